Source: an optimization exercise on an open RTL-to-GDS flow (aim: small area). Production flows keep margins and buffers that such runs may drop. The RTL was checked by simulation tests, not by an equivalence proof against the original design. Order is by start time. A run may have started before the one above it ended, and the first run may already hold edits. The series may have gaps, and a smaller design here may also do less where the tests do not look. Power and IR drop assume default switching activity.

File: flow/run.sh
#!/bin/bash
# synth_recipe.tcl (not shown) runs the flow's synth.tcl, then flattens the netlist and writes it again
# the make line also repeats each setting of config.mk as NAME=value (left out here)
make -C /OpenROAD-flow-scripts/flow DESIGN_CONFIG=/design/flow/config.mk WORK_HOME=/design/flow/orfs CLKGATE_MAP_FILE= SYNTH_SCRIPT=/design/flow/synth_recipe.tcl finish
File: flow/config.mk
export PLATFORM = sky130hd
export DESIGN_NAME = main
export DESIGN_NICKNAME = main
export VERILOG_FILES = /design/flow/design.v
export SDC_FILE = /design/flow/constraint.sdc
export NUM_CORES = 4
export LEC_CHECK = 0
export CAP_MARGIN = 20
export CORE_MARGIN = 2
export CORE_UTILIZATION = 40
export SLEW_MARGIN = 20
File: flow/constraint.sdc
create_clock -name core_clock -period 20.0 [get_ports {clk}]
set_input_delay 4.0000 -clock core_clock [delete_from_list [all_inputs] [get_ports {clk}]]
set_output_delay 4.0000 -clock core_clock [all_outputs]
set_load 0.01 [all_outputs]
File: flow/design.v
module i2c_controller(
		input reset,					 
		input clk,						 
		input i2c_sda,
		output i2c_sda_out,
		output i2c_scl_out,
		input [6:0] addr_in,
		input R_Wbar,
		input send_start,
		input [7:0] data_in,
		input write_enable,
		output reg [7:0] data_out,
		input read_enable,
		input send_ack,
		input send_nack,
		input send_stop,
		output reg slave_ack_received,
		output reg slave_nack_received,
		output reg communication_ongoing,
		output controller_idle
    );
	reg [6:0] slave_addr;
	reg slave_R_Wbar;
	reg [7:0] data_tx_buff;
	reg [7:0] data_rx_buff;
	reg [2:0] bit_addr;
	reg sda_en;
	reg scl_en;
	assign i2c_sda_out = sda_en;
	assign i2c_scl_out = scl_en;
	parameter sys_clk = 50000000;
	parameter i2c_frequency = 400 * 1000;
	parameter i2c_clock_divider_clocks = (sys_clk / i2c_frequency);
	parameter i2c_high_time = (i2c_clock_divider_clocks * 9) / 25;
	parameter i2c_half_high_time = i2c_high_time / 2;
	parameter i2c_low_time = (i2c_clock_divider_clocks - i2c_high_time);
	parameter i2c_half_low_time = i2c_low_time/2;
	parameter i2c_half_high_time_count = i2c_half_high_time - 1;
	parameter i2c_high_time_count = i2c_high_time - 1;
	parameter i2c_high_and_half_low_time_count =  i2c_high_time + i2c_half_low_time - 1;
	parameter i2c_low_time_count = i2c_low_time - 1;
	parameter i2c_half_low_time_count = i2c_half_low_time - 1;
	parameter i2c_half_low_and_half_high_time_count =  i2c_half_low_time + i2c_half_high_time - 1;
	parameter i2c_half_low_and_high_time_count =  i2c_half_low_time + i2c_high_time - 1;
	parameter i2c_half_low_and_high_and_half_low_time_count = i2c_low_time + i2c_high_time - 1;
	reg [2:0] i2c_state;
	localparam IDLE					= 3'b000;
	localparam START					= 3'b001;
	localparam SEND_BYTE				= 3'b010;
	localparam RECEIVE_BYTE			= 3'b011;
	localparam SEND_ACK				= 3'b100;
	localparam SEND_NACK				= 3'b101;
	localparam RECEIVE_ACK_NACK	= 3'b110;
	localparam SEND_STOP				= 3'b111;
	assign controller_idle = ((reset == 0) && (i2c_state == IDLE)) ? 1'b1 : 1'b0;
	integer i2c_clock_counter;
	always@(posedge clk) begin
		if(reset) begin
			i2c_state <= IDLE;
			sda_en <= 1;
			scl_en <= 1;
			i2c_clock_counter <= 0;
			communication_ongoing <= 0;
			slave_ack_received <= 0;
			slave_nack_received <= 0;
		end
		else begin
			case(i2c_state)
				IDLE : 
					begin
						if(send_start) begin
							sda_en <= 1;
							scl_en <= 1;
							slave_ack_received <= 0;
							slave_nack_received <= 0;
							i2c_clock_counter <= 0;
							i2c_state <= START;
							communication_ongoing <= 1;
							slave_addr <= addr_in;
							slave_R_Wbar <= R_Wbar;
						end
						else if(communication_ongoing) begin
							if(send_stop && !send_ack && !send_nack) begin
								i2c_clock_counter <= 0;
								i2c_state <= SEND_STOP;
								sda_en <= 0;
								scl_en <= 0;
							end
							else if(!send_stop && send_ack && !send_nack && slave_R_Wbar) begin
								i2c_clock_counter <= 0;
								i2c_state <= SEND_ACK;
								sda_en <= 0;
							end
							else if(!send_stop && !send_ack && send_nack && slave_R_Wbar) begin
								i2c_clock_counter <= 0;
								i2c_state <= SEND_NACK;
								sda_en <= 1;
							end
							else if(write_enable && !slave_R_Wbar) begin
								i2c_clock_counter <= 0;
								data_tx_buff <= data_in;
								i2c_state <= SEND_BYTE;
								bit_addr <= 7;
								sda_en <= data_in[7];
								scl_en <= 0;
							end
							else if(read_enable && slave_R_Wbar) begin
								i2c_clock_counter <= 0;
								slave_ack_received <= 0;
								slave_nack_received <= 0;
							end
						end
					end
				START	:
					begin
						if(i2c_clock_counter == i2c_half_high_time_count) begin
							sda_en <= 0;
							i2c_clock_counter <= i2c_clock_counter + 1;
						end
						else if(i2c_clock_counter == i2c_high_time_count) begin
							scl_en <= 0;
							i2c_clock_counter <= i2c_clock_counter + 1;
						end
						else if(i2c_clock_counter == i2c_high_and_half_low_time_count) begin
							i2c_clock_counter <= 0;
							data_tx_buff <= {slave_addr, slave_R_Wbar};
							bit_addr <= 7;
							sda_en <= slave_addr[6];
							i2c_state <= SEND_BYTE;
						end
						else begin
							i2c_clock_counter <= i2c_clock_counter + 1;
						end
					end
				SEND_BYTE :
					begin
						if(i2c_clock_counter == i2c_half_low_time_count) begin
							scl_en <= 1;
							i2c_clock_counter <= i2c_clock_counter + 1;
						end
						else if(i2c_clock_counter == i2c_half_low_and_high_time_count) begin
							scl_en <= 0;
							i2c_clock_counter <= i2c_clock_counter + 1;
						end
						else if(i2c_clock_counter == i2c_half_low_and_high_and_half_low_time_count) begin
							i2c_clock_counter <= 0;
							if(bit_addr == 0) begin
								i2c_state <= RECEIVE_ACK_NACK;
								sda_en <= 1;
							end
							else begin
								bit_addr <= bit_addr - 1;
								sda_en <= data_tx_buff[bit_addr - 1];
							end
						end
						else
							i2c_clock_counter <= i2c_clock_counter + 1;
					end
				RECEIVE_BYTE :
					begin
						if(i2c_clock_counter == i2c_half_low_time_count) begin
							scl_en <= 1;
							i2c_clock_counter <= i2c_clock_counter + 1;
						end
						else if(i2c_clock_counter == i2c_half_low_and_half_high_time_count) begin
							data_rx_buff[bit_addr] <= i2c_sda;
							bit_addr <= bit_addr - 1;
							i2c_clock_counter <= i2c_clock_counter + 1;
						end
						else if(i2c_clock_counter == i2c_half_low_and_high_time_count) begin
							scl_en <= 0;
							i2c_clock_counter <= i2c_clock_counter + 1;
						end
						else if(i2c_clock_counter == i2c_half_low_and_high_and_half_low_time_count) begin
							i2c_clock_counter <= 0;
							if(bit_addr == 7) begin
								data_out <= data_rx_buff;
								i2c_state <= IDLE;
							end
						end
						else
							i2c_clock_counter <= i2c_clock_counter + 1;
					end
				SEND_ACK :
					begin
						if(i2c_clock_counter == i2c_half_low_time_count) begin
							scl_en <= 1;
							i2c_clock_counter <= i2c_clock_counter + 1;
						end
						else if(i2c_clock_counter == i2c_half_low_and_high_time_count) begin
							scl_en <= 0;
							i2c_clock_counter <= i2c_clock_counter + 1;
						end
						else if(i2c_clock_counter == i2c_half_low_and_high_and_half_low_time_count) begin
							i2c_clock_counter <= 0;
							if(i2c_state == SEND_ACK) begin
								bit_addr <= 7;
								i2c_state <= RECEIVE_BYTE;
								sda_en <= 1;
							end
							else begin
								i2c_state <= SEND_STOP;
								sda_en <= 0;
								scl_en <= 0;
							end
						end
						else begin
							i2c_clock_counter <= i2c_clock_counter + 1;
						end
					end
				SEND_NACK :
					begin
						if(i2c_clock_counter == i2c_half_low_time_count) begin
							scl_en <= 1;
							i2c_clock_counter <= i2c_clock_counter + 1;
						end
						else if(i2c_clock_counter == i2c_half_low_and_high_time_count) begin
							scl_en <= 0;
							i2c_clock_counter <= i2c_clock_counter + 1;
						end
						else if(i2c_clock_counter == i2c_half_low_and_high_and_half_low_time_count) begin
							i2c_clock_counter <= 0;
							if(i2c_state == SEND_ACK) begin
								bit_addr <= 7;
								i2c_state <= RECEIVE_BYTE;
								sda_en <= 1;
							end
							else begin
								i2c_state <= SEND_STOP;
								sda_en <= 0;
								scl_en <= 0;
							end
						end
						else begin
							i2c_clock_counter <= i2c_clock_counter + 1;
						end
					end
				RECEIVE_ACK_NACK :
					begin
						if(i2c_clock_counter == i2c_half_low_time_count) begin
							scl_en <= 1;
							i2c_clock_counter <= i2c_clock_counter + 1;
						end
						else if(i2c_clock_counter == i2c_half_low_and_half_high_time_count) begin
							if(i2c_sda) begin
								slave_nack_received <= 1;
								slave_ack_received <= 0;
							end
							else begin
								slave_nack_received <= 0;
								slave_ack_received <= 1;
							end
							i2c_clock_counter <= i2c_clock_counter + 1;
						end
						else if(i2c_clock_counter == i2c_half_low_and_high_time_count) begin
							scl_en <= 0;
							i2c_clock_counter <= i2c_clock_counter + 1;
						end
						else if(i2c_clock_counter == i2c_half_low_and_high_and_half_low_time_count) begin
							i2c_clock_counter <= 0;
							if(slave_R_Wbar && slave_ack_received) begin
								bit_addr <= 7;
								i2c_state <= RECEIVE_BYTE;
							end
							else begin
								i2c_state <= IDLE;
							end
						end
						else
							i2c_clock_counter <= i2c_clock_counter + 1;
					end
				SEND_STOP :
					begin
						if(i2c_clock_counter == i2c_half_low_time_count) begin
							scl_en <= 1;
							i2c_clock_counter <= i2c_clock_counter + 1;
						end
						else if(i2c_clock_counter == i2c_half_low_and_half_high_time_count) begin
							sda_en <= 1;
							i2c_clock_counter <= i2c_clock_counter + 1;
						end
						else if(i2c_clock_counter == i2c_half_low_and_high_time_count) begin
							communication_ongoing <= 0;
							i2c_clock_counter <= 0;
							i2c_state <= IDLE;
						end
						else
							i2c_clock_counter <= i2c_clock_counter + 1;
					end
			endcase
		end
	end
endmodule
module main(
	input reset_bar,
	input clk,
	input start_bar,
	input i2c_sda_in,
	output i2c_sda_out,
	output i2c_scl_out,
	output indicate_ack_received_bar,
	output indicate_nack_received_bar,
	output reg [7:0] display
    );
	 wire reset;
	 assign reset = ~reset_bar;
	 wire start;
	 assign start = ~start_bar;
	 reg indicate_ack_received;
	 assign indicate_ack_received_bar = ~indicate_ack_received;
	 reg indicate_nack_received;
	 assign indicate_nack_received_bar = ~indicate_nack_received;
	 reg [3:0]dev_state;
	 reg [6:0]device_addr;
	 reg R_Wbar;
	 reg send_start;
	 reg send_ack;
	 reg send_nack;
	 reg send_stop;
	 wire ack_received;
	 wire nack_received;
	 wire communication_ongoing;
	 wire controller_idle;
	 reg [7:0] data_in;
	 reg write_enable;
	 wire [7:0] data_out;
	 reg read_enable;
	 localparam I2C_CONT_RESET 		= 0;
	 localparam DETECT_DEVICE 			= 1;
	 localparam SETUP_DEVICE			= 2;
	 localparam READ_SENSOR_DATA 		= 3;
	 localparam WAIT_1_SEC 				= 4;
	 localparam HALT						= 5;
	 reg [7:0] SETUP_ADDR;
	 reg [7:0] mpu_data_addr;
	 reg [7:0] mpu_data [0:13];
	 reg [7:0] bytes_read;
	integer step_counter;
	reg signalled;
	integer i;
	always@(posedge clk) begin
		if(reset) begin
			dev_state <= I2C_CONT_RESET;
			for(i = 0; i < 14; i = i + 1)
				mpu_data[i] <= 8'h00;
			device_addr <= 8'h00;
			R_Wbar <= 0;
			send_start <= 0;
			send_ack <= 0;
			send_nack <= 0;
			send_stop <= 0;
			data_in <= 0;
			write_enable <= 0;
			read_enable <= 0;
			step_counter <= 0;
			indicate_ack_received <= 0;
			indicate_nack_received <= 0;
			signalled <= 0;
		end
		else begin
			case (dev_state)
				I2C_CONT_RESET : begin
					if(start) begin
						step_counter <= 0;
						dev_state <= DETECT_DEVICE;
						signalled <= 0;
					end
				end
				DETECT_DEVICE : begin
					if(controller_idle && !signalled) begin
						if(step_counter == 0) begin
							R_Wbar <= 0;
							send_start <= 1;
							signalled <= 1;
							step_counter <= step_counter + 1;
						end
						else if(step_counter == 1) begin
							if(ack_received) begin
								indicate_ack_received <= 1;
								indicate_nack_received <= 0;
							end
							else if(nack_received) begin
								indicate_ack_received <= 0;
								indicate_nack_received <= 1;
							end
							send_stop <= 1;
							signalled <= 1;
							step_counter <= step_counter + 1;
						end
						else if(step_counter == 2) begin
							if(ack_received) begin
								dev_state <= SETUP_DEVICE;
							end
							else if(device_addr == 7'h7f) begin
								dev_state <= HALT;
							end
							else begin
								device_addr <= device_addr + 1;
							end
							step_counter <= 0;
						end
					end
					else begin
						send_start <= 0;
						send_stop <= 0;
						signalled <= 0;
					end
				end
				SETUP_DEVICE : begin
					if(controller_idle && !signalled) begin
						if(step_counter == 0) begin
							R_Wbar <= 0;
							send_start <= 1;
							signalled <= 1;
							step_counter <= step_counter + 1;
						end
						else if(step_counter == 1) begin
							if(ack_received) begin
								indicate_ack_received <= 1;
								data_in <= 8'h6b;
								write_enable <= 1;
								signalled <= 1;
								step_counter <= step_counter + 1;
							end
							else if(nack_received) begin
								dev_state <= HALT;
								indicate_nack_received <= 1;
							end
						end
						else if(step_counter == 2) begin
							if(ack_received) begin
								indicate_ack_received <= 1;
								data_in <= 8'h00;
								write_enable <= 1;
								signalled <= 1;
								step_counter <= step_counter + 1;
							end
							else if(nack_received) begin
								dev_state <= HALT;
								indicate_nack_received <= 1;
							end
						end
						else if(step_counter == 3) begin
							if(ack_received) begin
								indicate_ack_received <= 1;
								send_stop <= 1;
								signalled <= 1;
								step_counter <= step_counter + 1;
							end
							else if(nack_received) begin
								dev_state <= HALT;
								indicate_nack_received <= 1;
							end
						end
						else if(step_counter == 4) begin
							step_counter <= 0;
							dev_state <= READ_SENSOR_DATA;
						end
						else begin
							step_counter <= 0;
						end
					end
					else begin
						send_start <= 0;
						write_enable <= 0;
						send_stop <= 0;
						signalled <= 0;
					end
				end
				READ_SENSOR_DATA : begin
					if(controller_idle && !signalled) begin
						if(step_counter == 0) begin
							R_Wbar <= 0;
							send_start <= 1;
							signalled <= 1;
							step_counter <= step_counter + 1;
						end
						else if(step_counter == 1) begin
							if(ack_received) begin
								indicate_ack_received <= 1;
								data_in <= 8'h3b;
								write_enable <= 1;
								signalled <= 1;
								step_counter <= step_counter + 1;
							end
							else if(nack_received) begin
								dev_state <= HALT;
								indicate_nack_received <= 1;
							end
						end
						else if(step_counter == 2) begin
							if(ack_received) begin
								indicate_ack_received <= 1;
								R_Wbar <= 1;
								send_start <= 1;
								bytes_read <= 0;
								signalled <= 1;
								step_counter <= step_counter + 1;
							end
							else if(nack_received) begin
								dev_state <= HALT;
								indicate_nack_received <= 1;
							end
						end
						else if(step_counter == 3) begin
							if(bytes_read == 0 && nack_received) begin
								dev_state <= HALT;
								indicate_nack_received <= 1;
							end
							else begin
								if(bytes_read == 0) begin
									indicate_ack_received <= 1;
								end
								read_enable <= 1;
								step_counter <= step_counter + 1;
							end
						end
						else if(step_counter == 4) begin
							mpu_data[bytes_read] <= data_out;
							bytes_read <= bytes_read + 1;
							read_enable <= 0;
							if(bytes_read == 13) begin
								send_nack <= 1;
								step_counter <= step_counter + 1;
							end
							else begin
								send_ack <= 1;
								step_counter <= 3;		
							end
							signalled <= 1;
						end
						else if(step_counter == 5) begin
							send_stop <= 1;
							signalled <= 1;
							step_counter <= step_counter + 1;
						end
						else if(step_counter == 6) begin
							step_counter <= 0;
							dev_state <= WAIT_1_SEC;
						end
						else begin
							step_counter <= 0;
						end
					end
					else begin
						send_start <= 0;
						write_enable <= 0;
						read_enable <= 0;
						send_ack <= 0;
						send_nack <= 0;
						send_stop <= 0;
						signalled <= 0;
					end
				end
				WAIT_1_SEC : begin
					if(step_counter == 5000000) begin
						dev_state <= READ_SENSOR_DATA;
						step_counter <= 0;
					end
					else begin
						step_counter <= step_counter + 1;
					end
				end
				HALT : begin
				end
			endcase
		end
	end
	wire[15:0] acclz;
	assign acclz = {mpu_data[4],mpu_data[5]};
	wire[15:0] pos_acclz;
	assign pos_acclz = (acclz[15]) ? ((~acclz) + 1) : acclz;
	wire[2:0] pos_acclz_3;
	assign pos_acclz_3 = pos_acclz[14:12];
	always@(posedge clk) begin
		if(reset) begin
			display <= 0;
		end
		else if(send_stop) begin
			case(pos_acclz_3)
				3'b000 : display <= 8'b00000001;
				3'b001 : display <= 8'b00000011;
				3'b010 : display <= 8'b00000111;
				3'b011 : display <= 8'b00001111;
				3'b100 : display <= 8'b00011111;
				3'b101 : display <= 8'b00111111;
				3'b110 : display <= 8'b01111111;
				3'b111 : display <= 8'b11111111;
			endcase
		end
	end
	i2c_controller i2c_controller (
						reset, clk, 
						i2c_sda_in, i2c_sda_out, i2c_scl_out, 
						device_addr, R_Wbar, send_start,
						data_in, write_enable,
						data_out, read_enable,
						send_ack, send_nack, send_stop,
						ack_received, nack_received,
						communication_ongoing, controller_idle);
endmodule
==> run summary, run 1 <==
----------------------------------------------------
[Routing]
  Avg WL per Cell ... 17.08 um
  Via/cell ratio ... 5.850
  Post-detailed-route DRC marker count ... 0
  Vias ... 8225
  Number of antenna-violating nets in the routed design ... 0
  Routed Wire Length ... 24010 um
  Total iterations of the first detailed-routing run ... 5
  Number of violations reported at the end of detailed-routing iteration 0 ... 826

[Floorplanning]
  Starting density of the core ... 0.4063
  Overall die height ... 158.4 um
  Standard-cell row count ... 56
  Placeable core area ... 23470 um2
  Horizontal extent of the die ... 158.4 um
  Count of boundary I/O pins ... 16
  Area of the die ... 25090 um2

[Logic synthesis]
  Post-synthesis sequential area ratio ... 0.4041
  Yosys top cell by area ... sky130_fd_sc_hd__dfxtp_1
  Synthesized flop and latch total ... 163
  Most used DFF post-synth ... sky130_fd_sc_hd__dfxtp_1
  Post-synthesis cell type count ... 96
  Most frequent cell after synthesis ... sky130_fd_sc_hd__nand2_1
  Synthesis Warnings ... 2
  Number of instances in the synthesized netlist ... 1098
  Mean instance size in the synthesized netlist ... 8.685 um2
  Proportion of netlist area held by the largest area contributor ... 0.2183
  Net count after synthesis ... 1118
  FFs w/ async S/R, synth ... 0
  Synth top cells by count ... sky130_fd_sc_hd__nand2_1, sky130_fd_sc_hd__nor2_1, sky130_fd_sc_hd__dfxtp_1
  Netlist Area Pre-Place ... 9537 um2
  Number of enable flip-flop cells after synthesis ... 59
  Area contributors post-synth ... sky130_fd_sc_hd__dfxtp_1, sky130_fd_sc_hd__edfxtp_1, sky130_fd_sc_hd__nand2_1

[Hold path]
  Startpoint of the lowest-slack hold path ... i2c_controller.data_rx_buff[4]
  Hold Crit Class ... flop to flop

[Timing]
  Part of the cycle the worst path needs ... 0.3280
  Highest clock frequency the design can meet ... 0.1525 GHz
  RSZ-0062 raised after global routing ... no
  Setup-violating endpoint count in the final report ... 0
  Worst Clk Skew ... 22.93 ps
  Worst max-slew margin expressed relative to the limit ... 0.2743
  Final critical delay including setup and external delays ... 6559 ps
  Worst Setup Slack, final ... 13440 ps
  Sum Neg Setup Slack ... 0 ps
  Final Max Tran Viols ... 0
  Transition at the pin with the smallest max-transition slack ... 1079 ps
  Endpoints failing hold ... 0

[Clocking]
  Clock-pin slew on the worst setup and hold paths ... 70 ps
  Deepest clock path buffer count ... 2
  CTS-repair resized insts ... 0
  CTS sink count ... 163
  Post-CTS Setup Inserts ... 0
  Cell chosen for the clock root ... sky130_fd_sc_hd__clkbuf_16
  Insertion delay of the later-clocked pin in the worst-skew pair ... 440 ps
  Clock tree from TritonCTS ... yes
  H-tree Lvls ... 4
  Cts-stage hold buffer count ... 0
  CTS Buf Count ... 17

[Layout]
  Final cell count without fillers ... 1406
  Final design utilization ... 0.4432
  Fraction of final layout cells with drive strength greater than 1 ... 0.08280
  Inserted Diodes ... 0
  Total Nets Final ... 1094
  P&R area growth vs syn ... 9.092%

[Global route]
  Pin count of the biggest net entering global routing ... 44
  Vias in the first global route ... 7544
  GRT Overall Usage ... 0.1956
  Number of antenna violations at the first check in global routing ... 0
  Wire length of the first global-routing pass ... 39110 um
  Congestion Overflow GR ... 0

[Job]
  Number of max-cap violations ... 0

[Power]
  Lkg Pwr ... 3.544 nW
  Total power after layout ... 966.8 uW
  Power density of the placed cells ... 92.93 nW/um2
  Worst IR Drop VDD ... 0.00005959 V

[Placed design]
  Post-Place Setup Slack ... 13010 ps
  Placer congestion estimate ... 0.9520
  Number of input and output port buffers inserted ... 15
  Sum of net half-perimeters after detailed placement ... 17000 um
  Number of placed cells counting well taps ... 1374

[Setup path]
  Kind of start point of the critical path ... input pin
  Req. time, crit path ... 20110 ps
  Worst setup path startpoint ... reset_bar
  Critical path fanouts, max ... 35
  Critical Setup Path Class ... input pin to flop
  Launching point of the worst reg2reg path ... step_counter[16]
  CP endpoint kind ... flop
  Arrival time at the worst endpoint ... 6670 ps

[Status]
  Result of the run ... no timing/DRC/antenna violations

----------------------------------------------------
==> layout by cell type (no fill, tap or decap), types with 15 or more instances in the layout <==
cell type and count:
sky130_fd_sc_hd__nand2_1 108, sky130_fd_sc_hd__clkbuf_16 17, sky130_fd_sc_hd__nand4_1 36, sky130_fd_sc_hd__clkdlybuf4s50_1 15, sky130_fd_sc_hd__xnor2_1 17, sky130_fd_sc_hd__inv_1 30
sky130_fd_sc_hd__o21ai_0 56, sky130_fd_sc_hd__edfxtp_1 59, sky130_fd_sc_hd__nor3_1 30, sky130_fd_sc_hd__a21oi_1 59, sky130_fd_sc_hd__and3_1 29, sky130_fd_sc_hd__dfxtp_1 104
sky130_fd_sc_hd__xor2_1 24, sky130_fd_sc_hd__nor4_1 35, sky130_fd_sc_hd__ha_1 16, sky130_fd_sc_hd__nand3_1 53, sky130_fd_sc_hd__or3_1 17, sky130_fd_sc_hd__nor2_1 106
==> per-layer routing <==
| layer | wire length, um | vias up | track usage |
|---|---|---|---|
| met5 | 0 | - | 0 |
| met1 | 11300 | 3850 | 0.2733 |
| met4 | 575 | 0 | 0.07722 |
| met3 | 1463 | 43 | 0.03865 |
| li1 | - | 4073 | - |
| met2 | 10680 | 259 | 0.2973 |
==> path summary, 6_finish.rpt <==
path                                 to  slack (ps)  cells past startpoint
max reg2reg              mpu_data[5][4]       15930                      7
max                      mpu_data[5][4]       13440                      7
min          i2c_controller.data_out[4]         450                      0
min reg2reg  i2c_controller.data_out[4]         450                      0
==> cell families (layout without fill, tap and decap cells) <==
group / after synthesis / in the layout / synth area share
AND/OR/NAND/NOR: 505 / 505 / 0.2816
AO/OA/AOI/OAI: 256 / 256 / 0.1871
flip-flops: 163 / 163 / 0.4041
buffers and inverters: 98 / 87 / 0.04658
XOR/XNOR: 41 / 41 / 0.03765
multiplexers: 18 / 18 / 0.02099
adder cells (fa/ha/maj): 17 / 17 / 0.02204
==> critical path, stage by stage <==
cell,delay (ps)
sky130_fd_sc_hd__clkdlybuf4s50_1,450
sky130_fd_sc_hd__buf_4,380
sky130_fd_sc_hd__and2_1,450
sky130_fd_sc_hd__nand2_1,160
sky130_fd_sc_hd__nor4_2,790
sky130_fd_sc_hd__nand2_1,120
sky130_fd_sc_hd__nand2_1,280
==> flip-flops by register name, indices dropped and copies added, names as in the netlist, 8 cells and up <==
name	flops
i2c_controller.i2c_clock_counter	32
step_counter	32
mpu_data	16
bytes_read	8
display	8
i2c_controller.data_out	8
i2c_controller.data_rx_buff	8
i2c_controller.data_tx_buff	8
==> area by class of cell <==
type / instances / area (um2)
tap: 319 / 399.1
inverter: 32 / 120.1
fill: 2268 / 13070
multi-input combinational: 837 / 5239
sequential: 163 / 3854
clock inverter: 15 / 156.4
clock buffer: 17 / 425.4
timing repair buffer: 23 / 210.2
==> where the power goes <==
part | switching (mW) | internal, mW
logic | 0.177 | 0.0891
clock network | 0.156 | 0.167
registers | 0.0215 | 0.357
==> per-stage QoR <==
step                hold slack (ps)  area (um2)
global route                  476.9       10400
detailed placement            439.5        9822
floorplan                     409.1        9537
global placement              431.2        9822
CTS                           455.8       10400
finish                        451.8       10400
==> run 2: changes to the inputs <==
==> flow/design.v (replaced) <==
module i2c_controller(
	input v,
	input [2:0] code,
	output [7:0] display
    );
	assign display[0] = v;
	assign display[1] = v & (code != 3'd0);
	assign display[2] = v & (code[2] | code[1]);
	assign display[3] = v & (code[2] | (code[1] & code[0]));
	assign display[4] = v & code[2];
	assign display[5] = v & code[2] & (code[1] | code[0]);
	assign display[6] = v & code[2] & code[1];
	assign display[7] = v & (code == 3'd7);
endmodule
module main(
	input reset_bar,
	input clk,
	input start_bar,
	input i2c_sda_in,
	output i2c_sda_out,
	output i2c_scl_out,
	output indicate_ack_received_bar,
	output indicate_nack_received_bar,
	output [7:0] display
    );
	localparam P_RST = 4'd0, P_START = 4'd1, P_TX = 4'd2, P_RXACK = 4'd3,
	           P_RX = 4'd4, P_TXACK = 4'd5, P_TXNACK = 4'd6, P_STOP = 4'd7,
	           P_WAIT = 4'd8, P_HALT = 4'd9;
	localparam D_DET = 2'd0, D_SET = 2'd1, D_RD = 2'd2;
	reg [3:0] ph;
	reg [6:0] cnt;
	reg [2:0] bitn;
	reg [3:0] k;
	reg [1:0] dev;
	reg [6:0] addr;
	reg ack;
	reg sda, scl;
	reg ind_ack, ind_nack;
	reg dv;
	reg [2:0] dcode;
	reg [2:0] c;
	reg p;
	reg [15:0] hi;
	assign i2c_sda_out = sda;
	assign i2c_scl_out = scl;
	assign indicate_ack_received_bar = ~ind_ack;
	assign indicate_nack_received_bar = ~ind_nack;
	i2c_controller disp_dec(.v(dv), .code(dcode), .display(display));
	reg [7:0] txbyte;
	always @(*) begin
		if (k == 4'd0) txbyte = {addr, 1'b0};
		else if (dev == D_SET) txbyte = (k == 4'd1) ? 8'h6b : 8'h00;
		else txbyte = (k == 4'd1) ? 8'h3b : {addr, 1'b1};
	end
	wire c39 = (cnt == 7'd39);
	wire c61 = (cnt == 7'd61);
	wire c84 = (cnt == 7'd84);
	wire c124 = (cnt == 7'd124);
	always @(posedge clk) begin
		if (!reset_bar) begin
			ph <= P_RST;
			cnt <= 7'd126;
			sda <= 1'b1;
			scl <= 1'b1;
			ind_ack <= 1'b0;
			ind_nack <= 1'b0;
			dv <= 1'b0;
			dcode <= 3'd0;
			c <= 3'd0;
			p <= 1'b0;
			addr <= 7'd0;
			dev <= D_DET;
			k <= 4'd0;
			hi <= 16'd0;
		end else begin
			case (ph)
			P_RST: begin
				if (!start_bar) ph <= P_START;
			end
			P_START: begin
				cnt <= cnt + 7'd1;
				if (cnt == 7'd21) sda <= 1'b0;
				if (cnt == 7'd44) scl <= 1'b0;
				if (c84) begin
					ph <= P_TX;
					cnt <= 7'd0;
					bitn <= 3'd7;
					sda <= txbyte[7];
				end
			end
			P_TX, P_TXACK, P_TXNACK, P_RXACK, P_RX: begin
				cnt <= cnt + 7'd1;
				if (c39) scl <= 1'b1;
				if (c84) scl <= 1'b0;
				if (c61 && ph == P_RXACK) ack <= ~i2c_sda_in;
				if (c61 && ph == P_RX) begin
					if (k == 4'd4) begin
						if (bitn == 3'd7) p <= i2c_sda_in;
						else if (bitn[2]) c[bitn[1:0]] <= i2c_sda_in ^ p;
						else p <= p & ~i2c_sda_in;
					end
					if (k == 4'd5) p <= p & ~i2c_sda_in;
				end
				case (ph)
				P_TX: if (c124) begin
					cnt <= 7'd0;
					bitn <= bitn - 3'd1;
					if (bitn == 3'd0) begin
						ph <= P_RXACK;
						sda <= 1'b1;
					end else
						sda <= txbyte[bitn - 3'd1];
				end
				P_TXACK: if (c124) begin
					cnt <= 7'd0;
					ph <= P_RX;
					bitn <= 3'd7;
					sda <= 1'b1;
				end
				P_TXNACK: if (c124) begin
					cnt <= 7'd0;
					ph <= P_STOP;
					sda <= 1'b0;
					scl <= 1'b0;
				end
				P_RX: begin
					if (c124 && bitn != 3'd0) begin
						cnt <= 7'd0;
						bitn <= bitn - 3'd1;
					end
					if (cnt == 7'd127) begin
						k <= k + 4'd1;
						bitn <= 3'd7;
						if (k == 4'd13) begin
							ph <= P_TXNACK;
							sda <= 1'b1;
						end else begin
							ph <= P_TXACK;
							sda <= 1'b0;
						end
					end
				end
				default: begin  
					if (c124 && dev == D_RD && k == 4'd2 && ack) begin
						cnt <= 7'd0;
						ph <= P_RX;
						bitn <= 3'd7;
						k <= 4'd0;
					end
					if (cnt == 7'd125) begin
						ind_nack <= ~ack;
						if (ack) ind_ack <= 1'b1;
						if (!ack && dev != D_DET) ph <= P_HALT;
					end
					if (cnt == 7'd126) begin
						cnt <= 7'd0;
						if (dev == D_DET || (dev == D_SET && k == 4'd2)) begin
							ph <= P_STOP;
							sda <= 1'b0;
							scl <= 1'b0;
							dv <= 1'b1;
							dcode <= c + {2'b00, p};
						end else if (dev == D_RD && k == 4'd1) begin
							ph <= P_START;
							k <= 4'd2;
							sda <= 1'b1;
							scl <= 1'b1;
						end else begin
							ph <= P_TX;
							k <= k + 4'd1;
							bitn <= 3'd7;
							sda <= 1'b0;
						end
					end
				end
				endcase
			end
			P_STOP: begin
				cnt <= cnt + 7'd1;
				if (c39) scl <= 1'b1;
				if (c61) sda <= 1'b1;
				if (cnt == 7'd85 && dev == D_DET && !ack && addr == 7'h7f) ph <= P_HALT;
				if (cnt == 7'd86 && dev == D_RD) begin
					dv <= 1'b1;
					dcode <= c + {2'b00, p};
				end
				if (cnt == 7'd87) begin
					cnt <= 7'd0;
					k <= 4'd0;
					if (dev == D_RD) ph <= P_WAIT;
					else begin
						ph <= P_START;
						scl <= 1'b1;
						if (dev == D_SET) dev <= D_RD;
						else if (ack) dev <= D_SET;
						else addr <= addr + 7'd1;
					end
				end
			end
			P_WAIT: begin
				cnt <= cnt + 7'd1;
				if (cnt == 7'd127) hi <= hi + 16'd1;
				if (hi == 16'd39062 && cnt == 7'd66) begin
					hi <= 16'd0;
					cnt <= 7'd0;
					ph <= P_START;
				end
			end
			default: ;
			endcase
		end
	end
endmodule
==> run summary, run 2 <==
----------------------------------------------------
[Status]
  Result of the run ... no timing/DRC/antenna violations

[Logic synthesis]
  Post-synthesis sequential area ratio ... 0.2787 (-0.1254)
  Number of instances in the synthesized netlist ... 518 (-53%)
  Net count after synthesis ... 544 (-51%)
  Number of enable flip-flop cells after synthesis ... 4 (-93%)
  Post-synthesis cell type count ... 81 (-16%)
  Yosys top cell by area ... sky130_fd_sc_hd__dfxtp_1
  FFs w/ async S/R, synth ... 0 (unchanged)
  Most frequent cell after synthesis ... sky130_fd_sc_hd__nor2_1
  Synth top cells by count ... sky130_fd_sc_hd__nor2_1, sky130_fd_sc_hd__dfxtp_1, sky130_fd_sc_hd__nand2_1
  Synthesized flop and latch total ... 56 (-66%)
  Most used DFF post-synth ... sky130_fd_sc_hd__dfxtp_1
  Proportion of netlist area held by the largest area contributor ... 0.2498 (+0.03153)
  Area contributors post-synth ... sky130_fd_sc_hd__dfxtp_1, sky130_fd_sc_hd__ha_1, sky130_fd_sc_hd__nor2_1
  Synthesis Warnings ... 1 (-1)
  Mean instance size in the synthesized netlist ... 8.043 um2 (-7.4%)
  Netlist Area Pre-Place ... 4166 um2 (-56%)

[Power]
  Total power after layout ... 385.8 uW (-60%)
  Worst IR Drop VDD ... 0.00004010 V (-33%)
  Power density of the placed cells ... 88.55 nW/um2 (-4.7%)
  Lkg Pwr ... 1.610 nW (-55%)

[Global route]
  Congestion Overflow GR ... 0 (unchanged)
  Pin count of the biggest net entering global routing ... 31 (-30%)
  Number of antenna violations at the first check in global routing ... 0 (unchanged)
  Vias in the first global route ... 3616 (-52%)
  GRT Overall Usage ... 0.1988 (+0.003131)
  Wire length of the first global-routing pass ... 18110 um (-54%)

[Clocking]
  Cell chosen for the clock root ... sky130_fd_sc_hd__clkbuf_8
  Post-CTS Setup Inserts ... 0 (unchanged)
  Clock tree from TritonCTS ... yes
  H-tree Lvls ... 2 (-2)
  CTS sink count ... 56 (-66%)
  Clock-pin slew on the worst setup and hold paths ... 110 ps (+40 ps)
  Insertion delay of the later-clocked pin in the worst-skew pair ... 320 ps (-120 ps)
  CTS-repair resized insts ... 0 (unchanged)
  CTS Buf Count ... 5 (-12)
  Deepest clock path buffer count ... 2 (unchanged)
  Cts-stage hold buffer count ... 0 (unchanged)

[Placed design]
  Number of placed cells counting well taps ... 640 (-53%)
  Number of input and output port buffers inserted ... 15 (unchanged)
  Sum of net half-perimeters after detailed placement ... 7985 um (-53%)
  Placer congestion estimate ... 1.009 (+6.0%)

[Timing]
  Worst Clk Skew ... 5.228 ps (-17.70 ps)
  Sum Neg Setup Slack ... 0 ps (unchanged)
  Setup-violating endpoint count in the final report ... 0 (unchanged)
  Highest clock frequency the design can meet ... 0.1757 GHz (+15%)
  Endpoints failing hold ... 0 (unchanged)
  Worst max-slew margin expressed relative to the limit ... 0.3839 (+0.1095)
  RSZ-0062 raised after global routing ... no
  Final critical delay including setup and external delays ... 5693 ps (-866.4 ps)
  Part of the cycle the worst path needs ... 0.2846 (-0.04332)
  Transition at the pin with the smallest max-transition slack ... 911.3 ps (-167.2 ps)
  Final Max Tran Viols ... 0 (unchanged)

[Setup path]
  Critical Setup Path Class ... input pin to flop
  Launching point of the worst reg2reg path ... ph[3]
  Req. time, crit path ... 19970 ps (-140 ps)
  CP endpoint kind ... flop
  Worst setup path startpoint ... reset_bar
  Critical path fanouts, max ... 14 (-60%)
  End of the critical path ... bitn[0]
  Kind of start point of the critical path ... input pin
  Arrival time at the worst endpoint ... 5660 ps (-1010 ps)
  Count of cells along the worst register-to-register path ... 6 (-1)
  Capture point of the worst reg-to-reg path ... cnt[3]
  Reg2Reg Setup Slack ... 16830 ps (+900 ps)

[Floorplanning]
  Area of the die ... 11250 um2 (-55%)
  Count of boundary I/O pins ... 16 (unchanged)
  Standard-cell row count ... 37 (-34%)
  Starting density of the core ... 0.4072 (+0.0009499)
  Overall die height ... 106.1 um (-33%)
  Placeable core area ... 10230 um2 (-56%)
  Horizontal extent of the die ... 106.1 um (-33%)

[Layout]
  Largest Register ... hi
  Final cell count without fillers ... 648 (-54%)
  Most used cells in the layout excluding fill and tap cells ... sky130_fd_sc_hd__nor2_1, sky130_fd_sc_hd__dfxtp_1, sky130_fd_sc_hd__nand2_1
  P&R area growth vs syn ... 4.565%
  Total Nets Final ... 537 (-51%)
  Leading cell type in the layout, fill and taps excluded ... sky130_fd_sc_hd__nor2_1
  Fraction of final layout cells with drive strength greater than 1 ... 0.06055 (-0.02225)
  Top Registers ... hi: 16 flops, addr: 7 flops, cnt: 7 flops
  Final design utilization ... 0.4258 (-0.01740)
  Inserted Diodes ... 0 (unchanged)
  Largest register FFs ... 16

[Routing]
  Routed Wire Length ... 11090 um (-54%)
  Number of violations reported at the end of detailed-routing iteration 0 ... 318 (-62%)
  Via/cell ratio ... 5.980 (+2.2%)
  Post-detailed-route DRC marker count ... 0 (unchanged)
  Number of antenna-violating nets in the routed design ... 0 (unchanged)
  Vias ... 3875 (-53%)
  Avg WL per Cell ... 17.11 um (+0.17%)
  Total iterations of the first detailed-routing run ... 5 (unchanged)

[Hold path]
  Hold Crit Class ... flop to flop

[Job]
  Number of max-cap violations ... 0 (unchanged)

----------------------------------------------------
-- run 2: changes by cell type after synthesis, moves of 17 or more --
cell	before	now
sky130_fd_sc_hd__nand4_1	36	17
sky130_fd_sc_hd__a21oi_1	59	37
sky130_fd_sc_hd__clkbuf_1	39	10
sky130_fd_sc_hd__and3_1	29	12
sky130_fd_sc_hd__nand3_1	53	21
sky130_fd_sc_hd__nand2_1	108	39
sky130_fd_sc_hd__nor2_1	106	60
sky130_fd_sc_hd__edfxtp_1	59	4
sky130_fd_sc_hd__dfxtp_1	104	52
sky130_fd_sc_hd__o21ai_0	56	19
sky130_fd_sc_hd__nor4_1	35	5
sky130_fd_sc_hd__nor3_1	30	13
-- run 2: worst max-delay path, stage by stage --
cell,delay [ps]
sky130_fd_sc_hd__clkdlybuf4s50_1,890
sky130_fd_sc_hd__inv_1,130
sky130_fd_sc_hd__nor4b_1,640
-- run 2: worst min path at each step --
stage | startpoint | endpoint | slack (ps) | depth (start not counted)
finish | ind_ack | ind_ack | 470 | 2
global route | ind_ack | ind_ack | 500 | 2
CTS | ind_ack | ind_ack | 480 | 2
detailed placement | ind_ack | ind_ack | 460 | 2
global placement | ind_ack | ind_ack | 440 | 2
floorplan | c[2] | c[2] | 450 | 2
-- run 2: power by group --
group	internal (mW)	leakage [nW]	switching, mW	total (mW)
combinational	0.0607	1.12	0.103	0.163
clock	0.0258	0.0463	0.0419	0.0677
sequential	0.124	0.448	0.0311	0.155
total	0.210	1.61	0.176	0.386
-- run 2: metal layers --
| layer | share of wire | global-route usage |
|---|---|---|
| met1 | 0.46 | 0.2729 |
| met5 | 0 | 0 |
| met4 | 0.022 | 0.06391 |
| met3 | 0.059 | 0.03679 |
| met2 | 0.46 | 0.3157 |
-- run 2: logic make-up after synthesis --
family / synth area share
flip-flops: 0.2787
XOR/XNOR: 0.03994
multiplexers: 0.02222
adder cells (fa/ha/maj): 0.06607
AO/OA/AOI/OAI: 0.2108
buffers and inverters: 0.07958
AND/OR/NAND/NOR: 0.3027
-- run 2: through the flow --
step                      setup WS, ps  hold slack [ps]  instance area (um2)
final                            14310            470.9                 4357
after global routing             14220            499.5                 4357
after CTS                        14380            475.6                 4357
after detailed placement         14040            459.4                 4260
after global placement           14050            443.6                 4260
after floorplan                  14900            448.1                 4167
-- run 2: final cells by class --
class                   count  area [um2]
inverters                  24       90.09
well taps                 136       170.2
repair buffers             17       165.2
fillers                  1024        5874
clock inverters             3       27.53
clock buffers               5       68.82
multi-input cells         407        2674
flip-flops and latches     56        1161
==> run 3: changes to the inputs <==
==> flow/design.v (replaced) <==
module i2c_controller(
	input v,
	input [2:0] code,
	output [7:0] display
    );
	assign display[0] = v;
	assign display[1] = (code != 3'd0);
	assign display[2] = code[2] | code[1];
	assign display[3] = code[2] | (code[1] & code[0]);
	assign display[4] = code[2];
	assign display[5] = code[2] & (code[1] | code[0]);
	assign display[6] = code[2] & code[1];
	assign display[7] = (code == 3'd7);
endmodule
module main(
	input reset_bar,
	input clk,
	input start_bar,
	input i2c_sda_in,
	output i2c_sda_out,
	output i2c_scl_out,
	output indicate_ack_received_bar,
	output indicate_nack_received_bar,
	output [7:0] display
    );
	localparam P_TX = 3'd0, P_RX = 3'd1, P_TXA = 3'd2, P_RXACK = 3'd3,
	           P_START = 3'd4, P_WAIT = 3'd5, P_STOP = 3'd6;
	localparam D_DET = 2'd0, D_SET = 2'd1, D_RD = 2'd2;
	reg [2:0] ph;
	reg [6:0] cnt;
	reg [2:0] bitn;
	reg [3:0] k;
	reg [1:0] dev;
	reg [6:0] addr;
	reg p;           
	reg ind_ack, ind_nack;
	reg dv;
	reg [2:0] dcode;
	reg [2:0] c;
	reg [8:0] hi;
	wire st_start = (ph == P_START);
	wire st_tx = (ph == P_TX);
	wire st_rx = (ph == P_RX);
	wire st_txa = (ph == P_TXA);
	wire st_rxack = (ph == P_RXACK);
	wire st_stop = (ph == P_STOP);
	wire st_wait = (ph == P_WAIT);
	wire ge40 = cnt >= 7'd40;
	wire le84 = cnt <= 7'd84;
	wire ge62 = cnt >= 7'd62;
	wire c61 = (cnt == 7'd61);
	wire c124 = (cnt == 7'd124);
	wire c125 = (cnt == 7'd125);
	wire c126 = (cnt == 7'd126);
	wire c127 = (cnt == 7'd127);
	wire c86 = (cnt == 7'd86);
	wire c87 = (cnt == 7'd87);
	wire det = (dev == D_DET);
	wire set = (dev == D_SET);
	wire rd = (dev == D_RD);
	reg txbit;
	always @(*) begin
		if (k[1:0] == 2'd0 || (rd && k[1:0] == 2'd2))
			txbit = (bitn == 3'd0) ? (k[1:0] == 2'd2) : addr[bitn - 3'd1];
		else if (set) txbit = (k[1:0] == 2'd1) ? 8'h6b >> bitn : 1'b0;
		else txbit = 8'h3b >> bitn;
	end
	reg sda, scl;
	always @(*) begin
		sda = 1'b1;
		if (st_tx) sda = txbit;
		if (st_txa) sda = (k == 4'd0);
		if (st_start) sda = ~ge62;
		if (st_stop) sda = ge62;
		scl = ge40 & le84;
		if (st_start) scl = le84;
		if (st_stop) scl = ge40;
		if (st_wait) scl = 1'b1;
	end
	assign i2c_sda_out = sda;
	assign i2c_scl_out = scl;
	assign indicate_ack_received_bar = ~ind_ack;
	assign indicate_nack_received_bar = ~ind_nack;
	i2c_controller disp_dec(.v(dv), .code(dcode), .display(display));
	wire addr_max = (addr == 7'h7f);
	wire wait_end = st_wait && hi == 9'd312 && k == 4'd8 && bitn == 3'd7 && cnt == 7'd90;
	wire freeze = (st_start && cnt == 7'd37 && start_bar) ||
	              (st_rxack && c125 && !p && !det) ||
	              (st_stop && c87 && det && !p && addr_max);
	wire rx_to_data = st_rxack && c124 && rd && k[1:0] == 2'd2 && p;
	wire rxack_next = st_rxack && c126;
	wire stop_end = st_stop && c87;
	wire load40 = (rxack_next && rd && k[1:0] == 2'd1) || (stop_end && !rd) || wait_end;
	wire load0 = ((st_start || st_tx || st_txa || st_wait) && c124) ||
	             (st_rx && c124 && bitn != 3'd0) || rx_to_data || rxack_next;
	wire bit_step = (st_tx || st_rx || st_wait) && c124;
	wire samp = st_rx && c61;
	always @(posedge clk) begin
		if (!reset_bar) cnt <= 7'd37;
		else if (freeze) cnt <= cnt;
		else if (load40) cnt <= 7'd40;
		else if (load0) cnt <= 7'd0;
		else cnt <= cnt + 7'd1;
		if (!reset_bar) ph <= P_START;
		else if (!freeze) begin
			if (st_start && c124) ph <= P_TX;
			if (st_tx && c124 && bitn == 3'd0) ph <= P_RXACK;
			if (st_rx && c127) ph <= P_TXA;
			if (st_txa && c124) ph <= (k == 4'd0) ? P_STOP : P_RX;
			if (rx_to_data) ph <= P_RX;
			if (rxack_next) ph <= (det || (set && k[1:0] == 2'd2)) ? P_STOP :
			                      (rd && k[1:0] == 2'd1) ? P_START : P_TX;
			if (stop_end) ph <= rd ? P_WAIT : P_START;
			if (wait_end) ph <= P_START;
		end
		if (!reset_bar || wait_end) bitn <= 3'd7;
		else if (bit_step) bitn <= bitn - 3'd1;
		if (!reset_bar || wait_end || stop_end) k <= 4'd0;
		else if ((st_rx && c127) || rxack_next ||
		         (st_wait && c124 && bitn == 3'd0)) k <= k + 4'd1;
		if (!reset_bar || wait_end) hi <= 9'd0;
		else if (st_wait && c124 && bitn == 3'd0 && k == 4'd15) hi <= hi + 9'd1;
		if (!reset_bar) begin
			dev <= D_DET;
			addr <= 7'd0;
		end else if (stop_end && !freeze) begin
			if (set) dev <= D_RD;
			else if (det && p) dev <= D_SET;
			else if (det) addr <= addr + 7'd1;
		end
		if (st_rxack && c61) p <= ~i2c_sda_in;
		else if (samp && k == 4'd6 && bitn == 3'd7) p <= i2c_sda_in;
		else if (samp && ((k == 4'd6 && !bitn[2]) || k == 4'd7)) p <= p & ~i2c_sda_in;
		if (samp && k == 4'd6 && bitn[2]) c <= {c[1:0], i2c_sda_in ^ p};
		if (!reset_bar) begin
			ind_ack <= 1'b0;
			ind_nack <= 1'b0;
		end else if (st_rxack && c125) begin
			ind_nack <= ~p;
			if (p) ind_ack <= 1'b1;
		end
		if (!reset_bar) dv <= 1'b0;
		else if (rxack_next && det) dv <= 1'b1;
		if (!reset_bar) dcode <= 3'd0;
		else if (st_stop && c86 && rd) dcode <= c + {2'b00, p};
	end
endmodule
==> run summary, run 3 <==
----------------------------------------------------
[Logic synthesis]
  Most used DFF post-synth ... sky130_fd_sc_hd__dfxtp_1
  FFs w/ async S/R, synth ... 0 (unchanged)
  Net count after synthesis ... 382 (-30%)
  Number of instances in the synthesized netlist ... 360 (-31%)
  Synthesis Warnings ... 1 (unchanged)
  Area contributors post-synth ... sky130_fd_sc_hd__dfxtp_1, sky130_fd_sc_hd__ha_1, sky130_fd_sc_hd__nor2_1
  Post-synthesis sequential area ratio ... 0.3141 (+0.03544)
  Yosys top cell by area ... sky130_fd_sc_hd__dfxtp_1
  Post-synthesis cell type count ... 63 (-22%)
  Mean instance size in the synthesized netlist ... 8.320 um2 (+3.4%)
  Synthesized flop and latch total ... 45 (-20%)
  Netlist Area Pre-Place ... 2995 um2 (-28%)
  Proportion of netlist area held by the largest area contributor ... 0.2740 (+0.02417)
  Most frequent cell after synthesis ... sky130_fd_sc_hd__nor2_1
  Synth top cells by count ... sky130_fd_sc_hd__nor2_1, sky130_fd_sc_hd__dfxtp_1, sky130_fd_sc_hd__nand2_1
  Number of enable flip-flop cells after synthesis ... 4 (unchanged)

[Clocking]
  Cell chosen for the clock root ... sky130_fd_sc_hd__clkbuf_8
  Post-CTS Setup Inserts ... 0 (unchanged)
  H-tree Lvls ... 2 (unchanged)
  CTS-repair resized insts ... 0 (unchanged)
  Deepest clock path buffer count ... 2 (unchanged)
  CTS Buf Count ... 5 (unchanged)
  Clock-pin slew on the worst setup and hold paths ... 90 ps (-20 ps)
  Clock tree from TritonCTS ... yes
  Cts-stage hold buffer count ... 0 (unchanged)
  Insertion delay of the later-clocked pin in the worst-skew pair ... 300 ps (-20 ps)
  CTS sink count ... 45 (-20%)

[Layout]
  Seq. cell area ... 940.9 um2 (-19%)
  P&R area growth vs syn ... 10.74%
  Inserted Diodes ... 0 (unchanged)
  Top Registers ... hi: 9 flops, addr: 7 flops, cnt: 7 flops
  Fraction of final layout cells with drive strength greater than 1 ... 0.05234 (-0.008205)
  Largest Register ... hi
  Area of the multi-input gates ... 1886 um2 (-29%)
  Final cell count without fillers ... 462 (-29%)
  Total Nets Final ... 384 (-28%)
  Leading cell type in the layout, fill and taps excluded ... sky130_fd_sc_hd__nor2_1
  Most used cells in the layout excluding fill and tap cells ... sky130_fd_sc_hd__nor2_1, sky130_fd_sc_hd__dfxtp_1, sky130_fd_sc_hd__nand2_1
  FILL cells ... 741 (-28%)
  Largest register FFs ... 9 (-7)

[Setup path]
  End of the critical path ... i2c_sda_out
  Capture point of the worst reg-to-reg path ... cnt[6]
  Cell at the slowest stage of the critical path ... sky130_fd_sc_hd__clkdlybuf4s50_1
  Delay of the slowest cell on the worst path ... 500 ps (-390 ps)
  Dominant cell type by count on the critical path ... sky130_fd_sc_hd__a2111oi_0
  CP endpoint kind ... output pin
  Critical Setup Path Class ... flop to output pin
  Launching point of the worst reg2reg path ... cnt[0]
  Req. time, crit path ... 16000 ps (-3970 ps)
  Critical path fanouts, max ... 5 (-9)
  Count of cells along the worst register-to-register path ... 8 (+2)
  Kind of start point of the critical path ... flop
  Worst setup path startpoint ... bitn[0]
  Arrival time at the worst endpoint ... 3190 ps (-2470 ps)
  Reg2Reg Setup Slack ... 17340 ps (+510 ps)
  Crit-path cells ... inv_1, ha_1, mux4_2, nor2b_1, a2111oi_0, a211oi_1, a2111oi_0, o31ai_1, clkdlybuf4s50_1

[Global route]
  GRT Overall Usage ... 0.1782 (-0.02057)
  Number of antenna violations at the first check in global routing ... 0 (unchanged)
  Congestion Overflow GR ... 0 (unchanged)
  Global route hottest layer ... met2
  Met2 usage in global routing ... 0.2873 (-0.02835)
  Met3 Use GR ... 0.02838 (-0.008407)
  Met1 capacity usage during global routing ... 0.2438 (-0.02915)
  Vias in the first global route ... 2442 (-32%)
  Wire length of the first global-routing pass ... 12020 um (-34%)
  Pin count of the biggest net entering global routing ... 27 (-13%)

[Hold path]
  Startpoint of the lowest-slack hold path ... ind_nack
  Hold Crit Class ... flop to flop

[Floorplanning]
  Area of the die ... 8197 um2 (-27%)
  Count of boundary I/O pins ... 16 (unchanged)
  Standard-cell row count ... 31 (-16%)
  Overall die height ... 90.54 um (-15%)
  Horizontal extent of the die ... 90.54 um (-15%)
  Placeable core area ... 7253 um2 (-29%)
  Starting density of the core ... 0.4130 (+0.005732)

[Routing]
  Routed Wire Length ... 7231 um (-35%)
  Number of violations reported at the end of detailed-routing iteration 0 ... 267 (-16%)
  Post-detailed-route DRC marker count ... 0 (unchanged)
  Vias ... 2662 (-31%)
  Via/cell ratio ... 5.762 (-3.6%)
  Avg WL per Cell ... 15.65 um (-8.5%)
  Total iterations of the first detailed-routing run ... 7 (+2)
  Number of antenna-violating nets in the routed design ... 0 (unchanged)

[Timing]
  Endpoints failing hold ... 0 (unchanged)
  Final critical delay including setup and external delays ... 7191 ps (+1498 ps)
  Setup-violating endpoint count in the final report ... 0 (unchanged)
  Sum Neg Setup Slack ... 0 ps (unchanged)
  Transition at the pin with the smallest max-transition slack ... 879.0 ps (-32.36 ps)
  RSZ-0062 raised after global routing ... no
  Part of the cycle the worst path needs ... 0.3595 (+0.07489)
  Worst Clk Skew ... 5.780 ps (+0.5518 ps)
  Final Max Tran Viols ... 0 (unchanged)
  Highest clock frequency the design can meet ... 0.1391 GHz (-21%)
  Worst max-slew margin expressed relative to the limit ... 0.4086 (+0.02473)

[Placed design]
  Placer congestion estimate ... 0.8633 (-14%)
  Number of placed cells counting well taps ... 454 (-29%)
  Sum of net half-perimeters after detailed placement ... 5261 um (-34%)
  Number of input and output port buffers inserted ... 15 (unchanged)

[Power]
  Total power after layout ... 219.0 uW (-43%)
  Power density of the placed cells ... 66.03 nW/um2 (-25%)
  Lkg Pwr ... 1.225 nW (-24%)
  Worst IR Drop VDD ... 0.00002819 V (-30%)

[Status]
  Result of the run ... no timing/DRC/antenna violations

[Job]
  Number of max-cap violations ... 0 (unchanged)

----------------------------------------------------
[run 3: cell types whose count changed in the layout (fill, tap and decap cells not counted), moves of 5 or more]
cell,previous run,this run
sky130_fd_sc_hd__a21oi_1,37,9
sky130_fd_sc_hd__nor2_1,60,42
sky130_fd_sc_hd__nand2_1,39,25
sky130_fd_sc_hd__o21ai_0,19,7
sky130_fd_sc_hd__dfxtp_1,52,41
sky130_fd_sc_hd__nand3_1,21,13
sky130_fd_sc_hd__mux2i_1,7,13
sky130_fd_sc_hd__nand4_1,17,12
sky130_fd_sc_hd__nor3_1,13,8
[run 3: power breakdown]
part / internal (mW) / total (mW) / switching, mW / leakage, nW
combinational: 0.0146 / 0.0354 / 0.0207 / 0.789
sequential: 0.0940 / 0.101 / 0.00721 / 0.367
clock: 0.0497 / 0.0825 / 0.0328 / 0.0681
total: 0.158 / 0.219 / 0.0607 / 1.22
[run 3: worst min path at each step]
stage	to	slack, ps	cells after the start
4_1_cts	ind_nack	470	2
5_1_grt	c[1]	500	0
3_3_place_gp	c[2]	450	0
2_1_floorplan	c[1]	430	0
6_report	ind_nack	470	2
3_5_place_dp	ind_nack	460	2
[run 3: through the flow]
step | hold slack [ps] | setup slack (ps) | utilization | area, um2
after floorplan | 433.4 | 13840 | - | 2995
after global placement | 448.4 | 13290 | 0.4378 | 3176
after detailed placement | 457.1 | 13160 | 0.4388 | 3183
after CTS | 474.1 | 12810 | 0.4573 | 3317
after global routing | 497.0 | 12500 | 0.4573 | 3317
final | 467.4 | 12810 | 0.4573 | 3317
[run 3: cells by family after synthesis]
family,count (synthesis),synth area share
xor gates and xnor gates,20,0.05848
AOI/OAI and AO/OA,57,0.1370
buffers and inverters,41,0.05889
DFF,45,0.3141
and+or+nand+nor,165,0.3054
muxes,14,0.05096
adders and majority gates,18,0.07519
[run 3: routing by layer]
layer	wire, um	share of wire
met1	3364	0.47
met2	3309	0.46
met3	383	0.053
met4	174	0.024
met5	0	0
[run 3: critical path: cells and delay by family (launching register included)]
| kind | cells | cell delay [ps] |
|---|---|---|
| fa+ha+maj | 1 | 400 |
| buf+inv | 2 | 620 |
| flops | 1 | 440 |
| simple gates | 1 | 140 |
| mux | 1 | 340 |
| compound gates | 4 | 960 |
[run 3: area by class of cell]
| type | count | share of cell area |
|---|---|---|
| well taps | 99 | 0.03734 |
| multi-input cells | 274 | 0.5685 |
| flip-flops and latches | 45 | 0.2837 |
| clock inverters | 3 | 0.01962 |
| inverters | 20 | 0.02263 |
| repair buffers | 16 | 0.04753 |
| clock buffers | 5 | 0.02075 |
==> run 4: changes to the inputs <==
==> flow/flow/run.sh (new file) <==
#!/bin/bash
# Standard ORFS layout with buf_1 port buffers and a lean clock tree without dummy loads.
set -e
bash standard.sh BUFFER_PORTS_ARGS="-buffer_cell sky130_fd_sc_hd__buf_1" \
  CTS_ARGS="-sink_clustering_enable -repair_clock_nets -dont_use_dummy_load -buf_list sky130_fd_sc_hd__clkbuf_16 -sink_clustering_size 50 -sink_clustering_max_diameter 500" \
  finish > standard.log 2>&1
==> flow/standard.sh (new file) <==
#!/bin/bash
# synth_recipe.tcl (not shown) runs the flow's synth.tcl, then flattens the netlist and writes it again
# the make line also repeats each setting of config.mk as NAME=value (left out here)
make -C /OpenROAD-flow-scripts/flow DESIGN_CONFIG=/design/flow/config.mk WORK_HOME=/design/flow/orfs CLKGATE_MAP_FILE= SYNTH_SCRIPT=/design/flow/synth_recipe.tcl "${@:-finish}"
removed: flow/run.sh
==> run summary, run 4 <==
----------------------------------------------------
[Timing]
  Worst max-slew margin expressed relative to the limit ... 0.3449 (-0.06369)
  Highest clock frequency the design can meet ... 0.1480 GHz (+6.4%)
  Endpoints failing hold ... 0 (unchanged)
  Setup-violating endpoint count in the final report ... 0 (unchanged)
  Part of the cycle the worst path needs ... 0.3379 (-0.02167)
  Worst Clk Skew ... 13.38 ps (+7.601 ps)
  Worst Setup Slack, final ... 13240 ps (+433.4 ps)
  Transition at the pin with the smallest max-transition slack ... 973.6 ps (+94.66 ps)
  Final Max Tran Viols ... 0 (unchanged)
  Final critical delay including setup and external delays ... 6757 ps (-433.4 ps)
  RSZ-0062 raised after global routing ... no
  Sum Neg Setup Slack ... 0 ps (unchanged)

[Placed design]
  Sum of net half-perimeters after detailed placement ... 5298 um (+0.72%)
  Number of input and output port buffers inserted ... 15 (unchanged)
  Post-Place Setup Slack ... 13540 ps (+376.8 ps)
  Placer congestion estimate ... 0.8721 (+1.0%)

[Floorplanning]
  Overall die height ... 90.54 um (unchanged)
  Count of boundary I/O pins ... 16 (unchanged)
  Starting density of the core ... 0.4130 (unchanged)
  Standard-cell row count ... 31 (unchanged)
  Area of the die ... 8197 um2 (unchanged)
  Horizontal extent of the die ... 90.54 um (unchanged)
  Placeable core area ... 7253 um2 (unchanged)

[Logic synthesis]
  Number of enable flip-flop cells after synthesis ... 4 (unchanged)
  Proportion of netlist area held by the largest area contributor ... 0.2740 (unchanged)
  Area contributors post-synth ... sky130_fd_sc_hd__dfxtp_1, sky130_fd_sc_hd__ha_1, sky130_fd_sc_hd__nor2_1
  Mux cell area share after synthesis ... 0.05096 (unchanged)
  Net count after synthesis ... 382 (unchanged)
  Simple-gate area share of the yosys netlist ... 0.3053 (unchanged)
  Post-synthesis cell type count ... 63 (unchanged)
  Post-synthesis sequential area ratio ... 0.3141 (unchanged)
  Yosys top cell by area ... sky130_fd_sc_hd__dfxtp_1
  Netlist Area Pre-Place ... 2995 um2 (unchanged)
  Number of instances in the synthesized netlist ... 360 (unchanged)
  Main combinational cell family by area after synthesis ... simple AND/OR/NAND/NOR gates
  FFs w/ async S/R, synth ... 0 (unchanged)
  Most used DFF post-synth ... sky130_fd_sc_hd__dfxtp_1
  Synth top cells by count ... sky130_fd_sc_hd__nor2_1, sky130_fd_sc_hd__dfxtp_1, sky130_fd_sc_hd__nand2_1
  Share of the synthesized area in compound gates (AO/OA/AOI/OAI) ... 0.1370 (unchanged)
  Adder-cell share of the synthesized area ... 0.07519 (unchanged)
  Mean instance size in the synthesized netlist ... 8.320 um2 (unchanged)
  Most frequent cell after synthesis ... sky130_fd_sc_hd__nor2_1
  Fraction of synthesized cell area in xor and xnor cells ... 0.05848 (unchanged)
  Synthesis Warnings ... 1 (unchanged)
  Synthesized flop and latch total ... 45 (unchanged)

[Setup path]
  Arrival time at the worst endpoint ... 2760 ps (-430 ps)
  Critical path fanouts, max ... 5 (unchanged)
  CP endpoint kind ... output pin
  Critical Setup Path Class ... flop to output pin
  Reg2Reg Setup Slack ... 17400 ps (+60 ps)
  Kind of start point of the critical path ... flop
  Req. time, crit path ... 16000 ps (about the same)

[Layout]
  Area of the multi-input gates ... 1878 um2 (-0.40%)
  Seq. cell area ... 940.9 um2 (unchanged)
  P&R area growth vs syn ... 7.059%
  Leading cell type in the layout, fill and taps excluded ... sky130_fd_sc_hd__nor2_1
  Largest register FFs ... 9 (unchanged)
  Total Nets Final ... 384 (unchanged)
  Most used cells in the layout excluding fill and tap cells ... sky130_fd_sc_hd__nor2_1, sky130_fd_sc_hd__dfxtp_1, sky130_fd_sc_hd__nand2_1
  Largest Register ... hi
  Fraction of final layout cells with drive strength greater than 1 ... 0.04167 (-0.01067)
  FILL cells ... 746 (+0.67%)
  Inserted Diodes ... 0 (unchanged)
  Top Registers ... hi: 9 flops, addr: 7 flops, cnt: 7 flops

[Global route]
  Congestion Overflow GR ... 0 (unchanged)
  Number of antenna violations at the first check in global routing ... 0 (unchanged)
  Pin count of the biggest net entering global routing ... 27 (unchanged)
  Wire length of the first global-routing pass ... 12510 um (+4.1%)
  GRT Overall Usage ... 0.1862 (+0.007997)
  Vias in the first global route ... 2495 (+2.2%)

[Power]
  Lkg Pwr ... 1.178 nW (-3.8%)
  Worst IR Drop VDD ... 0.00003400 V (+21%)
  Power density of the placed cells ... 66.69 nW/um2 (+1.0%)

[Clocking]
  CTS Buf Count ... 5 (unchanged)
  CTS-repair resized insts ... 0 (unchanged)
  Clock tree from TritonCTS ... yes
  Deepest clock path buffer count ... 2 (unchanged)
  Clock-pin slew on the worst setup and hold paths ... 60 ps (-30 ps)
  Cts-stage hold buffer count ... 0 (unchanged)
  Post-CTS Setup Inserts ... 0 (unchanged)
  Insertion delay of the later-clocked pin in the worst-skew pair ... 290 ps (about the same)
  CTS sink count ... 45 (unchanged)
  Cell chosen for the clock root ... sky130_fd_sc_hd__clkbuf_16
  H-tree Lvls ... 2 (unchanged)

[Routing]
  Post-detailed-route DRC marker count ... 0 (unchanged)
  Routed Wire Length ... 7215 um (-0.22%)
  Vias ... 2588 (-2.8%)
  Number of violations reported at the end of detailed-routing iteration 0 ... 220 (-18%)
  Avg WL per Cell ... 15.72 um (+0.43%)
  Number of antenna-violating nets in the routed design ... 0 (unchanged)
  Total iterations of the first detailed-routing run ... 4 (-3)
  Via/cell ratio ... 5.638 (-2.1%)

[Job]
  Number of max-cap violations ... 0 (unchanged)

[Status]
  Result of the run ... no timing/DRC/antenna violations

[Hold path]
  Hold Crit Class ... flop to flop

----------------------------------------------------
-- run 4: cell count changes in the layout (fill, tap and decap cells not counted), sizes merged --
| cell | change |
|---|---|
| clkdlybuf4s50 | -15 |
| buf | +15 |
| clkinv | -1 |
| bufinv | -2 |
-- run 4: where the power goes --
part,switching [mW],internal [mW],leakage [nW]
Sequential,0.00715,0.0941,0.367
Combinational,0.0208,0.0149,0.749
Clock,0.0327,0.0442,0.0616
-- run 4: area by class of cell --
type,instances,area share
Clock buffer,5,0.03902
Tap cell,99,0.03863
Multi-Input combinational cell,274,0.5856
Sequential cell,45,0.2934
Timing Repair Buffer,16,0.01990
Inverter,20,0.02341
-- run 4: metal layers --
layer,GRT usage,wire length [um],vias to the layer above
li1,-,-,1285
met2,0.2979,3329,62
met1,0.2601,3436,1234
met4,0.05000,85,0
met3,0.03005,364,7
met5,0,0,-
-- run 4: final timing paths --
check                               from           to  depth (start not counted)
worst max-delay path             bitn[0]  i2c_sda_out                          9
worst min-delay path            ind_nack     ind_nack                          2
worst max register to register    cnt[0]       cnt[6]                          8
worst min register to register  ind_nack     ind_nack                          2
-- run 4: stage by stage --
step	hold WS, ps	power [mW]	instances	cell area, um2	utilization
finish	462.5	0.2139	459	3207	0.4421
global route	484.0	0.2242	459	3207	0.4421
CTS	468.2	0.2153	459	3207	0.4421
detailed placement	456.7	0.1382	454	3082	0.4249
global placement	448.2	0.1381	454	3082	0.4249
floorplan	433.4	0.1292	360	2995	-
-- run 4: cells by family after synthesis --
| family | after synthesis |
|---|---|
| buffers and inverters | 41 |
| and+or+nand+nor | 165 |
| AOI/OAI and AO/OA | 57 |
| DFF | 45 |
| xor gates and xnor gates | 20 |
| adders and majority gates | 18 |
| muxes | 14 |
-- run 4: worst max-delay path: stages (launching register included) --
cell and delay (ps):
sky130_fd_sc_hd__dfxtp_1 420, sky130_fd_sc_hd__inv_1 120, sky130_fd_sc_hd__ha_1 400, sky130_fd_sc_hd__mux4_2 340
sky130_fd_sc_hd__nor2b_1 150, sky130_fd_sc_hd__a2111oi_0 410, sky130_fd_sc_hd__a211oi_1 90, sky130_fd_sc_hd__a2111oi_0 310
sky130_fd_sc_hd__o31ai_1 120, sky130_fd_sc_hd__buf_1 140
==> run 5: changes to the inputs <==
==> flow/flow/run.sh (replaced) <==
#!/bin/bash
# Standard ORFS layout with buf_1 port buffers and a lean clock tree without dummy loads.
set -e
bash standard.sh BUFFER_PORTS_ARGS="-buffer_cell sky130_fd_sc_hd__buf_1" \
  CTS_ARGS="-sink_clustering_enable -repair_clock_nets -dont_use_dummy_load -buf_list sky130_fd_sc_hd__clkbuf_8 -sink_clustering_size 50 -sink_clustering_max_diameter 500" \
  finish > standard.log 2>&1
==> run summary, run 5 <==
----------------------------------------------------
[Power]
  Internal power of the cells ... 131.5 uW (-14%)
  Power density of the placed cells ... 59.66 nW/um2 (-11%)
  Lkg Pwr ... 1.152 nW (-2.2%)
  Combinational share of power ... 0.190 (+0.023)
  Power dissipated by switching net loads ... 56.51 uW (-6.9%)
  Worst IR Drop VDD ... 0.00002296 V (-32%)
  Part of the power in the clock network ... 0.272 (-0.088)
  Sequential cell fraction of total power ... 0.538 (+0.064)
  Switching share of power ... 0.3006 (+0.01688)

[Routing]
  Post-detailed-route DRC marker count ... 0 (unchanged)
  Number of antenna-violating nets in the routed design ... 0 (unchanged)
  Total iterations of the first detailed-routing run ... 5 (+1)
  Avg WL per Cell ... 15.71 um (about the same)
  Via/cell ratio ... 5.673 (+0.62%)
  Vias ... 2604 (+0.62%)
  Routed Wire Length ... 7210 um (about the same)
  Number of violations reported at the end of detailed-routing iteration 0 ... 225 (+2.3%)

[Timing]
  Worst Clk Skew ... 22.30 ps (+8.917 ps)
  Setup-violating endpoint count in the final report ... 0 (unchanged)
  Sum Neg Setup Slack ... 0 ps (unchanged)
  RSZ-0062 raised after global routing ... no
  Transition at the pin with the smallest max-transition slack ... 971.8 ps (-1.831 ps)
  Worst Setup Slack, final ... 13250 ps (+3.100 ps)
  Part of the cycle the worst path needs ... 0.3377 (about the same)
  Worst max-slew margin expressed relative to the limit ... 0.3461 (+0.001232)
  Highest clock frequency the design can meet ... 0.1481 GHz (about the same)
  Final Max Tran Viols ... 0 (unchanged)
  Endpoints failing hold ... 0 (unchanged)
  Final critical delay including setup and external delays ... 6754 ps (-3.100 ps)

[Logic synthesis]
  Post-synthesis cell type count ... 63 (unchanged)
  Number of instances in the synthesized netlist ... 360 (unchanged)
  Adder-cell share of the synthesized area ... 0.07519 (unchanged)
  Post-synthesis sequential area ratio ... 0.3141 (unchanged)
  Most frequent cell after synthesis ... sky130_fd_sc_hd__nor2_1
  FFs w/ async S/R, synth ... 0 (unchanged)
  Net count after synthesis ... 382 (unchanged)
  Proportion of netlist area held by the largest area contributor ... 0.2740 (unchanged)
  Number of enable flip-flop cells after synthesis ... 4 (unchanged)
  Main combinational cell family by area after synthesis ... simple AND/OR/NAND/NOR gates
  Share of the synthesized area in compound gates (AO/OA/AOI/OAI) ... 0.1370 (unchanged)
  Fraction of synthesized cell area in xor and xnor cells ... 0.05848 (unchanged)
  Simple-gate area share of the yosys netlist ... 0.3053 (unchanged)
  Mux cell area share after synthesis ... 0.05096 (unchanged)
  Area contributors post-synth ... sky130_fd_sc_hd__dfxtp_1, sky130_fd_sc_hd__ha_1, sky130_fd_sc_hd__nor2_1
  Netlist Area Pre-Place ... 2995 um2 (unchanged)
  Mean instance size in the synthesized netlist ... 8.320 um2 (unchanged)
  Synth top cells by count ... sky130_fd_sc_hd__nor2_1, sky130_fd_sc_hd__dfxtp_1, sky130_fd_sc_hd__nand2_1
  Most used DFF post-synth ... sky130_fd_sc_hd__dfxtp_1
  Synthesized flop and latch total ... 45 (unchanged)
  Yosys top cell by area ... sky130_fd_sc_hd__dfxtp_1
  Synthesis Warnings ... 1 (unchanged)

[Clocking]
  Cell chosen for the clock root ... sky130_fd_sc_hd__clkbuf_8
  Insertion delay of the later-clocked pin in the worst-skew pair ... 290 ps (about the same)
  Clock tree from TritonCTS ... yes
  H-tree Lvls ... 2 (unchanged)
  CTS Buf Count ... 5 (unchanged)
  Post-CTS Setup Inserts ... 0 (unchanged)
  Clock-pin slew on the worst setup and hold paths ... 80 ps (+20 ps)
  Deepest clock path buffer count ... 2 (unchanged)
  CTS sink count ... 45 (unchanged)
  CTS-repair resized insts ... 0 (unchanged)
  Cts-stage hold buffer count ... 0 (unchanged)

[Global route]
  Met2 usage in global routing ... 0.2973 (-0.0006219)
  Global route hottest layer ... met2
  GRT Overall Usage ... 0.1834 (-0.002821)
  Wire length of the first global-routing pass ... 12430 um (-0.61%)
  Met1 capacity usage during global routing ... 0.2575 (-0.002591)
  Vias in the first global route ... 2492 (-0.12%)
  Pin count of the biggest net entering global routing ... 27 (unchanged)
  Congestion Overflow GR ... 0 (unchanged)
  Met3 Use GR ... 0.02838 (-0.001669)
  Number of antenna violations at the first check in global routing ... 0 (unchanged)

[Floorplanning]
  Placeable core area ... 7253 um2 (unchanged)
  Overall die height ... 90.54 um (unchanged)
  Area of the die ... 8197 um2 (unchanged)
  Count of boundary I/O pins ... 16 (unchanged)
  Horizontal extent of the die ... 90.54 um (unchanged)
  Starting density of the core ... 0.4130 (unchanged)
  Standard-cell row count ... 31 (unchanged)

[Layout]
  Most used cells in the layout excluding fill and tap cells ... sky130_fd_sc_hd__nor2_1, sky130_fd_sc_hd__dfxtp_1, sky130_fd_sc_hd__nand2_1
  P&R area growth vs syn ... 5.180%
  Top Registers ... hi: 9 flops, addr: 7 flops, cnt: 7 flops
  Leading cell type in the layout, fill and taps excluded ... sky130_fd_sc_hd__nor2_1
  Fraction of final layout cells with drive strength greater than 1 ... 0.04167 (unchanged)
  Inserted Diodes ... 0 (unchanged)
  Largest Register ... hi
  Final design utilization ... 0.4344 (-0.007762)
  Largest register FFs ... 9 (unchanged)
  Total Nets Final ... 384 (unchanged)

[Hold path]
  Hold Crit Class ... flop to flop
  Startpoint of the lowest-slack hold path ... ind_nack

[Placed design]
  Placer congestion estimate ... 0.8721 (unchanged)
  Post-Place Setup Slack ... 13540 ps (unchanged)
  Number of input and output port buffers inserted ... 15 (unchanged)
  Sum of net half-perimeters after detailed placement ... 5298 um (unchanged)

[Setup path]
  Arrival time at the worst endpoint ... 2750 ps (about the same)
  Critical Setup Path Class ... flop to output pin
  Worst setup path startpoint ... bitn[0]
  Launching point of the worst reg2reg path ... cnt[0]
  CP endpoint kind ... output pin
  End of the critical path ... i2c_sda_out
  Capture point of the worst reg-to-reg path ... cnt[6]
  Req. time, crit path ... 16000 ps (about the same)
  Reg2Reg Setup Slack ... 17390 ps (about the same)
  Critical path fanouts, max ... 5 (unchanged)
  Count of cells along the worst register-to-register path ... 8 (unchanged)
  Kind of start point of the critical path ... flop

[Status]
  Result of the run ... no timing/DRC/antenna violations

[Job]
  Number of max-cap violations ... 0 (unchanged)

----------------------------------------------------
-- run 5: cell counts after synthesis --
Identical to the previous run, type by type.
-- run 5: kinds of logic after synthesis --
family          count (synthesis)
simple gates                  165
compound gates                 57
flops                          45
buf+inv                        41
xor+xnor                       20
fa+ha+maj                      18
mux                            14
-- run 5: how the worst min path moves through the flow --
stage / depth (start not counted) / to / slack, ps
after floorplan: 0 / c[1] / 430
after global placement: 0 / c[2] / 450
after detailed placement: 0 / c[2] / 460
after CTS: 2 / ind_nack / 470
after global routing: 2 / ind_nack / 490
final: 2 / ind_nack / 470
-- run 5: per-layer routing --
layer / wire length, um / vias up / part of all wire
met3: 312 / 8 / 0.043
li1: - / 1285 / -
met1: 3497 / 1234 / 0.49
met4: 72 / 0 / 0.010
met5: 0 / - / 0
met2: 3326 / 77 / 0.46
-- run 5: layout make-up --
class	count	area, um2
fillers	750	4103
multi-input cells	274	1878
flip-flops and latches	45	940.9
well taps	99	123.9
inverters	20	75.07
clock buffers	5	68.82
repair buffers	16	63.81
-- run 5: metrics by stage --
stage	cells	hold slack [ps]	instance area, um2	total power, mW
final	459	465.4	3151	0.1880
after global routing	459	487.2	3151	0.1986
after CTS	459	471.4	3151	0.1899
after detailed placement	454	456.7	3082	0.1382
after global placement	454	448.2	3082	0.1381
after floorplan	360	433.4	2995	0.1292
-- run 5: power groups by stage --
stage | clock, mW | sequential (mW) | combinational, mW
global route | 0.0568 | 0.102 | 0.0395
detailed placement | 0 | 0.103 | 0.0351
global placement | 0 | 0.103 | 0.0348
floorplan | 0 | 0.0985 | 0.0307
finish | 0.0511 | 0.101 | 0.0357
CTS | 0.0537 | 0.101 | 0.0353
-- run 5: critical path, cell delays in order (launching register included) --
cell	delay (ps)
sky130_fd_sc_hd__dfxtp_1	420
sky130_fd_sc_hd__inv_1	120
sky130_fd_sc_hd__ha_1	400
sky130_fd_sc_hd__mux4_2	340
sky130_fd_sc_hd__nor2b_1	150
sky130_fd_sc_hd__a2111oi_0	410
sky130_fd_sc_hd__a211oi_1	90
sky130_fd_sc_hd__a2111oi_0	310
sky130_fd_sc_hd__o31ai_1	110
sky130_fd_sc_hd__buf_1	140
==> run 6: changes to the inputs <==
==> flow/flow/run.sh (replaced) <==
#!/bin/bash
set -e
bash standard.sh BUFFER_PORTS_ARGS="-buffer_cell sky130_fd_sc_hd__buf_1" \
  CTS_ARGS="-repair_clock_nets -dont_use_dummy_load -buf_list sky130_fd_sc_hd__clkbuf_8 -root_buf sky130_fd_sc_hd__clkbuf_8" \
  finish > standard.log 2>&1
==> run summary, run 6 <==
----------------------------------------------------
[Status]
  Result of the run ... no timing/DRC/antenna violations

[Timing]
  Endpoints failing hold ... 0 (unchanged)
  Worst Clk Skew ... 22.30 ps (unchanged)
  Setup-violating endpoint count in the final report ... 0 (unchanged)
  Hold Worst Slack ... 465.4 ps (unchanged)
  Worst max-slew margin expressed relative to the limit ... 0.3461 (unchanged)
  Final Max Tran Viols ... 0 (unchanged)
  Worst Setup Slack, final ... 13250 ps (unchanged)
  RSZ-0062 raised after global routing ... no
  Sum Neg Setup Slack ... 0 ps (unchanged)
  Part of the cycle the worst path needs ... 0.3377 (unchanged)
  Transition at the pin with the smallest max-transition slack ... 971.8 ps (unchanged)
  Final critical delay including setup and external delays ... 6754 ps (unchanged)
  Highest clock frequency the design can meet ... 0.1481 GHz (unchanged)

[Clocking]
  CTS Buf Count ... 5 (unchanged)
  Insertion delay of the later-clocked pin in the worst-skew pair ... 290 ps (about the same)
  Cell chosen for the clock root ... sky130_fd_sc_hd__clkbuf_8
  CTS sink count ... 45 (unchanged)
  Clock-pin slew on the worst setup and hold paths ... 80 ps (about the same)
  CTS-repair resized insts ... 0 (unchanged)
  Deepest clock path buffer count ... 2 (unchanged)
  Clock tree from TritonCTS ... yes
  Cts-stage hold buffer count ... 0 (unchanged)
  H-tree Lvls ... 2 (unchanged)
  Post-CTS Setup Inserts ... 0 (unchanged)

[Floorplanning]
  Area of the die ... 8197 um2 (unchanged)
  Standard-cell row count ... 31 (unchanged)
  Count of boundary I/O pins ... 16 (unchanged)
  Placeable core area ... 7253 um2 (unchanged)
  Overall die height ... 90.54 um (unchanged)
  Horizontal extent of the die ... 90.54 um (unchanged)
  Starting density of the core ... 0.4130 (unchanged)

[Logic synthesis]
  Most frequent cell after synthesis ... sky130_fd_sc_hd__nor2_1
  Synth top cells by count ... sky130_fd_sc_hd__nor2_1, sky130_fd_sc_hd__dfxtp_1, sky130_fd_sc_hd__nand2_1
  Yosys top cell by area ... sky130_fd_sc_hd__dfxtp_1
  Number of instances in the synthesized netlist ... 360 (unchanged)
  Proportion of netlist area held by the largest area contributor ... 0.2740 (unchanged)
  Netlist Area Pre-Place ... 2995 um2 (unchanged)
  Net count after synthesis ... 382 (unchanged)
  Post-synthesis cell type count ... 63 (unchanged)
  Synthesis Warnings ... 1 (unchanged)
  Number of enable flip-flop cells after synthesis ... 4 (unchanged)
  Post-synthesis sequential area ratio ... 0.3141 (unchanged)
  FFs w/ async S/R, synth ... 0 (unchanged)
  Synthesized flop and latch total ... 45 (unchanged)
  Most used DFF post-synth ... sky130_fd_sc_hd__dfxtp_1
  Mean instance size in the synthesized netlist ... 8.320 um2 (unchanged)
  Area contributors post-synth ... sky130_fd_sc_hd__dfxtp_1, sky130_fd_sc_hd__ha_1, sky130_fd_sc_hd__nor2_1

[Setup path]
  Dominant cell type by count on the critical path ... sky130_fd_sc_hd__a2111oi_0
  Critical Setup Path Class ... flop to output pin
  Top Family by Delay on Critical Path ... compound AO/OA/AOI/OAI gates
  Crit path buf inv count ... 2 (unchanged)
  Kind of start point of the critical path ... flop
  CP endpoint kind ... output pin
  Critical path fanouts, max ... 5 (unchanged)
  Req. time, crit path ... 16000 ps (about the same)
  Cell at the slowest stage of the critical path ... sky130_fd_sc_hd__dfxtp_1
  Worst setup path startpoint ... bitn[0]
  Launching point of the worst reg2reg path ... cnt[0]
  Delay of the slowest cell on the worst path ... 420 ps (about the same)
  Reg2Reg Setup Slack ... 17390 ps (about the same)
  Crit-path cells ... inv_1, ha_1, mux4_2, nor2b_1, a2111oi_0, a211oi_1, a2111oi_0, o31ai_1, buf_1
  Arrival time at the worst endpoint ... 2750 ps (about the same)

[Layout]
  Fraction of final layout cells with drive strength greater than 1 ... 0.04167 (unchanged)
  FILL cells ... 750 (unchanged)
  Most used cells in the layout excluding fill and tap cells ... sky130_fd_sc_hd__nor2_1, sky130_fd_sc_hd__dfxtp_1, sky130_fd_sc_hd__nand2_1
  Inserted Diodes ... 0 (unchanged)
  Largest register FFs ... 9 (unchanged)
  Largest Register ... hi
  Total Nets Final ... 384 (unchanged)
  P&R area growth vs syn ... 5.180% (unchanged)
  Top Registers ... hi: 9 flops, addr: 7 flops, cnt: 7 flops
  Final cell count without fillers ... 459 (unchanged)
  Leading cell type in the layout, fill and taps excluded ... sky130_fd_sc_hd__nor2_1

[Placed design]
  Sum of net half-perimeters after detailed placement ... 5298 um (unchanged)
  Placer congestion estimate ... 0.8721 (unchanged)
  Number of input and output port buffers inserted ... 15 (unchanged)
  Post-Place Setup Slack ... 13540 ps (unchanged)
  Number of placed cells counting well taps ... 454 (unchanged)

[Routing]
  Number of violations reported at the end of detailed-routing iteration 0 ... 225 (unchanged)
  Number of antenna-violating nets in the routed design ... 0 (unchanged)
  Avg WL per Cell ... 15.71 um (unchanged)
  Routed Wire Length ... 7210 um (unchanged)
  Vias ... 2604 (unchanged)
  Total iterations of the first detailed-routing run ... 5 (unchanged)
  Via/cell ratio ... 5.673 (unchanged)
  Post-detailed-route DRC marker count ... 0 (unchanged)

[Global route]
  Vias in the first global route ... 2492 (unchanged)
  Wire length of the first global-routing pass ... 12430 um (unchanged)
  GRT Overall Usage ... 0.1834 (unchanged)
  Congestion Overflow GR ... 0 (unchanged)
  Number of antenna violations at the first check in global routing ... 0 (unchanged)
  Pin count of the biggest net entering global routing ... 27 (unchanged)

[Power]
  Worst IR Drop VDD ... 0.00002296 V (unchanged)
  Lkg Pwr ... 1.152 nW (unchanged)
  Power density of the placed cells ... 59.66 nW/um2 (unchanged)

[Job]
  Number of max-cap violations ... 0 (unchanged)

[Hold path]
  Hold Crit Class ... flop to flop
  Startpoint of the lowest-slack hold path ... ind_nack

----------------------------------------------------
[run 6: power by group]
part,switching [mW],total (mW),internal (mW)
clock,0.0285,0.0511,0.0226
combinational,0.0208,0.0357,0.0149
sequential,0.00719,0.101,0.0940
total,0.0565,0.188,0.131
[run 6: metrics by stage]
step	total power, mW	area, um2	util
finish	0.1880	3151	0.4344
global route	0.1986	3151	0.4344
CTS	0.1899	3151	0.4344
detailed placement	0.1382	3082	0.4249
global placement	0.1381	3082	0.4249
floorplan	0.1292	2995	-
[run 6: cells by family after synthesis]
logic type	synth area share
buf+inv	0.05889
compound gates	0.1370
mux	0.05096
xor+xnor	0.05848
fa+ha+maj	0.07519
flops	0.3141
simple gates	0.3054
[run 6: worst reg2reg max path, stage by stage, from the launching register on]
cell and delay, ps:
sky130_fd_sc_hd__dfxtp_1 370, sky130_fd_sc_hd__inv_1 120, sky130_fd_sc_hd__ha_1 390, sky130_fd_sc_hd__nand4_1 130, sky130_fd_sc_hd__or4_1 540, sky130_fd_sc_hd__o221ai_1 340
sky130_fd_sc_hd__nor3_1 190, sky130_fd_sc_hd__a21boi_0 160, sky130_fd_sc_hd__o221a_2 280
[run 6: cell type report]
cell class | count | area [um2] | area share
Clock buffer | 5 | 68.82 | 0.02184
Inverter | 20 | 75.07 | 0.02383
Multi-Input combinational cell | 274 | 1878 | 0.5961
Sequential cell | 45 | 940.9 | 0.2986
Tap cell | 99 | 123.9 | 0.03932
Timing Repair Buffer | 16 | 63.81 | 0.02025
[run 6: worst paths after layout]
| path | to | depth (start not counted) |
|---|---|---|
| max reg2reg | cnt[6] | 8 |
| max | i2c_sda_out | 9 |
| min | ind_nack | 2 |
| min reg2reg | ind_nack | 2 |
[run 6: routing by layer]
layer / vias to the layer above / part of all wire / global-route usage
li1: 1285 / - / -
met1: 1234 / 0.49 / 0.2575
met2: 77 / 0.46 / 0.2973
met3: 8 / 0.043 / 0.02838
met4: 0 / 0.010 / 0.03974
met5: - / 0 / 0
==> run 7: changes to the inputs <==
==> flow/flow/run.sh (replaced) <==
#!/bin/bash
set -e
bash standard.sh BUFFER_PORTS_ARGS="-buffer_cell sky130_fd_sc_hd__buf_1" \
  CTS_ARGS="-sink_clustering_enable -repair_clock_nets -dont_use_dummy_load -root_buf sky130_fd_sc_hd__clkbuf_8 -buf_list sky130_fd_sc_hd__clkbuf_4 -sink_clustering_size 12 -sink_clustering_max_diameter 100" \
  finish > standard.log 2>&1
--- a/flow/config.mk
+++ b/flow/config.mk
@@ -7,5 +7,5 @@
 export LEC_CHECK = 0
 export CAP_MARGIN = 20
 export CORE_MARGIN = 2
-export CORE_UTILIZATION = 40
+export CORE_UTILIZATION = 75
 export SLEW_MARGIN = 20
==> run summary, run 7 <==
----------------------------------------------------
[Status]
  Result of the run ... no timing/DRC/antenna violations

[Logic synthesis]
  Most used DFF post-synth ... sky130_fd_sc_hd__dfxtp_1
  Number of instances in the synthesized netlist ... 360 (unchanged)
  Mean instance size in the synthesized netlist ... 8.320 um2 (unchanged)
  Synth top cells by count ... sky130_fd_sc_hd__nor2_1, sky130_fd_sc_hd__dfxtp_1, sky130_fd_sc_hd__nand2_1
  Net count after synthesis ... 382 (unchanged)
  Synthesized flop and latch total ... 45 (unchanged)
  Area contributors post-synth ... sky130_fd_sc_hd__dfxtp_1, sky130_fd_sc_hd__ha_1, sky130_fd_sc_hd__nor2_1
  Most frequent cell after synthesis ... sky130_fd_sc_hd__nor2_1
  Proportion of netlist area held by the largest area contributor ... 0.2740 (unchanged)
  Post-synthesis sequential area ratio ... 0.3141 (unchanged)
  FFs w/ async S/R, synth ... 0 (unchanged)
  Netlist Area Pre-Place ... 2995 um2 (unchanged)
  Synthesis Warnings ... 1 (unchanged)
  Yosys top cell by area ... sky130_fd_sc_hd__dfxtp_1
  Post-synthesis cell type count ... 63 (unchanged)
  Number of enable flip-flop cells after synthesis ... 4 (unchanged)

[Clocking]
  Post-CTS Setup Inserts ... 0 (unchanged)
  CTS Buf Count ... 5 (unchanged)
  CTS-repair resized insts ... 0 (unchanged)
  Clock tree from TritonCTS ... yes
  Cell chosen for the clock root ... sky130_fd_sc_hd__clkbuf_8
  Clock-pin slew on the worst setup and hold paths ... 80 ps (about the same)
  Cts-stage hold buffer count ... 0 (unchanged)
  Deepest clock path buffer count ... 2 (unchanged)
  CTS sink count ... 45 (unchanged)
  H-tree Lvls ... 2 (unchanged)
  Insertion delay of the later-clocked pin in the worst-skew pair ... 300 ps (about the same)

[Layout]
  Largest Register ... hi
  FILL cells ... 249 (-67%)
  Most used cells in the layout excluding fill and tap cells ... sky130_fd_sc_hd__nor2_1, sky130_fd_sc_hd__dfxtp_1, sky130_fd_sc_hd__nand2_1
  Final cell count without fillers ... 408 (-11%)
  Inserted Diodes ... 0 (unchanged)
  Fraction of final layout cells with drive strength greater than 1 ... 0.04444 (+0.002778)
  Total Nets Final ... 384 (unchanged)
  Top Registers ... hi: 9 flops, addr: 7 flops, cnt: 7 flops
  P&R area growth vs syn ... 3.300%
  Largest register FFs ... 9 (unchanged)
  Leading cell type in the layout, fill and taps excluded ... sky130_fd_sc_hd__nor2_1

[Power]
  Power density of the placed cells ... 61.00 nW/um2 (+2.2%)
  Total power after layout ... 188.8 uW (+0.42%)
  Lkg Pwr ... 1.153 nW (about the same)
  Worst IR Drop VDD ... 0.00003492 V (+52%)

[Floorplanning]
  Starting density of the core ... 0.8001 (+0.3872)
  Count of boundary I/O pins ... 16 (unchanged)
  Area of the die ... 4515 um2 (-45%)
  Placeable core area ... 3744 um2 (-48%)
  Standard-cell row count ... 22 (-29%)
  Horizontal extent of the die ... 67.20 um (-26%)
  Overall die height ... 67.20 um (-26%)

[Routing]
  Total iterations of the first detailed-routing run ... 5 (unchanged)
  Avg WL per Cell ... 17.89 um (+14%)
  Vias ... 2780 (+6.8%)
  Number of violations reported at the end of detailed-routing iteration 0 ... 492 (+120%)
  Number of antenna-violating nets in the routed design ... 0 (unchanged)
  Post-detailed-route DRC marker count ... 0 (unchanged)
  Routed Wire Length ... 7299 um (+1.2%)
  Via/cell ratio ... 6.814 (+20%)

[Global route]
  Wire length of the first global-routing pass ... 11670 um (-6.2%)
  Vias in the first global route ... 2515 (+0.92%)
  Pin count of the biggest net entering global routing ... 27 (unchanged)
  GRT Overall Usage ... 0.3416 (+0.1582)
  Number of antenna violations at the first check in global routing ... 0 (unchanged)
  Congestion Overflow GR ... 0 (unchanged)

[Timing]
  Worst Clk Skew ... 11.92 ps (-10.38 ps)
  Sum Neg Setup Slack ... 0 ps (unchanged)
  Final critical delay including setup and external delays ... 7086 ps (+331.5 ps)
  Highest clock frequency the design can meet ... 0.1411 GHz (-4.7%)
  Worst max-slew margin expressed relative to the limit ... 0.3840 (+0.03789)
  Endpoints failing hold ... 0 (unchanged)
  Transition at the pin with the smallest max-transition slack ... 915.5 ps (-56.32 ps)
  Part of the cycle the worst path needs ... 0.3543 (+0.01658)
  RSZ-0062 raised after global routing ... no
  Setup-violating endpoint count in the final report ... 0 (unchanged)
  Final Max Tran Viols ... 0 (unchanged)

[Job]
  Number of max-cap violations ... 0 (unchanged)

[Setup path]
  CP endpoint kind ... output pin
  Kind of start point of the critical path ... flop
  Req. time, crit path ... 16000 ps (about the same)
  Critical Setup Path Class ... flop to output pin
  Count of cells along the worst register-to-register path ... 6 (-2)
  Arrival time at the worst endpoint ... 3090 ps (+340 ps)
  Critical path fanouts, max ... 5 (unchanged)

[Placed design]
  Number of input and output port buffers inserted ... 15 (unchanged)
  Sum of net half-perimeters after detailed placement ... 5252 um (-0.87%)
  Placer congestion estimate ... 0.8731 (+0.11%)
  Number of placed cells counting well taps ... 403 (-11%)

[Hold path]
  Hold Crit Class ... flop to flop
  Worst hold stages ... 2 (unchanged)

----------------------------------------------------
==> run 7: cell count changes in the layout (fill, tap and decap cells not counted) <==
| cell | before | now |
|---|---|---|
| sky130_fd_sc_hd__o32ai_2 | 0 | 1 |
| sky130_fd_sc_hd__o32ai_1 | 1 | 0 |
==> run 7: area by class of cell <==
| cell class | instances | area [um2] | area share |
|---|---|---|---|
| clock buffers | 5 | 68.82 | 0.02224 |
| inverters | 20 | 75.07 | 0.02426 |
| multi-input cells | 274 | 1886 | 0.6094 |
| flip-flops and latches | 45 | 940.9 | 0.3041 |
| well taps | 48 | 60.06 | 0.01941 |
| repair buffers | 16 | 63.81 | 0.02062 |
==> run 7: worst max-delay path: stages (launching register included) <==
cell and delay [ps]:
sky130_fd_sc_hd__dfxtp_1 450, sky130_fd_sc_hd__inv_1 140, sky130_fd_sc_hd__ha_1 400, sky130_fd_sc_hd__mux4_2 340, sky130_fd_sc_hd__nor2b_1 160, sky130_fd_sc_hd__a2111oi_0 530, sky130_fd_sc_hd__a211oi_1 100, sky130_fd_sc_hd__a2111oi_0 380
sky130_fd_sc_hd__o31ai_1 140, sky130_fd_sc_hd__buf_1 150
==> run 7: final timing paths <==
path / slack, ps / end / startpoint
worst min register to register: 470 / ind_nack / ind_nack
worst max register to register: 17210 / cnt[6] / cnt[6]
worst max-delay path: 12910 / i2c_sda_out / bitn[0]
worst min-delay path: 470 / ind_nack / ind_nack
==> run 7: cells by family (layout without fill, tap and decap cells) <==
kind of cell / count (synthesis) / count (layout) / synth area share
xor+xnor: 20 / 20 / 0.05848
mux: 14 / 14 / 0.05096
buf+inv: 41 / 41 / 0.05889
compound gates: 57 / 57 / 0.1370
fa+ha+maj: 18 / 18 / 0.07519
simple gates: 165 / 165 / 0.3054
flops: 45 / 45 / 0.3141
==> run 7: per-layer routing <==
layer | wire, um | global-route usage
met2 | 3303 | 0.5532
met1 | 2969 | 0.4357
met5 | 0 | 0
met3 | 789 | 0.08833
met4 | 238 | 0.1352
==> run 7: report_power, final <==
| group | leakage (nW) | internal (mW) | switching [mW] |
|---|---|---|---|
| logic | 0.750 | 0.0144 | 0.0219 |
| clock network | 0.0359 | 0.0226 | 0.0286 |
| registers | 0.367 | 0.0940 | 0.00733 |
==> run 7: per-stage QoR <==
stage          setup WS, ps  area, um2    util  hold slack, ps
3_5_place_dp          13450       3018  0.8062           451.4
4_1_cts               13050       3087  0.8245           469.4
2_1_floorplan         13840       2995       -           433.4
6_report              12910       3094  0.8265           465.3
3_3_place_gp          13620       3018  0.8062           444.9
5_1_grt               12830       3094  0.8265           488.2
==> run 8: changes to the inputs <==
==> flow/flow/run.sh (replaced) <==
#!/bin/bash
# The standard ORFS layout, with three changes to how the layout is made:
#  - synthesis maps the logic with an area-oriented ABC script (flow/area.abc)
#    in place of abc_speed.script; everything else in synth_recipe.tcl is kept,
#    so the registers are the standard synthesis's;
#  - ports are buffered with buf_1 cells;
#  - the clock tree is built without dummy loads, from clkbuf_8 cells.
# Each tool's full output goes to the ORFS logs under orfs/logs and to the
# log files written here.
set -euo pipefail
FLOWDIR=$(cd "$(dirname "${BASH_SOURCE[0]}")" && pwd)
{
  echo "proc abc {args} {"
  echo "  set i [lsearch -exact \$args -script]"
  echo "  if {\$i >= 0 && [string match *abc_speed.script [lindex \$args [expr {\$i + 1}]]]} {"
  echo "    lset args [expr {\$i + 1}] $FLOWDIR/area.abc"
  echo "  }"
  echo "  yosys abc {*}\$args"
  echo "}"
  cat synth_recipe.tcl
} > area_synth.tcl
bash standard.sh SYNTH_SCRIPT=$PWD/area_synth.tcl \
  BUFFER_PORTS_ARGS="-buffer_cell sky130_fd_sc_hd__buf_1" \
  CTS_ARGS="-sink_clustering_enable -repair_clock_nets -dont_use_dummy_load -buf_list sky130_fd_sc_hd__clkbuf_8" \
  finish > flow_make.log 2>&1
==> flow/flow/area.abc (new file) <==
strash
&get -n
&deepsyn -T 30
&dch -f
&nf -a
&put
topo
dnsize
--- a/flow/config.mk
+++ b/flow/config.mk
@@ -7,5 +7,5 @@
 export LEC_CHECK = 0
 export CAP_MARGIN = 20
 export CORE_MARGIN = 2
-export CORE_UTILIZATION = 75
+export CORE_UTILIZATION = 40
 export SLEW_MARGIN = 20
==> run summary, run 8 <==
----------------------------------------------------
[Status]
  Result of the run ... no timing/DRC/antenna violations

[Setup path]
  Critical path fanouts, max ... 6 (+1)
  Launching point of the worst reg2reg path ... cnt[2]
  Req. time, crit path ... 16000 ps (about the same)
  CP endpoint kind ... output pin
  Critical Setup Path Class ... flop to output pin
  Count of cells along the worst register-to-register path ... 7 (+1)
  Arrival time at the worst endpoint ... 2470 ps (-620 ps)
  Capture point of the worst reg-to-reg path ... ph[2]
  Reg2Reg Setup Slack ... 16560 ps (-650 ps)
  Kind of start point of the critical path ... flop

[Timing]
  Hold Worst Slack ... 466.5 ps (+1.117 ps)
  Worst Setup Slack, final ... 13530 ps (+616.4 ps)
  Sum Neg Setup Slack ... 0 ps (unchanged)
  Worst max-slew margin expressed relative to the limit ... 0.4090 (+0.02494)
  Transition at the pin with the smallest max-transition slack ... 864.2 ps (-51.32 ps)
  Endpoints failing hold ... 0 (unchanged)
  Part of the cycle the worst path needs ... 0.3235 (-0.03082)
  RSZ-0062 raised after global routing ... no
  Highest clock frequency the design can meet ... 0.1546 GHz (+9.5%)
  Setup-violating endpoint count in the final report ... 0 (unchanged)
  Final Max Tran Viols ... 0 (unchanged)
  Final critical delay including setup and external delays ... 6469 ps (-616.4 ps)
  Worst Clk Skew ... 8.511 ps (-3.408 ps)

[Placed design]
  Sum of net half-perimeters after detailed placement ... 4949 um (-5.8%)
  Post-Place Setup Slack ... 13840 ps (+387.6 ps)
  Number of input and output port buffers inserted ... 15 (unchanged)
  Placer congestion estimate ... 0.9047 (+3.6%)

[Logic synthesis]
  Post-synthesis sequential area ratio ... 0.3446 (+0.03052)
  Netlist Area Pre-Place ... 2730 um2 (-8.9%)
  Main combinational cell family by area after synthesis ... simple AND/OR/NAND/NOR gates
  FFs w/ async S/R, synth ... 0 (unchanged)
  Synthesis Warnings ... 1 (unchanged)
  Synth top cells by count ... sky130_fd_sc_hd__dfxtp_1, sky130_fd_sc_hd__nor2_1, sky130_fd_sc_hd__a21oi_1
  Fraction of synthesized cell area in xor and xnor cells ... 0.02566 (-0.03282)
  Post-synthesis cell type count ... 47 (-25%)
  Most frequent cell after synthesis ... sky130_fd_sc_hd__dfxtp_1
  Adder-cell share of the synthesized area ... 0.08249 (+0.007305)
  Number of enable flip-flop cells after synthesis ... 4 (unchanged)
  Area contributors post-synth ... sky130_fd_sc_hd__dfxtp_1, sky130_fd_sc_hd__ha_1, sky130_fd_sc_hd__a21oi_1
  Synthesized flop and latch total ... 45 (unchanged)
  Mean instance size in the synthesized netlist ... 8.199 um2 (-1.5%)
  Proportion of netlist area held by the largest area contributor ... 0.3006 (+0.02662)
  Yosys top cell by area ... sky130_fd_sc_hd__dfxtp_1
  Number of instances in the synthesized netlist ... 333 (-7.5%)
  Share of the synthesized area in compound gates (AO/OA/AOI/OAI) ... 0.1783 (+0.04127)
  Net count after synthesis ... 355 (-7.1%)
  Most used DFF post-synth ... sky130_fd_sc_hd__dfxtp_1
  Simple-gate area share of the yosys netlist ... 0.2988 (-0.006538)
  Mux cell area share after synthesis ... 0.03025 (-0.02071)

[Layout]
  Final design utilization ... 0.4401 (-0.3865)
  Largest Register ... hi
  Total Nets Final ... 375 (-2.3%)
  Fraction of final layout cells with drive strength greater than 1 ... 0.01709 (-0.02735)
  Inserted Diodes ... 0 (unchanged)
  P&R area growth vs syn ... 7.699%
  Top Registers ... hi: 9 flops, addr: 7 flops, cnt: 7 flops
  Leading cell type in the layout, fill and taps excluded ... sky130_fd_sc_hd__dfxtp_1
  Largest register FFs ... 9 (unchanged)
  FILL cells ... 688 (+180%)
  Most used cells in the layout excluding fill and tap cells ... sky130_fd_sc_hd__dfxtp_1, sky130_fd_sc_hd__nor2_1, sky130_fd_sc_hd__a21oi_1

[Clocking]
  Deepest clock path buffer count ... 2 (unchanged)
  CTS sink count ... 45 (unchanged)
  Insertion delay of the later-clocked pin in the worst-skew pair ... 300 ps (about the same)
  Clock tree from TritonCTS ... yes
  CTS Buf Count ... 5 (unchanged)
  Cell chosen for the clock root ... sky130_fd_sc_hd__clkbuf_8
  Cts-stage hold buffer count ... 0 (unchanged)
  Clock-pin slew on the worst setup and hold paths ... 80 ps (about the same)
  CTS-repair resized insts ... 0 (unchanged)
  H-tree Lvls ... 2 (unchanged)
  Post-CTS Setup Inserts ... 0 (unchanged)

[Hold path]
  Min-Delay Endpoint ... c[2]
  Hold Crit Class ... flop to flop
  Startpoint of the lowest-slack hold path ... c[1]
  Worst hold stages ... 0 (-2)

[Power]
  Total power after layout ... 182.8 uW (-3.2%)
  Lkg Pwr ... 1.066 nW (-7.5%)
  Power density of the placed cells ... 62.16 nW/um2 (+1.9%)
  Worst IR Drop VDD ... 0.00003465 V (-0.79%)

[Floorplanning]
  Count of boundary I/O pins ... 16 (unchanged)
  Horizontal extent of the die ... 86.62 um (+29%)
  Placeable core area ... 6681 um2 (+78%)
  Starting density of the core ... 0.4086 (-0.3915)
  Standard-cell row count ... 30 (+36%)
  Area of the die ... 7502 um2 (+66%)
  Overall die height ... 86.62 um (+29%)

[Job]
  Number of max-cap violations ... 0 (unchanged)

[Routing]
  Total iterations of the first detailed-routing run ... 4 (-1)
  Routed Wire Length ... 6616 um (-9.4%)
  Via/cell ratio ... 5.684 (-17%)
  Avg WL per Cell ... 15.35 um (-14%)
  Number of violations reported at the end of detailed-routing iteration 0 ... 155 (-68%)
  Post-detailed-route DRC marker count ... 0 (unchanged)
  Vias ... 2450 (-12%)
  Number of antenna-violating nets in the routed design ... 0 (unchanged)

[Global route]
  GRT Overall Usage ... 0.1859 (-0.1557)
  Pin count of the biggest net entering global routing ... 14 (-48%)
  Wire length of the first global-routing pass ... 11070 um (-5.1%)
  Congestion Overflow GR ... 0 (unchanged)
  Number of antenna violations at the first check in global routing ... 0 (unchanged)
  Vias in the first global route ... 2208 (-12%)

----------------------------------------------------
## run 8: worst max-delay path by stage
stage | start | to | depth (start not counted)
floorplan | bitn[0] | i2c_sda_out | 7
global placement | bitn[0] | i2c_sda_out | 8
detailed placement | bitn[0] | i2c_sda_out | 8
CTS | bitn[0] | i2c_sda_out | 8
global route | bitn[0] | i2c_sda_out | 8
finish | bitn[0] | i2c_sda_out | 8
## run 8: cell families after synthesis
group	after synthesis
buf+inv	27
compound gates	78
xor+xnor	8
fa+ha+maj	18
simple gates	150
mux	7
flops	45
## run 8: critical path: stages, from the launching register on
cell and delay (ps):
sky130_fd_sc_hd__dfxtp_1 400, sky130_fd_sc_hd__clkinv_1 140, sky130_fd_sc_hd__ha_1 420, sky130_fd_sc_hd__mux2i_1 160, sky130_fd_sc_hd__mux4_2 480, sky130_fd_sc_hd__mux2i_1 130
sky130_fd_sc_hd__o21ai_0 110, sky130_fd_sc_hd__a31oi_1 170, sky130_fd_sc_hd__buf_1 170
## run 8: per-layer routing
metal / GRT usage / up-vias / wire, um
met4: 0.05540 / 0 / 74
met1: 0.2750 / 1130 / 3319
met3: 0.02857 / 5 / 291
li1: - / 1265 / -
met5: 0 / - / 0
met2: 0.2776 / 50 / 2930
## run 8: metrics by stage
step           area, um2  std cells
6_report            2940        431
3_5_place_dp        2872        426
2_1_floorplan       2730        333
4_1_cts             2940        431
5_1_grt             2940        431
3_3_place_gp        2872        426
## run 8: layout make-up
cell class,instances,area [um2],area share
multi-input combinational,261,1680,0.5715
sequential,45,940.9,0.3200
tap,80,100.1,0.03404
inverter,25,93.84,0.03191
clock buffer,5,68.82,0.02340
timing repair buffer,15,56.30,0.01915
## run 8: power by group
part | internal [mW] | switching (mW)
registers | 0.0945 | 0.00868
clock network | 0.0226 | 0.0291
logic | 0.0110 | 0.0170
==> run 9: changes to the inputs <==
--- a/flow/design.v
+++ b/flow/design.v
@@ -32,12 +32,10 @@
 	reg [3:0] k;
 	reg [1:0] dev;
 	reg [6:0] addr;
-	reg p;           
-	reg ind_ack, ind_nack;
-	reg dv;
 	reg [2:0] dcode;
-	reg [2:0] c;
 	reg [8:0] hi;
+	wire p = hi[3];
+	wire [2:0] c = hi[2:0];
 	wire st_start = (ph == P_START);
 	wire st_tx = (ph == P_TX);
 	wire st_rx = (ph == P_RX);
@@ -61,7 +59,7 @@
 	reg txbit;
 	always @(*) begin
 		if (k[1:0] == 2'd0 || (rd && k[1:0] == 2'd2))
-			txbit = (bitn == 3'd0) ? (k[1:0] == 2'd2) : addr[bitn - 3'd1];
+			txbit = (bitn == 3'd0) ? (k[1:0] == 2'd2) : addr[6];
 		else if (set) txbit = (k[1:0] == 2'd1) ? 8'h6b >> bitn : 1'b0;
 		else txbit = 8'h3b >> bitn;
 	end
@@ -79,13 +77,18 @@
 	end
 	assign i2c_sda_out = sda;
 	assign i2c_scl_out = scl;
+	wire post125 = st_stop || (st_rxack && c126);
+	wire addr_nz = (addr != 7'd0);
+	wire ind_ack = !det || (p && post125);
+	wire ind_nack = det ? (post125 ? !p : addr_nz) : (st_rxack && c126 && !p);
+	wire dv = !det || st_stop || addr_nz;
 	assign indicate_ack_received_bar = ~ind_ack;
 	assign indicate_nack_received_bar = ~ind_nack;
 	i2c_controller disp_dec(.v(dv), .code(dcode), .display(display));
 	wire addr_max = (addr == 7'h7f);
 	wire wait_end = st_wait && hi == 9'd312 && k == 4'd8 && bitn == 3'd7 && cnt == 7'd90;
 	wire freeze = (st_start && cnt == 7'd37 && start_bar) ||
-	              (st_rxack && c125 && !p && !det) ||
+	              (st_rxack && c126 && !p && !det) ||
 	              (st_stop && c87 && det && !p && addr_max);
 	wire rx_to_data = st_rxack && c124 && rd && k[1:0] == 2'd2 && p;
 	wire rxack_next = st_rxack && c126;
@@ -116,31 +119,26 @@
 		if (!reset_bar || wait_end) bitn <= 3'd7;
 		else if (bit_step) bitn <= bitn - 3'd1;
 		if (!reset_bar || wait_end || stop_end) k <= 4'd0;
-		else if ((st_rx && c127) || rxack_next ||
+		else if ((st_rx && c127) || (rxack_next && !freeze) ||
 		         (st_wait && c124 && bitn == 3'd0)) k <= k + 4'd1;
-		if (!reset_bar || wait_end) hi <= 9'd0;
+		if (stop_end && !freeze) hi <= 9'd0;
 		else if (st_wait && c124 && bitn == 3'd0 && k == 4'd15) hi <= hi + 9'd1;
+		else begin
+			if (st_rxack && c61) hi[3] <= ~i2c_sda_in;
+			else if (samp && k == 4'd6 && bitn == 3'd7) hi[3] <= i2c_sda_in;
+			else if (samp && ((k == 4'd6 && !bitn[2]) || k == 4'd7)) hi[3] <= p & ~i2c_sda_in;
+			if (samp && k == 4'd6 && bitn[2]) hi[2:0] <= {c[1:0], i2c_sda_in ^ p};
+		end
 		if (!reset_bar) begin
 			dev <= D_DET;
 			addr <= 7'd0;
+		end else if (st_tx && c124 && bitn != 3'd0 && (k[1:0] == 2'd0 || (rd && k[1:0] == 2'd2))) begin
+			addr <= {addr[5:0], addr[6]};
 		end else if (stop_end && !freeze) begin
 			if (set) dev <= D_RD;
 			else if (det && p) dev <= D_SET;
 			else if (det) addr <= addr + 7'd1;
 		end
-		if (st_rxack && c61) p <= ~i2c_sda_in;
-		else if (samp && k == 4'd6 && bitn == 3'd7) p <= i2c_sda_in;
-		else if (samp && ((k == 4'd6 && !bitn[2]) || k == 4'd7)) p <= p & ~i2c_sda_in;
-		if (samp && k == 4'd6 && bitn[2]) c <= {c[1:0], i2c_sda_in ^ p};
-		if (!reset_bar) begin
-			ind_ack <= 1'b0;
-			ind_nack <= 1'b0;
-		end else if (st_rxack && c125) begin
-			ind_nack <= ~p;
-			if (p) ind_ack <= 1'b1;
-		end
-		if (!reset_bar) dv <= 1'b0;
-		else if (rxack_next && det) dv <= 1'b1;
 		if (!reset_bar) dcode <= 3'd0;
 		else if (st_stop && c86 && rd) dcode <= c + {2'b00, p};
 	end
==> flow/flow/area.abc (replaced) <==
strash
&get -n
&deepsyn -T 90
&dch -f
&nf -a
&put
topo
dnsize
==> run summary, run 9 <==
----------------------------------------------------
[Clocking]
  CTS sink count ... 38 (-16%)
  CTS-repair resized insts ... 0 (unchanged)
  Post-CTS Setup Inserts ... 0 (unchanged)
  Clock-pin slew on the worst setup and hold paths ... 70 ps (about the same)
  Clock tree from TritonCTS ... yes
  Cell chosen for the clock root ... sky130_fd_sc_hd__clkbuf_8
  CTS Buf Count ... 5 (unchanged)
  Cts-stage hold buffer count ... 0 (unchanged)
  Insertion delay of the later-clocked pin in the worst-skew pair ... 300 ps (about the same)
  Deepest clock path buffer count ... 2 (unchanged)
  H-tree Lvls ... 2 (unchanged)

[Floorplanning]
  Horizontal extent of the die ... 83.29 um (-3.8%)
  Starting density of the core ... 0.4198 (+0.01119)
  Overall die height ... 83.29 um (-3.8%)
  Area of the die ... 6937 um2 (-7.5%)
  Count of boundary I/O pins ... 16 (unchanged)
  Placeable core area ... 5991 um2 (-10%)
  Standard-cell row count ... 28 (-6.7%)

[Layout]
  Final design utilization ... 0.4561 (+0.01606)
  Total Nets Final ... 362 (-3.5%)
  Largest register FFs ... 9 (unchanged)
  Largest Register ... hi
  FILL cells ... 625 (-9.2%)
  Most used cells in the layout excluding fill and tap cells ... sky130_fd_sc_hd__dfxtp_1, sky130_fd_sc_hd__nand2_1, sky130_fd_sc_hd__nor2_1
  Seq. cell area ... 760.7 um2 (-19%)
  Fraction of final layout cells with drive strength greater than 1 ... 0.02077 (+0.003677)
  P&R area growth vs syn ... 8.657%
  Area of the multi-input gates ... 1674 um2 (-0.37%)
  Top Registers ... hi: 9 flops, addr: 7 flops, cnt: 7 flops
  Inserted Diodes ... 0 (unchanged)
  Leading cell type in the layout, fill and taps excluded ... sky130_fd_sc_hd__dfxtp_1

[Logic synthesis]
  FFs w/ async S/R, synth ... 0 (unchanged)
  Yosys top cell by area ... sky130_fd_sc_hd__dfxtp_1
  Number of instances in the synthesized netlist ... 318 (-4.5%)
  Synthesized flop and latch total ... 38 (-16%)
  Mean instance size in the synthesized netlist ... 7.909 um2 (-3.5%)
  Synth top cells by count ... sky130_fd_sc_hd__dfxtp_1, sky130_fd_sc_hd__nand2_1, sky130_fd_sc_hd__nor2_1
  Net count after synthesis ... 341 (-3.9%)
  Netlist Area Pre-Place ... 2515 um2 (-7.9%)
  Most used DFF post-synth ... sky130_fd_sc_hd__dfxtp_1
  Post-synthesis cell type count ... 49 (+4.3%)
  Proportion of netlist area held by the largest area contributor ... 0.3025 (+0.001846)
  Synthesis Warnings ... 1 (unchanged)
  Number of enable flip-flop cells after synthesis ... 0 (-4)
  Most frequent cell after synthesis ... sky130_fd_sc_hd__dfxtp_1
  Area contributors post-synth ... sky130_fd_sc_hd__dfxtp_1, sky130_fd_sc_hd__ha_1, sky130_fd_sc_hd__nand2_1
  Post-synthesis sequential area ratio ... 0.3025 (-0.04215)

[Timing]
  Worst max-slew margin expressed relative to the limit ... 0.4524 (+0.04346)
  Setup-violating endpoint count in the final report ... 0 (unchanged)
  Endpoints failing hold ... 0 (unchanged)
  Part of the cycle the worst path needs ... 0.3152 (-0.008290)
  Sum Neg Setup Slack ... 0 ps (unchanged)
  Highest clock frequency the design can meet ... 0.1586 GHz (+2.6%)
  Final critical delay including setup and external delays ... 6303 ps (-165.8 ps)
  Worst Clk Skew ... 17.97 ps (+9.461 ps)
  Transition at the pin with the smallest max-transition slack ... 813.8 ps (-50.35 ps)
  Final Max Tran Viols ... 0 (unchanged)
  RSZ-0062 raised after global routing ... no

[Placed design]
  Number of input and output port buffers inserted ... 15 (unchanged)
  Sum of net half-perimeters after detailed placement ... 5016 um (+1.4%)
  Placer congestion estimate ... 0.9727 (+7.5%)

[Power]
  Lkg Pwr ... 1.009 nW (-5.4%)
  Power density of the placed cells ... 60.99 nW/um2 (-1.9%)
  Worst IR Drop VDD ... 0.00003964 V (+14%)

[Setup path]
  Crit-path cells ... and4_1, nand3_1, nor2b_1, o21ai_0, a21oi_1, buf_1
  Kind of start point of the critical path ... flop
  Arrival time at the worst endpoint ... 2300 ps (-170 ps)
  CP endpoint kind ... output pin
  Cell at the slowest stage of the critical path ... sky130_fd_sc_hd__nor2b_1
  Delay of the slowest cell on the worst path ... 480 ps (about the same)
  Critical path fanouts, max ... 8 (+2)
  Req. time, crit path ... 16000 ps (about the same)
  Critical Setup Path Class ... flop to output pin

[Job]
  Number of max-cap violations ... 0 (unchanged)

[Hold path]
  Hold Crit Class ... flop to flop

[Routing]
  Post-detailed-route DRC marker count ... 0 (unchanged)
  Number of antenna-violating nets in the routed design ... 0 (unchanged)
  Total iterations of the first detailed-routing run ... 4 (unchanged)
  Number of violations reported at the end of detailed-routing iteration 0 ... 202 (+30%)
  Via/cell ratio ... 6.015 (+5.8%)
  Avg WL per Cell ... 15.96 um (+4.0%)
  Routed Wire Length ... 6577 um (-0.59%)
  Vias ... 2478 (+1.1%)

[Global route]
  Number of antenna violations at the first check in global routing ... 0 (unchanged)
  Pin count of the biggest net entering global routing ... 17 (+3)
  GRT Overall Usage ... 0.1974 (+0.01152)
  Vias in the first global route ... 2272 (+2.9%)
  Wire length of the first global-routing pass ... 11270 um (+1.8%)
  Congestion Overflow GR ... 0 (unchanged)

[Status]
  Result of the run ... no timing/DRC/antenna violations

----------------------------------------------------
## run 9: changes by cell type in the layout (fill, tap and decap cells not counted), moves of 4 or more
cell / change
sky130_fd_sc_hd__a21oi_1: -5
sky130_fd_sc_hd__and2_0: +4
sky130_fd_sc_hd__clkinv_1: -6
sky130_fd_sc_hd__edfxtp_1: -4
sky130_fd_sc_hd__nand2_1: +9
sky130_fd_sc_hd__nor2_1: -6
sky130_fd_sc_hd__nor3_1: -4
sky130_fd_sc_hd__nor4_1: +6
sky130_fd_sc_hd__or2_0: -7
## run 9: cells by family after synthesis
family	share of synthesized area
adders and majority gates	0.09453
and+or+nand+nor	0.3264
xor gates and xnor gates	0.01742
muxes	0.01194
AOI/OAI and AO/OA	0.2129
buffers and inverters	0.03433
DFF	0.3025
## run 9: area by class of cell
type	count	area share
multi-input cells	259	0.6126
flip-flops and latches	38	0.2784
well taps	75	0.03434
inverters	19	0.02610
clock buffers	5	0.02518
repair buffers	16	0.02335
## run 9: per-layer routing
layer,up-vias,global-route usage,part of all wire
met5,-,0,0
met4,0,0.07154,0.021
met3,12,0.04076,0.056
met2,84,0.2933,0.43
met1,1137,0.2809,0.49
li1,1245,-,-
## run 9: worst paths after layout
check	start	endpoint	slack, ps	cells past startpoint
setup reg to reg	ph[1]	cnt[1]	16700	7
setup / recovery	cnt[3]	indicate_nack_received_bar	13700	6
hold reg to reg	hi[8]	hi[8]	480	1
hold / removal	hi[8]	hi[8]	480	1
## run 9: worst max-delay path, delay by kind of cell, from the launching register on
kind	cells	cell delay (ps)
AO/OA/AOI/OAI	2	370
buffers and inverters	1	160
flip-flops	1	470
AND/OR/NAND/NOR	3	1010
## run 9: power breakdown
part	internal, mW	switching (mW)
sequential	0.0794	0.00685
clock	0.0225	0.0252
combinational	0.0123	0.0204
## run 9: metrics by stage
step	cell area [um2]	setup slack, ps	total power [mW]	instances	hold WS, ps
6_report	2733	13700	0.1667	412	480.7
2_1_floorplan	2515	14320	0.1104	318	453.9
3_3_place_gp	2658	14120	0.1198	407	474.3
3_5_place_dp	2658	14050	0.1196	407	476.4
4_1_cts	2726	13730	0.1673	412	486.4
5_1_grt	2733	13470	0.1758	412	519.0
==> run 10: changes to the inputs <==
--- a/flow/flow/run.sh
+++ b/flow/flow/run.sh
@@ -21,5 +21,5 @@
 } > area_synth.tcl
 bash standard.sh SYNTH_SCRIPT=$PWD/area_synth.tcl \
   BUFFER_PORTS_ARGS="-buffer_cell sky130_fd_sc_hd__buf_1" \
-  CTS_ARGS="-sink_clustering_enable -repair_clock_nets -dont_use_dummy_load -buf_list sky130_fd_sc_hd__clkbuf_8" \
+  CTS_ARGS="-sink_clustering_enable -repair_clock_nets -dont_use_dummy_load -buf_list sky130_fd_sc_hd__clkbuf_4" \
   finish > flow_make.log 2>&1
--- a/flow/config.mk
+++ b/flow/config.mk
@@ -7,5 +7,5 @@
 export LEC_CHECK = 0
 export CAP_MARGIN = 20
 export CORE_MARGIN = 2
-export CORE_UTILIZATION = 40
+export CORE_UTILIZATION = 85
 export SLEW_MARGIN = 20
==> run summary, run 10 <==
----------------------------------------------------
[Status]
  Result of the run ... aborted with a tool error
  Last step reached ... global placement without I/O
  Tool error ... [ERROR GPL-0301] Utilization 104.063 % exceeds 100%.

[Logic synthesis]
  Net count after synthesis ... 341 (unchanged)
  Mean instance size in the synthesized netlist ... 7.909 um2 (unchanged)
  Yosys top cell by area ... sky130_fd_sc_hd__dfxtp_1
  Proportion of netlist area held by the largest area contributor ... 0.3025 (unchanged)
  Most frequent cell after synthesis ... sky130_fd_sc_hd__dfxtp_1
  Netlist Area Pre-Place ... 2515 um2 (unchanged)
  FFs w/ async S/R, synth ... 0 (unchanged)
  Synthesized flop and latch total ... 38 (unchanged)
  Number of enable flip-flop cells after synthesis ... 0 (unchanged)
  Number of instances in the synthesized netlist ... 318 (unchanged)
  Post-synthesis sequential area ratio ... 0.3025 (unchanged)
  Area contributors post-synth ... sky130_fd_sc_hd__dfxtp_1, sky130_fd_sc_hd__ha_1, sky130_fd_sc_hd__nand2_1
  Post-synthesis cell type count ... 49 (unchanged)
  Synthesis Warnings ... 1 (unchanged)
  Synth top cells by count ... sky130_fd_sc_hd__dfxtp_1, sky130_fd_sc_hd__nand2_1, sky130_fd_sc_hd__nor2_1
  Most used DFF post-synth ... sky130_fd_sc_hd__dfxtp_1

[Floorplanning]
  Standard-cell row count ... 19 (-32%)
  Overall die height ... 58.40 um (-30%)
  Starting density of the core ... 0.9042 (+0.4844)
  Horizontal extent of the die ... 58.40 um (-30%)

----------------------------------------------------
## run 10: cells by family after synthesis
kind of cell,count (synthesis),share of synthesized area
simple gates,151,0.3264
compound gates,81,0.2129
flops,38,0.3025
buf+inv,21,0.03433
fa+ha+maj,19,0.09453
xor+xnor,5,0.01742
mux,3,0.01194
==> run 11: changes to the inputs <==
--- a/flow/design.v
+++ b/flow/design.v
@@ -25,12 +25,10 @@
     );
 	localparam P_TX = 3'd0, P_RX = 3'd1, P_TXA = 3'd2, P_RXACK = 3'd3,
 	           P_START = 3'd4, P_WAIT = 3'd5, P_STOP = 3'd6;
-	localparam D_DET = 2'd0, D_SET = 2'd1, D_RD = 2'd2;
 	reg [2:0] ph;
 	reg [6:0] cnt;
 	reg [2:0] bitn;
 	reg [3:0] k;
-	reg [1:0] dev;
 	reg [6:0] addr;
 	reg [2:0] dcode;
 	reg [8:0] hi;
@@ -53,15 +51,15 @@
 	wire c127 = (cnt == 7'd127);
 	wire c86 = (cnt == 7'd86);
 	wire c87 = (cnt == 7'd87);
-	wire det = (dev == D_DET);
-	wire set = (dev == D_SET);
-	wire rd = (dev == D_RD);
+	wire k15 = (k == 4'd15);
+	wire det = k15 && !(st_rx || st_txa || st_wait);
+	wire useaddr = k15 || k == 4'd12 || k == 4'd0 || k == 4'd2;
 	reg txbit;
 	always @(*) begin
-		if (k[1:0] == 2'd0 || (rd && k[1:0] == 2'd2))
-			txbit = (bitn == 3'd0) ? (k[1:0] == 2'd2) : addr[6];
-		else if (set) txbit = (k[1:0] == 2'd1) ? 8'h6b >> bitn : 1'b0;
-		else txbit = 8'h3b >> bitn;
+		if (useaddr) txbit = (bitn == 3'd0) ? (k == 4'd2) : addr[6];
+		else if (k == 4'd13) txbit = 8'h6b >> bitn;
+		else if (k == 4'd1) txbit = 8'h3b >> bitn;
+		else txbit = 1'b0;
 	end
 	reg sda, scl;
 	always @(*) begin
@@ -88,12 +86,13 @@
 	wire addr_max = (addr == 7'h7f);
 	wire wait_end = st_wait && hi == 9'd312 && k == 4'd8 && bitn == 3'd7 && cnt == 7'd90;
 	wire freeze = (st_start && cnt == 7'd37 && start_bar) ||
-	              (st_rxack && c126 && !p && !det) ||
-	              (st_stop && c87 && det && !p && addr_max);
-	wire rx_to_data = st_rxack && c124 && rd && k[1:0] == 2'd2 && p;
+	              (st_rxack && c126 && !p && !k15) ||
+	              (st_stop && c87 && k15 && !p && addr_max);
+	wire rx_to_data = st_rxack && c124 && k == 4'd2 && p;
+	wire rxack_stop = k15 || k == 4'd14;
 	wire rxack_next = st_rxack && c126;
 	wire stop_end = st_stop && c87;
-	wire load40 = (rxack_next && rd && k[1:0] == 2'd1) || (stop_end && !rd) || wait_end;
+	wire load40 = (rxack_next && k == 4'd1) || (stop_end && k != 4'd0) || wait_end;
 	wire load0 = ((st_start || st_tx || st_txa || st_wait) && c124) ||
 	             (st_rx && c124 && bitn != 3'd0) || rx_to_data || rxack_next;
 	wire bit_step = (st_tx || st_rx || st_wait) && c124;
@@ -111,15 +110,16 @@
 			if (st_rx && c127) ph <= P_TXA;
 			if (st_txa && c124) ph <= (k == 4'd0) ? P_STOP : P_RX;
 			if (rx_to_data) ph <= P_RX;
-			if (rxack_next) ph <= (det || (set && k[1:0] == 2'd2)) ? P_STOP :
-			                      (rd && k[1:0] == 2'd1) ? P_START : P_TX;
-			if (stop_end) ph <= rd ? P_WAIT : P_START;
+			if (rxack_next) ph <= rxack_stop ? P_STOP : (k == 4'd1) ? P_START : P_TX;
+			if (stop_end) ph <= (k == 4'd0) ? P_WAIT : P_START;
 			if (wait_end) ph <= P_START;
 		end
 		if (!reset_bar || wait_end) bitn <= 3'd7;
 		else if (bit_step) bitn <= bitn - 3'd1;
-		if (!reset_bar || wait_end || stop_end) k <= 4'd0;
-		else if ((st_rx && c127) || (rxack_next && !freeze) ||
+		if (!reset_bar) k <= 4'd15;
+		else if (wait_end || (stop_end && k == 4'd14)) k <= 4'd0;
+		else if (stop_end && !freeze && k15 && p) k <= 4'd12;
+		else if ((st_rx && c127) || (rxack_next && !freeze && !rxack_stop) ||
 		         (st_wait && c124 && bitn == 3'd0)) k <= k + 4'd1;
 		if (stop_end && !freeze) hi <= 9'd0;
 		else if (st_wait && c124 && bitn == 3'd0 && k == 4'd15) hi <= hi + 9'd1;
@@ -130,16 +130,13 @@
 			if (samp && k == 4'd6 && bitn[2]) hi[2:0] <= {c[1:0], i2c_sda_in ^ p};
 		end
 		if (!reset_bar) begin
-			dev <= D_DET;
 			addr <= 7'd0;
-		end else if (st_tx && c124 && bitn != 3'd0 && (k[1:0] == 2'd0 || (rd && k[1:0] == 2'd2))) begin
+		end else if (st_tx && c124 && bitn != 3'd0 && useaddr) begin
 			addr <= {addr[5:0], addr[6]};
-		end else if (stop_end && !freeze) begin
-			if (set) dev <= D_RD;
-			else if (det && p) dev <= D_SET;
-			else if (det) addr <= addr + 7'd1;
+		end else if (stop_end && !freeze && k15 && !p) begin
+			addr <= addr + 7'd1;
 		end
 		if (!reset_bar) dcode <= 3'd0;
-		else if (st_stop && c86 && rd) dcode <= c + {2'b00, p};
+		else if (st_stop && c86 && k == 4'd0) dcode <= c + {2'b00, p};
 	end
 endmodule
==> flow/flow/run.sh (replaced) <==
#!/bin/bash
# The standard ORFS layout, with three changes to how the layout is made:
#  - synthesis maps the logic with an area-oriented ABC script (flow/area.abc)
#    in place of abc_speed.script, and leaves adders to ABC instead of
#    mapping them to half/full-adder cells first (ADDER_MAP_FILE empty);
#    everything else in synth_recipe.tcl is kept, so the registers are the
#    standard synthesis's;
#  - ports are buffered with buf_1 cells;
#  - the clock tree is built without dummy loads, from clkbuf_8 cells.
# Each tool's full output goes to the ORFS logs under orfs/logs and to the
# log files written here.
set -euo pipefail
FLOWDIR=$(cd "$(dirname "${BASH_SOURCE[0]}")" && pwd)
{
  echo "proc abc {args} {"
  echo "  set i [lsearch -exact \$args -script]"
  echo "  if {\$i >= 0 && [string match *abc_speed.script [lindex \$args [expr {\$i + 1}]]]} {"
  echo "    lset args [expr {\$i + 1}] $FLOWDIR/area.abc"
  echo "  }"
  echo "  yosys abc {*}\$args"
  echo "}"
  cat synth_recipe.tcl
} > area_synth.tcl
bash standard.sh SYNTH_SCRIPT=$PWD/area_synth.tcl ADDER_MAP_FILE= \
  BUFFER_PORTS_ARGS="-buffer_cell sky130_fd_sc_hd__buf_1" \
  CTS_ARGS="-sink_clustering_enable -repair_clock_nets -dont_use_dummy_load -buf_list sky130_fd_sc_hd__clkbuf_8" \
  finish > flow_make.log 2>&1
--- a/flow/config.mk
+++ b/flow/config.mk
@@ -7,5 +7,5 @@
 export LEC_CHECK = 0
 export CAP_MARGIN = 20
 export CORE_MARGIN = 2
-export CORE_UTILIZATION = 85
+export CORE_UTILIZATION = 40
 export SLEW_MARGIN = 20
==> run summary, run 11 <==
----------------------------------------------------
[Floorplanning]
  Starting density of the core ... 0.4072 (-0.4970)
  Standard-cell row count ... 27 (+8)
  Horizontal extent of the die ... 78.18 um (+34%)
  Placeable core area ... 5405 um2
  Count of boundary I/O pins ... 16
  Area of the die ... 6111 um2
  Overall die height ... 78.18 um (+34%)

[Layout]
  Leading cell type in the layout, fill and taps excluded ... sky130_fd_sc_hd__dfxtp_1
  Final cell count without fillers ... 381
  Final design utilization ... 0.4456
  Inserted Diodes ... 0
  Largest register FFs ... 9
  Fraction of final layout cells with drive strength greater than 1 ... 0.01942
  Most used cells in the layout excluding fill and tap cells ... sky130_fd_sc_hd__dfxtp_1, sky130_fd_sc_hd__nor2_1, sky130_fd_sc_hd__nand2_1
  Top Registers ... hi: 9 flops, addr: 7 flops, cnt: 7 flops
  Total Nets Final ... 315
  Largest Register ... hi
  P&R area growth vs syn ... 9.437%
  Post-route cell area ... 2409 um2

[Global route]
  Wire length of the first global-routing pass ... 9970 um
  Congestion Overflow GR ... 0
  Number of antenna violations at the first check in global routing ... 0
  Vias in the first global route ... 2049
  GRT Overall Usage ... 0.2022
  Pin count of the biggest net entering global routing ... 18

[Logic synthesis]
  Netlist Area Pre-Place ... 2201 um2 (-12%)
  Adder-cell share of the synthesized area ... 0 (-0.09453)
  Synthesis Warnings ... 1 (unchanged)
  Number of enable flip-flop cells after synthesis ... 0 (unchanged)
  Mean instance size in the synthesized netlist ... 7.589 um2 (-4.0%)
  Fraction of synthesized cell area in xor and xnor cells ... 0.04377 (+0.02636)
  FFs w/ async S/R, synth ... 0 (unchanged)
  Post-synthesis sequential area ratio ... 0.3275 (+0.02497)
  Simple-gate area share of the yosys netlist ... 0.3854 (+0.05908)
  Main combinational cell family by area after synthesis ... simple AND/OR/NAND/NOR gates
  Proportion of netlist area held by the largest area contributor ... 0.3275 (+0.02497)
  Post-synthesis cell type count ... 49 (unchanged)
  Mux cell area share after synthesis ... 0.009665 (-0.002276)
  Area contributors post-synth ... sky130_fd_sc_hd__dfxtp_1, sky130_fd_sc_hd__nand2_1, sky130_fd_sc_hd__nor2_1
  Net count after synthesis ... 294 (-14%)
  Share of the synthesized area in compound gates (AO/OA/AOI/OAI) ... 0.2098 (-0.003157)
  Synthesized flop and latch total ... 36 (-5.3%)
  Most used DFF post-synth ... sky130_fd_sc_hd__dfxtp_1
  Number of instances in the synthesized netlist ... 290 (-8.8%)
  Synth top cells by count ... sky130_fd_sc_hd__dfxtp_1, sky130_fd_sc_hd__nand2_1, sky130_fd_sc_hd__nor2_1
  Most frequent cell after synthesis ... sky130_fd_sc_hd__dfxtp_1
  Yosys top cell by area ... sky130_fd_sc_hd__dfxtp_1

[Setup path]
  Cell at the slowest stage of the critical path ... sky130_fd_sc_hd__nor3_1
  Critical path fanouts, max ... 7
  Critical Setup Path Class ... flop to output pin
  Arrival time at the worst endpoint ... 2140 ps
  Delay of the slowest cell on the worst path ... 590 ps
  Crit path buf inv count ... 1
  Top Family by Delay on Critical Path ... simple AND/OR/NAND/NOR gates
  Crit-path cells ... nor3_1, or3b_1, nand3_1, a21oi_1, o21bai_1, buf_1
  Req. time, crit path ... 16000 ps
  CP endpoint kind ... output pin
  Kind of start point of the critical path ... flop

[Clocking]
  Clock tree from TritonCTS ... yes
  Cell chosen for the clock root ... sky130_fd_sc_hd__clkbuf_8
  Post-CTS Setup Inserts ... 0
  Deepest clock path buffer count ... 2
  Clock-pin slew on the worst setup and hold paths ... 80 ps
  Insertion delay of the later-clocked pin in the worst-skew pair ... 290 ps
  H-tree Lvls ... 2
  CTS-repair resized insts ... 0
  CTS sink count ... 36
  Cts-stage hold buffer count ... 0
  CTS Buf Count ... 5

[Routing]
  Via/cell ratio ... 5.942
  Number of antenna-violating nets in the routed design ... 0
  Avg WL per Cell ... 15.32 um
  Routed Wire Length ... 5837 um
  Post-detailed-route DRC marker count ... 0
  Total iterations of the first detailed-routing run ... 5
  Vias ... 2264
  Number of violations reported at the end of detailed-routing iteration 0 ... 179

[Placed design]
  Sum of net half-perimeters after detailed placement ... 4278 um
  Placer congestion estimate ... 0.9306
  Number of placed cells counting well taps ... 376
  Post-Place Setup Slack ... 14200 ps
  Number of input and output port buffers inserted ... 15
  Placed cell areas ... 2340 um2

[Power]
  Internal power of the cells ... 107.1 uW
  Power density of the placed cells ... 63.74 nW/um2
  Worst IR Drop VDD ... 0.00004434 V
  Part of the power in the clock network ... 0.308
  Lkg Pwr ... 0.8474 nW
  Sequential cell fraction of total power ... 0.538
  Power dissipated by switching net loads ... 46.38 uW
  Switching share of power ... 0.3021
  Combinational share of power ... 0.154

[Timing]
  Final Max Tran Viols ... 0
  Worst Clk Skew ... 11.81 ps
  Worst Setup Slack, final ... 13860 ps
  Final critical delay including setup and external delays ... 6137 ps
  RSZ-0062 raised after global routing ... no
  Highest clock frequency the design can meet ... 0.1630 GHz
  Part of the cycle the worst path needs ... 0.3068
  Setup-violating endpoint count in the final report ... 0
  Sum Neg Setup Slack ... 0 ps
  Transition at the pin with the smallest max-transition slack ... 845.4 ps
  Endpoints failing hold ... 0
  Worst max-slew margin expressed relative to the limit ... 0.4312

[Hold path]
  Hold Crit Class ... flop to flop

[Status]
  Result of the run ... no timing/DRC/antenna violations

[Job]
  Number of max-cap violations ... 0

----------------------------------------------------
-- run 11: cell types whose count changed after synthesis, sizes merged, moves of 4 or more --
cell and delta:
ha -19, clkinv -9, nor2 +8, nand3 +6
nor2b -5, a211oi -4, and2 -4, nand2 -4
nand4b +4
-- run 11: cells by family (layout without fill, tap and decap cells) --
logic type | Yosys count | count (layout)
compound gates | 73 | 73
flops | 36 | 36
buf+inv | 12 | 31
simple gates | 156 | 156
mux | 2 | 2
xor+xnor | 11 | 11
-- run 11: worst paths after layout --
check            from     endpoint  slack, ps  cells after the start
max reg2reg     ph[1]      addr[5]      17000                      8
max           bitn[2]  i2c_sda_out      13860                      6
min          dcode[0]     dcode[0]        520                      2
min reg2reg  dcode[0]     dcode[0]        520                      2
-- run 11: worst min-delay path, cell delays in order, from the launching register on --
cell	delay [ps]
sky130_fd_sc_hd__dfxtp_1	300
sky130_fd_sc_hd__clkinv_1	80
sky130_fd_sc_hd__o22ai_1	90
-- run 11: layout make-up --
type | instances | area (um2)
fill | 587 | 2997
multi-input combinational | 242 | 1428
sequential | 36 | 720.7
tap | 72 | 90.09
clock buffer | 5 | 68.82
timing repair buffer | 16 | 63.81
inverter | 10 | 37.54
-- run 11: metal layers --
metal / GRT usage / routed length, um / part of all wire / up-vias
met5: 0 / 0 / 0 / -
li1: - / - / - / 1128
met3: 0.04253 / 330 / 0.057 / 8
met4: 0.07719 / 106 / 0.018 / 0
met1: 0.2783 / 2785 / 0.48 / 1055
met2: 0.3103 / 2614 / 0.45 / 73
-- run 11: power by group through the flow --
stage,Sequential (mW),Clock (mW),Combinational (mW)
floorplan,0.0811,0,0.0188
global placement,0.0839,0,0.0234
detailed placement,0.0838,0,0.0231
CTS,0.0821,0.0485,0.0233
global route,0.0829,0.0510,0.0272
finish,0.0826,0.0473,0.0237
-- run 11: stage by stage --
stage / hold WS, ps / total power [mW]
CTS: 520.1 / 0.1539
global placement: 488.7 / 0.1073
finish: 515.9 / 0.1535
detailed placement: 506.8 / 0.1068
floorplan: 472.3 / 0.09983
global route: 548.2 / 0.1611
==> run 12: changes to the inputs <==
==> flow/flow/area.abc (replaced) <==
strash
&get -n
&deepsyn -T 60
&dch -f
&nf -p -R 1000 -F 8
&put
topo
dnsize
==> run summary, run 12 <==
----------------------------------------------------
[Timing]
  Sum Neg Setup Slack ... 0 ps (unchanged)
  Hold Worst Slack ... 512.6 ps (-3.382 ps)
  Highest clock frequency the design can meet ... 0.1537 GHz (-5.7%)
  Final critical delay including setup and external delays ... 6508 ps (+371.3 ps)
  RSZ-0062 raised after global routing ... no
  Part of the cycle the worst path needs ... 0.3254 (+0.01857)
  Setup-violating endpoint count in the final report ... 0 (unchanged)
  Endpoints failing hold ... 0 (unchanged)
  Final Max Tran Viols ... 0 (unchanged)
  Transition at the pin with the smallest max-transition slack ... 827.7 ps (-17.62 ps)
  Worst Clk Skew ... 22.04 ps (+10.23 ps)
  Worst max-slew margin expressed relative to the limit ... 0.4482 (+0.01694)

[Placed design]
  Number of placed cells counting well taps ... 372 (-1.1%)
  Placed cell areas ... 2228 um2 (-4.8%)
  Sum of net half-perimeters after detailed placement ... 4102 um (-4.1%)
  Number of input and output port buffers inserted ... 15 (unchanged)
  Placer congestion estimate ... 0.9424 (+1.3%)

[Power]
  Power density of the placed cells ... 64.64 nW/um2 (+1.4%)
  Worst IR Drop VDD ... 0.00002262 V (-49%)
  Lkg Pwr ... 0.8168 nW (-3.6%)

[Logic synthesis]
  Post-synthesis sequential area ratio ... 0.3433 (+0.01581)
  Synthesized flop and latch total ... 36 (unchanged)
  Most used DFF post-synth ... sky130_fd_sc_hd__dfxtp_1
  Number of instances in the synthesized netlist ... 289 (-0.34%)
  Number of enable flip-flop cells after synthesis ... 0 (unchanged)
  Netlist Area Pre-Place ... 2100 um2 (-4.6%)
  Area contributors post-synth ... sky130_fd_sc_hd__dfxtp_1, sky130_fd_sc_hd__nand2_1, sky130_fd_sc_hd__nor2_1
  Proportion of netlist area held by the largest area contributor ... 0.3433 (+0.01581)
  Post-synthesis cell type count ... 39 (-20%)
  Mean instance size in the synthesized netlist ... 7.265 um2 (-4.3%)
  Net count after synthesis ... 293 (-0.34%)
  FFs w/ async S/R, synth ... 0 (unchanged)
  Synth top cells by count ... sky130_fd_sc_hd__nand2_1, sky130_fd_sc_hd__nor2_1, sky130_fd_sc_hd__dfxtp_1
  Synthesis Warnings ... 1 (unchanged)
  Yosys top cell by area ... sky130_fd_sc_hd__dfxtp_1

[Floorplanning]
  Overall die height ... 76.45 um (-2.2%)
  Starting density of the core ... 0.4137 (+0.006532)
  Placeable core area ... 5075 um2 (-6.1%)
  Standard-cell row count ... 26 (-3.7%)
  Horizontal extent of the die ... 76.45 um (-2.2%)
  Area of the die ... 5845 um2 (-4.4%)
  Count of boundary I/O pins ... 16 (unchanged)

[Layout]
  Final design utilization ... 0.4527 (+0.007061)
  P&R area growth vs syn ... 9.416% (about the same)
  Top Registers ... hi: 9 flops, addr: 7 flops, cnt: 7 flops
  Largest register FFs ... 9 (unchanged)
  FILL cells ... 547 (-6.8%)
  Total Nets Final ... 313 (-0.63%)
  Inserted Diodes ... 0 (unchanged)
  Fraction of final layout cells with drive strength greater than 1 ... 0.01629 (-0.003131)
  Largest Register ... hi
  Post-route cell area ... 2297 um2 (-4.6%)
  Most used cells in the layout excluding fill and tap cells ... sky130_fd_sc_hd__nor2_1, sky130_fd_sc_hd__nand2_1, sky130_fd_sc_hd__dfxtp_1
  Final cell count without fillers ... 377 (-1.0%)

[Global route]
  Pin count of the biggest net entering global routing ... 18 (unchanged)
  Number of antenna violations at the first check in global routing ... 0 (unchanged)
  Wire length of the first global-routing pass ... 9135 um (-8.4%)
  GRT Overall Usage ... 0.1930 (-0.009187)
  Vias in the first global route ... 1913 (-6.6%)
  Congestion Overflow GR ... 0 (unchanged)

[Routing]
  Via/cell ratio ... 5.764 (-3.0%)
  Number of antenna-violating nets in the routed design ... 0 (unchanged)
  Number of violations reported at the end of detailed-routing iteration 0 ... 141 (-21%)
  Vias ... 2173 (-4.0%)
  Avg WL per Cell ... 14.58 um (-4.9%)
  Post-detailed-route DRC marker count ... 0 (unchanged)
  Routed Wire Length ... 5495 um (-5.9%)
  Total iterations of the first detailed-routing run ... 6 (+1)

[Hold path]
  Hold Crit Class ... flop to flop

[Setup path]
  Launching point of the worst reg2reg path ... cnt[3]
  End of the critical path ... indicate_nack_received_bar
  Count of cells along the worst register-to-register path ... 13 (+5)
  Critical path fanouts, max ... 7 (unchanged)
  Req. time, crit path ... 16000 ps (about the same)
  Worst setup path startpoint ... cnt[3]
  Capture point of the worst reg-to-reg path ... hi[8]
  CP endpoint kind ... output pin
  Arrival time at the worst endpoint ... 2510 ps (+370 ps)
  Critical Setup Path Class ... flop to output pin
  Kind of start point of the critical path ... flop
  Reg2Reg Setup Slack ... 16150 ps (-850 ps)

[Clocking]
  Deepest clock path buffer count ... 2 (unchanged)
  Clock tree from TritonCTS ... yes
  Cell chosen for the clock root ... sky130_fd_sc_hd__clkbuf_8
  Insertion delay of the later-clocked pin in the worst-skew pair ... 290 ps (about the same)
  H-tree Lvls ... 2 (unchanged)
  Cts-stage hold buffer count ... 0 (unchanged)
  CTS Buf Count ... 5 (unchanged)
  CTS sink count ... 36 (unchanged)
  Post-CTS Setup Inserts ... 0 (unchanged)
  Clock-pin slew on the worst setup and hold paths ... 80 ps (about the same)
  CTS-repair resized insts ... 0 (unchanged)

[Status]
  Result of the run ... no timing/DRC/antenna violations

[Job]
  Number of max-cap violations ... 0 (unchanged)

----------------------------------------------------
-- run 12: worst min path at each step --
| stage | startpoint | to | slack (ps) | cells past startpoint |
|---|---|---|---|---|
| after CTS | hi[5] | hi[5] | 520 | 2 |
| after global routing | dcode[0] | dcode[0] | 540 | 2 |
| after detailed placement | hi[5] | hi[5] | 500 | 2 |
| final | hi[5] | hi[5] | 510 | 2 |
| after global placement | hi[5] | hi[5] | 500 | 2 |
| after floorplan | hi[5] | hi[5] | 470 | 2 |
-- run 12: critical path, stage by stage (launching register included) --
cell	delay [ps]
sky130_fd_sc_hd__dfxtp_1	460
sky130_fd_sc_hd__nand2_1	150
sky130_fd_sc_hd__nor3b_1	600
sky130_fd_sc_hd__nand4_1	400
sky130_fd_sc_hd__a21oi_1	240
sky130_fd_sc_hd__nor2_1	70
sky130_fd_sc_hd__a21oi_1	140
sky130_fd_sc_hd__buf_1	160
-- run 12: cell type report --
cell class | instances | area [um2] | share of cell area
multi-input combinational | 242 | 1330 | 0.5790
inverter | 9 | 33.78 | 0.01471
clock buffer | 5 | 68.82 | 0.02996
timing repair buffer | 15 | 56.30 | 0.02451
sequential | 36 | 720.7 | 0.3137
tap | 70 | 87.58 | 0.03813
-- run 12: per-layer routing --
metal,vias up,track usage,part of all wire
met3,14,0.03673,0.057
li1,1098,-,-
met4,0,0.07818,0.028
met5,-,0,0
met1,977,0.2592,0.48
met2,84,0.3044,0.44
-- run 12: kinds of logic (layout without fill, tap and decap cells) --
group,count (synthesis),after routing,synth area share
muxes,1,1,0.004768
xor gates and xnor gates,10,10,0.04172
and+or+nand+nor,152,152,0.3606
AOI/OAI and AO/OA,79,79,0.2265
DFF,36,36,0.3433
buffers and inverters,11,29,0.02324
-- run 12: metrics by stage --
step	setup WS (ps)	total power [mW]
CTS	13560	0.1497
global placement	14000	0.1038
global route	13340	0.1566
floorplan	14250	0.09661
finish	13490	0.1485
detailed placement	13900	0.1031
-- run 12: where the power goes --
part           switching (mW)  total, mW  internal (mW)
Combinational          0.0134     0.0220        0.00863
Clock                  0.0236     0.0461         0.0224
Sequential            0.00584     0.0804         0.0746
==> run 13: changes to the inputs <==
--- a/flow/design.v
+++ b/flow/design.v
@@ -24,14 +24,14 @@
 	output [7:0] display
     );
 	localparam P_TX = 3'd0, P_RX = 3'd1, P_TXA = 3'd2, P_RXACK = 3'd3,
-	           P_START = 3'd4, P_WAIT = 3'd5, P_STOP = 3'd6;
+	           P_START = 3'd4, P_STOP = 3'd5, P_WAIT = 3'd6;
 	reg [2:0] ph;
 	reg [6:0] cnt;
 	reg [2:0] bitn;
 	reg [3:0] k;
 	reg [6:0] addr;
 	reg [2:0] dcode;
-	reg [8:0] hi;
+	reg [7:0] hi;
 	wire p = hi[3];
 	wire [2:0] c = hi[2:0];
 	wire st_start = (ph == P_START);
@@ -40,7 +40,7 @@
 	wire st_txa = (ph == P_TXA);
 	wire st_rxack = (ph == P_RXACK);
 	wire st_stop = (ph == P_STOP);
-	wire st_wait = (ph == P_WAIT);
+	wire st_wait = ph[2] & ph[1];	 
 	wire ge40 = cnt >= 7'd40;
 	wire le84 = cnt <= 7'd84;
 	wire ge62 = cnt >= 7'd62;
@@ -84,7 +84,7 @@
 	assign indicate_nack_received_bar = ~ind_nack;
 	i2c_controller disp_dec(.v(dv), .code(dcode), .display(display));
 	wire addr_max = (addr == 7'h7f);
-	wire wait_end = st_wait && hi == 9'd312 && k == 4'd8 && bitn == 3'd7 && cnt == 7'd90;
+	wire wait_end = st_wait && hi == 8'd156 && !ph[0] && k == 4'd8 && bitn == 3'd7 && cnt == 7'd90;
 	wire freeze = (st_start && cnt == 7'd37 && start_bar) ||
 	              (st_rxack && c126 && !p && !k15) ||
 	              (st_stop && c87 && k15 && !p && addr_max);
@@ -112,6 +112,7 @@
 			if (rx_to_data) ph <= P_RX;
 			if (rxack_next) ph <= rxack_stop ? P_STOP : (k == 4'd1) ? P_START : P_TX;
 			if (stop_end) ph <= (k == 4'd0) ? P_WAIT : P_START;
+			if (st_wait && c124 && bitn == 3'd0 && k == 4'd15) ph[0] <= ~ph[0];
 			if (wait_end) ph <= P_START;
 		end
 		if (!reset_bar || wait_end) bitn <= 3'd7;
@@ -121,8 +122,8 @@
 		else if (stop_end && !freeze && k15 && p) k <= 4'd12;
 		else if ((st_rx && c127) || (rxack_next && !freeze && !rxack_stop) ||
 		         (st_wait && c124 && bitn == 3'd0)) k <= k + 4'd1;
-		if (stop_end && !freeze) hi <= 9'd0;
-		else if (st_wait && c124 && bitn == 3'd0 && k == 4'd15) hi <= hi + 9'd1;
+		if (stop_end && !freeze) hi <= 8'd0;
+		else if (st_wait && c124 && bitn == 3'd0 && k == 4'd15 && ph[0]) hi <= hi + 8'd1;
 		else begin
 			if (st_rxack && c61) hi[3] <= ~i2c_sda_in;
 			else if (samp && k == 4'd6 && bitn == 3'd7) hi[3] <= i2c_sda_in;
==> run summary, run 13 <==
----------------------------------------------------
[Logic synthesis]
  Mean instance size in the synthesized netlist ... 7.430 um2 (+2.3%)
  Synthesis Warnings ... 1 (unchanged)
  Synth top cells by count ... sky130_fd_sc_hd__dfxtp_1, sky130_fd_sc_hd__nand2_1, sky130_fd_sc_hd__nor2_1
  Mux cell area share after synthesis ... 0.004917 (+0.0001494)
  Proportion of netlist area held by the largest area contributor ... 0.3442 (+0.0009260)
  Post-synthesis sequential area ratio ... 0.3442 (+0.0009260)
  Share of the synthesized area in compound gates (AO/OA/AOI/OAI) ... 0.2274 (+0.0009523)
  Most used DFF post-synth ... sky130_fd_sc_hd__dfxtp_1
  Net count after synthesis ... 278 (-5.1%)
  Synthesized flop and latch total ... 35 (-2.8%)
  Fraction of synthesized cell area in xor and xnor cells ... 0.04302 (+0.001308)
  Area contributors post-synth ... sky130_fd_sc_hd__dfxtp_1, sky130_fd_sc_hd__nand2_1, sky130_fd_sc_hd__a21oi_1
  Adder-cell share of the synthesized area ... 0 (unchanged)
  Number of enable flip-flop cells after synthesis ... 0 (unchanged)
  FFs w/ async S/R, synth ... 0 (unchanged)
  Yosys top cell by area ... sky130_fd_sc_hd__dfxtp_1
  Number of instances in the synthesized netlist ... 274 (-5.2%)
  Simple-gate area share of the yosys netlist ... 0.3620 (+0.001468)
  Main combinational cell family by area after synthesis ... simple AND/OR/NAND/NOR gates
  Netlist Area Pre-Place ... 2036 um2 (-3.0%)
  Post-synthesis cell type count ... 38 (-2.6%)

[Global route]
  Pin count of the biggest net entering global routing ... 16 (-2)
  Wire length of the first global-routing pass ... 9087 um (-0.53%)
  Vias in the first global route ... 1843 (-3.7%)
  Number of antenna violations at the first check in global routing ... 0 (unchanged)
  Congestion Overflow GR ... 0 (unchanged)
  GRT Overall Usage ... 0.2130 (+0.02005)

[Timing]
  Highest clock frequency the design can meet ... 0.1566 GHz (+1.9%)
  RSZ-0062 raised after global routing ... no
  Final critical delay including setup and external delays ... 6384 ps (-124.2 ps)
  Part of the cycle the worst path needs ... 0.3192 (-0.006210)
  Sum Neg Setup Slack ... 0 ps (unchanged)
  Final Max Tran Viols ... 0 (unchanged)
  Hold Worst Slack ... 500.8 ps (-11.81 ps)
  Transition at the pin with the smallest max-transition slack ... 748.5 ps (-79.21 ps)
  Setup-violating endpoint count in the final report ... 0 (unchanged)
  Worst Clk Skew ... 12.81 ps (-9.236 ps)
  Worst max-slew margin expressed relative to the limit ... 0.5010 (+0.05280)
  Endpoints failing hold ... 0 (unchanged)

[Setup path]
  Launching point of the worst reg2reg path ... cnt[6]
  Reg2Reg Setup Slack ... 15140 ps (-1010 ps)
  Count of cells along the worst register-to-register path ... 20 (+7)
  Req. time, crit path ... 16000 ps (about the same)
  Arrival time at the worst endpoint ... 2380 ps (-130 ps)
  Critical Setup Path Class ... flop to output pin
  Worst setup path startpoint ... cnt[3]
  Kind of start point of the critical path ... flop
  Capture point of the worst reg-to-reg path ... hi[7]
  CP endpoint kind ... output pin
  Critical path fanouts, max ... 7 (unchanged)

[Floorplanning]
  Overall die height ... 75.34 um (-1.5%)
  Placeable core area ... 4817 um2 (-5.1%)
  Count of boundary I/O pins ... 16 (unchanged)
  Standard-cell row count ... 25 (-3.8%)
  Horizontal extent of the die ... 75.34 um (-1.5%)
  Area of the die ... 5676 um2 (-2.9%)
  Starting density of the core ... 0.4226 (+0.008889)

[Clocking]
  Clock-pin slew on the worst setup and hold paths ... 60 ps (-20 ps)
  Clock tree from TritonCTS ... yes
  Cts-stage hold buffer count ... 0 (unchanged)
  CTS Buf Count ... 5 (unchanged)
  Insertion delay of the later-clocked pin in the worst-skew pair ... 290 ps (about the same)
  H-tree Lvls ... 2 (unchanged)
  CTS sink count ... 35 (-2.8%)
  Post-CTS Setup Inserts ... 0 (unchanged)
  Deepest clock path buffer count ... 2 (unchanged)
  CTS-repair resized insts ... 0 (unchanged)
  Cell chosen for the clock root ... sky130_fd_sc_hd__clkbuf_8

[Routing]
  Avg WL per Cell ... 14.97 um (+2.7%)
  Via/cell ratio ... 5.780 (+0.28%)
  Number of violations reported at the end of detailed-routing iteration 0 ... 237 (+68%)
  Total iterations of the first detailed-routing run ... 5 (-1)
  Routed Wire Length ... 5373 um (-2.2%)
  Number of antenna-violating nets in the routed design ... 0 (unchanged)
  Vias ... 2075 (-4.5%)
  Post-detailed-route DRC marker count ... 0 (unchanged)

[Layout]
  Top Registers ... hi: 8 flops, addr: 7 flops, cnt: 7 flops
  Largest register FFs ... 8 (-1)
  Seq. cell area ... 700.7 um2 (-2.8%)
  Largest Register ... hi
  FILL cells ... 525 (-4.0%)
  Most used cells in the layout excluding fill and tap cells ... sky130_fd_sc_hd__nand2_1, sky130_fd_sc_hd__dfxtp_1, sky130_fd_sc_hd__nor2_1
  Inserted Diodes ... 0 (unchanged)
  Final cell count without fillers ... 359 (-4.8%)
  Total Nets Final ... 298 (-4.8%)
  P&R area growth vs syn ... 9.527%
  Area of the multi-input gates ... 1297 um2 (-2.4%)
  Fraction of final layout cells with drive strength greater than 1 ... 0.01712 (+0.0008366)

[Power]
  Lkg Pwr ... 0.7802 nW (-4.5%)
  Total power after layout ... 140.1 uW (-5.6%)
  Power density of the placed cells ... 62.85 nW/um2 (-2.8%)
  Worst IR Drop VDD ... 0.00004063 V (+80%)

[Placed design]
  Number of placed cells counting well taps ... 354 (-4.8%)
  Number of input and output port buffers inserted ... 15 (unchanged)
  Sum of net half-perimeters after detailed placement ... 3917 um (-4.5%)
  Placer congestion estimate ... 0.9517 (+0.99%)

[Status]
  Result of the run ... no timing/DRC/antenna violations

[Hold path]
  Hold Crit Class ... flop to flop
  Worst hold stages ... 1 (-1)
  Startpoint of the lowest-slack hold path ... addr[3]
  Min-Delay Endpoint ... addr[3]

[Job]
  Number of max-cap violations ... 0 (unchanged)

----------------------------------------------------
## run 13: cell count changes after synthesis, sizes merged, moves of 4 or more
cell    before  now
o22ai        4    0
a211oi       0    5
nor2        38   29
or3          1    6
nand3       12   16
o21ai       23   18
## run 13: worst max-delay path, cell delays in order, from the launching register on
cell and delay (ps):
sky130_fd_sc_hd__dfxtp_1 460, sky130_fd_sc_hd__nand2_1 140, sky130_fd_sc_hd__nor2_1 280, sky130_fd_sc_hd__nand2_1 140
sky130_fd_sc_hd__nor3_1 370, sky130_fd_sc_hd__nand2_1 110, sky130_fd_sc_hd__a22o_1 280, sky130_fd_sc_hd__a21oi_1 140
sky130_fd_sc_hd__buf_1 180
## run 13: cell families after synthesis
kind of cell | after synthesis
mux | 1
xor+xnor | 10
buf+inv | 8
flops | 35
simple gates | 145
compound gates | 75
## run 13: layout make-up
cell class                      count  share of cell area
Clock buffer                        5             0.03086
Tap cell                           67             0.03760
Multi-Input combinational cell    231              0.5819
Sequential cell                    35              0.3143
Inverter                            6             0.01010
Timing Repair Buffer               15             0.02525
## run 13: worst max-delay path by stage
stage / slack, ps / cells after the start / to
after floorplan: 14260 / 7 / indicate_nack_received_bar
after global routing: 13370 / 8 / indicate_nack_received_bar
final: 13620 / 8 / indicate_nack_received_bar
after global placement: 14040 / 8 / indicate_nack_received_bar
after detailed placement: 13980 / 8 / indicate_nack_received_bar
after CTS: 13660 / 8 / indicate_nack_received_bar
## run 13: routing by layer
metal / vias up / GRT usage / part of all wire
li1: 1052 / - / -
met1: 943 / 0.3088 / 0.50
met2: 69 / 0.3111 / 0.43
met3: 11 / 0.04101 / 0.051
met4: 0 / 0.08577 / 0.019
met5: - / 0 / 0
## run 13: stage by stage
step / util / area [um2] / worst slack (ps)
6_report: 0.4629 / 2230 / 13620
5_1_grt: 0.4629 / 2230 / 13370
4_1_cts: 0.4629 / 2230 / 13660
3_5_place_dp: 0.4486 / 2161 / 13980
3_3_place_gp: 0.4486 / 2161 / 14040
2_1_floorplan: - / 2036 / 14260
## run 13: report_power, final
| group | switching, mW | total (mW) | internal [mW] |
|---|---|---|---|
| logic | 0.00782 | 0.0149 | 0.00711 |
| clock network | 0.0236 | 0.0461 | 0.0224 |
| registers | 0.00655 | 0.0791 | 0.0726 |
| total | 0.0380 | 0.140 | 0.102 |

afterwards: timing with drivers on the ports:
No port has a modelled driver above. Below, the same layouts with a new extraction and two added sets of constraints.
Step 1 sets driving cells, clkbuf_16 on the clock port and buf_2 on the other inputs (assumed; they add their load-dependent delay and slew).
Step 2, shift: input delay + t, output delay - t, t = (earliest + latest rising clock arrival at the registers) / 2. This alone moves slack from input paths to output paths.
Three values: ideal, step 1, step 2; two values: the first two.
run	shift t [ns]	slack for setup (ns)	clock arrival spread, ns	worst slew at a driven data input, ns	cell pins on the clock port's net
run 1	0.475	13.441 / 13.466 / 12.991	0.024 / 0.023	0.03	1
run 2	0.350	14.307 / 14.316 / 13.966	0.005 / 0.005	0.03	1
run 3	0.332	12.810 / 12.777 / 13.109	0.006 / 0.005	0.03	1
run 4	0.318	13.243 / 13.207 / 13.524	0.014 / 0.013	0.03	1
run 5	0.314	13.246 / 13.215 / 13.528	0.022 / 0.023	0.03	1
run 6	0.314	13.246 / 13.215 / 13.528	0.022 / 0.023	0.03	1
run 7	0.318	12.914 / 12.888 / 13.206	0.012 / 0.012	0.03	1
run 8	0.325	13.531 / 13.497 / 13.822	0.008 / 0.009	0.03	1
run 9	0.317	13.697 / 13.666 / 13.983	0.018 / 0.018	0.03	1
run 11	0.309	13.863 / 13.833 / 14.142	0.012 / 0.011	0.03	1
run 12	0.314	13.492 / 13.461 / 13.775	0.022 / 0.022	0.03	1
run 13	0.308	13.616 / 13.589 / 13.897	0.013 / 0.013	0.03	1
After both steps setup and hold are still met in every run listed. The setup slack of run 1, which loses most, moves by +0.025 ns with the drivers and by -0.450 ns with both steps.
